This design comes from an exercise in tuning for small area and few clock cycles on the open sky130 flow, not from production work. At most, simulation tests tie the RTL to the original design; equivalence was not proved. The runs stand in the order in which they began. Some may have run side by side, so a run need not build on the results above it, and the first need not be the original design. The series may have gaps, and a smaller design here may also do less where the tests do not look. For runs 4 to 7, only the layout was checked, not whether the RTL still works. No driver is modelled on the clock port, so clocking that relies on it looks cheaper here than on a real chip.

### design/flow/run.sh
#!/bin/bash
# synth_recipe.tcl (not shown) runs the flow's synth.tcl, then flattens the netlist and writes it again
# the make line also repeats each setting of config.mk as NAME=value (left out here)
make -C /OpenROAD-flow-scripts/flow DESIGN_CONFIG=/design/flow/config.mk WORK_HOME=/design/flow/orfs CLKGATE_MAP_FILE= SYNTH_SCRIPT=/design/flow/synth_recipe.tcl finish
### design/flow/config.mk
export PLATFORM = sky130hd
export DESIGN_NAME = ft245_bridge
export DESIGN_NICKNAME = ft245_bridge
export VERILOG_FILES = /design/flow/design.v
export SDC_FILE = /design/flow/constraint.sdc
export NUM_CORES = 4
export LEC_CHECK = 0
export CAP_MARGIN = 20
export CORE_MARGIN = 2
export CORE_UTILIZATION = 40
export PLACE_DENSITY = 0.6
export SLEW_MARGIN = 20
### design/flow/constraint.sdc
create_clock -name core_clock -period 20.0 [get_ports {clk}]
set_input_delay 4.0000 -clock core_clock [delete_from_list [all_inputs] [get_ports {clk}]]
set_output_delay 4.0000 -clock core_clock [all_outputs]
set_load 0.01 [all_outputs]
### design/flow/design.v
module ft245_bridge (
    input clk,
    input rst,
    input [7:0] D_in,
    output [7:0] D_out,
    output D_oe,
    input RXFn,
    input TXEn,
    output RDn,
    output WRn,
    input rd_en,
    output [7:0] rd_data,
    output rd_empty,
    input wr_en,
    input [7:0] wr_data,
    output wr_full
    );
    reg [1:0] rxf_sync, txe_sync;
    always @(posedge clk)
        if(rst) begin
            rxf_sync <= 2'b11;
            txe_sync <= 2'b11;
        end else begin
            rxf_sync <= {rxf_sync[0], RXFn};
            txe_sync <= {txe_sync[0], TXEn};
        end
    ft245_async_fifo #(.read_depth(3), .write_depth(3)) bridge (
        .D_in(D_in), .D_out(D_out), .D_oe(D_oe),
        .RXFn_sync(rxf_sync[1]), .TXEn_sync(txe_sync[1]),
        .RDn(RDn), .WRn(WRn),
        .clk_50mhz(clk), .rst(rst),
        .rd_en(rd_en), .rd_data(rd_data), .rd_empty(rd_empty),
        .wr_en(wr_en), .wr_data(wr_data), .wr_full(wr_full));
endmodule

module fifo #(
    parameter data_width=8,
    parameter depth_width=5
    )
    (
    input clk,
    input reset,
    input rd_en,
    output reg [data_width-1:0] rd_data,
    input wr_en,
    input [data_width-1:0] wr_data,
    output full,
    output empty
    );
    (* RAM_STYLE="BLOCK" *)
    reg [data_width-1:0] memory[(1<<depth_width)-1:0];
    localparam head_width = log2(1<<depth_width);
    reg [head_width:0] rd_head, wr_head;
    assign empty=reset?1'h0:(rd_head==wr_head);
    assign full=reset?1'h0:((rd_head[head_width-1:0]==wr_head[head_width-1:0])&&(rd_head[head_width]!=wr_head[head_width]));
    always @(posedge clk)
    begin
        if(reset)
            wr_head<=0;
        else if(wr_en && !full)
        begin
            memory[wr_head[head_width-1:0]]<=wr_data;
            wr_head<=wr_head+1'b1;
        end
    end
    always @(posedge clk)
    begin
        if(reset)
            rd_head<=0;
        else if(rd_en && !empty)
        begin
            rd_data<=memory[rd_head[head_width-1:0]];
            rd_head<=rd_head+1'b1;
        end
    end
    function integer log2(input integer n);
        integer i;
        begin
            log2=1;
            for(i=0; 2**i<n; i=i+1)
                log2=i+1;
        end
    endfunction
endmodule
module ft245_async_fifo #(
    parameter read_depth=3,
    parameter write_depth=3
    )
    (
    input [7:0] D_in,       
    output [7:0] D_out,     
    output D_oe,            
    input RXFn_sync,        
    input TXEn_sync,        
    output reg RDn,  
    output reg WRn,  
    input clk_50mhz,
    input rst,
    input rd_en,
    output [7:0] rd_data,
    output rd_empty,
    input wr_en,
    input [7:0] wr_data,
    output wr_full
    );
    wire read_full;
    reg read_wr_en;
    fifo #(.data_width(8), .depth_width(read_depth)) read_fifo
                (.clk(clk_50mhz), .reset(rst),
                 .rd_en(rd_en), .rd_data(rd_data),
                 .wr_en(read_wr_en), .wr_data(D_in),
                 .full(read_full), .empty(rd_empty));
    wire write_empty;
    reg write_rd_en;
    fifo #(.data_width(8), .depth_width(write_depth)) write_fifo
               (.clk(clk_50mhz), .reset(rst),
                .rd_en(write_rd_en), .rd_data(D_out),
                .wr_en(wr_en), .wr_data(wr_data),
                .full(wr_full), .empty(write_empty));
    assign D_oe=(WR_delay || !WRn);
    reg WR, WR_delay;
    always @(posedge clk_50mhz)
        if(rst) WR_delay<=1'b0;
        else WR_delay<=WR;
    always @(negedge clk_50mhz)
        if(rst) WRn<=1'b1;
        else WRn<=!WR_delay;
    reg [1:0] wait_clocks;
    localparam STATE_IDLE=2'h0, STATE_READ=2'h1, STATE_WRITE=2'h2, STATE_COMPLETE=2'h3;
    reg [1:0] state;
    always @(posedge clk_50mhz)
    begin
        if(rst)
        begin
            state <= STATE_IDLE;
            RDn <= 1'b1;
            WR <= 1'b0;
            read_wr_en <= 1'b0;
            write_rd_en <= 1'b0;
            wait_clocks <= 2'd0;
        end
        else
        case(state)
        STATE_IDLE:
        begin
            if((!read_full)&&(!RXFn_sync))  
            begin
                if(WRn)
                begin
                    state <= STATE_READ;
                    RDn <= 1'b0;  
                    write_rd_en <= 1'b0;  
                end
            end
            else if((!write_empty)&&(!TXEn_sync))  
            begin
                state <= STATE_WRITE;
                RDn <= 1'b1;  
                write_rd_en <= 1'b1;  
                WR <= 1'b1;
            end
            else
            begin
                RDn <= 1'b1;
                write_rd_en <= 1'b0;
            end
        end
        STATE_READ:
        begin
            read_wr_en <= 1'b1;
            wait_clocks <= 2'd2;
            state <= STATE_COMPLETE;
        end
        STATE_WRITE:
        begin
            write_rd_en <= 1'b0;  
            wait_clocks <= 2'd2;
            state <= STATE_COMPLETE;
        end
        STATE_COMPLETE:
        begin
            WR <= 1'b0;
            RDn <= 1'b1;  
            read_wr_en <= 1'b0;
            if(wait_clocks)
                wait_clocks <= wait_clocks - 1'b1;
            else
                state <= STATE_IDLE;
        end
        endcase
    end
endmodule
==> results of run 1 <==
-- registers in the layout, indices dropped and copies added, names as in the netlist --
name / count
bridge.read_fifo.wr_head: 4
bridge.WR: 1
bridge.read_fifo.rd_head: 4
bridge.read_fifo.memory: 64
bridge.WR_delay: 1
bridge.read_fifo.rd_data: 8
bridge.write_fifo.memory: 64
bridge.write_rd_en: 1
bridge.write_fifo.wr_head: 4
bridge.read_wr_en: 1
bridge.write_fifo.rd_data: 8
bridge.RDn: 1
txe_sync: 2
bridge.state: 2
bridge.WRn: 1
bridge.wait_clocks: 2
bridge.write_fifo.rd_head: 4
rxf_sync: 2
-- through the flow --
step	hold WS, ps	util [%]	area [µm²]
final	396.7	48.05	8283
after global routing	431.1	48.05	8283
after CTS	415.1	48.05	8283
after detailed placement	400.6	44.69	7702
after global placement	400.8	44.69	7702
after floorplan	389.5	-	7007
-- cell type report --
class                      instances  share of cell area, %
clock buffer                      20                  5.529
clock inverter                    13                  1.526
inverter                           7                 0.3172
multi-input combinational        200                  23.70
sequential                       174                  59.46
tap                              225                  3.399
timing repair buffer              53                  6.073
-- synth_stat cells (all sizes together) (2+ instances only) --
cell type | count | area share, %
edfxtp | 144 | 62
o21a | 2 | 0.21
nand2 | 12 | 0.64
o21bai | 2 | 0.21
mux2 | 17 | 2.7
buf | 12 | 1.1
a21oi | 6 | 0.48
dfxtp | 30 | 8.6
xor2 | 18 | 2.2
or2 | 4 | 0.36
nor2 | 30 | 1.6
and2 | 2 | 0.18
inv | 8 | 0.43
nand3 | 3 | 0.21
o211ai | 9 | 0.96
nor2b | 2 | 0.18
mux2i | 3 | 0.43
nor4 | 7 | 0.84
nand2b | 4 | 0.36
mux4 | 32 | 10
o21ai | 7 | 0.66
nor3 | 4 | 0.29
o2111ai | 4 | 0.50
xnor2 | 3 | 0.38
or4 | 3 | 0.37
nor4b | 2 | 0.25
ha | 9 | 1.6
and3 | 4 | 0.36
clkbuf | 10 | 0.54
-- logic make-up after synthesis --
family	share of synthesized area [%]
and+or+nand+nor	5.982
muxes	13.45
buffers and inverters	2.089
DFF	70.29
AOI/OAI and AO/OA	3.964
adders and majority gates	1.607
xor gates and xnor gates	2.625
-- per-layer routing --
metal	vias up	wire length, µm	track usage (%)	part of all wire, %
li1	1681	-	-	-
met1	1822	5706	19.00	45
met2	66	6231	23.95	50
met3	12	475	3.766	3.8
met4	0	146	6.076	1.2
met5	-	0	0	0
-- worst min path at each step --
| stage | from | endpoint | slack, ps |
|---|---|---|---|
| after global routing | rxf_sync[0]$_SDFF_PP1_ | rxf_sync[1]$_SDFF_PP1_ | 430 |
| after CTS | rxf_sync[0]$_SDFF_PP1_ | rxf_sync[1]$_SDFF_PP1_ | 420 |
| after floorplan | rxf_sync[0]$_SDFF_PP1_ | rxf_sync[1]$_SDFF_PP1_ | 390 |
| after global placement | txe_sync[0]$_SDFF_PP1_ | txe_sync[1]$_SDFF_PP1_ | 400 |
| final | rxf_sync[0]$_SDFF_PP1_ | rxf_sync[1]$_SDFF_PP1_ | 400 |
| after detailed placement | txe_sync[0]$_SDFF_PP1_ | txe_sync[1]$_SDFF_PP1_ | 400 |
==> summary.txt, run 1 <==
IO Pins - 43
row count - 48
core area - 0.01724 mm²
path type of the worst setup path - reg -> out
FILL cells - 1432
Total Nets Final - 485
Routed wire per std cell - 18.15 µm
Slew headroom - 33.71%
Crit Path Max Fanout - 6
total detailed-routing wirelength - 12560 µm
CP required - 16000 ps
DIE AREA - 0.01859 mm²
final hold violations - 0
CTS sink count - 174
Syn-to-layout area delta - 18.21%
fin worst setup slack - 4572 ps
residual DRC count - 0
register area - 0.004925 mm²
Worst-Margin Slew - 985.3 ps
commonest non-fill, non-tap cell in the layout - edfxtp_1
CTS tree - yes
vias in the first global route - 3571
CP Launch Type - register
width of the die - 136.4 µm
Placed Cells - 660
Mapped Area - 0.007007 mm²
FF-to-FF Start - bridge.WRn$_SDFF_NP1_
post-synth cell types - 47
hold depth - 1
CTS clk-pin slew, worst paths - 70 ps
DPL Wire Length - 7706 µm
CP Data Arrival Time - 11430 ps
post-route insts no fill - 692
Clock Latency Late Sink - 460 ps
max incr delay on CP - 570 ps
highest-count cells in the layout ignoring fill and taps - edfxtp_1 (144), clkdlybuf4s50_1 (42), mux4_2 (32)
routed via count - 3581
gr usage total - 14.78%
FF+latch count, synth - 174
WP buf/inv - 1
GP Congestion - 0.8127
CP Cell Sequence - clkdlybuf4s50_1
syn_nets - 435
synthesized instance count - 404
CP endpoint kind - output port
largest net degree at the start of global routing - 45
reg2reg setup slack - 8640 ps
Post-CTS Hold Buffers - 0
worst setup path endpoint - WRn
critical path's slowest cell - clkdlybuf4s50_1
WP depth - 1
layout cells sized above 1 - 22.27%
area of the multi-input gates - 0.001963 mm²
EDFF count, synth - 144
ANT nets after route - 0
clock root buffer - clkbuf_16
vias per inst - 5.175
antenna violations before repair - 0
delay-heaviest family, CP - buffers and inverters
setup_tns - 0 ps
dpl ws - 4928 ps
Syn Area/Cell - 17.34 µm²
Post-synth ARST share - 0%
Die Ht - 136.4 µm
initial DRC count - 236
Slew Viols, Final - 0
FF-to-FF End - bridge.RDn$_SDFFE_PP1P_
outcome - finished clean
Clock Tree Buf Depth - 2
postcts setup bufs - 0
synth warn - 3
H-tree Lvls - 4
R2R cell count - 3
max-cap viol count - 0
Final Skew - 46.23 ps
first-pass GRT wire length - 19780 µm
RSZ-0062 raised after global routing - false
Starting Density - 40.65%
CTS Buf Count - 17
post-cts repair resize count - 0
Main synth FF type - edfxtp_1
final setup vio count - 0
Worst Hold Class - reg -> reg
count of antenna diodes in the layout - 0
sequential area share after synthesis - 70.29%
1st-pass router iterations - 6
GR Overflow Total - 0
I/O Buffers - 42
Worst Setup SP - bridge.WRn$_SDFF_NP1_
Testbench counts, summed over its fixed seeds: cycles 10,282.
Power of run 1 is not shown: the default activity estimate is doubtful for this run.
==> run 2: changes to the inputs <==
==> design/flow/design.v (replaced) <==
module ft245_bridge (
    input clk,
    input rst,
    input [7:0] D_in,
    output [7:0] D_out,
    output D_oe,
    input RXFn,
    input TXEn,
    output RDn,
    output WRn,
    input rd_en,
    output [7:0] rd_data,
    output rd_empty,
    input wr_en,
    input [7:0] wr_data,
    output wr_full
    );
    reg [1:0] rxf_sync, txe_sync;
    always @(posedge clk)
        if(rst) begin
            rxf_sync <= 2'b11;
            txe_sync <= 2'b11;
        end else begin
            rxf_sync <= {rxf_sync[0], RXFn};
            txe_sync <= {txe_sync[0], TXEn};
        end
    ft245_async_fifo #(.read_depth(3), .write_depth(3)) bridge (
        .D_in(D_in), .D_out(D_out), .D_oe(D_oe),
        .RXFn_sync(rxf_sync[1]), .TXEn_sync(txe_sync[1]),
        .RDn(RDn), .WRn(WRn),
        .clk_50mhz(clk), .rst(rst),
        .rd_en(rd_en), .rd_data(rd_data), .rd_empty(rd_empty),
        .wr_en(wr_en), .wr_data(wr_data), .wr_full(wr_full));
endmodule

module fifo #(
    parameter data_width=8,
    parameter slots=9
    )
    (
    input clk,
    input push,
    input [data_width-1:0] din,
    input [3:0] sel,
    output [data_width-1:0] dout
    );
    reg [data_width*slots-1:0] mem;
    always @(posedge clk)
        if(push)
            mem <= {mem[data_width*(slots-1)-1:0], din};
    assign dout = mem[sel*data_width +: data_width];
endmodule
module ft245_async_fifo #(
    parameter read_depth=3,
    parameter write_depth=3,
    parameter policy=0
    )
    (
    input [7:0] D_in,       
    output [7:0] D_out,     
    output D_oe,            
    input RXFn_sync,        
    input TXEn_sync,        
    output RDn,             
    output WRn,             
    input clk_50mhz,
    input rst,
    input rd_en,
    output [7:0] rd_data,
    output rd_empty,
    input wr_en,
    input [7:0] wr_data,
    output wr_full
    );
    reg rs1, rs2, ws1, ws2;
    reg [3:0] rx_n;
    reg [3:0] tx_n;
    wire rd_can = !rs1 && !rs2 && !RXFn_sync && !rx_n[3];
    wire wr_can = !ws1 && !ws2 && !TXEn_sync && (tx_n != 4'd0);
    reg pref_wr;
    wire start_rd = rd_can && !ws1 && !(wr_can && pref_wr);
    wire start_wr = wr_can && !rs1 && !(rd_can && !pref_wr);
    assign RDn = !(start_rd || rs1);
    assign WRn = !(start_wr || ws1);
    assign D_oe = RDn;
    assign rd_empty = (rx_n == 4'd0);
    assign wr_full = (tx_n == 4'd9);
    wire rx_pop = rd_en && !rd_empty;
    wire tx_push = wr_en && !wr_full;
    fifo #(.data_width(8), .slots(9)) read_fifo
        (.clk(clk_50mhz), .push(rs1), .din(D_in), .sel(rx_n), .dout(rd_data));
    fifo #(.data_width(8), .slots(9)) write_fifo
        (.clk(clk_50mhz), .push(tx_push), .din(wr_data), .sel(tx_n - 4'd1), .dout(D_out));
    always @(posedge clk_50mhz)
    begin
        if(rst)
        begin
            rs1 <= 1'b0;
            rs2 <= 1'b0;
            ws1 <= 1'b0;
            ws2 <= 1'b0;
            rx_n <= 4'd0;
            tx_n <= 4'd0;
            pref_wr <= 1'b0;
        end
        else
        begin
            rs1 <= start_rd;
            rs2 <= rs1;
            ws1 <= start_wr;
            ws2 <= ws1;
            rx_n <= rx_n + rs1 - rx_pop;
            tx_n <= tx_n + tx_push - ws1;
            if(policy == 1)
            begin
                if(start_rd) pref_wr <= 1'b1;
                else if(start_wr) pref_wr <= 1'b0;
            end
            else if(policy == 2)
                pref_wr <= 1'b1;
        end
    end
endmodule
==> summary.txt, run 2 <==
outcome - finished clean
postcts setup bufs - 0
Yosys top cell area share - 67.65%
count of antenna diodes in the layout - 0
GP Congestion - 0.6936
synthesized instance count - 337
clock root buffer - clkbuf_16
most numerous cell in the Yosys netlist - edfxtp_1
Crit Path Max Fanout - 20
vias per inst - 5.106
CTS Buf Count - 17
gr usage total - 13.08%
path type of the worst setup path - reg -> out
CP Launch Type - register
Routed wire per std cell - 16.96 µm
width of the die - 130.4 µm
commonest non-fill, non-tap cell in the layout - edfxtp_1
residual DRC count - 0
Total Nets Final - 425
CP required - 16000 ps
GR Overflow Total - 0
IO Pins - 43
Post-synth ARST share - 0%
Syn-to-layout area delta - 18.34%
layout cells sized above 1 - 14.57%
Die Ht - 130.4 µm
synth warn - 3
Final Cycle Share - 38.82%
fin worst setup slack - 12240 ps
Slew headroom - 29.20%
DIE AREA - 0.01701 mm²
Clock Latency Late Sink - 420 ps
top cells by area, synth - edfxtp_1 (68%), mux4_1 (6.6%), dfxtp_1 (5.0%), ha_1 (2.9%), mux4_2 (2.8%)
hold_ws - 417.6 ps
first-pass GRT wire length - 16580 µm
final setup vio count - 0
DPL Wire Length - 6100 µm
Final Skew - 7.059 ps
fin util - 47.97%
area leader, netlist - edfxtp_1
Post-CTS Hold Buffers - 0
Worst-Margin Slew - 1061 ps
FF+latch count, synth - 160
CTS clk-pin slew, worst paths - 60 ps
post-cts repair resize count - 0
1st-pass router iterations - 4
antenna violations before repair - 0
Slew Viols, Final - 0
reg2reg setup slack - 16910 ps
RSZ-0062 raised after global routing - false
CTS sink count - 160
initial DRC count - 184
I/O Buffers - 42
final hold violations - 0
highest-count cells in the layout ignoring fill and taps - edfxtp_1 (144), clkdlybuf4s50_1 (42), nand2_1 (19)
Achievable Freq - 0.1288 GHz
Mapped Area - 0.006392 mm²
routed via count - 3135
syn_nets - 376
H-tree Lvls - 4
EDFF count, synth - 144
Worst Hold Class - reg -> reg
row count - 46
core area - 0.01577 mm²
ANT nets after route - 0
Final min period - 7764 ps
sequential area share after synthesis - 72.66%
vias in the first global route - 3120
max-cap viol count - 0
Main synth FF type - edfxtp_1
CP Data Arrival Time - 3760 ps
Starting Density - 40.53%
Clock Tree Buf Depth - 2
dpl ws - 12560 ps
post-synth cell types - 36
total detailed-routing wirelength - 10410 µm
CP endpoint kind - output port
Syn Area/Cell - 18.97 µm²
top cells by count, synth - edfxtp_1 (144), nand2_1 (19), dfxtp_1 (16), mux4_1 (16), ha_1 (15)
setup_tns - 0 ps
CTS tree - yes
largest net degree at the start of global routing - 76
## run 2: cell families after synthesis
family	synth area share, %
compound gates	3.797
xor+xnor	1.057
fa+ha+maj	3.562
buf+inv	2.329
flops	72.66
mux	12.06
simple gates	4.541
## run 2: area by class of cell
cell class              instances  area, µm²
repair buffers                 45      442.9
multi-input cells             148       1607
fillers                      1357       8205
inverters                      14      52.55
flip-flops and latches        160       4646
clock buffers                  17      425.4
clock inverters                14      121.4
well taps                     216      270.3
## run 2: metal layers
layer  GRT usage (%)  vias up  routed length (µm)
li1                -     1452                   -
met1           18.26     1598                5029
met2           19.13       69                4759
met3           4.275       16                 449
met4           5.319        0                 173
met5               0        -                   0
## run 2: worst paths after layout
kind	from	endpoint	cells after the start
max	bridge.tx_n[0]$_SDFF_PP0_	D_out[4]	6
max reg2reg	bridge.tx_n[0]$_SDFF_PP0_	bridge.tx_n[1]$_SDFF_PP0_	7
min	txe_sync[0]$_SDFF_PP1_	txe_sync[1]$_SDFF_PP1_	1
min reg2reg	txe_sync[0]$_SDFF_PP1_	txe_sync[1]$_SDFF_PP1_	1
## run 2: critical path, stage by stage (launching register included)
cell and delay, ps:
dfxtp_1 1020, inv_1 160, ha_1 770, nand2_1 180
nor3_4 400, a221o_1 260, clkdlybuf4s50_1 550
## run 2: per-stage QoR
step                      instances  cell area [µm²]
after detailed placement        583             7018
after floorplan                 337             6392
after global routing            614             7565
after CTS                       614             7565
final                           614             7565
after global placement          583             7018
Testbench counts for the RTL of run 2, summed over its fixed seeds: cycles 7,406.
Power of run 2 is not shown: the default activity estimate is doubtful for this run.
==> run 3: changes to the inputs <==
--- a/design/flow/config.mk
+++ b/design/flow/config.mk
@@ -10,2 +10,5 @@
 export CORE_UTILIZATION = 40
+export CTS_BUF_LIST = sky130_fd_sc_hd__clkbuf_8
+export CTS_CLUSTER_DIAMETER = 200
+export CTS_CLUSTER_SIZE = 60
 export PLACE_DENSITY = 0.6
==> summary.txt, run 3 <==
outcome - finished clean
max incr delay on CP - 1030 ps
FILL cells - 1387
Worst Hold Class - reg -> reg
Main synth FF type - edfxtp_1
clock root buffer - clkbuf_8
CTS clk-pin slew, worst paths - 80 ps
Clock Tree Buf Depth - 2
GP Congestion - 0.6936
Achievable Freq - 0.1278 GHz
Total Nets Final - 425
dpl ws - 12560 ps
layout cells sized above 1 - 14.57%
critical path's slowest cell - dfxtp_1
most numerous cell in the Yosys netlist - edfxtp_1
CP endpoint kind - output port
highest-count cells in the layout ignoring fill and taps - edfxtp_1 (144), clkdlybuf4s50_1 (42), nand2_1 (19)
first-pass GRT wire length - 16560 µm
initial DRC count - 199
IO Pins - 43
Final Skew - 9.488 ps
residual DRC count - 0
core area - 0.01577 mm²
vias per inst - 5.060
Post-synth ARST share - 0%
DPL Wire Length - 6100 µm
post-cts repair resize count - 0
setup_tns - 0 ps
I/O Buffers - 42
syn_nets - 376
CTS sink count - 160
max-cap viol count - 0
Worst-Margin Slew - 1070 ps
FF-to-FF Start - bridge.tx_n[0]$_SDFF_PP0_
Slew headroom - 28.58%
final hold violations - 0
register area - 0.004646 mm²
row count - 46
Post-CTS Hold Buffers - 0
worst hold start - txe_sync[0]$_SDFF_PP1_
top cells by count, synth - edfxtp_1 (144), nand2_1 (19), dfxtp_1 (16), mux4_1 (16), ha_1 (15)
Starting Density - 40.53%
RSZ-0062 raised after global routing - false
CP Data Arrival Time - 3820 ps
CTS tree - yes
Slew Viols, Final - 0
area leader, netlist - edfxtp_1
final setup vio count - 0
DIE AREA - 0.01701 mm²
R2R cell count - 7
postcts setup bufs - 0
total detailed-routing wirelength - 10390 µm
synth warn - 3
H-tree Lvls - 4
gr usage total - 13.02%
CTS Buf Count - 17
sequential area share after synthesis - 72.66%
Routed wire per std cell - 16.92 µm
EDFF count, synth - 144
GR Overflow Total - 0
Crit Path Max Fanout - 20
area of the multi-input gates - 0.001607 mm²
commonest non-fill, non-tap cell in the layout - edfxtp_1
synthesized instance count - 337
post-synth cell types - 36
Hold Path Sink - txe_sync[1]$_SDFF_PP1_
CP Cell Sequence - inv_1 > ha_1 > nand2_1 > nor3_4 > a221o_1 > clkdlybuf4s50_1
CP required - 16000 ps
vias in the first global route - 3110
Syn-to-layout area delta - 15.35%
CP Launch Type - register
antenna violations before repair - 0
Die Ht - 130.4 µm
path type of the worst setup path - reg -> out
Final min period - 7824 ps
largest net degree at the start of global routing - 76
routed via count - 3107
Clock Latency Late Sink - 450 ps
Syn Area/Cell - 18.97 µm²
Yosys top cell area share - 67.65%
Final Cycle Share - 39.12%
Mapped Area - 0.006392 mm²
ANT nets after route - 0
WP buf/inv - 2
1st-pass router iterations - 4
FF+latch count, synth - 160
hold depth - 1
width of the die - 130.4 µm
top cells by area, synth - edfxtp_1 (68%), mux4_1 (6.6%), dfxtp_1 (5.0%), ha_1 (2.9%), mux4_2 (2.8%)
reg2reg setup slack - 16890 ps
delay-heaviest family, CP - flip-flops
fin worst setup slack - 12180 ps
count of antenna diodes in the layout - 0
FF-to-FF End - bridge.tx_n[1]$_SDFF_PP0_
-- run 3: worst max path at each step --
stage	from	end	cells after the start
after global placement	bridge.tx_n[0]$_SDFF_PP0_	D_out[4]	6
after CTS	bridge.tx_n[0]$_SDFF_PP0_	D_out[4]	6
after global routing	bridge.tx_n[0]$_SDFF_PP0_	D_out[4]	6
final	bridge.tx_n[0]$_SDFF_PP0_	D_out[4]	6
after detailed placement	bridge.tx_n[0]$_SDFF_PP0_	D_out[4]	6
after floorplan	wr_en	bridge.tx_n[1]$_SDFF_PP0_	4
-- run 3: metrics by stage --
step,cells,hold slack (ps),util [%],cell area (µm²)
floorplan,337,389.5,-,6392
global placement,583,402.4,44.50,7018
detailed placement,583,405.9,44.50,7018
CTS,614,420.9,46.76,7373
global route,614,434.2,46.76,7373
finish,614,420.2,46.76,7373
-- run 3: logic make-up (layout without fill, tap and decap cells) --
family,after synthesis,in the layout,synth area share [%]
adders and majority gates,17,17,3.562
and+or+nand+nor,55,55,4.541
DFF,160,160,72.66
muxes,40,40,12.06
xor gates and xnor gates,6,6,1.057
buffers and inverters,29,90,2.329
AOI/OAI and AO/OA,30,30,3.797
-- run 3: routing by layer --
layer	up-vias	global-route usage, %	routed length, µm
li1	1446	-	-
met2	73	19.09	4845
met4	0	5.882	195
met1	1569	18.27	4899
met5	-	0	0
met3	19	3.664	449
-- run 3: layout make-up --
type	count	area share [%]
inverter	14	0.7127
clock buffer	17	3.173
sequential	160	63.01
clock inverter	14	1.646
timing repair buffer	45	6.007
multi-input combinational	148	21.79
tap	216	3.665
Power of run 3 is not shown: the default activity estimate is doubtful for this run.
==> run 4: changes to the inputs <==
--- a/design/flow/design.v
+++ b/design/flow/design.v
@@ -43,4 +43,4 @@
     input [data_width-1:0] din,
-    input [3:0] sel,
-    output [data_width-1:0] dout
+    input [slots-1:0] sel,
+    output reg [data_width-1:0] dout
     );
@@ -50,3 +50,9 @@
             mem <= {mem[data_width*(slots-1)-1:0], din};
-    assign dout = mem[sel*data_width +: data_width];
+    integer i;
+    always @*
+    begin
+        dout = {data_width{1'b0}};
+        for(i=0; i<slots; i=i+1)
+            dout = dout | (mem[i*data_width +: data_width] & {data_width{sel[i]}});
+    end
 endmodule
@@ -54,4 +60,3 @@
     parameter read_depth=3,
-    parameter write_depth=3,
-    parameter policy=0
+    parameter write_depth=3
     )
@@ -76,8 +81,19 @@
     reg [3:0] rx_n;
-    reg [3:0] tx_n;
+    reg [3:0] tx_t;
+    wire [8:0] rx_sel, tx_sel;
+    genvar g;
+    generate
+        for(g=0; g<9; g=g+1)
+        begin : dec
+            assign rx_sel[g] = (rx_n == g);
+            assign tx_sel[g] = (tx_t == g);
+        end
+    endgenerate
+    assign rd_empty = rx_sel[0];
+    assign wr_full = tx_sel[8];
+    wire tx_empty = tx_t[3] & tx_t[2];
     wire rd_can = !rs1 && !rs2 && !RXFn_sync && !rx_n[3];
-    wire wr_can = !ws1 && !ws2 && !TXEn_sync && (tx_n != 4'd0);
-    reg pref_wr;
-    wire start_rd = rd_can && !ws1 && !(wr_can && pref_wr);
-    wire start_wr = wr_can && !rs1 && !(rd_can && !pref_wr);
+    wire wr_can = !ws1 && !ws2 && !TXEn_sync && !tx_empty;
+    wire start_rd = rd_can && !ws1;
+    wire start_wr = wr_can && !rs1 && !rd_can;
     assign RDn = !(start_rd || rs1);
@@ -85,4 +101,2 @@
     assign D_oe = RDn;
-    assign rd_empty = (rx_n == 4'd0);
-    assign wr_full = (tx_n == 4'd9);
     wire rx_pop = rd_en && !rd_empty;
@@ -90,5 +104,5 @@
     fifo #(.data_width(8), .slots(9)) read_fifo
-        (.clk(clk_50mhz), .push(rs1), .din(D_in), .sel(rx_n), .dout(rd_data));
+        (.clk(clk_50mhz), .push(rs1), .din(D_in), .sel(rx_sel), .dout(rd_data));
     fifo #(.data_width(8), .slots(9)) write_fifo
-        (.clk(clk_50mhz), .push(tx_push), .din(wr_data), .sel(tx_n - 4'd1), .dout(D_out));
+        (.clk(clk_50mhz), .push(tx_push), .din(wr_data), .sel(tx_sel), .dout(D_out));
     always @(posedge clk_50mhz)
@@ -102,4 +116,3 @@
             rx_n <= 4'd0;
-            tx_n <= 4'd0;
-            pref_wr <= 1'b0;
+            tx_t <= 4'd15;
         end
@@ -111,11 +124,6 @@
             ws2 <= ws1;
-            rx_n <= rx_n + rs1 - rx_pop;
-            tx_n <= tx_n + tx_push - ws1;
-            if(policy == 1)
-            begin
-                if(start_rd) pref_wr <= 1'b1;
-                else if(start_wr) pref_wr <= 1'b0;
-            end
-            else if(policy == 2)
-                pref_wr <= 1'b1;
+            if(rs1 && !rx_pop) rx_n <= rx_n + 1'b1;
+            else if(rx_pop && !rs1) rx_n <= rx_n - 1'b1;
+            if(tx_push && !ws1) tx_t <= tx_t + 1'b1;
+            else if(ws1 && !tx_push) tx_t <= tx_t - 1'b1;
         end
--- a/design/flow/config.mk
+++ b/design/flow/config.mk
@@ -11,4 +11,2 @@
 export CTS_BUF_LIST = sky130_fd_sc_hd__clkbuf_8
-export CTS_CLUSTER_DIAMETER = 200
-export CTS_CLUSTER_SIZE = 60
 export PLACE_DENSITY = 0.6
==> summary.txt, run 4 <==
outcome - finished clean
R2R cell count - 10
syn_nets - 423
width of the die - 127.8 µm
top cells by area, synth - edfxtp_1 (70%), dfxtp_1 (5.2%), a22oi_1 (3.8%), a21oi_1 (2.5%), ha_1 (2.4%)
reg2reg setup slack - 16260 ps
ANT nets after route - 0
FF-to-FF End - bridge.tx_t[2]$_SDFFE_PP1P_
Final min period - 7066 ps
DPL Wire Length - 6329 µm
H-tree Lvls - 4
critical path's slowest cell - ha_1
Syn-to-layout area delta - 15.19%
CTS clk-pin slew, worst paths - 90 ps
Crit Path Max Fanout - 18
vias per inst - 5.524
first-pass GRT wire length - 18020 µm
Starting Density - 40.66%
Total Nets Final - 463
row count - 45
CTS sink count - 160
fin util - 46.83%
1st-pass router iterations - 8
max incr delay on CP - 650 ps
initial DRC count - 406
GR Overflow Total - 0
Worst-Margin Slew - 938.4 ps
FF-to-FF Start - bridge.tx_t[0]$_SDFFE_PP1P_
largest net degree at the start of global routing - 77
FF+latch count, synth - 160
Routed wire per std cell - 17.75 µm
layout cells sized above 1 - 9.729%
IO Pins - 43
CP Launch Type - register
worst setup path endpoint - D_out[4]
Clock Tree Buf Depth - 2
commonest non-fill, non-tap cell in the layout - edfxtp_1
synth warn - 3
Slew headroom - 37.44%
CTS tree - yes
Clock Latency Late Sink - 450 ps
DIE AREA - 0.01634 mm²
synthesized instance count - 389
Slew Viols, Final - 0
Final Skew - 12.24 ps
area leader, netlist - edfxtp_1
RSZ-0062 raised after global routing - false
Main synth FF type - edfxtp_1
CP endpoint kind - output port
Post-synth ARST share - 0%
Final Cycle Share - 35.33%
WP depth - 6
Worst Setup SP - bridge.tx_t[0]$_SDFFE_PP1P_
Achievable Freq - 0.1415 GHz
count of antenna diodes in the layout - 0
Mapped Area - 0.006135 mm²
Worst Hold Class - reg -> reg
gr usage total - 14.38%
vias in the first global route - 3413
GP Congestion - 0.7567
Placed Cells - 598
final hold violations - 0
Die Ht - 127.8 µm
Yosys top cell area share - 70.49%
Post-CTS Hold Buffers - 0
CP required - 16000 ps
clock root buffer - clkbuf_8
most numerous cell in the Yosys netlist - edfxtp_1
postcts setup bufs - 0
highest-count cells in the layout ignoring fill and taps - edfxtp_1 (144), clkdlybuf4s50_1 (42), a22oi_1 (31), a21oi_1 (31), nand2_1 (26)
FILL cells - 1311
antenna violations before repair - 0
post-synth cell types - 42
path type of the worst setup path - reg -> out
I/O Buffers - 42
hold_ws - 416.0 ps
final setup vio count - 0
routed via count - 3480
sequential area share after synthesis - 75.71%
setup_tns - 0 ps
EDFF count, synth - 144
WP buf/inv - 2
post-route insts no fill - 630
CP Data Arrival Time - 3070 ps
core area - 0.01509 mm²
top cells by count, synth - edfxtp_1 (144), a21oi_1 (31), a22oi_1 (31), nand2_1 (26), dfxtp_1 (16)
CP Cell Sequence - inv_1 > ha_1 > nor2b_1 > and2_1 > o2bb2ai_1 > clkdlybuf4s50_1
delay-heaviest family, CP - simple AND/OR/NAND/NOR gates
post-cts repair resize count - 0
CTS Buf Count - 17
residual DRC count - 0
max-cap viol count - 0
Syn Area/Cell - 15.77 µm²
total detailed-routing wirelength - 11180 µm
## run 4: stage by stage
stage	cell area [µm²]	setup slack, ps
2_1_floorplan	6135	11350
3_3_place_gp	6675	13500
3_5_place_dp	6675	13410
4_1_cts	7067	12910
5_1_grt	7067	12690
6_report	7067	12930
## run 4: worst min path at each step
stage                                 from                endpoint  slack (ps)  cells after the start
finish              txe_sync[0]$_SDFF_PP1_  txe_sync[1]$_SDFF_PP1_         420                      1
global route        rxf_sync[0]$_SDFF_PP1_  rxf_sync[1]$_SDFF_PP1_         430                      1
CTS                 rxf_sync[0]$_SDFF_PP1_  rxf_sync[1]$_SDFF_PP1_         420                      1
detailed placement  rxf_sync[0]$_SDFF_PP1_  rxf_sync[1]$_SDFF_PP1_         400                      1
global placement    rxf_sync[0]$_SDFF_PP1_  rxf_sync[1]$_SDFF_PP1_         400                      1
floorplan           rxf_sync[0]$_SDFF_PP1_  rxf_sync[1]$_SDFF_PP1_         390                      1
## run 4: cell type report
class	count	area, µm²	area share [%]
Clock buffer	17	234.0	3.311
Clock inverter	15	157.7	2.231
Inverter	6	22.52	0.3187
Multi-Input combinational cell	200	1336	18.91
Sequential cell	160	4646	65.74
Tap cell	188	235.2	3.329
Timing Repair Buffer	44	435.4	6.161
## run 4: cells by family (layout without fill, tap and decap cells)
family                     count (synthesis)  count (layout)  share of synthesized area [%]
AOI/OAI and AO/OA                        105             105                          11.89
xor gates and xnor gates                   6               6                         0.8566
adders and majority gates                 12              12                          2.447
buffers and inverters                     29              82                          2.631
DFF                                      160             160                          75.71
muxes                                      3               3                         0.5099
and+or+nand+nor                           74              74                          5.955
## run 4: worst reg2reg max path: stages, from the launching register on
cell and delay, ps:
dfxtp_1 430, inv_1 110, ha_1 480, nor2b_1 330, and2_1 310, nor2b_4 110
buf_4 690, ha_1 400, mux2i_1 240, nor3_1 60, or3b_2 460
## run 4: routing by layer
metal / wire (µm) / vias up / share of wire, % / GRT usage (%)
met5: 0 / - / 0 / 0
met3: 463 / 16 / 4.1 / 3.965
li1: - / 1621 / - / -
met2: 5410 / 98 / 48 / 22.24
met1: 5082 / 1745 / 45 / 19.00
met4: 223 / 0 / 2.0 / 6.593
Power of run 4 is not shown: the default activity estimate is doubtful for this run.
==> run 5: changes to the inputs <==
==> design/flow/flow/run.sh (new file) <==
#!/bin/bash
# The standard layout (standard.sh, standard synthesis unchanged),
# with two placement/CTS options changed:
#  - port buffers use the smallest buffer cell instead of clkdlybuf4s50_1;
#  - clock tree built from clkbuf_8 without dummy balancing loads.
# Full tool output goes to standard.log; ORFS's per-step logs stay under orfs/logs.
set -uo pipefail
export BUFFER_PORTS_ARGS="-buffer_cell sky130_fd_sc_hd__buf_1"
export CTS_ARGS="-sink_clustering_enable -repair_clock_nets -buf_list sky130_fd_sc_hd__clkbuf_8 -dont_use_dummy_load"
bash standard.sh > standard.log 2>&1
==> design/flow/standard.sh (new file) <==
#!/bin/bash
# synth_recipe.tcl (not shown) runs the flow's synth.tcl, then flattens the netlist and writes it again
# the make line also repeats each setting of config.mk as NAME=value (left out here)
make -C /OpenROAD-flow-scripts/flow DESIGN_CONFIG=/design/flow/config.mk WORK_HOME=/design/flow/orfs CLKGATE_MAP_FILE= SYNTH_SCRIPT=/design/flow/synth_recipe.tcl "${@:-finish}"
removed: design/flow/run.sh
==> summary.txt, run 5 <==
path type of the worst setup path - reg -> out
most numerous cell in the Yosys netlist - edfxtp_1
residual DRC count - 0
EDFF count, synth - 144
width of the die - 127.8 µm
Slew headroom - 37.48%
Starting Density - 40.66%
GP Congestion - 0.7418
initial DRC count - 410
Clock Tree Buf Depth - 2
Achievable Freq - 0.1501 GHz
routed via count - 3391
post-cts repair resize count - 0
layout cells sized above 1 - 7.026%
CTS sink count - 160
CP endpoint kind - output port
mux cell area share after synthesis - 0.5099%
synthesized instance count - 389
vias in the first global route - 3420
first-pass GRT wire length - 18070 µm
Clock Latency Late Sink - 440 ps
commonest non-fill, non-tap cell in the layout - edfxtp_1
row count - 45
RSZ-0062 raised after global routing - false
area leader, netlist - edfxtp_1
final setup vio count - 0
CP required - 16000 ps
Final Cycle Share - 33.32%
Slew Viols, Final - 0
ANT nets after route - 0
Post-CTS Hold Buffers - 0
synth warn - 3
top cells by area, synth - edfxtp_1 (70%), dfxtp_1 (5.2%), a22oi_1 (3.8%), a21oi_1 (2.5%), ha_1 (2.4%)
CTS Buf Count - 17
highest-count cells in the layout ignoring fill and taps - edfxtp_1 (144), buf_1 (42), a22oi_1 (31), a21oi_1 (31), nand2_1 (26)
clock root buffer - clkbuf_8
Post-synth ARST share - 0%
Yosys top cell area share - 70.49%
Final Skew - 23.12 ps
CTS tree - yes
largest net degree at the start of global routing - 77
postcts setup bufs - 0
critical path's slowest cell - ha_1
max-cap viol count - 0
Simple-Gate Fraction of Synth Area - 5.956%
top cells by count, synth - edfxtp_1 (144), a21oi_1 (31), a22oi_1 (31), nand2_1 (26), dfxtp_1 (16)
largest family of logic cells by synthesized area - compound AO/OA/AOI/OAI gates
post-synth cell types - 42
syn_nets - 423
IO Pins - 43
design area - 0.006646 mm²
CP Cell Sequence - inv_1 > ha_1 > nor2b_1 > and2_1 > o2bb2ai_1 > buf_1
Post-Synth Adder-Cell Area - 2.447%
Total Nets Final - 463
H-tree Lvls - 4
Worst Hold Class - reg -> reg
GR Overflow Total - 0
CP Launch Type - register
Die Ht - 127.8 µm
I/O Buffers - 42
DPL Wire Length - 6419 µm
FF+latch count, synth - 160
Routed wire per std cell - 18.25 µm
Syn-to-layout area delta - 8.342%
outcome - finished clean
total detailed-routing wirelength - 11220 µm
area post-placement - 0.006412 mm²
Syn Area/Cell - 15.77 µm²
count of antenna diodes in the layout - 0
1st-pass router iterations - 5
post-synthesis compound-gate area fraction - 11.89%
gr usage total - 14.50%
setup_tns - 0 ps
final hold violations - 0
core area - 0.01509 mm²
Crit Path Max Fanout - 18
max incr delay on CP - 670 ps
CTS clk-pin slew, worst paths - 70 ps
Main synth FF type - edfxtp_1
DIE AREA - 0.01634 mm²
antenna violations before repair - 0
CP Data Arrival Time - 2660 ps
vias per inst - 5.514
Final min period - 6664 ps
Mapped Area - 0.006135 mm²
sequential area share after synthesis - 75.71%
Worst-Margin Slew - 937.8 ps
area share of xor/xnor cells in the synthesized design - 0.8566%
## run 5: changes by cell type in the layout (fill, tap and decap cells not counted), sizes merged
| cell | delta |
|---|---|
| clkinv | -7 |
| bufinv | -2 |
| inv | -6 |
| clkdlybuf4s50 | -42 |
| buf | +42 |
## run 5: final timing paths
path	start	to	slack [ps]	cells after the start
worst min-delay path	txe_sync[0]$_SDFF_PP1_	txe_sync[1]$_SDFF_PP1_	410	1
worst max-delay path	bridge.tx_t[0]$_SDFFE_PP1P_	D_out[5]	13340	6
worst min register to register	txe_sync[0]$_SDFF_PP1_	txe_sync[1]$_SDFF_PP1_	410	1
worst max register to register	bridge.tx_t[0]$_SDFFE_PP1P_	bridge.tx_t[2]$_SDFFE_PP1P_	16230	10
## run 5: cell families after synthesis
family                     after synthesis
xor gates and xnor gates                 6
adders and majority gates               12
DFF                                    160
and+or+nand+nor                         74
buffers and inverters                   29
muxes                                    3
AOI/OAI and AO/OA                      105
## run 5: area by class of cell
type	instances	area (µm²)
clock buffers	17	234.0
fillers	1341	8443
inverters	6	22.52
multi-input cells	200	1336
flip-flops and latches	160	4646
well taps	188	235.2
repair buffers	44	172.7
## run 5: stage by stage
stage	hold WS [ps]	instances	util, %	setup slack (ps)
6_report	412.3	615	44.05	13340
5_1_grt	426.9	615	44.05	13130
4_1_cts	417.8	615	44.05	13300
3_5_place_dp	401.3	598	42.50	13750
3_3_place_gp	396.4	598	42.50	13870
2_1_floorplan	389.5	389	-	11350
## run 5: per-layer routing
| metal | GRT usage [%] | share of wire, % | up-vias |
|---|---|---|---|
| met2 | 23.12 | 48 | 93 |
| met5 | 0 | 0 | - |
| met3 | 4.215 | 5.4 | 10 |
| met1 | 19.01 | 45 | 1692 |
| met4 | 5.236 | 1.2 | 0 |
| li1 | - | - | 1596 |
## run 5: worst max-delay path, delay by kind of cell (launching register included)
kind | cells | cell delay, ps
buffers and inverters | 2 | 300
adders and majority gates | 1 | 670
DFF | 1 | 360
AOI/OAI and AO/OA | 1 | 150
and+or+nand+nor | 2 | 750
Power of run 5 is not shown: the default activity estimate is doubtful for this run.
==> run 6: changes to the inputs <==
--- a/design/flow/design.v
+++ b/design/flow/design.v
@@ -91,3 +91,3 @@
     endgenerate
-    assign rd_empty = rx_sel[0];
+    assign rd_empty = rx_sel[0] && !rs1;
     assign wr_full = tx_sel[8];
@@ -96,4 +96,5 @@
     wire wr_can = !ws1 && !ws2 && !TXEn_sync && !tx_empty;
-    wire start_rd = rd_can && !ws1;
-    wire start_wr = wr_can && !rs1 && !rd_can;
+    reg pref_wr;
+    wire start_rd = rd_can && !ws1 && !(wr_can && pref_wr);
+    wire start_wr = wr_can && !rs1 && !(rd_can && !pref_wr);
     assign RDn = !(start_rd || rs1);
@@ -117,2 +118,3 @@
             tx_t <= 4'd15;
+            pref_wr <= 1'b0;
         end
@@ -124,2 +126,4 @@
             ws2 <= ws1;
+            if(start_rd) pref_wr <= 1'b1;
+            else if(start_wr) pref_wr <= 1'b0;
             if(rs1 && !rx_pop) rx_n <= rx_n + 1'b1;
--- a/design/flow/config.mk
+++ b/design/flow/config.mk
@@ -9,5 +9,5 @@
 export CORE_MARGIN = 2
-export CORE_UTILIZATION = 40
+export CORE_UTILIZATION = 75
 export CTS_BUF_LIST = sky130_fd_sc_hd__clkbuf_8
-export PLACE_DENSITY = 0.6
+export PLACE_DENSITY = 0.85
 export SLEW_MARGIN = 20
==> summary.txt, run 6 <==
Mapped Area - 0.006148 mm²
Slew Viols, Final - 0
Final Cycle Share - 33.47%
post-synth cell types - 41
reg2reg setup slack - 16290 ps
antenna violations before repair - 0
ANT nets after route - 0
IO Pins - 43
Hold Path Sink - txe_sync[1]$_SDFF_PP1_
fin util - 81.48%
fin worst setup slack - 13310 ps
post-cts repair resize count - 0
max-cap viol count - 0
Final Skew - 18.48 ps
width of the die - 94.54 µm
Starting Density - 75.97%
Syn-to-layout area delta - 7.245%
Main synth FF type - edfxtp_1
setup_tns - 0 ps
clock root buffer - clkbuf_8
Clock Tree Buf Depth - 2
area leader, netlist - edfxtp_1
highest-count cells in the layout ignoring fill and taps - edfxtp_1 (144), buf_1 (42), a21oi_1 (25)
CTS tree - yes
FILL cells - 421
final hold violations - 0
Routed wire per std cell - 22.89 µm
count of antenna diodes in the layout - 0
RSZ-0062 raised after global routing - false
DPL Wire Length - 6916 µm
R2R cell count - 10
syn_nets - 421
design area - 0.006594 mm²
commonest non-fill, non-tap cell in the layout - edfxtp_1
EDFF count, synth - 144
GP Congestion - 0.7986
Post-CTS Hold Buffers - 0
CP Data Arrival Time - 2690 ps
vias per inst - 7.098
top cells by area, synth - edfxtp_1 (70%), dfxtp_1 (5.5%), a22oi_1 (2.6%), ha_1 (2.2%), a22o_1 (2.1%)
row count - 33
DIE AREA - 0.008938 mm²
most numerous cell in the Yosys netlist - edfxtp_1
Post-synth ARST share - 0%
vias in the first global route - 3631
dpl ws - 13770 ps
Worst-Margin Slew - 931.7 ps
layout cells sized above 1 - 6.383%
FF-to-FF Start - bridge.tx_t[0]$_SDFFE_PP1P_
CTS sink count - 161
Clock Latency Late Sink - 430 ps
Achievable Freq - 0.1494 GHz
GR Overflow Total - 0
CTS clk-pin slew, worst paths - 80 ps
initial DRC count - 464
largest net degree at the start of global routing - 78
hold depth - 1
outcome - finished clean
I/O Buffers - 42
gr usage total - 29.09%
CP endpoint kind - output port
Final min period - 6694 ps
sequential area share after synthesis - 75.86%
core area - 0.008093 mm²
Worst Hold Class - reg -> reg
area post-placement - 0.006360 mm²
FF-to-FF End - bridge.tx_t[2]$_SDFFE_PP1P_
Yosys top cell area share - 70.33%
H-tree Lvls - 4
Syn Area/Cell - 15.85 µm²
Crit Path Max Fanout - 20
worst hold start - txe_sync[0]$_SDFF_PP1_
synth warn - 3
synthesized instance count - 388
final setup vio count - 0
top cells by count, synth - edfxtp_1 (144), a21oi_1 (25), a22oi_1 (21), clkbuf_1 (20), dfxtp_1 (17)
1st-pass router iterations - 8
CTS Buf Count - 17
path type of the worst setup path - reg -> out
routed via count - 3748
total detailed-routing wirelength - 12090 µm
postcts setup bufs - 0
CP required - 16000 ps
CP Launch Type - register
Slew headroom - 37.88%
Die Ht - 94.54 µm
residual DRC count - 0
FF+latch count, synth - 161
Total Nets Final - 458
first-pass GRT wire length - 18810 µm
run 6: changes by cell type after synthesis, moves of 7 or more:
cell / change
nand2_1: -12
buf_2: -9
o22ai_1: +7
a22o_1: +12
clkbuf_1: +13
a22oi_1: -10
run 6: metrics by stage:
| step | hold WS [ps] | std cells |
|---|---|---|
| after CTS | 423.8 | 528 |
| final | 421.5 | 528 |
| after floorplan | 389.5 | 388 |
| after global placement | 393.9 | 511 |
| after detailed placement | 403.7 | 511 |
| after global routing | 446.2 | 528 |
run 6: critical path: stages, from the launching register on:
cell and delay (ps):
dfxtp_1 380, inv_1 130, ha_1 690, nor2b_1 330
a21oi_1 110, a311oi_1 420, buf_1 200
run 6: cells by family after synthesis:
family / after synthesis / synth area share (%)
xor gates and xnor gates: 5 / 0.7124
buffers and inverters: 32 / 2.015
adders and majority gates: 11 / 2.238
DFF: 161 / 75.86
AOI/OAI and AO/OA: 118 / 13.74
and+or+nand+nor: 58 / 4.925
muxes: 3 / 0.5088
run 6: how the worst max path moves through the flow:
stage | depth (start not counted) | from | end
floorplan | 5 | wr_en | bridge.tx_t[2]$_SDFFE_PP1P_
global placement | 7 | wr_en | bridge.tx_t[2]$_SDFFE_PP1P_
detailed placement | 7 | wr_en | bridge.tx_t[2]$_SDFFE_PP1P_
CTS | 7 | bridge.tx_t[0]$_SDFFE_PP1P_ | D_out[4]
global route | 7 | bridge.tx_t[0]$_SDFFE_PP1P_ | D_out[4]
finish | 6 | bridge.tx_t[0]$_SDFFE_PP1P_ | D_out[4]
run 6: layout make-up:
cell class / instances / area (µm²) / share of cell area (%)
Tap cell: 105 / 131.4 / 1.992
Multi-Input combinational cell: 195 / 1368 / 20.74
Timing Repair Buffer: 44 / 172.7 / 2.619
Clock buffer: 17 / 234.0 / 3.548
Inverter: 6 / 22.52 / 0.3416
Sequential cell: 161 / 4666 / 70.76
run 6: routing by layer:
| layer | part of all wire (%) | wire length (µm) | track usage [%] | vias up |
|---|---|---|---|---|
| met4 | 3.1 | 375 | 12.56 | 0 |
| met2 | 49 | 5877 | 44.23 | 264 |
| li1 | - | - | - | 1617 |
| met1 | 39 | 4696 | 40.76 | 1829 |
| met3 | 9.4 | 1136 | 7.741 | 38 |
| met5 | 0 | 0 | 0 | - |
Power of run 6 is not shown: the default activity estimate is doubtful for this run.
==> run 7: changes to the inputs <==
--- a/design/flow/config.mk
+++ b/design/flow/config.mk
@@ -9,5 +9,5 @@
 export CORE_MARGIN = 2
-export CORE_UTILIZATION = 75
+export CORE_UTILIZATION = 60
 export CTS_BUF_LIST = sky130_fd_sc_hd__clkbuf_8
-export PLACE_DENSITY = 0.85
+export PLACE_DENSITY = 0.75
 export SLEW_MARGIN = 20
==> summary.txt, run 7 <==
fin worst setup slack - 13330 ps
CP required - 16000 ps
Final Cycle Share - 33.36%
row count - 36
vias per inst - 6.272
sequential area share after synthesis - 75.86%
I/O Buffers - 42
Post-CTS Hold Buffers - 0
met1 wire length - 4878 µm
Slew Viols, Final - 0
GR Overflow Total - 0
Mapped Area - 0.006148 mm²
Slew headroom - 37.65%
DPL Wire Length - 6197 µm
Syn-to-layout area delta - 7.814%
design area - 0.006629 mm²
top cells by count, synth - edfxtp_1 (144), a21oi_1 (25), a22oi_1 (21), clkbuf_1 (20), dfxtp_1 (17)
final setup vio count - 0
postcts setup bufs - 0
Yosys top cell area share - 70.33%
vias in the first global route - 3293
ANT nets after route - 0
RSZ-0062 raised after global routing - false
clock root buffer - clkbuf_8
syn_nets - 421
path type of the worst setup path - reg -> out
IO Pins - 43
Starting Density - 62.33%
final hold violations - 0
Die Ht - 105.2 µm
CP Data Arrival Time - 2670 ps
met3 routed WL - 664 µm
dpl ws - 13760 ps
Post-synth ARST share - 0%
total detailed-routing wirelength - 10770 µm
GP Congestion - 0.7751
Top Metal Used - met4
Achievable Freq - 0.1499 GHz
area leader, netlist - edfxtp_1
setup_tns - 0 ps
commonest non-fill, non-tap cell in the layout - edfxtp_1
largest net degree at the start of global routing - 78
CTS tree - yes
hold_ws - 407.8 ps
DIE AREA - 0.01107 mm²
width of the die - 105.2 µm
Worst Setup SP - bridge.rx_n[0]$_SDFFE_PP0P_
highest-count cells in the layout ignoring fill and taps - edfxtp_1 (144), buf_1 (42), a21oi_1 (25)
FF-to-FF Start - bridge.tx_t[0]$_SDFFE_PP1P_
area post-placement - 0.006395 mm²
layout cells sized above 1 - 6.383%
1st-pass router iterations - 5
CP endpoint kind - output port
gr usage total - 20.75%
R2R cell count - 10
top cells by area, synth - edfxtp_1 (70%), dfxtp_1 (5.5%), a22oi_1 (2.6%), ha_1 (2.2%), a22o_1 (2.1%)
reg2reg setup slack - 16300 ps
antenna violations before repair - 0
Final min period - 6673 ps
Syn Area/Cell - 15.85 µm²
met2 wire len - 5122 µm
post-synth cell types - 41
CTS clk-pin slew, worst paths - 80 ps
worst setup path endpoint - rd_data[0]
Clock Tree Buf Depth - 2
post-cts repair resize count - 0
Routed wire per std cell - 19.38 µm
EDFF count, synth - 144
initial DRC count - 387
H-tree Lvls - 4
FF-to-FF End - bridge.tx_t[2]$_SDFFE_PP1P_
routed via count - 3487
synth warn - 3
Worst-Margin Slew - 935.2 ps
Crit Path Max Fanout - 24
Worst Hold Class - reg -> reg
most numerous cell in the Yosys netlist - edfxtp_1
count of antenna diodes in the layout - 0
outcome - finished clean
Main synth FF type - edfxtp_1
max-cap viol count - 0
synthesized instance count - 388
Final Skew - 23.01 ps
CTS sink count - 161
CP Launch Type - register
Clock Latency Late Sink - 440 ps
FF+latch count, synth - 161
core area - 0.009864 mm²
CTS Buf Count - 17
Total Nets Final - 458
residual DRC count - 0
first-pass GRT wire length - 17330 µm
## run 7: cell counts in the layout (fill, tap and decap cells not counted)
No cell type changed its count.
## run 7: how the worst min path moves through the flow
stage / from / to / cells after the start
2_1_floorplan: rxf_sync[0]$_SDFF_PP1_ / rxf_sync[1]$_SDFF_PP1_ / 1
3_3_place_gp: txe_sync[0]$_SDFF_PP1_ / txe_sync[1]$_SDFF_PP1_ / 1
3_5_place_dp: txe_sync[0]$_SDFF_PP1_ / txe_sync[1]$_SDFF_PP1_ / 1
4_1_cts: txe_sync[0]$_SDFF_PP1_ / txe_sync[1]$_SDFF_PP1_ / 1
5_1_grt: txe_sync[0]$_SDFF_PP1_ / txe_sync[1]$_SDFF_PP1_ / 1
6_report: txe_sync[0]$_SDFF_PP1_ / txe_sync[1]$_SDFF_PP1_ / 1
## run 7: stage by stage
stage | std cells | util [%]
6_report | 556 | 67.20
5_1_grt | 556 | 67.20
4_1_cts | 556 | 67.20
3_5_place_dp | 539 | 64.83
3_3_place_gp | 539 | 64.83
2_1_floorplan | 388 | -
## run 7: routing by layer
metal  vias up  global-route usage, %
li1       1617                      -
met1      1743                  30.77
met2       119                  28.89
met3         8                  6.741
met4         0                  7.810
met5         -                      0
## run 7: critical path: stages, from the launching register on
cell	delay, ps
dfxtp_1	410
inv_1	120
ha_1	520
nand3_1	200
o21ai_0	90
a2111oi_0	620
a311oi_1	90
buf_1	170
## run 7: final cells by class
type | count | area, µm²
clock buffers | 17 | 234.0
fillers | 678 | 3236
inverters | 6 | 22.52
multi-input cells | 195 | 1368
flip-flops and latches | 161 | 4666
well taps | 133 | 166.4
repair buffers | 44 | 172.7
## run 7: cell families (layout without fill, tap and decap cells)
logic type	after synthesis	count (layout)	share of synthesized area (%)
flip-flops	161	161	75.86
AO/OA/AOI/OAI	118	118	13.74
AND/OR/NAND/NOR	58	58	4.925
buffers and inverters	32	67	2.015
adder cells (fa/ha/maj)	11	11	2.238
XOR/XNOR	5	5	0.7124
multiplexers	3	3	0.5088
Power of run 7 is not shown: the default activity estimate is doubtful for this run.
==> run 8: changes to the inputs <==
==> design/flow/design.v (replaced) <==
module ft245_bridge (
    input clk,
    input rst,
    input [7:0] D_in,
    output [7:0] D_out,
    output D_oe,
    input RXFn,
    input TXEn,
    output RDn,
    output WRn,
    input rd_en,
    output [7:0] rd_data,
    output rd_empty,
    input wr_en,
    input [7:0] wr_data,
    output wr_full
    );
    reg [1:0] rxf_sync, txe_sync;
    always @(posedge clk)
        if(rst) begin
            rxf_sync <= 2'b11;
            txe_sync <= 2'b11;
        end else begin
            rxf_sync <= {rxf_sync[0], RXFn};
            txe_sync <= {txe_sync[0], TXEn};
        end
    ft245_async_fifo #(.read_depth(3), .write_depth(3)) bridge (
        .D_in(D_in), .D_out(D_out), .D_oe(D_oe),
        .RXFn_sync(rxf_sync[1]), .TXEn_sync(txe_sync[1]),
        .RDn(RDn), .WRn(WRn),
        .clk_50mhz(clk), .rst(rst),
        .rd_en(rd_en), .rd_data(rd_data), .rd_empty(rd_empty),
        .wr_en(wr_en), .wr_data(wr_data), .wr_full(wr_full));
endmodule

module fifo #(
    parameter data_width=8,
    parameter stages=9
    )
    (
    input clk,
    input reset,
    input push,                      
    input [data_width-1:0] din,
    input pop,                       
    output [data_width-1:0] dout,    
    output head_valid,               
    output ready_top                 
    );
    reg [data_width-1:0] data [0:stages-1];
    reg [stages-1:0] valid;
    wire [stages-1:0] ready;
    genvar i;
    generate
        for(i=0; i<stages; i=i+1)
        begin : st
            if(i == 0)
                assign ready[i] = !valid[i] || pop;
            else
                assign ready[i] = !valid[i] || ready[i-1];
            if(i == stages-1)
            begin
                always @(posedge clk)
                    if(reset) valid[i] <= 1'b0;
                    else if(ready[i]) valid[i] <= push;
                always @(posedge clk)
                    if(ready[i]) data[i] <= din;
            end
            else
            begin
                always @(posedge clk)
                    if(reset) valid[i] <= 1'b0;
                    else if(ready[i]) valid[i] <= valid[i+1];
                always @(posedge clk)
                    if(ready[i]) data[i] <= data[i+1];
            end
        end
    endgenerate
    assign dout = data[0];
    assign head_valid = valid[0];
    assign ready_top = ready[stages-1];
endmodule
module ft245_async_fifo #(
    parameter read_depth=3,
    parameter write_depth=3
    )
    (
    input [7:0] D_in,       
    output [7:0] D_out,     
    output D_oe,            
    input RXFn_sync,        
    input TXEn_sync,        
    output RDn,             
    output WRn,             
    input clk_50mhz,
    input rst,
    input rd_en,
    output reg [7:0] rd_data,
    output rd_empty,
    input wr_en,
    input [7:0] wr_data,
    output wr_full
    );
    reg rs1, rs2, ws1, ws2;
    wire rx_valid, rx_room;
    wire [7:0] rx_head;
    assign rd_empty = !rx_valid;
    wire rx_pop = rd_en && rx_valid;
    wire tx_valid, tx_room;
    assign wr_full = !tx_room;
    wire tx_push = wr_en && tx_room;
    reg pref_wr;
    wire rd_can = !rs1 && !rs2 && !RXFn_sync && rx_room;
    wire wr_can = !ws1 && !ws2 && !TXEn_sync && tx_valid;
    wire start_rd = rd_can && !ws1 && !(wr_can && pref_wr);
    wire start_wr = wr_can && !rs1 && !(rd_can && !pref_wr);
    assign RDn = !(start_rd || rs1);
    assign WRn = !(start_wr || ws1);
    assign D_oe = RDn;
    fifo #(.data_width(8), .stages(8)) read_fifo
        (.clk(clk_50mhz), .reset(rst),
         .push(rs1), .din(D_in),
         .pop(rx_pop), .dout(rx_head), .head_valid(rx_valid), .ready_top(rx_room));
    fifo #(.data_width(8), .stages(9)) write_fifo
        (.clk(clk_50mhz), .reset(rst),
         .push(tx_push), .din(wr_data),
         .pop(ws1), .dout(D_out), .head_valid(tx_valid), .ready_top(tx_room));
    always @(posedge clk_50mhz)
        if(rx_pop)
            rd_data <= rx_head;
    always @(posedge clk_50mhz)
    begin
        if(rst)
        begin
            rs1 <= 1'b0;
            rs2 <= 1'b0;
            ws1 <= 1'b0;
            ws2 <= 1'b0;
            pref_wr <= 1'b0;
        end
        else
        begin
            rs1 <= start_rd;
            rs2 <= rs1;
            ws1 <= start_wr;
            ws2 <= ws1;
            if(start_rd) pref_wr <= 1'b1;
            else if(start_wr) pref_wr <= 1'b0;
        end
    end
endmodule
--- a/design/flow/config.mk
+++ b/design/flow/config.mk
@@ -9,5 +9,5 @@
 export CORE_MARGIN = 2
-export CORE_UTILIZATION = 60
+export CORE_UTILIZATION = 40
 export CTS_BUF_LIST = sky130_fd_sc_hd__clkbuf_8
-export PLACE_DENSITY = 0.75
+export PLACE_DENSITY = 0.6
 export SLEW_MARGIN = 20
==> summary.txt, run 8 <==
GR Overflow Total - 0
FF-to-FF Start - bridge.read_fifo.valid[0]$_SDFFE_PP0P_
core area - 0.01314 mm²
FF+latch count, synth - 170
CTS sink count - 170
syn_nets - 283
Slew Viols, Final - 0
row count - 42
initial DRC count - 92
CTS tree - yes
DPL Wire Length - 3629 µm
Slew headroom - 62.33%
H-tree Lvls - 4
Mapped Area - 0.005339 mm²
Clock Latency Late Sink - 430 ps
Worst Setup SP - rd_en
top cells by area, synth - edfxtp_1 (81%), dfxtp_1 (9.7%), a21oi_1 (1.5%), inv_1 (0.98%), nor2_1 (0.70%)
synthesized instance count - 261
highest-count cells in the layout ignoring fill and taps - edfxtp_1 (144), buf_1 (41), dfxtp_1 (26)
Crit Path Max Fanout - 5
Final Cycle Share - 45.72%
Starting Density - 40.64%
Yosys top cell area share - 80.99%
GP Congestion - 0.7684
max-cap viol count - 0
setup_tns - 0 ps
I/O Buffers - 42
top cells by count, synth - edfxtp_1 (144), dfxtp_1 (26), a21oi_1 (16), inv_1 (14), nor2_1 (10)
Main synth FF type - edfxtp_1
Post-CTS Hold Buffers - 0
Syn Area/Cell - 20.46 µm²
IO Pins - 43
sequential area share after synthesis - 90.74%
worst setup path endpoint - D_oe
max reg flops - 72
final hold violations - 0
gr usage total - 9.035%
CP Launch Type - input port
antenna violations before repair - 0
CP endpoint kind - output port
postcts setup bufs - 0
Clock Tree Buf Depth - 2
area of the multi-input gates - 404.1 µm²
CP Data Arrival Time - 5140 ps
FILL cells - 1169
CTS clk-pin slew, worst paths - 70 ps
layout cells sized above 1 - 7.987%
clock root buffer - clkbuf_8
ANT nets after route - 0
routed via count - 2095
width of the die - 119.5 µm
commonest non-fill, non-tap cell in the layout - edfxtp_1
most numerous cell in the Yosys netlist - edfxtp_1
first-pass GRT wire length - 9556 µm
FF-to-FF End - bridge.read_fifo.data[7][5]$_DFFE_PP_
RSZ-0062 raised after global routing - false
register area - 0.004845 mm²
largest net degree at the start of global routing - 27
Top reg by flops - bridge.write_fifo.data
Post-synth ARST share - 0%
count of antenna diodes in the layout - 0
total detailed-routing wirelength - 5556 µm
Routed wire per std cell - 11.36 µm
Total Nets Final - 337
path type of the worst setup path - in -> out
Final Skew - 14.99 ps
post-synth cell types - 29
Worst-Margin Slew - 565.1 ps
vias in the first global route - 2056
DIE AREA - 0.01429 mm²
synth warn - 6
post-cts repair resize count - 0
Die Ht - 119.5 µm
vias per inst - 4.284
Syn-to-layout area delta - 10.78%
residual DRC count - 0
Achievable Freq - 0.1094 GHz
Final min period - 9144 ps
reg2reg setup slack - 17930 ps
EDFF count, synth - 144
Worst Hold Class - reg -> reg
1st-pass router iterations - 4
CTS Buf Count - 17
R2R cell count - 3
outcome - finished clean
area leader, netlist - edfxtp_1
CP required - 16000 ps
final setup vio count - 0
## run 8: cell families (layout without fill, tap and decap cells)
group / after synthesis / after routing / share of synthesized area (%)
buffers and inverters: 21 / 73 / 1.687
AND/OR/NAND/NOR: 49 / 49 / 5.390
flip-flops: 170 / 170 / 90.74
AO/OA/AOI/OAI: 21 / 21 / 2.180
## run 8: worst max-delay path: stages
cell     delay [ps]
buf_1           100
and4b_1         370
nand4_1         220
a31oi_1         280
buf_1           180
## run 8: how the worst min path moves through the flow
stage,depth (start not counted),start,endpoint
after floorplan,1,rxf_sync[0]$_SDFF_PP1_,rxf_sync[1]$_SDFF_PP1_
final,0,bridge.write_fifo.data[5][6]$_DFFE_PP_,bridge.write_fifo.data[4][6]$_DFFE_PP_
after detailed placement,1,rxf_sync[0]$_SDFF_PP1_,rxf_sync[1]$_SDFF_PP1_
after CTS,0,bridge.write_fifo.data[5][6]$_DFFE_PP_,bridge.write_fifo.data[4][6]$_DFFE_PP_
after global routing,0,bridge.read_fifo.data[6][6]$_DFFE_PP_,bridge.read_fifo.data[5][6]$_DFFE_PP_
after global placement,1,txe_sync[0]$_SDFF_PP1_,txe_sync[1]$_SDFF_PP1_
## run 8: stage by stage
step / utilization (%) / worst slack [ps] / hold WS, ps / cells / cell area (µm²)
after global placement: 43.23 / 10930 / 392.5 / 472 / 5679
after detailed placement: 43.23 / 10870 / 392.8 / 472 / 5679
after CTS: 45.01 / 10860 / 409.3 / 489 / 5913
after global routing: 45.02 / 10720 / 417.3 / 489 / 5914
final: 45.02 / 10860 / 407.0 / 489 / 5914
after floorplan: - / 11040 / 389.5 / 261 / 5339
## run 8: cell type report
cell class              instances  area share [%]
inverters                      14          0.8885
flip-flops and latches        170           81.91
clock buffers                  17           3.956
multi-input cells              70           6.833
repair buffers                 42           2.687
well taps                     176           3.723
## run 8: layer usage
layer	vias up	wire, µm	GRT usage (%)
li1	1075	-	-
met1	949	2463	10.88
met2	57	2604	13.18
met3	14	338	3.755
met4	0	149	6.324
met5	-	0	0
Testbench counts for the RTL of run 8, summed over its fixed seeds: cycles 7,398.
Power of run 8 is not shown: the default activity estimate is doubtful for this run.
==> run 9: changes to the inputs <==
==> design/flow/flow/run.sh (replaced) <==
#!/bin/bash
# The standard layout (standard.sh, standard synthesis unchanged),
# with two placement/CTS changes:
#  - port buffers use the smallest buffer cell instead of clkdlybuf4s50_1;
#  - the clock tree is built by flow/manual_cts.tcl (PRE_CTS hook): a root
#    clkbuf_4 and 10 clkbuf_8 leaves over balanced register clusters.
# Full tool output goes to standard.log; ORFS's per-step logs stay under orfs/logs.
set -uo pipefail
export BUFFER_PORTS_ARGS="-buffer_cell sky130_fd_sc_hd__buf_1"
export PRE_CTS_TCL="$PWD/flow/manual_cts.tcl"
export CTS_ARGS="-clk_nets clk -buf_list sky130_fd_sc_hd__clkbuf_8 -dont_use_dummy_load"
bash standard.sh > standard.log 2>&1
==> design/flow/flow/manual_cts.tcl (new file) <==
# PRE_CTS hook: builds the clock tree by hand, then TritonCTS (run with
# -clk_nets clk) finds the clock net already buffered and leaves it alone.
# Two levels: one root buffer at the centre of the leaves, driving NLEAF leaf
# buffers, each at the centroid of a balanced k-means cluster of register
# clock pins (clusters of equal size, so every leaf sees about the same load).
proc manual_clock_tree {nleaf leafcell rootcell} {
  set block [ord::get_db_block]
  set dbu [$block getDefUnits]
  set net [$block findNet clk]
  set pts {}
  foreach sp [get_pins -of_objects [get_nets clk] -filter "direction==input"] {
    set inst [[sta::sta_to_db_pin $sp] getInst]
    set bb [$inst getBBox]
    set x [expr {([$bb xMin] + [$bb xMax]) / 2.0 / $dbu}]
    set y [expr {([$bb yMin] + [$bb yMax]) / 2.0 / $dbu}]
    lappend pts [list $sp $x $y]
  }
  set n [llength $pts]
  # k-means, initial centres spread along sorted x then y
  set sorted [lsort -real -index 1 $pts]
  set cent {}
  for {set k 0} {$k < $nleaf} {incr k} {
    set p [lindex $sorted [expr {int(($k + 0.5) * $n / $nleaf)}]]
    lappend cent [list [lindex $p 1] [lindex $p 2]]
  }
  set cap [expr {int(ceil(double($n) / $nleaf))}]
  for {set iter 0} {$iter < 60} {incr iter} {
    # balanced assignment: points ordered by how much they prefer their best centre
    set order {}
    set i 0
    foreach p $pts {
      set ds {}
      for {set k 0} {$k < $nleaf} {incr k} {
        lassign [lindex $cent $k] cx cy
        lappend ds [list $k [expr {abs([lindex $p 1]-$cx) + abs([lindex $p 2]-$cy)}]]
      }
      set ds [lsort -real -index 1 $ds]
      set regret [expr {[llength $ds] > 1 ? [lindex $ds 1 1] - [lindex $ds 0 1] : 0}]
      lappend order [list $i $regret $ds]
      incr i
    }
    set order [lsort -real -decreasing -index 1 $order]
    for {set k 0} {$k < $nleaf} {incr k} { set sx($k) 0.0; set sy($k) 0.0; set c($k) 0 }
    set assign [lrepeat $n -1]
    foreach o $order {
      lassign $o i regret ds
      foreach kd $ds {
        set k [lindex $kd 0]
        if {$c($k) < $cap} {
          lset assign $i $k
          set p [lindex $pts $i]
          set sx($k) [expr {$sx($k) + [lindex $p 1]}]
          set sy($k) [expr {$sy($k) + [lindex $p 2]}]
          incr c($k)
          break
        }
      }
    }
    set cent {}
    for {set k 0} {$k < $nleaf} {incr k} {
      if {$c($k) > 0} { lappend cent [list [expr {$sx($k)/$c($k)}] [expr {$sy($k)/$c($k)}]] } else { lappend cent {0 0} }
    }
  }
  set gx 0.0; set gy 0.0
  foreach cc $cent { set gx [expr {$gx + [lindex $cc 0]}]; set gy [expr {$gy + [lindex $cc 1]}] }
  set gx [expr {$gx / $nleaf}]; set gy [expr {$gy / $nleaf}]
  insert_buffer -buffer_cell $rootcell -net clk -location [list $gx $gy] -buffer_name clkbuf_root -net_name clk_root
  for {set k 0} {$k < $nleaf} {incr k} {
    set pl {}
    set i 0
    foreach p $pts {
      if {[lindex $assign $i] == $k} { lappend pl [lindex $p 0] }
      incr i
    }
    puts "leaf $k: [llength $pl] sinks at [lindex $cent $k]"
    insert_buffer -buffer_cell $leafcell -net clk_root -load_pins $pl -location [lindex $cent $k] -buffer_name clkbuf_leaf_$k -net_name clk_leaf_$k
  }
}

manual_clock_tree 10 sky130_fd_sc_hd__clkbuf_8 sky130_fd_sc_hd__clkbuf_4
set_propagated_clock [all_clocks]
==> summary.txt, run 9 <==
GR Overflow Total - 0
CP Launch Type - input port
Yosys top cell area share - 80.99%
CP most frequent cell - buf_1
core area - 0.01314 mm²
syn_nets - 283
residual DRC count - 0
GP Congestion - 0.7684
antenna violations before repair - 1
top cells by count, synth - edfxtp_1 (144), dfxtp_1 (26), a21oi_1 (16), inv_1 (14), nor2_1 (10)
commonest non-fill, non-tap cell in the layout - edfxtp_1
RSZ-0062 raised after global routing - false
WP depth - 5
largest net degree at the start of global routing - 27
Worst Setup SP - rd_en
EDFF count, synth - 144
Crit Path Max Fanout - 5
gr usage total - 7.911%
CP Cell Sequence - buf_1 > and4b_1 > nand4_1 > a31oi_1 > buf_1
Final min period - 9149 ps
routed via count - 2062
FF-to-FF End - bridge.read_fifo.data[7][5]$_DFFE_PP_
Post-synth ARST share - 0%
Die Ht - 119.5 µm
max reg flops - 72
reg2reg setup slack - 17920 ps
IO Pins - 43
total detailed-routing wirelength - 5542 µm
delay-heaviest family, CP - simple AND/OR/NAND/NOR gates
Final Cycle Share - 45.75%
CP endpoint kind - output port
setup_tns - 0 ps
FF+latch count, synth - 170
Starting Density - 40.64%
most numerous cell in the Yosys netlist - edfxtp_1
synthesized instance count - 261
Post-CTS Hold Buffers - 0
final hold violations - 0
I/O Buffers - 42
Clock Latency Late Sink - 510 ps
max-cap viol count - 0
Syn Area/Cell - 20.46 µm²
worst hold start - rxf_sync[0]$_SDFF_PP1_
top cells by area, synth - edfxtp_1 (81%), dfxtp_1 (9.7%), a21oi_1 (1.5%), inv_1 (0.98%), nor2_1 (0.70%)
Worst Hold Class - reg -> reg
width of the die - 119.5 µm
DPL Wire Length - 3629 µm
CP Data Arrival Time - 5150 ps
Top reg by flops - bridge.write_fifo.data
post-synth cell types - 29
Worst-Margin Slew - 570.8 ps
CP required - 16000 ps
area leader, netlist - edfxtp_1
Total Nets Final - 331
Main synth FF type - edfxtp_1
sequential area share after synthesis - 90.74%
row count - 42
Routed wire per std cell - 11.45 µm
WP buf/inv - 2
DIE AREA - 0.01429 mm²
hold depth - 1
path type of the worst setup path - in -> out
ANT nets after route - 0
layout cells sized above 1 - 6.189%
vias per inst - 4.260
FF-to-FF Start - bridge.read_fifo.valid[0]$_SDFFE_PP0P_
vias in the first global route - 1998
worst setup path endpoint - D_oe
Slew headroom - 61.94%
FILL cells - 1171
Final Skew - 11.77 ps
critical path's slowest cell - and4b_1
Achievable Freq - 0.1093 GHz
post-cts repair resize count - 0
Mapped Area - 0.005339 mm²
Slew Viols, Final - 0
max incr delay on CP - 370 ps
initial DRC count - 71
Syn-to-layout area delta - 9.163%
outcome - finished clean
final setup vio count - 0
R2R cell count - 3
CTS clk-pin slew, worst paths - 90 ps
highest-count cells in the layout ignoring fill and taps - edfxtp_1 (144), buf_1 (41), dfxtp_1 (26)
first-pass GRT wire length - 9459 µm
1st-pass router iterations - 5
postcts setup bufs - 0
synth warn - 6
## run 9: cell counts after synthesis
No cell type changed its count.
## run 9: per-layer routing
| metal | track usage [%] | vias up | share of wire, % |
|---|---|---|---|
| li1 | - | 1061 | - |
| met1 | 10.81 | 921 | 43 |
| met2 | 13.32 | 70 | 47 |
| met3 | 1.568 | 10 | 7.5 |
| met4 | 1.618 | 0 | 2.1 |
| met5 | 0 | - | 0 |
## run 9: layout make-up, clock buffers not listed
type	instances	area, µm²	area share (%)
diodes	1	2.502	0.04294
flip-flops and latches	170	4845	83.13
well taps	176	220.2	3.778
repair buffers	42	158.9	2.726
multi-input cells	70	404.1	6.934
inverters	14	52.55	0.9017
## run 9: per-stage QoR
stage / setup slack [ps] / utilization, % / std cells / hold slack, ps / area [µm²]
global placement: 10930 / 43.23 / 472 / 392.5 / 5679
floorplan: 11040 / - / 261 / 389.5 / 5339
CTS: 10860 / 44.33 / 483 / 415.3 / 5824
detailed placement: 10870 / 43.23 / 472 / 392.8 / 5679
global route: 10720 / 44.34 / 483 / 428.3 / 5826
finish: 10850 / 44.36 / 484 / 415.8 / 5828
## run 9: cell families after synthesis
logic type / share of synthesized area [%]
AND/OR/NAND/NOR: 5.390
AO/OA/AOI/OAI: 2.180
flip-flops: 90.74
buffers and inverters: 1.687
## run 9: worst min path at each step
| stage | slack, ps | end |
|---|---|---|
| after detailed placement | 390 | rxf_sync[1]$_SDFF_PP1_ |
| after floorplan | 390 | rxf_sync[1]$_SDFF_PP1_ |
| after global placement | 390 | txe_sync[1]$_SDFF_PP1_ |
| final | 420 | rxf_sync[1]$_SDFF_PP1_ |
| after CTS | 420 | rxf_sync[1]$_SDFF_PP1_ |
| after global routing | 430 | rxf_sync[1]$_SDFF_PP1_ |
Power of run 9 is not shown: the default activity estimate is doubtful for this run.
==> run 10: changes to the inputs <==
--- a/design/flow/design.v
+++ b/design/flow/design.v
@@ -111,7 +111,6 @@
     wire tx_push = wr_en && tx_room;
-    reg pref_wr;
     wire rd_can = !rs1 && !rs2 && !RXFn_sync && rx_room;
     wire wr_can = !ws1 && !ws2 && !TXEn_sync && tx_valid;
-    wire start_rd = rd_can && !ws1 && !(wr_can && pref_wr);
-    wire start_wr = wr_can && !rs1 && !(rd_can && !pref_wr);
+    wire start_rd = rd_can && !ws1;
+    wire start_wr = wr_can && !rs1 && !rd_can;
     assign RDn = !(start_rd || rs1);
@@ -138,3 +137,2 @@
             ws2 <= 1'b0;
-            pref_wr <= 1'b0;
         end
@@ -146,4 +144,2 @@
             ws2 <= ws1;
-            if(start_rd) pref_wr <= 1'b1;
-            else if(start_wr) pref_wr <= 1'b0;
         end
--- a/design/flow/flow/run.sh
+++ b/design/flow/flow/run.sh
@@ -5,3 +5,3 @@
 #  - the clock tree is built by flow/manual_cts.tcl (PRE_CTS hook): a root
-#    clkbuf_4 and 10 clkbuf_8 leaves over balanced register clusters.
+#    clkbuf_4 and 8 clkbuf_8 leaves over balanced register clusters.
 # Full tool output goes to standard.log; ORFS's per-step logs stay under orfs/logs.
--- a/design/flow/flow/manual_cts.tcl
+++ b/design/flow/flow/manual_cts.tcl
@@ -79,3 +79,3 @@
 
-manual_clock_tree 10 sky130_fd_sc_hd__clkbuf_8 sky130_fd_sc_hd__clkbuf_4
+manual_clock_tree 8 sky130_fd_sc_hd__clkbuf_8 sky130_fd_sc_hd__clkbuf_4
 set_propagated_clock [all_clocks]
--- a/design/flow/config.mk
+++ b/design/flow/config.mk
@@ -9,5 +9,5 @@
 export CORE_MARGIN = 2
-export CORE_UTILIZATION = 40
+export CORE_UTILIZATION = 70
 export CTS_BUF_LIST = sky130_fd_sc_hd__clkbuf_8
-export PLACE_DENSITY = 0.6
+export PLACE_DENSITY = 0.8
 export SLEW_MARGIN = 20
==> summary.txt, run 10 <==
CP required - 16000 ps
highest-count cells in the layout ignoring fill and taps - edfxtp_1 (144), buf_1 (42), dfxtp_1 (25)
first-pass GRT wire length - 8480 µm
Routed wire per std cell - 13.05 µm
CTS clk-pin slew, worst paths - 110 ps
Slew headroom - 33.72%
critical path's slowest cell - and3b_1
syn_nets - 274
vias in the first global route - 1940
postcts setup bufs - 0
Final min period - 9119 ps
top cells by count, synth - edfxtp_1 (144), dfxtp_1 (25), nor2_1 (15), a21oi_1 (13), inv_1 (13)
Yosys top cell area share - 82.07%
Post-CTS Hold Buffers - 0
Syn-to-layout area delta - 6.910%
final setup vio count - 0
vias per inst - 5.217
final hold violations - 0
Slew Viols, Final - 0
max incr delay on CP - 320 ps
Die Ht - 90.76 µm
Mapped Area - 0.005269 mm²
Achievable Freq - 0.1097 GHz
max-cap viol count - 0
Total Nets Final - 321
DPL Wire Length - 3581 µm
Clock Latency Late Sink - 470 ps
Worst Hold Class - reg -> reg
RSZ-0062 raised after global routing - false
Syn Area/Cell - 20.91 µm²
GP Congestion - 0.7084
gr usage total - 12.52%
total detailed-routing wirelength - 5168 µm
Starting Density - 72.64%
antenna violations before repair - 0
sequential area share after synthesis - 91.57%
IO Pins - 43
Main synth FF type - edfxtp_1
count of antenna diodes in the layout - 0
synth warn - 6
DIE AREA - 0.008236 mm²
initial DRC count - 103
residual DRC count - 0
Crit Path Max Fanout - 12
EDFF count, synth - 144
FF+latch count, synth - 169
setup_tns - 0 ps
R2R cell count - 4
Final Cycle Share - 45.60%
ANT nets after route - 0
commonest non-fill, non-tap cell in the layout - edfxtp_1
path type of the worst setup path - in -> out
area leader, netlist - edfxtp_1
CP Launch Type - input port
GR Overflow Total - 0
Worst-Margin Slew - 994.2 ps
Final Skew - 12.59 ps
CP Data Arrival Time - 5120 ps
CP endpoint kind - output port
FILL cells - 414
routed via count - 2066
CP most frequent cell - buf_1
synthesized instance count - 252
outcome - finished clean
hold depth - 1
I/O Buffers - 42
row count - 31
top cells by area, synth - edfxtp_1 (82%), dfxtp_1 (9.5%), a21oi_1 (1.2%), nor2_1 (1.1%), inv_1 (0.93%)
CP Cell Sequence - buf_1 > and3b_1 > a41o_1 > a41oi_1 > buf_1
post-synth cell types - 27
1st-pass router iterations - 4
largest net degree at the start of global routing - 25
Post-synth ARST share - 0%
layout cells sized above 1 - 4.377%
Top reg by flops - bridge.write_fifo.data
width of the die - 90.76 µm
post-cts repair resize count - 0
most numerous cell in the Yosys netlist - edfxtp_1
max reg flops - 72
core area - 0.007253 mm²
[run 10: changes by cell type in the layout (fill, tap and decap cells not counted), sizes merged, moves of 2 or more]
cell and delta:
nor2 +5, clkbuf -3, a21oi -2, a41oi +2, and2 -2, and3 -2, and4 +2, nand2 -2
nor3 -2, or3 -2
[run 10: metrics by stage]
| step | utilization [%] | cells | area [µm²] | hold WS, ps | setup WS, ps |
|---|---|---|---|---|---|
| floorplan | - | 252 | 5269 | 383.2 | 11050 |
| global placement | 76.04 | 387 | 5515 | 387.4 | 10910 |
| detailed placement | 76.04 | 387 | 5515 | 393.4 | 10900 |
| CTS | 77.66 | 396 | 5633 | 418.9 | 10880 |
| global route | 77.66 | 396 | 5633 | 425.0 | 10770 |
| finish | 77.66 | 396 | 5633 | 415.5 | 10880 |
[run 10: logic make-up after synthesis]
kind of cell	count (synthesis)	synth area share, %
compound gates	18	2.042
simple gates	45	4.678
flops	169	91.57
buf+inv	20	1.710
[run 10: cell type report, clock buffers not listed]
type / instances / area (µm²) / share of cell area (%)
flip-flops and latches: 169 / 4825 / 85.65
inverters: 14 / 55.05 / 0.9773
well taps: 99 / 123.9 / 2.199
multi-input cells: 63 / 354.1 / 6.286
repair buffers: 42 / 157.7 / 2.799
[run 10: final timing paths]
kind | endpoint | from | slack, ps
worst max-delay path | WRn | rd_en | 10880
worst max register to register | bridge.write_fifo.data[7][4]$_DFFE_PP_ | bridge.ws1$_SDFF_PP0_ | 18140
worst min register to register | txe_sync[1]$_SDFF_PP1_ | txe_sync[0]$_SDFF_PP1_ | 420
worst min-delay path | txe_sync[1]$_SDFF_PP1_ | txe_sync[0]$_SDFF_PP1_ | 420
[run 10: worst max-delay path: cells and delay by family]
kind                   cells  cell delay [ps]
AOI/OAI and AO/OA          2              530
and+or+nand+nor            1              320
buffers and inverters      2              270
[run 10: routing by layer]
metal / vias to the layer above / global-route usage [%] / share of wire [%]
met3: 9 / 2.003 / 5.8
met1: 970 / 15.20 / 41
met4: 0 / 2.308 / 1.5
met2: 59 / 23.88 / 51
li1: 1028 / - / -
met5: - / 0 / 0
Testbench counts for the RTL of run 10, summed over its fixed seeds: cycles 7,432.
Power of run 10 is not shown: the default activity estimate is doubtful for this run.
==> run 11: changes to the inputs <==
--- a/design/flow/flow/run.sh
+++ b/design/flow/flow/run.sh
@@ -5,3 +5,3 @@
 #  - the clock tree is built by flow/manual_cts.tcl (PRE_CTS hook): a root
-#    clkbuf_4 and 8 clkbuf_8 leaves over balanced register clusters.
+#    clkbuf_4 and 10 clkbuf_8 leaves over balanced register clusters.
 # Full tool output goes to standard.log; ORFS's per-step logs stay under orfs/logs.
--- a/design/flow/flow/manual_cts.tcl
+++ b/design/flow/flow/manual_cts.tcl
@@ -79,3 +79,3 @@
 
-manual_clock_tree 8 sky130_fd_sc_hd__clkbuf_8 sky130_fd_sc_hd__clkbuf_4
+manual_clock_tree 10 sky130_fd_sc_hd__clkbuf_8 sky130_fd_sc_hd__clkbuf_4
 set_propagated_clock [all_clocks]
--- a/design/flow/config.mk
+++ b/design/flow/config.mk
@@ -9,5 +9,5 @@
 export CORE_MARGIN = 2
-export CORE_UTILIZATION = 70
+export CORE_UTILIZATION = 40
 export CTS_BUF_LIST = sky130_fd_sc_hd__clkbuf_8
-export PLACE_DENSITY = 0.8
+export PLACE_DENSITY = 0.6
 export SLEW_MARGIN = 20
==> summary.txt, run 11 <==
outcome - finished clean
CP Data Arrival Time - 5150 ps
postcts setup bufs - 0
Final Cycle Share - 45.76%
Post-Synth Adder-Cell Area - 0%
design area - 0.005752 mm²
final hold violations - 0
post-synthesis compound-gate area fraction - 2.042%
syn_nets - 274
FILL cells - 1136
Clock Latency Late Sink - 510 ps
Slew Viols, Final - 0
fin worst setup slack - 10850 ps
EDFF count, synth - 144
RSZ-0062 raised after global routing - false
Routed wire per std cell - 10.92 µm
Die Ht - 118.8 µm
area leader, netlist - edfxtp_1
post-synth cell types - 27
FF-to-FF Start - bridge.ws1$_SDFF_PP0_
largest net degree at the start of global routing - 25
setup_tns - 0 ps
vias per inst - 4.306
width of the die - 118.8 µm
highest-count cells in the layout ignoring fill and taps - edfxtp_1 (144), buf_1 (42), dfxtp_1 (25)
Post-synth ARST share - 0%
row count - 41
Syn Area/Cell - 20.91 µm²
synthesized instance count - 252
CP endpoint kind - output port
Final min period - 9151 ps
Main synth FF type - edfxtp_1
sequential area share after synthesis - 91.57%
Syn-to-layout area delta - 9.167%
Crit Path Max Fanout - 12
I/O Buffers - 42
post-route insts no fill - 471
Total Nets Final - 323
antenna violations before repair - 0
Starting Density - 41.41%
top cells by area, synth - edfxtp_1 (82%), dfxtp_1 (9.5%), a21oi_1 (1.2%), nor2_1 (1.1%), inv_1 (0.93%)
Final Skew - 13.93 ps
residual DRC count - 0
GP Congestion - 0.7529
routed via count - 2028
Mapped Area - 0.005269 mm²
initial DRC count - 115
path type of the worst setup path - in -> out
max-cap viol count - 0
layout cells sized above 1 - 5.017%
most numerous cell in the Yosys netlist - edfxtp_1
final setup vio count - 0
Worst-Margin Slew - 1066 ps
FF-to-FF End - bridge.write_fifo.data[7][1]$_DFFE_PP_
Top reg by flops - bridge.write_fifo.data
Achievable Freq - 0.1093 GHz
Worst Hold Class - reg -> reg
Simple-Gate Fraction of Synth Area - 4.678%
FF+latch count, synth - 169
CP Launch Type - input port
count of antenna diodes in the layout - 0
DIE AREA - 0.01411 mm²
total detailed-routing wirelength - 5142 µm
GR Overflow Total - 0
reg2reg setup slack - 18200 ps
max reg flops - 72
DPL Wire Length - 3401 µm
dpl ws - 10840 ps
hold depth - 0
Post-CTS Hold Buffers - 0
Placed Cells - 460
synth warn - 6
mux cell area share after synthesis - 0%
top cells by count, synth - edfxtp_1 (144), dfxtp_1 (25), nor2_1 (15), a21oi_1 (13), inv_1 (13)
gr usage total - 7.233%
first-pass GRT wire length - 8728 µm
IO Pins - 43
largest family of logic cells by synthesized area - simple AND/OR/NAND/NOR gates
worst hold start - bridge.write_fifo.data[6][6]$_DFFE_PP_
CTS clk-pin slew, worst paths - 100 ps
core area - 0.01272 mm²
area share of xor/xnor cells in the synthesized design - 0%
R2R cell count - 4
commonest non-fill, non-tap cell in the layout - edfxtp_1
post-cts repair resize count - 0
ANT nets after route - 0
Yosys top cell area share - 82.07%
area post-placement - 0.005607 mm²
1st-pass router iterations - 4
Slew headroom - 28.90%
vias in the first global route - 1951
CP required - 16000 ps
Hold Path Sink - bridge.write_fifo.data[5][6]$_DFFE_PP_
-- run 11: worst max-delay path, stage by stage --
cell and delay, ps:
buf_1 120, and3b_1 340, a41o_1 300, a41oi_1 210, buf_1 180
-- run 11: cells by family after synthesis --
| group | Yosys count |
|---|---|
| buf+inv | 20 |
| flops | 169 |
| simple gates | 45 |
| compound gates | 18 |
-- run 11: worst max-delay path by stage --
stage,start,endpoint,slack (ps),cells past startpoint
6_report,rd_en,WRn,10850,5
5_1_grt,rd_en,RDn,10720,5
4_1_cts,rd_en,WRn,10830,5
3_5_place_dp,rd_en,WRn,10840,5
3_3_place_gp,rd_en,WRn,10870,5
2_1_floorplan,rd_en,RDn,11050,5
-- run 11: metal layers --
| metal | wire length [µm] | track usage, % |
|---|---|---|
| met1 | 2279 | 9.390 |
| met4 | 119 | 1.711 |
| met2 | 2373 | 12.50 |
| met5 | 0 | 0 |
| met3 | 368 | 1.496 |
-- run 11: metrics by stage --
step | hold WS, ps | util, %
final | 414.0 | 45.21
after global placement | 387.3 | 44.07
after global routing | 429.1 | 45.21
after floorplan | 383.2 | -
after detailed placement | 395.5 | 44.07
after CTS | 414.0 | 45.21
-- run 11: cell type report, clock buffers not listed --
type | count | area [µm²] | area share (%)
Sequential cell | 169 | 4825 | 83.88
Timing Repair Buffer | 42 | 157.7 | 2.741
Tap cell | 172 | 215.2 | 3.742
Inverter | 14 | 55.05 | 0.9571
Multi-Input combinational cell | 63 | 354.1 | 6.156
Power of run 11 is not shown: the default activity estimate is doubtful for this run.
==> run 12: changes to the inputs <==
--- a/design/flow/design.v
+++ b/design/flow/design.v
@@ -88,3 +88,3 @@
     input [7:0] D_in,       
-    output [7:0] D_out,     
+    output reg [7:0] D_out,  
     output D_oe,            
@@ -109,2 +109,4 @@
     wire tx_valid, tx_room;
+    wire [7:0] tx_head;
+    reg tx_ready;
     assign wr_full = !tx_room;
@@ -112,3 +114,3 @@
     wire rd_can = !rs1 && !rs2 && !RXFn_sync && rx_room;
-    wire wr_can = !ws1 && !ws2 && !TXEn_sync && tx_valid;
+    wire wr_can = !ws1 && !ws2 && !TXEn_sync && tx_ready;
     wire start_rd = rd_can && !ws1;
@@ -122,6 +124,8 @@
          .pop(rx_pop), .dout(rx_head), .head_valid(rx_valid), .ready_top(rx_room));
-    fifo #(.data_width(8), .stages(9)) write_fifo
+    fifo #(.data_width(8), .stages(8)) write_fifo
         (.clk(clk_50mhz), .reset(rst),
          .push(tx_push), .din(wr_data),
-         .pop(ws1), .dout(D_out), .head_valid(tx_valid), .ready_top(tx_room));
+         .pop(start_wr), .dout(tx_head), .head_valid(tx_valid), .ready_top(tx_room));
+    always @(posedge clk_50mhz)
+        D_out <= tx_head;
     always @(posedge clk_50mhz)
@@ -137,2 +141,3 @@
             ws2 <= 1'b0;
+            tx_ready <= 1'b0;
         end
@@ -144,2 +149,3 @@
             ws2 <= ws1;
+            tx_ready <= tx_valid && !start_wr;
         end
==> summary.txt, run 12 <==
register area - 0.004745 mm²
CP endpoint kind - output port
CP required - 16000 ps
Final Cycle Share - 46.11%
max-cap viol count - 0
GP Congestion - 0.6896
initial DRC count - 143
area of the multi-input gates - 444.2 µm²
I/O Buffers - 42
postcts setup bufs - 0
Final Skew - 13.99 ps
FF-to-FF End - bridge.write_fifo.data[6][3]$_DFFE_PP_
Worst Setup SP - rd_en
final setup vio count - 0
Final min period - 9223 ps
Clock Latency Late Sink - 520 ps
width of the die - 118.8 µm
most numerous cell in the Yosys netlist - edfxtp_1
vias per inst - 4.277
Slew headroom - 65.59%
WP buf/inv - 2
1st-pass router iterations - 4
RSZ-0062 raised after global routing - false
Die Ht - 118.8 µm
max incr delay on CP - 500 ps
gr usage total - 7.942%
design area - 0.005764 mm²
EDFF count, synth - 136
vias in the first global route - 2022
post-synth cell types - 32
first-pass GRT wire length - 9508 µm
synthesized instance count - 260
Worst Hold Class - reg -> reg
critical path's slowest cell - o31ai_1
Post-CTS Hold Buffers - 0
WP depth - 6
Mapped Area - 0.005273 mm²
fin worst setup slack - 10780 ps
Syn Area/Cell - 20.28 µm²
FF-to-FF Start - bridge.read_fifo.valid[1]$_SDFFE_PP0P_
worst setup path endpoint - D_oe
Worst-Margin Slew - 516.1 ps
Total Nets Final - 332
delay-heaviest family, CP - compound AO/OA/AOI/OAI gates
final hold violations - 0
residual DRC count - 0
path type of the worst setup path - in -> out
core area - 0.01272 mm²
Routed wire per std cell - 11.54 µm
IO Pins - 43
area leader, netlist - edfxtp_1
Achievable Freq - 0.1084 GHz
highest-count cells in the layout ignoring fill and taps - edfxtp_1 (136), buf_1 (41), dfxtp_1 (33)
Main synth FF type - edfxtp_1
layout cells sized above 1 - 8.117%
CP Data Arrival Time - 5220 ps
area post-placement - 0.005615 mm²
commonest non-fill, non-tap cell in the layout - edfxtp_1
reg2reg setup slack - 18170 ps
setup_tns - 0 ps
CP Launch Type - input port
FILL cells - 1131
Post-synth ARST share - 0%
top cells by area, synth - edfxtp_1 (77%), dfxtp_1 (13%), nor2_1 (1.6%), inv_1 (0.78%), a21oi_1 (0.66%)
post-cts repair resize count - 0
Yosys top cell area share - 77.46%
routed via count - 2057
DIE AREA - 0.01412 mm²
Slew Viols, Final - 0
CTS clk-pin slew, worst paths - 100 ps
row count - 41
Crit Path Max Fanout - 4
antenna violations before repair - 1
largest net degree at the start of global routing - 28
FF+latch count, synth - 169
total detailed-routing wirelength - 5553 µm
dpl ws - 10780 ps
Syn-to-layout area delta - 9.326%
synth warn - 4
CP Cell Sequence - buf_1 > nand3b_1 > o31ai_1 > nor2_1 > nor2_1 > buf_1
GR Overflow Total - 0
outcome - finished clean
DPL Wire Length - 3662 µm
Starting Density - 41.44%
syn_nets - 282
sequential area share after synthesis - 89.99%
ANT nets after route - 0
top cells by count, synth - edfxtp_1 (136), dfxtp_1 (33), nor2_1 (23), inv_1 (11), a21oi_1 (7)
R2R cell count - 4
run 12: cell count changes after synthesis, moves of 3 or more:
cell / change
dfxtp_1: +8
edfxtp_1: -8
nor2_1: +8
a21oi_1: -6
nand4_1: -4
or2_1: -3
or2_2: +3
run 12: stage by stage:
| step | instances | utilization [%] | hold slack (ps) |
|---|---|---|---|
| 2_1_floorplan | 260 | - | 323.3 |
| 3_3_place_gp | 469 | 44.14 | 327.8 |
| 3_5_place_dp | 469 | 44.14 | 326.9 |
| 4_1_cts | 480 | 45.28 | 347.7 |
| 5_1_grt | 481 | 45.31 | 348.3 |
| 6_report | 481 | 45.31 | 338.3 |
run 12: layout make-up, clock buffers not listed:
class | instances | share of cell area [%]
sequential | 169 | 82.31
tap | 172 | 3.733
inverter | 13 | 0.9334
timing repair buffer | 42 | 2.757
antenna | 1 | 0.04341
multi-input combinational | 73 | 7.706
run 12: cells by family after synthesis:
kind of cell / count (synthesis) / synth area share [%]
AOI/OAI and AO/OA: 15 / 2.112
buffers and inverters: 18 / 1.590
DFF: 169 / 89.99
and+or+nand+nor: 58 / 6.312
run 12: routing by layer:
layer  vias to the layer above  track usage (%)  share of wire [%]
li1                       1047                -                  -
met5                         -                0                  0
met3                         9            1.628                5.8
met1                       950            10.28                 43
met4                         0            2.158                2.8
met2                        51            13.65                 48
run 12: how the worst min path moves through the flow:
stage / startpoint / depth (start not counted) / endpoint / slack [ps]
floorplan: bridge.write_fifo.data[0][0]$_DFFE_PP_ / 0 / bridge.D_out[0]$_DFF_P_ / 320
global placement: bridge.write_fifo.data[0][5]$_DFFE_PP_ / 0 / bridge.D_out[5]$_DFF_P_ / 330
detailed placement: bridge.write_fifo.data[0][6]$_DFFE_PP_ / 0 / bridge.D_out[6]$_DFF_P_ / 330
CTS: bridge.write_fifo.data[0][2]$_DFFE_PP_ / 0 / bridge.D_out[2]$_DFF_P_ / 350
global route: bridge.write_fifo.data[0][2]$_DFFE_PP_ / 0 / bridge.D_out[2]$_DFF_P_ / 350
finish: bridge.write_fifo.data[0][2]$_DFFE_PP_ / 0 / bridge.D_out[2]$_DFF_P_ / 340
Testbench counts for the RTL of run 12, summed over its fixed seeds: cycles 7,432.
Power of run 12 is not shown: the default activity estimate is doubtful for this run.
==> run 13: changes to the inputs <==
--- a/design/flow/design.v
+++ b/design/flow/design.v
@@ -88,3 +88,3 @@
     input [7:0] D_in,       
-    output reg [7:0] D_out,  
+    output [7:0] D_out,     
     output D_oe,            
@@ -109,4 +109,2 @@
     wire tx_valid, tx_room;
-    wire [7:0] tx_head;
-    reg tx_ready;
     assign wr_full = !tx_room;
@@ -114,3 +112,3 @@
     wire rd_can = !rs1 && !rs2 && !RXFn_sync && rx_room;
-    wire wr_can = !ws1 && !ws2 && !TXEn_sync && tx_ready;
+    wire wr_can = !ws1 && !ws2 && !TXEn_sync && tx_valid;
     wire start_rd = rd_can && !ws1;
@@ -124,8 +122,6 @@
          .pop(rx_pop), .dout(rx_head), .head_valid(rx_valid), .ready_top(rx_room));
-    fifo #(.data_width(8), .stages(8)) write_fifo
+    fifo #(.data_width(8), .stages(9)) write_fifo
         (.clk(clk_50mhz), .reset(rst),
          .push(tx_push), .din(wr_data),
-         .pop(start_wr), .dout(tx_head), .head_valid(tx_valid), .ready_top(tx_room));
-    always @(posedge clk_50mhz)
-        D_out <= tx_head;
+         .pop(ws1), .dout(D_out), .head_valid(tx_valid), .ready_top(tx_room));
     always @(posedge clk_50mhz)
@@ -141,3 +137,2 @@
             ws2 <= 1'b0;
-            tx_ready <= 1'b0;
         end
@@ -149,3 +144,2 @@
             ws2 <= ws1;
-            tx_ready <= tx_valid && !start_wr;
         end
--- a/design/flow/flow/run.sh
+++ b/design/flow/flow/run.sh
@@ -9,2 +9,3 @@
 export BUFFER_PORTS_ARGS="-buffer_cell sky130_fd_sc_hd__buf_1"
+export RECOVER_POWER=100
 export PRE_CTS_TCL="$PWD/flow/manual_cts.tcl"
==> summary.txt, run 13 <==
DPL Wire Length - 3401 µm
CP endpoint kind - output port
I/O Buffers - 42
ANT nets after route - 0
first-pass GRT wire length - 8728 µm
final hold violations - 0
DIE AREA - 0.01411 mm²
Die Ht - 118.8 µm
Crit Path Max Fanout - 12
antenna violations before repair - 0
dpl ws - 10840 ps
IO Pins - 43
syn_nets - 274
core area - 0.01272 mm²
initial DRC count - 114
GR Overflow Total - 0
Slew headroom - 27.04%
CP Cell Sequence - buf_1 > and3b_1 > a41o_1 > a41oi_1 > buf_1
critical path's slowest cell - and3b_1
final setup vio count - 0
Worst Hold Class - reg -> reg
area leader, netlist - edfxtp_1
EDFF count, synth - 144
top cells by area, synth - edfxtp_1 (82%), dfxtp_1 (9.5%), a21oi_1 (1.2%), nor2_1 (1.1%), inv_1 (0.93%)
Post-CTS Hold Buffers - 0
Slew Viols, Final - 0
highest-count cells in the layout ignoring fill and taps - edfxtp_1 (144), buf_1 (41), dfxtp_1 (25)
Top reg by flops - bridge.write_fifo.data
most numerous cell in the Yosys netlist - edfxtp_1
max-cap viol count - 0
R2R cell count - 3
max incr delay on CP - 330 ps
fin worst setup slack - 10850 ps
largest family of logic cells by synthesized area - simple AND/OR/NAND/NOR gates
Final Skew - 14.70 ps
Post-Synth Adder-Cell Area - 0%
Yosys top cell area share - 82.07%
Post-synth ARST share - 0%
vias in the first global route - 1951
post-cts repair resize count - 0
Simple-Gate Fraction of Synth Area - 4.678%
RSZ-0062 raised after global routing - false
width of the die - 118.8 µm
outcome - finished clean
Mapped Area - 0.005269 mm²
mux cell area share after synthesis - 0%
layout cells sized above 1 - 4.682%
post-synthesis compound-gate area fraction - 2.042%
CP required - 16000 ps
CP most frequent cell - buf_1
Final min period - 9151 ps
total detailed-routing wirelength - 5153 µm
Starting Density - 41.41%
CP Launch Type - input port
sequential area share after synthesis - 91.57%
max reg flops - 72
Worst-Margin Slew - 1094 ps
synth warn - 6
residual DRC count - 0
CTS clk-pin slew, worst paths - 100 ps
Syn-to-layout area delta - 9.048%
1st-pass router iterations - 4
path type of the worst setup path - in -> out
Achievable Freq - 0.1093 GHz
synthesized instance count - 252
area share of xor/xnor cells in the synthesized design - 0%
Total Nets Final - 323
gr usage total - 7.233%
CP Data Arrival Time - 5150 ps
count of antenna diodes in the layout - 0
FF+latch count, synth - 169
GP Congestion - 0.7529
top cells by count, synth - edfxtp_1 (144), dfxtp_1 (25), nor2_1 (15), a21oi_1 (13), inv_1 (13)
hold depth - 0
commonest non-fill, non-tap cell in the layout - edfxtp_1
row count - 41
Routed wire per std cell - 10.94 µm
Syn Area/Cell - 20.91 µm²
routed via count - 2038
post-synth cell types - 27
Main synth FF type - edfxtp_1
Final Cycle Share - 45.75%
vias per inst - 4.327
postcts setup bufs - 0
largest net degree at the start of global routing - 25
setup_tns - 0 ps
Clock Latency Late Sink - 510 ps
[run 13: changes by cell type after synthesis, moves of 3 or more]
cell | previous run | this run
or2_2 | 4 | 1
dfxtp_1 | 33 | 25
a21oi_1 | 7 | 13
nand4_1 | 1 | 5
or2_1 | 1 | 4
edfxtp_1 | 136 | 144
nor2_1 | 23 | 15
[run 13: per-stage QoR]
stage               instances  utilization (%)  hold WS (ps)  cell area, µm²
global placement          460            44.07         387.3            5607
floorplan                 252                -         383.2            5269
detailed placement        460            44.07         395.5            5607
finish                    471            45.16         415.0            5746
CTS                       471            45.21         414.0            5752
global route              471            45.16         429.1            5746
[run 13: path summary, 6_finish.rpt]
path,to,slack (ps),startpoint
worst min register to register,bridge.write_fifo.data[5][6]$_DFFE_PP_,420,bridge.write_fifo.data[6][6]$_DFFE_PP_
worst min-delay path,bridge.write_fifo.data[5][6]$_DFFE_PP_,420,bridge.write_fifo.data[6][6]$_DFFE_PP_
worst max-delay path,WRn,10850,rd_en
worst max register to register,bridge.write_fifo.data[8][1]$_DFFE_PN_,17770,bridge.ws1$_SDFF_PP0_
[run 13: worst max-delay path: cells and delay by family]
family,cells,cell delay [ps]
buffers and inverters,2,300
AND/OR/NAND/NOR,1,330
AO/OA/AOI/OAI,2,510
[run 13: kinds of logic (layout without fill, tap and decap cells)]
logic type      after synthesis  after routing
flops                       169            169
compound gates               18             18
buf+inv                      20             67
simple gates                 45             45
[run 13: cell type report, clock buffers not listed]
| type | count | area [µm²] |
|---|---|---|
| multi-input combinational | 63 | 349.1 |
| fill | 1138 | 6977 |
| tap | 172 | 215.2 |
| inverter | 14 | 53.80 |
| sequential | 169 | 4825 |
| timing repair buffer | 42 | 157.7 |
[run 13: layer usage]
metal  routed length, µm  track usage, %  up-vias
met5                   0               0        -
met3                 328           1.496       10
met4                 131           1.711        0
met1                2315           9.390      942
li1                    -               -     1033
met2                2377           12.50       53
Testbench counts for the RTL of run 13, summed over its fixed seeds: cycles 7,432.
Power of run 13 is not shown: the default activity estimate is doubtful for this run.
==> run 14: changes to the inputs <==
--- a/design/flow/design.v
+++ b/design/flow/design.v
@@ -88,3 +88,3 @@
     input [7:0] D_in,       
-    output [7:0] D_out,     
+    output reg [7:0] D_out,  
     output D_oe,            
@@ -109,2 +109,4 @@
     wire tx_valid, tx_room;
+    wire [7:0] tx_head;
+    reg tx_ready;
     assign wr_full = !tx_room;
@@ -112,3 +114,3 @@
     wire rd_can = !rs1 && !rs2 && !RXFn_sync && rx_room;
-    wire wr_can = !ws1 && !ws2 && !TXEn_sync && tx_valid;
+    wire wr_can = !ws1 && !ws2 && !TXEn_sync && tx_ready;
     wire start_rd = rd_can && !ws1;
@@ -122,6 +124,8 @@
          .pop(rx_pop), .dout(rx_head), .head_valid(rx_valid), .ready_top(rx_room));
-    fifo #(.data_width(8), .stages(9)) write_fifo
+    fifo #(.data_width(8), .stages(8)) write_fifo
         (.clk(clk_50mhz), .reset(rst),
          .push(tx_push), .din(wr_data),
-         .pop(ws1), .dout(D_out), .head_valid(tx_valid), .ready_top(tx_room));
+         .pop(start_wr), .dout(tx_head), .head_valid(tx_valid), .ready_top(tx_room));
+    always @(posedge clk_50mhz)
+        D_out <= tx_head;
     always @(posedge clk_50mhz)
@@ -137,2 +141,3 @@
             ws2 <= 1'b0;
+            tx_ready <= 1'b0;
         end
@@ -144,2 +149,3 @@
             ws2 <= ws1;
+            tx_ready <= tx_valid && !start_wr;
         end
==> summary.txt, run 14 <==
DPL Wire Length - 3662 µm
Total Nets Final - 332
RSZ-0062 raised after global routing - false
CP Cell Sequence - buf_1 > nand3b_1 > o31ai_1 > nor2_1 > nor2_1 > buf_1
Crit Path Max Fanout - 4
fin worst setup slack - 10770 ps
total detailed-routing wirelength - 5548 µm
area post-placement - 0.005615 mm²
post-cts repair resize count - 0
commonest non-fill, non-tap cell in the layout - edfxtp_1
postcts setup bufs - 0
max-cap viol count - 0
synthesized instance count - 260
1st-pass router iterations - 4
outcome - finished clean
highest-count cells in the layout ignoring fill and taps - edfxtp_1 (136), buf_1 (41), dfxtp_1 (33)
post-route insts no fill - 481
width of the die - 118.8 µm
EDFF count, synth - 136
residual DRC count - 0
GP Congestion - 0.6896
design area - 0.005741 mm²
Die Ht - 118.8 µm
final hold violations - 0
CP Launch Type - input port
Yosys top cell area share - 77.46%
antenna violations before repair - 1
most numerous cell in the Yosys netlist - edfxtp_1
core area - 0.01272 mm²
critical path's slowest cell - o31ai_1
FF+latch count, synth - 169
Syn-to-layout area delta - 8.875%
gr usage total - 7.942%
first-pass GRT wire length - 9508 µm
initial DRC count - 131
area leader, netlist - edfxtp_1
DIE AREA - 0.01412 mm²
area share of xor/xnor cells in the synthesized design - 0%
Worst Setup SP - rd_en
largest family of logic cells by synthesized area - simple AND/OR/NAND/NOR gates
CP required - 16000 ps
Starting Density - 41.44%
Clock Latency Late Sink - 520 ps
Mapped Area - 0.005273 mm²
syn_nets - 282
I/O Buffers - 42
Post-CTS Hold Buffers - 0
ANT nets after route - 0
row count - 41
Routed wire per std cell - 11.53 µm
GR Overflow Total - 0
Final Cycle Share - 46.14%
vias per inst - 4.301
Worst-Margin Slew - 1100 ps
largest net degree at the start of global routing - 28
IO Pins - 43
Placed Cells - 469
path type of the worst setup path - in -> out
CP endpoint kind - output port
layout cells sized above 1 - 6.818%
max incr delay on CP - 510 ps
synth warn - 4
top cells by area, synth - edfxtp_1 (77%), dfxtp_1 (13%), nor2_1 (1.6%), inv_1 (0.78%), a21oi_1 (0.66%)
CP Data Arrival Time - 5230 ps
Worst Hold Class - reg -> reg
Achievable Freq - 0.1084 GHz
Final min period - 9228 ps
Post-synth ARST share - 0%
top cells by count, synth - edfxtp_1 (136), dfxtp_1 (33), nor2_1 (23), inv_1 (11), a21oi_1 (7)
worst hold start - bridge.write_fifo.data[0][2]$_DFFE_PP_
Post-Synth Adder-Cell Area - 0%
dpl ws - 10780 ps
Slew headroom - 26.69%
vias in the first global route - 2022
routed via count - 2069
sequential area share after synthesis - 89.99%
Final Skew - 13.11 ps
FF-to-FF Start - bridge.ws1$_SDFF_PP0_
CTS clk-pin slew, worst paths - 100 ps
setup_tns - 0 ps
Slew Viols, Final - 0
WP buf/inv - 2
final setup vio count - 0
Main synth FF type - edfxtp_1
Syn Area/Cell - 20.28 µm²
Simple-Gate Fraction of Synth Area - 6.312%
post-synth cell types - 32
post-synthesis compound-gate area fraction - 2.112%
mux cell area share after synthesis - 0%
delay-heaviest family, CP - compound AO/OA/AOI/OAI gates
run 14: cell types whose count changed in the layout (fill, tap and decap cells not counted), sizes merged, moves of 2 or more:
cell    change
o31ai       +2
and3        +3
edfxtp      -8
dfxtp       +8
and2        +2
nand4       -4
nand3b      +2
a31oi       +3
and3b       -2
nor2        +8
nand2       +2
a21oi       -7
run 14: through the flow:
step | hold WS (ps) | util, %
2_1_floorplan | 323.3 | -
3_3_place_gp | 327.8 | 44.14
3_5_place_dp | 326.9 | 44.14
4_1_cts | 347.7 | 45.28
5_1_grt | 348.3 | 45.12
6_report | 338.4 | 45.12
run 14: path summary, 6_finish.rpt:
check | slack [ps] | to | depth (start not counted)
hold / removal | 340 | bridge.D_out[2]$_DFF_P_ | 0
setup reg to reg | 17840 | bridge.write_fifo.data[0][3]$_DFFE_PP_ | 4
setup / recovery | 10770 | D_oe | 6
hold reg to reg | 340 | bridge.D_out[2]$_DFF_P_ | 0
run 14: layout make-up, clock buffers not listed:
type | instances | area [µm²]
antenna | 1 | 2.502
timing repair buffer | 42 | 157.7
tap | 172 | 215.2
fill | 1136 | 6982
multi-input combinational | 73 | 425.4
sequential | 169 | 4745
inverter | 13 | 50.05
run 14: kinds of logic after synthesis:
family,Yosys count
compound gates,15
buf+inv,18
flops,169
simple gates,58
run 14: per-layer routing:
metal / GRT usage, % / wire length (µm)
met5: 0 / 0
met3: 1.628 / 335
met4: 2.158 / 152
met1: 10.28 / 2379
met2: 13.65 / 2681
Testbench counts for the RTL of run 14, summed over its fixed seeds: cycles 7,432.
Power of run 14 is not shown: the default activity estimate is doubtful for this run.
==> run 15: changes to the inputs <==
==> design/flow/flow/run.sh (replaced) <==
#!/bin/bash
# The standard layout (standard.sh, standard synthesis unchanged),
# with these placement/CTS changes:
#  - port buffers use the smallest buffer cell instead of clkdlybuf4s50_1;
#  - the clock tree is built by flow/manual_cts.tcl (PRE_CTS hook): a root
#    clkbuf_4 and clkbuf_8 leaves over balanced register clusters;
#  - flow/post_cts.tcl (POST_CTS hook) swaps logic gates that synthesis
#    sized up for drive-1 cells, then repairs slew/capacitance.
# Full tool output goes to standard.log; ORFS's per-step logs stay under orfs/logs.
set -uo pipefail
export BUFFER_PORTS_ARGS="-buffer_cell sky130_fd_sc_hd__buf_1"
export PRE_CTS_TCL="$PWD/flow/manual_cts.tcl"
export POST_CTS_TCL="$PWD/flow/post_cts.tcl"
export CTS_ARGS="-clk_nets clk -buf_list sky130_fd_sc_hd__clkbuf_8 -dont_use_dummy_load"
bash standard.sh > standard.log 2>&1
--- a/design/flow/flow/manual_cts.tcl
+++ b/design/flow/flow/manual_cts.tcl
@@ -79,3 +79,3 @@
 
-manual_clock_tree 10 sky130_fd_sc_hd__clkbuf_8 sky130_fd_sc_hd__clkbuf_4
+manual_clock_tree 9 sky130_fd_sc_hd__clkbuf_8 sky130_fd_sc_hd__clkbuf_4
 set_propagated_clock [all_clocks]
==> design/flow/flow/post_cts.tcl (new file) <==
# Swap every logic gate with a drive strength above 1 for the drive-1 (or
# drive-0) cell of the same footprint; repair_design then fixes any slew or
# capacitance limit this breaks. Clock-tree cells, flip-flops, buffers and
# inverters are left alone.
proc downsize_logic {} {
  set n 0
  set saved 0.0
  foreach inst [get_cells *] {
    set m [get_property $inst ref_name]
    if {![regexp {^sky130_fd_sc_hd__([a-z0-9]+)_([0-9]+)$} $m -> base drv]} { continue }
    if {$drv <= 1} { continue }
    if {[regexp {^(clk|buf|inv|dl|df|edf|sdf|tap|conb|fill|decap)} $base]} { continue }
    set new ""
    foreach d {0 1} {
      set lc [get_lib_cells -quiet sky130_fd_sc_hd__${base}_$d]
      if {$lc != ""} { set new $lc; break }
    }
    if {$new == ""} { continue }
    set saved [expr {$saved + [get_property [get_lib_cells $m] area] - [get_property $new area]}]
    replace_cell $inst $new
    incr n
  }
  puts "downsize_logic: $n cells, [format %.1f $saved] um2"
}

# POST_CTS hook: runs after CTS's own repair, before 4_1_cts.odb is written.
downsize_logic
estimate_parasitics -placement
repair_design -slew_margin $::env(SLEW_MARGIN) -cap_margin $::env(CAP_MARGIN)
detailed_placement
check_placement -verbose
--- a/design/flow/config.mk
+++ b/design/flow/config.mk
@@ -9,5 +9,5 @@
 export CORE_MARGIN = 2
-export CORE_UTILIZATION = 40
+export CORE_UTILIZATION = 70
 export CTS_BUF_LIST = sky130_fd_sc_hd__clkbuf_8
-export PLACE_DENSITY = 0.6
+export PLACE_DENSITY = 0.8
 export SLEW_MARGIN = 20
==> summary.txt, run 15 <==
top cells by count, synth - edfxtp_1 (136), dfxtp_1 (33), nor2_1 (23), inv_1 (11), a21oi_1 (7)
sequential area share after synthesis - 89.99%
Worst-Margin Slew - 1059 ps
Final Skew - 15.50 ps
DIE AREA - 0.008243 mm²
EDFF count, synth - 136
Yosys top cell area share - 77.46%
width of the die - 90.79 µm
area post-placement - 0.005524 mm²
top cells by area, synth - edfxtp_1 (77%), dfxtp_1 (13%), nor2_1 (1.6%), inv_1 (0.78%), a21oi_1 (0.66%)
CP Data Arrival Time - 5140 ps
CP endpoint kind - output port
max incr delay on CP - 470 ps
Worst Hold Class - reg -> reg
Starting Density - 72.31%
I/O Buffers - 42
vias per inst - 5.177
gr usage total - 13.80%
row count - 31
core area - 0.007292 mm²
Achievable Freq - 0.1094 GHz
DPL Wire Length - 3754 µm
area leader, netlist - edfxtp_1
layout cells sized above 1 - 3.909%
antenna violations before repair - 0
FF+latch count, synth - 169
Simple-Gate Fraction of Synth Area - 6.312%
Mapped Area - 0.005273 mm²
CP Launch Type - input port
critical path's slowest cell - o31ai_1
vias in the first global route - 2063
most numerous cell in the Yosys netlist - edfxtp_1
Total Nets Final - 331
Main synth FF type - edfxtp_1
Routed wire per std cell - 13.74 µm
IO Pins - 43
largest net degree at the start of global routing - 28
Slew headroom - 29.41%
1st-pass router iterations - 4
Post-synth ARST share - 0%
residual DRC count - 0
Syn Area/Cell - 20.28 µm²
final setup vio count - 0
fin worst setup slack - 10860 ps
max-cap viol count - 0
Die Ht - 90.79 µm
outcome - finished clean
routed via count - 2102
mux cell area share after synthesis - 0%
largest family of logic cells by synthesized area - simple AND/OR/NAND/NOR gates
initial DRC count - 105
WP buf/inv - 2
GP Congestion - 0.7800
synth warn - 4
Clock Latency Late Sink - 490 ps
setup_tns - 0 ps
commonest non-fill, non-tap cell in the layout - edfxtp_1
post-synth cell types - 32
Crit Path Max Fanout - 4
CP required - 16000 ps
ANT nets after route - 0
total detailed-routing wirelength - 5577 µm
synthesized instance count - 260
Post-Synth Adder-Cell Area - 0%
delay-heaviest family, CP - compound AO/OA/AOI/OAI gates
path type of the worst setup path - in -> out
GR Overflow Total - 0
Syn-to-layout area delta - 6.241%
CTS clk-pin slew, worst paths - 100 ps
syn_nets - 282
RSZ-0062 raised after global routing - false
highest-count cells in the layout ignoring fill and taps - edfxtp_1 (136), buf_1 (42), dfxtp_1 (33)
design area - 0.005602 mm²
fin util - 76.82%
CP Cell Sequence - buf_1 > nand3b_1 > o31ai_1 > nor2_1 > nor2_1 > buf_1
Slew Viols, Final - 0
Final Cycle Share - 45.71%
first-pass GRT wire length - 9204 µm
post-synthesis compound-gate area fraction - 2.112%
dpl ws - 10850 ps
Final min period - 9142 ps
area share of xor/xnor cells in the synthesized design - 0%
final hold violations - 0
count of antenna diodes in the layout - 0
==> run 15: changes by cell type in the layout (fill, tap and decap cells not counted), sizes merged <==
cell,change
buf,+1
clkbuf,-2
clkinvlp,-1
diode,-1
inv,+1
==> run 15: cell type report, clock buffers not listed <==
class | count | area [µm²]
Fill cell | 427 | 1690
Inverter | 13 | 53.80
Multi-Input combinational cell | 73 | 390.4
Sequential cell | 169 | 4745
Tap cell | 99 | 123.9
Timing Repair Buffer | 42 | 157.7
==> run 15: per-stage QoR <==
step	hold WS, ps	instances
after global placement	324.2	396
final	352.5	406
after floorplan	323.3	260
after global routing	359.1	406
after detailed placement	330.7	396
==> run 15: per-layer routing <==
| metal | track usage, % | vias up | part of all wire, % |
|---|---|---|---|
| met5 | 0 | - | 0 |
| met4 | 2.652 | 0 | 2.2 |
| met3 | 2.170 | 8 | 6.5 |
| met2 | 25.81 | 58 | 49 |
| met1 | 17.31 | 991 | 42 |
| li1 | - | 1045 | - |
==> run 15: worst reg2reg max path, stage by stage (launching register included) <==
cell,delay [ps]
dfxtp_1,350
nor3b_1,480
nand4bb_1,350
and2_0,420
nand3_1,400
==> run 15: kinds of logic (layout without fill, tap and decap cells) <==
group | Yosys count | in the layout
compound gates | 15 | 15
buf+inv | 18 | 65
flops | 169 | 169
simple gates | 58 | 58
==> run 15: worst paths after layout <==
check | slack (ps) | end | startpoint | depth (start not counted)
worst max-delay path | 10860 | RDn | rd_en | 6
worst min-delay path | 350 | bridge.D_out[1]$_DFF_P_ | bridge.write_fifo.data[0][1]$_DFFE_PP_ | 0
worst max register to register | 17640 | bridge.write_fifo.data[4][3]$_DFFE_PP_ | bridge.tx_ready$_SDFF_PP0_ | 4
worst min register to register | 350 | bridge.D_out[1]$_DFF_P_ | bridge.write_fifo.data[0][1]$_DFFE_PP_ | 0
Power of run 15 is not shown: the default activity estimate is doubtful for this run.
==> run 16: changes to the inputs <==
--- a/design/flow/flow/manual_cts.tcl
+++ b/design/flow/flow/manual_cts.tcl
@@ -79,3 +79,3 @@
 
-manual_clock_tree 9 sky130_fd_sc_hd__clkbuf_8 sky130_fd_sc_hd__clkbuf_4
+manual_clock_tree 10 sky130_fd_sc_hd__clkbuf_8 sky130_fd_sc_hd__clkbuf_4
 set_propagated_clock [all_clocks]
--- a/design/flow/config.mk
+++ b/design/flow/config.mk
@@ -9,5 +9,5 @@
 export CORE_MARGIN = 2
-export CORE_UTILIZATION = 70
+export CORE_UTILIZATION = 40
 export CTS_BUF_LIST = sky130_fd_sc_hd__clkbuf_8
-export PLACE_DENSITY = 0.8
+export PLACE_DENSITY = 0.6
 export SLEW_MARGIN = 20
==> summary.txt, run 16 <==
Clock Latency Late Sink - 520 ps
Final Skew - 15.80 ps
Worst-Margin Slew - 514.6 ps
final hold violations - 0
Syn-to-layout area delta - 8.306%
most numerous cell in the Yosys netlist - edfxtp_1
top cells by count, synth - edfxtp_1 (136), dfxtp_1 (33), nor2_1 (23), inv_1 (11), a21oi_1 (7)
antenna violations before repair - 1
vias per inst - 4.306
CP Data Arrival Time - 5220 ps
layout cells sized above 1 - 4.545%
reg2reg setup slack - 17790 ps
Die Ht - 118.8 µm
max-cap viol count - 0
I/O Buffers - 42
worst hold start - bridge.write_fifo.data[0][2]$_DFFE_PP_
Mapped Area - 0.005273 mm²
Slew headroom - 65.53%
CP Cell Sequence - buf_1 > nand3b_1 > o31ai_1 > nor2_1 > nor2_1 > buf_1
CP required - 16000 ps
EDFF count, synth - 136
row count - 41
GR Overflow Total - 0
FF-to-FF Start - bridge.ws2$_SDFF_PP0_
sequential area share after synthesis - 89.99%
core area - 0.01272 mm²
setup_tns - 0 ps
outcome - finished clean
DIE AREA - 0.01412 mm²
width of the die - 118.8 µm
Worst Hold Class - reg -> reg
Total Nets Final - 332
syn_nets - 282
CP endpoint kind - output port
ANT nets after route - 0
commonest non-fill, non-tap cell in the layout - edfxtp_1
synthesized instance count - 260
Crit Path Max Fanout - 4
Routed wire per std cell - 11.59 µm
Syn Area/Cell - 20.28 µm²
total detailed-routing wirelength - 5574 µm
RSZ-0062 raised after global routing - false
Final Cycle Share - 46.11%
Post-synth ARST share - 0%
critical path's slowest cell - o31ai_1
first-pass GRT wire length - 9501 µm
Main synth FF type - edfxtp_1
max incr delay on CP - 510 ps
Worst Setup SP - rd_en
Yosys top cell area share - 77.46%
vias in the first global route - 2023
FF+latch count, synth - 169
top cells by area, synth - edfxtp_1 (77%), dfxtp_1 (13%), nor2_1 (1.6%), inv_1 (0.78%), a21oi_1 (0.66%)
hold_ws - 339.2 ps
gr usage total - 7.932%
post-synth cell types - 32
area leader, netlist - edfxtp_1
residual DRC count - 0
largest net degree at the start of global routing - 28
initial DRC count - 140
path type of the worst setup path - in -> out
highest-count cells in the layout ignoring fill and taps - edfxtp_1 (136), buf_1 (41), dfxtp_1 (33)
Final min period - 9223 ps
GP Congestion - 0.6896
Achievable Freq - 0.1084 GHz
Starting Density - 41.44%
1st-pass router iterations - 4
synth warn - 4
Slew Viols, Final - 0
CTS clk-pin slew, worst paths - 100 ps
final setup vio count - 0
IO Pins - 43
DPL Wire Length - 3662 µm
CP Launch Type - input port
routed via count - 2071
run 16: critical path, delay by kind of cell:
kind	cells	cell delay, ps
AND/OR/NAND/NOR	3	460
AO/OA/AOI/OAI	1	510
buffers and inverters	2	260
run 16: through the flow:
stage / worst slack [ps] / utilization (%) / instance area, µm² / cells
2_1_floorplan: 11000 / - / 5273 / 260
3_3_place_gp: 10830 / 44.14 / 5615 / 469
3_5_place_dp: 10780 / 44.14 / 5615 / 469
5_1_grt: 10650 / 44.89 / 5710 / 481
6_report: 10780 / 44.89 / 5710 / 481
run 16: cell families after synthesis:
| family | share of synthesized area (%) |
|---|---|
| flip-flops | 89.99 |
| AND/OR/NAND/NOR | 6.312 |
| buffers and inverters | 1.590 |
| AO/OA/AOI/OAI | 2.112 |
run 16: final cells by class, clock buffers not listed:
type                            instances  area (µm²)
Multi-Input combinational cell         73       390.4
Inverter                               13       53.80
Antenna cell                            1       2.502
Sequential cell                       169        4745
Fill cell                            1138        7012
Timing Repair Buffer                   42       158.9
Tap cell                              172       215.2
run 16: per-layer routing:
layer  global-route usage, %  up-vias  part of all wire [%]
li1                        -     1047                     -
met1                   10.28      958                    43
met2                   13.61       57                    48
met3                   1.628        9                   6.0
met4                   2.158        0                   2.8
met5                       0        -                     0
run 16: path summary, 6_finish.rpt:
| kind | depth (start not counted) | endpoint |
|---|---|---|
| worst max-delay path | 6 | D_oe |
| worst min-delay path | 0 | bridge.D_out[2]$_DFF_P_ |
| worst max register to register | 4 | bridge.write_fifo.data[6][3]$_DFFE_PP_ |
| worst min register to register | 0 | bridge.D_out[2]$_DFF_P_ |
Power of run 16 is not shown: the default activity estimate is doubtful for this run.
==> run 17: changes to the inputs <==
--- a/design/flow/design.v
+++ b/design/flow/design.v
@@ -50,4 +50,5 @@
     reg [data_width-1:0] data [0:stages-1];
-    reg [stages-1:0] valid;
+    reg [stages-1:0] empty;
     wire [stages-1:0] ready;
+    wire [stages:0] empty_in = {!push, empty[stages-1:1]};
     genvar i;
@@ -57,10 +58,9 @@
             if(i == 0)
-                assign ready[i] = !valid[i] || pop;
+                assign ready[i] = empty[i] || pop;
             else
-                assign ready[i] = !valid[i] || ready[i-1];
+                assign ready[i] = empty[i] || ready[i-1];
+            always @(posedge clk)
+                empty[i] <= reset || (ready[i] && empty_in[i]);
             if(i == stages-1)
             begin
-                always @(posedge clk)
-                    if(reset) valid[i] <= 1'b0;
-                    else if(ready[i]) valid[i] <= push;
                 always @(posedge clk)
@@ -71,5 +71,2 @@
                 always @(posedge clk)
-                    if(reset) valid[i] <= 1'b0;
-                    else if(ready[i]) valid[i] <= valid[i+1];
-                always @(posedge clk)
                     if(ready[i]) data[i] <= data[i+1];
@@ -79,3 +76,3 @@
     assign dout = data[0];
-    assign head_valid = valid[0];
+    assign head_valid = !empty[0];
     assign ready_top = ready[stages-1];
--- a/design/flow/flow/manual_cts.tcl
+++ b/design/flow/flow/manual_cts.tcl
@@ -79,3 +79,3 @@
 
-manual_clock_tree 10 sky130_fd_sc_hd__clkbuf_8 sky130_fd_sc_hd__clkbuf_4
+manual_clock_tree 9 sky130_fd_sc_hd__clkbuf_8 sky130_fd_sc_hd__clkbuf_4
 set_propagated_clock [all_clocks]
--- a/design/flow/config.mk
+++ b/design/flow/config.mk
@@ -9,5 +9,5 @@
 export CORE_MARGIN = 2
-export CORE_UTILIZATION = 40
+export CORE_UTILIZATION = 70
 export CTS_BUF_LIST = sky130_fd_sc_hd__clkbuf_8
-export PLACE_DENSITY = 0.6
+export PLACE_DENSITY = 0.8
 export SLEW_MARGIN = 20
==> summary.txt, run 17 <==
GP Congestion - 0.6960
fin worst setup slack - 9316 ps
Mapped Area - 0.005194 mm²
core area - 0.007214 mm²
setup_tns - 0 ps
CP required - 16000 ps
ANT nets after route - 0
total detailed-routing wirelength - 5258 µm
max incr delay on CP - 740 ps
I/O Buffers - 42
largest family of logic cells by synthesized area - simple AND/OR/NAND/NOR gates
area post-placement - 0.005453 mm²
1st-pass router iterations - 4
FILL cells - 417
Clock Latency Late Sink - 470 ps
DPL Wire Length - 3667 µm
CP Launch Type - input port
synthesized instance count - 251
highest-count cells in the layout ignoring fill and taps - edfxtp_1 (136), buf_1 (42), dfxtp_1 (33)
vias in the first global route - 2007
GR Overflow Total - 0
dpl ws - 9762 ps
path type of the worst setup path - in -> out
Slew headroom - 43.07%
Routed wire per std cell - 13.21 µm
Final min period - 10680 ps
layout cells sized above 1 - 3.679%
RSZ-0062 raised after global routing - false
largest net degree at the start of global routing - 21
max-cap viol count - 0
Yosys top cell area share - 78.63%
gr usage total - 12.90%
routed via count - 2068
DIE AREA - 0.008124 mm²
Total Nets Final - 323
Starting Density - 71.99%
Achievable Freq - 0.09360 GHz
Syn Area/Cell - 20.69 µm²
CP Cell Sequence - buf_1 > nor4_1 > nand3b_1 > o31a_1 > inv_1 > nor4_1 > buf_1
final setup vio count - 0
Final Skew - 14.12 ps
IO Pins - 43
CP endpoint kind - output port
vias per inst - 5.196
FF+latch count, synth - 169
synth warn - 4
syn_nets - 273
Crit Path Max Fanout - 13
commonest non-fill, non-tap cell in the layout - edfxtp_1
post-synthesis compound-gate area fraction - 2.072%
row count - 31
Simple-Gate Fraction of Synth Area - 5.637%
top cells by area, synth - edfxtp_1 (79%), dfxtp_1 (13%), nor2_1 (1.2%), nand2_1 (1.0%), a31oi_1 (0.84%)
Post-Synth Adder-Cell Area - 0%
CP Data Arrival Time - 6680 ps
count of antenna diodes in the layout - 0
CTS clk-pin slew, worst paths - 100 ps
antenna violations before repair - 0
first-pass GRT wire length - 8666 µm
Worst Hold Class - reg -> reg
residual DRC count - 0
area share of xor/xnor cells in the synthesized design - 0%
sequential area share after synthesis - 91.35%
Worst-Margin Slew - 846.1 ps
most numerous cell in the Yosys netlist - edfxtp_1
EDFF count, synth - 136
Main synth FF type - edfxtp_1
Post-synth ARST share - 0%
outcome - finished clean
post-synth cell types - 27
design area - 0.005567 mm²
Syn-to-layout area delta - 7.179%
hold_ws - 349.0 ps
Die Ht - 90.14 µm
Final Cycle Share - 53.42%
initial DRC count - 76
area leader, netlist - edfxtp_1
Slew Viols, Final - 0
width of the die - 90.14 µm
top cells by count, synth - edfxtp_1 (136), dfxtp_1 (33), nor2_1 (16), nand2_1 (14)
critical path's slowest cell - nor4_1
mux cell area share after synthesis - 0%
final hold violations - 0
## run 17: changes by cell type in the layout (fill, tap and decap cells not counted), moves of 2 or more
cell,before,now
or2_0,4,7
a31oi_1,4,7
nor3_1,0,5
a21o_1,0,4
and2_1,2,0
and3_1,4,1
nand3_1,6,0
or3_1,0,4
o31ai_1,2,0
nor2_1,23,16
nand2_1,6,14
or2b_1,0,2
a21oi_1,7,2
inv_1,11,5
## run 17: final cells by class, clock buffers not listed
class,count,area (µm²),area share (%)
Inverter,5,18.77,0.3372
Multi-Input combinational cell,72,382.9,6.878
Sequential cell,169,4745,85.23
Tap cell,99,123.9,2.225
Timing Repair Buffer,43,165.2,2.967
## run 17: logic make-up after synthesis
group / after synthesis
buffers and inverters: 10
AND/OR/NAND/NOR: 56
flip-flops: 169
AO/OA/AOI/OAI: 16
## run 17: path summary, 6_finish.rpt
check | start | to | slack (ps) | cells past startpoint
max | rd_en | wr_full | 9320 | 7
min | bridge.write_fifo.data[0][3]$_DFFE_PP_ | bridge.D_out[3]$_DFF_P_ | 350 | 0
max reg2reg | bridge.read_fifo.empty[0]$_DFF_P_ | bridge.write_fifo.data[6][4]$_DFFE_PP_ | 16620 | 5
min reg2reg | bridge.write_fifo.data[0][3]$_DFFE_PP_ | bridge.D_out[3]$_DFF_P_ | 350 | 0
## run 17: through the flow
stage | util [%] | cells
after floorplan | - | 251
after global placement | 75.58 | 388
after detailed placement | 75.58 | 388
after global routing | 77.16 | 398
final | 77.16 | 398
## run 17: layer usage
layer  up-vias  track usage (%)  routed length, µm
met5         -                0                  0
met4         0            2.051                 97
met3        10            1.844                363
met2        73            24.81               2638
met1       961            15.84               2158
li1       1024                -                  -
## run 17: worst max-delay path: cells and delay by family
family,cells,cell delay (ps)
simple gates,3,1390
buf+inv,3,680
compound gates,1,600
Testbench counts for the RTL of run 17, summed over its fixed seeds: cycles 7,432.
Power of run 17 is not shown: the default activity estimate is doubtful for this run.
==> run 18: changes to the inputs <==
--- a/design/flow/design.v
+++ b/design/flow/design.v
@@ -112,4 +112,5 @@
     wire wr_can = !ws1 && !ws2 && !TXEn_sync && tx_ready;
-    wire start_rd = rd_can && !ws1;
-    wire start_wr = wr_can && !rs1 && !rd_can;
+    reg pref_wr;
+    wire start_rd = rd_can && !ws1 && !(wr_can && pref_wr);
+    wire start_wr = wr_can && !rs1 && !(rd_can && !pref_wr);
     assign RDn = !(start_rd || rs1);
@@ -139,2 +140,3 @@
             tx_ready <= 1'b0;
+            pref_wr <= 1'b0;
         end
@@ -147,2 +149,4 @@
             tx_ready <= tx_valid && !start_wr;
+            if(start_rd) pref_wr <= 1'b1;
+            else if(start_wr) pref_wr <= 1'b0;
         end
==> summary.txt, run 18 <==
area of the multi-input gates - 356.6 µm²
post-synthesis compound-gate area fraction - 2.103%
highest-count cells in the layout ignoring fill and taps - edfxtp_1 (136), buf_1 (42), dfxtp_1 (34)
Worst-Margin Slew - 655.3 ps
CP required - 16000 ps
max incr delay on CP - 750 ps
commonest non-fill, non-tap cell in the layout - edfxtp_1
ANT nets after route - 0
1st-pass router iterations - 4
Total Nets Final - 318
Routed wire per std cell - 13.49 µm
Yosys top cell area share - 78.90%
Post-synth ARST share - 0%
Slew Viols, Final - 0
Final Skew - 12.78 ps
delay-heaviest family, CP - simple AND/OR/NAND/NOR gates
Worst Hold Class - reg -> reg
vias in the first global route - 1948
GR Overflow Total - 0
mux cell area share after synthesis - 0%
count of antenna diodes in the layout - 0
max-cap viol count - 0
path type of the worst setup path - in -> out
most numerous cell in the Yosys netlist - edfxtp_1
routed via count - 2026
largest family of logic cells by synthesized area - simple AND/OR/NAND/NOR gates
Die Ht - 89.99 µm
antenna violations before repair - 0
EDFF count, synth - 136
syn_nets - 266
FILL cells - 412
Slew headroom - 56.23%
Simple-Gate Fraction of Synth Area - 5.270%
outcome - finished clean
critical path's slowest cell - or4_1
top cells by count, synth - edfxtp_1 (136), dfxtp_1 (34), nand2_1 (13), nor2_1 (10)
largest net degree at the start of global routing - 20
Mapped Area - 0.005176 mm²
Achievable Freq - 0.09479 GHz
layout cells sized above 1 - 4.422%
first-pass GRT wire length - 8728 µm
top cells by area, synth - edfxtp_1 (79%), dfxtp_1 (13%), a21o_1 (1.0%), nand2_1 (0.94%), or2_2 (0.85%)
Final Cycle Share - 52.75%
CTS clk-pin slew, worst paths - 100 ps
final hold violations - 0
Starting Density - 71.75%
Final min period - 10550 ps
synth warn - 4
setup_tns - 0 ps
final setup vio count - 0
CP Launch Type - input port
DIE AREA - 0.008098 mm²
CP most frequent cell - buf_1
hold_ws - 350.5 ps
Post-Synth Adder-Cell Area - 0%
RSZ-0062 raised after global routing - false
Clock Latency Late Sink - 490 ps
core area - 0.007214 mm²
Main synth FF type - edfxtp_1
gr usage total - 13.18%
synthesized instance count - 244
width of the die - 89.99 µm
Crit Path Max Fanout - 12
sequential area share after synthesis - 92.05%
GP Congestion - 0.7118
Syn Area/Cell - 21.21 µm²
CP endpoint kind - output port
WP buf/inv - 3
vias per inst - 5.155
IO Pins - 43
area leader, netlist - edfxtp_1
DPL Wire Length - 3566 µm
residual DRC count - 0
total detailed-routing wirelength - 5302 µm
register area - 0.004765 mm²
area share of xor/xnor cells in the synthesized design - 0%
FF+latch count, synth - 170
I/O Buffers - 42
initial DRC count - 71
post-synth cell types - 26
CP Cell Sequence - buf_1 > or4_1 > or3_1 > nor2_1 > inv_2 > a21oi_1 > nor4_1 > buf_1
Syn-to-layout area delta - 7.348%
row count - 31
CP Data Arrival Time - 6550 ps
run 18: routing by layer:
layer,vias up,GRT usage [%],part of all wire (%)
met2,53,24.49,50
met3,7,2.431,5.7
li1,1009,-,-
met1,957,16.77,43
met4,0,2.051,1.7
met5,-,0,0
run 18: kinds of logic (layout without fill, tap and decap cells):
group           after synthesis  in the layout
flops                       170            170
simple gates                 52             52
compound gates               15             15
buf+inv                       7             57
run 18: cell type report, clock buffers not listed:
type | count | share of cell area (%)
Inverter | 4 | 0.2702
Tap cell | 99 | 2.229
Multi-Input combinational cell | 67 | 6.417
Timing Repair Buffer | 43 | 2.972
Sequential cell | 170 | 85.75
run 18: final timing paths:
check                                                             from                                     end  slack (ps)  cells after the start
worst max-delay path                                             rd_en                                 wr_full        9450                      8
worst min-delay path            bridge.write_fifo.data[0][7]$_DFFE_PP_                 bridge.D_out[7]$_DFF_P_         350                      0
worst max register to register       bridge.read_fifo.empty[0]$_DFF_P_  bridge.write_fifo.data[2][7]$_DFFE_PP_       16590                      7
worst min register to register  bridge.write_fifo.data[0][7]$_DFFE_PP_                 bridge.D_out[7]$_DFF_P_         350                      0
run 18: stage by stage:
step                      util (%)  cell area [µm²]  cells  setup WS [ps]
after floorplan                  -             5176    244          10290
after global placement       75.55             5450    383          10060
after detailed placement     75.55             5450    383          10030
after global routing         77.02             5557    393           9161
final                        77.02             5557    393           9450
Testbench counts for the RTL of run 18, summed over its fixed seeds: cycles 7,398.
Power of run 18 is not shown: the default activity estimate is doubtful for this run.
==> run 19: changes to the inputs <==
--- a/design/flow/design.v
+++ b/design/flow/design.v
@@ -47,3 +47,4 @@
     output head_valid,               
-    output ready_top                 
+    output ready_top,                
+    output top_empty                 
     );
@@ -78,2 +79,3 @@
     assign ready_top = ready[stages-1];
+    assign top_empty = empty[stages-1];
 endmodule
@@ -100,4 +102,4 @@
     );
-    reg rs1, rs2, ws1, ws2;
-    wire rx_valid, rx_room;
+    reg rs1, ws1;
+    wire rx_valid, rx_room, rx_top_empty;
     wire [7:0] rx_head;
@@ -110,5 +112,5 @@
     wire tx_push = wr_en && tx_room;
-    wire rd_can = !rs1 && !rs2 && !RXFn_sync && rx_room;
-    wire wr_can = !ws1 && !ws2 && !TXEn_sync && tx_ready;
     reg pref_wr;
+    wire rd_can = !rs1 && rx_top_empty && !RXFn_sync;
+    wire wr_can = tx_ready && !TXEn_sync;
     wire start_rd = rd_can && !ws1 && !(wr_can && pref_wr);
@@ -121,3 +123,4 @@
          .push(rs1), .din(D_in),
-         .pop(rx_pop), .dout(rx_head), .head_valid(rx_valid), .ready_top(rx_room));
+         .pop(rx_pop), .dout(rx_head), .head_valid(rx_valid),
+         .ready_top(rx_room), .top_empty(rx_top_empty));
     fifo #(.data_width(8), .stages(8)) write_fifo
@@ -125,3 +128,4 @@
          .push(tx_push), .din(wr_data),
-         .pop(start_wr), .dout(tx_head), .head_valid(tx_valid), .ready_top(tx_room));
+         .pop(start_wr), .dout(tx_head), .head_valid(tx_valid),
+         .ready_top(tx_room), .top_empty());
     always @(posedge clk_50mhz)
@@ -136,5 +140,3 @@
             rs1 <= 1'b0;
-            rs2 <= 1'b0;
             ws1 <= 1'b0;
-            ws2 <= 1'b0;
             tx_ready <= 1'b0;
@@ -145,6 +147,4 @@
             rs1 <= start_rd;
-            rs2 <= rs1;
             ws1 <= start_wr;
-            ws2 <= ws1;
-            tx_ready <= tx_valid && !start_wr;
+            tx_ready <= tx_valid && !start_wr && !ws1;
             if(start_rd) pref_wr <= 1'b1;
==> summary.txt, run 19 <==
hold_ws - 350.0 ps
final setup vio count - 0
FF-to-FF End - bridge.write_fifo.data[5][1]$_DFFE_PP_
DIE AREA - 0.008084 mm²
highest-count cells in the layout ignoring fill and taps - edfxtp_1 (136), buf_1 (42), dfxtp_1 (32)
Syn Area/Cell - 21.44 µm²
outcome - finished clean
Routed wire per std cell - 13.30 µm
FF-to-FF Start - bridge.read_fifo.empty[7]$_DFF_P_
reg2reg setup slack - 17410 ps
met1 wire length - 2125 µm
Yosys top cell area share - 79.05%
final hold violations - 0
met2 wire len - 2566 µm
RSZ-0062 raised after global routing - false
1st-pass router iterations - 4
R2R cell count - 4
Slew headroom - 34.59%
vias per inst - 5.250
Slew Viols, Final - 0
Main synth FF type - edfxtp_1
Top Metal Used - met4
gr usage total - 12.74%
Final min period - 6083 ps
Die Ht - 89.91 µm
synthesized instance count - 241
commonest non-fill, non-tap cell in the layout - edfxtp_1
vias in the first global route - 2001
fin worst setup slack - 13920 ps
routed via count - 2037
fin util - 76.81%
Clock Latency Late Sink - 480 ps
first-pass GRT wire length - 8590 µm
synth warn - 4
Starting Density - 71.61%
syn_nets - 263
CP endpoint kind - output port
core area - 0.007214 mm²
Total Nets Final - 313
Worst-Margin Slew - 981.1 ps
Simple-Gate Fraction of Synth Area - 5.110%
most numerous cell in the Yosys netlist - edfxtp_1
largest family of logic cells by synthesized area - simple AND/OR/NAND/NOR gates
post-synth cell types - 32
dpl ws - 14360 ps
max-cap viol count - 0
top cells by area, synth - edfxtp_1 (79%), dfxtp_1 (12%), a21o_1 (1.0%), or2_2 (0.73%), nor2_1 (0.58%)
setup_tns - 0 ps
CP required - 16000 ps
GP Congestion - 0.8010
met3 routed WL - 344 µm
path type of the worst setup path - reg -> out
mux cell area share after synthesis - 0.1938%
initial DRC count - 110
worst hold start - bridge.write_fifo.data[0][3]$_DFFE_PP_
EDFF count, synth - 136
post-synthesis compound-gate area fraction - 2.446%
antenna violations before repair - 0
Final Skew - 20.06 ps
GR Overflow Total - 0
row count - 31
Post-synth ARST share - 0%
area share of xor/xnor cells in the synthesized design - 0%
I/O Buffers - 42
DPL Wire Length - 3532 µm
total detailed-routing wirelength - 5160 µm
CTS clk-pin slew, worst paths - 100 ps
layout cells sized above 1 - 3.806%
Worst Hold Class - reg -> reg
Hold Path Sink - bridge.D_out[3]$_DFF_P_
Crit Path Max Fanout - 7
Achievable Freq - 0.1644 GHz
ANT nets after route - 0
top cells by count, synth - edfxtp_1 (136), dfxtp_1 (32), nor2_1 (8), a21o_1 (7), nand2_1 (7)
residual DRC count - 0
Post-Synth Adder-Cell Area - 0%
count of antenna diodes in the layout - 0
hold depth - 0
IO Pins - 43
Final Cycle Share - 30.41%
Syn-to-layout area delta - 7.266%
largest net degree at the start of global routing - 22
width of the die - 89.91 µm
Mapped Area - 0.005166 mm²
CP Launch Type - register
FF+latch count, synth - 168
CP Data Arrival Time - 2080 ps
sequential area share after synthesis - 91.45%
area leader, netlist - edfxtp_1
## run 19: cell count changes after synthesis, sizes merged, moves of 3 or more
| cell | change |
|---|---|
| nor2 | -4 |
| nor3b | +3 |
| nor3 | +3 |
| nand2 | -6 |
| or3 | -3 |
| or4 | +3 |
| nand3 | -3 |
## run 19: worst max-delay path, stage by stage (launching register included)
cell,delay [ps]
dfxtp_1,390
or4_1,570
a211oi_1,440
buf_1,200
## run 19: per-layer routing
metal	vias to the layer above	track usage, %
met5	-	0
li1	1010	-
met3	10	2.096
met4	0	3.205
met1	946	15.93
met2	71	23.55
## run 19: area by class of cell, clock buffers not listed
cell class                      count  area [µm²]
Inverter                            4       15.01
Tap cell                           99       123.9
Fill cell                         404        1673
Timing Repair Buffer               42       157.7
Multi-Input combinational cell     65       389.1
Sequential cell                   168        4725
## run 19: logic make-up (layout without fill, tap and decap cells)
| group | count (synthesis) | in the layout |
|---|---|---|
| AO/OA/AOI/OAI | 19 | 19 |
| buffers and inverters | 8 | 56 |
| flip-flops | 168 | 168 |
| multiplexers | 1 | 1 |
| AND/OR/NAND/NOR | 45 | 45 |
## run 19: worst max path at each step
stage                                  startpoint                           endpoint  slack (ps)  depth (start not counted)
2_1_floorplan                               rd_en  bridge.read_fifo.empty[5]$_DFF_P_       14550                          4
3_3_place_gp                                rd_en  bridge.read_fifo.empty[4]$_DFF_P_       14400                          4
3_5_place_dp                                rd_en  bridge.read_fifo.empty[5]$_DFF_P_       14360                          4
5_1_grt        bridge.write_fifo.empty[1]$_DFF_P_                            wr_full       13810                          3
6_report       bridge.write_fifo.empty[1]$_DFF_P_                            wr_full       13920                          3
## run 19: through the flow
step / instances / instance area, µm²
2_1_floorplan: 241 / 5166
3_3_place_gp: 378 / 5421
3_5_place_dp: 378 / 5421
5_1_grt: 388 / 5542
6_report: 388 / 5542
Testbench counts for the RTL of run 19, summed over its fixed seeds: cycles 7,398.
Power of run 19 is not shown: the default activity estimate is doubtful for this run.
==> run 20: changes to the inputs <==
--- a/design/flow/flow/manual_cts.tcl
+++ b/design/flow/flow/manual_cts.tcl
@@ -79,3 +79,3 @@
 
-manual_clock_tree 9 sky130_fd_sc_hd__clkbuf_8 sky130_fd_sc_hd__clkbuf_4
+manual_clock_tree 10 sky130_fd_sc_hd__clkbuf_8 sky130_fd_sc_hd__clkbuf_4
 set_propagated_clock [all_clocks]
--- a/design/flow/config.mk
+++ b/design/flow/config.mk
@@ -7,2 +7,3 @@
 export LEC_CHECK = 0
+export ABC_AREA = 1
 export CAP_MARGIN = 20
==> summary.txt, run 20 <==
DPL Wire Length - 3706 µm
DIE AREA - 0.008082 mm²
initial DRC count - 106
final setup vio count - 0
post-synth cell types - 21
gr usage total - 13.00%
Routed wire per std cell - 13.00 µm
vias in the first global route - 1957
sequential area share after synthesis - 91.47%
register area - 0.004725 mm²
fin util - 76.43%
routed via count - 2011
commonest non-fill, non-tap cell in the layout - edfxtp_1
final hold violations - 0
Post-synth ARST share - 0%
layout cells sized above 1 - 3.896%
Main synth FF type - edfxtp_1
CTS clk-pin slew, worst paths - 90 ps
Final Skew - 10.41 ps
Worst Hold Class - reg -> reg
GR Overflow Total - 0
Final Cycle Share - 33.87%
critical path's slowest cell - nand4_1
Syn Area/Cell - 20.02 µm²
1st-pass router iterations - 4
Worst-Margin Slew - 654.8 ps
IO Pins - 43
Slew headroom - 56.19%
core area - 0.007214 mm²
setup_tns - 0 ps
Starting Density - 71.59%
RSZ-0062 raised after global routing - false
most numerous cell in the Yosys netlist - edfxtp_1
fin worst setup slack - 13230 ps
Die Ht - 89.90 µm
Final min period - 6774 ps
CP Launch Type - register
Total Nets Final - 332
Slew Viols, Final - 0
Mapped Area - 0.005165 mm²
antenna violations before repair - 0
area of the multi-input gates - 261.5 µm²
synthesized instance count - 258
top cells by area, synth - edfxtp_1 (79%), dfxtp_1 (12%), inv_1 (1.9%), nand2_1 (1.4%), o21ai_0 (0.78%)
total detailed-routing wirelength - 5291 µm
count of antenna diodes in the layout - 0
max-cap viol count - 0
highest-count cells in the layout ignoring fill and taps - edfxtp_1 (136), buf_1 (42), dfxtp_1 (32)
GP Congestion - 0.7431
FILL cells - 418
CP endpoint kind - output port
vias per inst - 4.941
I/O Buffers - 42
EDFF count, synth - 136
first-pass GRT wire length - 8535 µm
Yosys top cell area share - 79.07%
Syn-to-layout area delta - 6.759%
outcome - finished clean
path type of the worst setup path - reg -> out
max incr delay on CP - 490 ps
CP Cell Sequence - inv_1 > nand3b_1 > nand2_1 > nand4_1 > nor3_1 > nand4_1 > inv_1 > buf_1
synth warn - 4
syn_nets - 280
Clock Latency Late Sink - 490 ps
width of the die - 89.90 µm
top cells by count, synth - edfxtp_1 (136), dfxtp_1 (32), inv_1 (26), nand2_1 (19), nor2_1 (10)
largest net degree at the start of global routing - 18
area leader, netlist - edfxtp_1
dpl ws - 14130 ps
FF+latch count, synth - 168
Achievable Freq - 0.1476 GHz
row count - 31
residual DRC count - 0
CP required - 16000 ps
CP Data Arrival Time - 2770 ps
ANT nets after route - 0
Crit Path Max Fanout - 11
run 20: worst max-delay path: cells and delay by family (launching register included):
kind / cells / cell delay (ps)
simple gates: 5 / 1590
buf+inv: 3 / 380
flops: 1 / 320
run 20: cell families (layout without fill, tap and decap cells):
logic type | Yosys count | count (layout) | share of synthesized area [%]
flops | 168 | 168 | 91.47
simple gates | 50 | 50 | 5.305
buf+inv | 30 | 80 | 2.253
compound gates | 10 | 10 | 0.9688
run 20: final cells by class, clock buffers not listed:
cell class / instances / area share (%)
tap: 99 / 2.246
timing repair buffer: 42 / 2.859
inverter: 27 / 1.838
sequential: 168 / 85.68
multi-input combinational: 60 / 4.742
run 20: final timing paths:
check                                    startpoint                                endpoint  slack (ps)  depth (start not counted)
min          bridge.write_fifo.data[0][4]$_DFFE_PP_                 bridge.D_out[4]$_DFF_P_         350                          0
max                     bridge.pref_wr$_SDFFE_PP0P_                                 wr_full       13230                          8
min reg2reg  bridge.write_fifo.data[0][4]$_DFFE_PP_                 bridge.D_out[4]$_DFF_P_         350                          0
max reg2reg             bridge.pref_wr$_SDFFE_PP0P_  bridge.write_fifo.data[6][5]$_DFFE_PP_       17330                          8
run 20: metrics by stage:
stage / instance area, µm² / hold slack (ps) / instances
after floorplan: 5165 / 323.3 / 258
after global placement: 5431 / 323.4 / 396
after detailed placement: 5431 / 333.5 / 396
after global routing: 5514 / 361.7 / 407
final: 5514 / 351.8 / 407
run 20: layer usage:
layer  wire (µm)  global-route usage [%]
met5           0                       0
met4         171                   3.590
met3         266                   1.593
met2        2745                   25.06
met1        2107                   15.46
Power of run 20 is not shown: the default activity estimate is doubtful for this run.
==> run 21: changes to the inputs <==
--- a/design/flow/flow/manual_cts.tcl
+++ b/design/flow/flow/manual_cts.tcl
@@ -79,3 +79,3 @@
 
-manual_clock_tree 10 sky130_fd_sc_hd__clkbuf_8 sky130_fd_sc_hd__clkbuf_4
+manual_clock_tree 9 sky130_fd_sc_hd__clkbuf_8 sky130_fd_sc_hd__clkbuf_4
 set_propagated_clock [all_clocks]
==> summary.txt, run 21 <==
outcome - finished clean
sequential area share after synthesis - 91.47%
post-synth cell types - 21
reg2reg setup slack - 17330 ps
Final Skew - 27.69 ps
CP Cell Sequence - nand3b_1 > nand2_1 > nand4_1 > nor3_1 > nand4_1 > inv_1 > buf_1
FF-to-FF Start - bridge.read_fifo.empty[0]$_DFF_P_
count of antenna diodes in the layout - 0
I/O Buffers - 42
Total Nets Final - 331
1st-pass router iterations - 4
ANT nets after route - 0
Starting Density - 71.59%
largest net degree at the start of global routing - 20
FF+latch count, synth - 168
Routed wire per std cell - 13.17 µm
highest-count cells in the layout ignoring fill and taps - edfxtp_1 (136), buf_1 (42), dfxtp_1 (32)
Final Cycle Share - 34.01%
Die Ht - 89.90 µm
width of the die - 89.90 µm
setup_tns - 0 ps
Worst Hold Class - reg -> reg
residual DRC count - 0
row count - 31
R2R cell count - 8
delay-heaviest family, CP - simple AND/OR/NAND/NOR gates
layout cells sized above 1 - 3.583%
GR Overflow Total - 0
final hold violations - 0
CP Launch Type - register
Post-synth ARST share - 0%
IO Pins - 43
Main synth FF type - edfxtp_1
FF-to-FF End - bridge.read_fifo.data[7][0]$_DFFE_PN_
Crit Path Max Fanout - 11
Slew Viols, Final - 0
WP buf/inv - 2
WP depth - 7
Achievable Freq - 0.1470 GHz
CP most frequent cell - nand4_1
DPL Wire Length - 3706 µm
Final min period - 6803 ps
Clock Latency Late Sink - 500 ps
RSZ-0062 raised after global routing - false
Mapped Area - 0.005165 mm²
CP required - 16000 ps
CTS clk-pin slew, worst paths - 120 ps
CP Data Arrival Time - 2800 ps
max-cap viol count - 0
Worst-Margin Slew - 654.2 ps
top cells by area, synth - edfxtp_1 (79%), dfxtp_1 (12%), inv_1 (1.9%), nand2_1 (1.4%), o21ai_0 (0.78%)
vias in the first global route - 1980
synthesized instance count - 258
critical path's slowest cell - nand4_1
worst hold start - bridge.write_fifo.data[0][4]$_DFFE_PP_
syn_nets - 280
path type of the worst setup path - reg -> out
max incr delay on CP - 500 ps
vias per inst - 4.966
area leader, netlist - edfxtp_1
DIE AREA - 0.008082 mm²
hold depth - 0
top cells by count, synth - edfxtp_1 (136), dfxtp_1 (32), inv_1 (26), nand2_1 (19), nor2_1 (10)
EDFF count, synth - 136
Yosys top cell area share - 79.07%
initial DRC count - 99
commonest non-fill, non-tap cell in the layout - edfxtp_1
most numerous cell in the Yosys netlist - edfxtp_1
Syn-to-layout area delta - 6.492%
final setup vio count - 0
CP endpoint kind - output port
Hold Path Sink - bridge.D_out[4]$_DFF_P_
synth warn - 4
antenna violations before repair - 0
gr usage total - 13.09%
Slew headroom - 56.23%
GP Congestion - 0.7431
first-pass GRT wire length - 8611 µm
routed via count - 2016
Syn Area/Cell - 20.02 µm²
total detailed-routing wirelength - 5347 µm
core area - 0.007214 mm²
## run 21: changes by cell type in the layout (fill, tap and decap cells not counted)
cell / before / now
clkbuf_8: 10 / 9
## run 21: how the worst max path moves through the flow
| stage | from | end | slack, ps |
|---|---|---|---|
| finish | rxf_sync[1]$_SDFF_PP1_ | wr_full | 13200 |
| global route | rxf_sync[1]$_SDFF_PP1_ | wr_full | 12960 |
| detailed placement | bridge.pref_wr$_SDFFE_PP0P_ | wr_full | 14130 |
| global placement | rxf_sync[1]$_SDFF_PP1_ | wr_full | 14260 |
| floorplan | rxf_sync[1]$_SDFF_PP1_ | wr_full | 14540 |
## run 21: cell type report, clock buffers not listed
class	instances	area (µm²)
Sequential cell	168	4725
Fill cell	429	1714
Multi-Input combinational cell	60	261.5
Timing Repair Buffer	42	157.7
Tap cell	99	123.9
Inverter	27	101.3
## run 21: cells by family after synthesis
kind of cell    after synthesis  share of synthesized area, %
flops                       168                         91.47
compound gates               10                        0.9688
buf+inv                      30                         2.253
simple gates                 50                         5.305
## run 21: worst reg2reg max path, stage by stage (launching register included)
cell	delay, ps
dfxtp_1	340
nor2_1	160
nand2_1	270
nor2_1	230
nand2_1	270
nor2_1	270
nand2_1	300
nor2_1	280
nand2_1	250
## run 21: metal layers
layer | vias up | global-route usage, % | wire (µm)
li1 | 1000 | - | -
met1 | 938 | 15.01 | 2100
met2 | 69 | 25.57 | 2789
met3 | 9 | 2.347 | 354
met4 | 0 | 2.949 | 103
met5 | - | 0 | 0
## run 21: metrics by stage
| stage | hold slack (ps) | area, µm² | util (%) | worst slack (ps) | instances |
|---|---|---|---|---|---|
| 5_1_grt | 364.5 | 5500 | 76.24 | 12960 | 406 |
| 3_5_place_dp | 333.5 | 5431 | 75.29 | 14130 | 396 |
| 3_3_place_gp | 323.4 | 5431 | 75.29 | 14260 | 396 |
| 6_report | 354.3 | 5500 | 76.24 | 13200 | 406 |
| 2_1_floorplan | 323.3 | 5165 | - | 14540 | 258 |
Power of run 21 is not shown: the default activity estimate is doubtful for this run.
==> run 22: changes to the inputs <==
--- a/design/flow/design.v
+++ b/design/flow/design.v
@@ -51,3 +51,4 @@
     reg [data_width-1:0] data [0:stages-1];
-    reg [stages-1:0] empty;
+    reg [stages-1:0] flag;           
+    wire [stages-1:0] empty;
     wire [stages-1:0] ready;
@@ -58,2 +59,3 @@
         begin : st
+            assign empty[i] = (i % 2) ? !flag[i] : flag[i];
             if(i == 0)
@@ -62,4 +64,5 @@
                 assign ready[i] = empty[i] || ready[i-1];
+            wire empty_next = reset || (ready[i] && empty_in[i]);
             always @(posedge clk)
-                empty[i] <= reset || (ready[i] && empty_in[i]);
+                flag[i] <= (i % 2) ? !empty_next : empty_next;
             if(i == stages-1)
--- a/design/flow/flow/manual_cts.tcl
+++ b/design/flow/flow/manual_cts.tcl
@@ -79,3 +79,3 @@
 
-manual_clock_tree 9 sky130_fd_sc_hd__clkbuf_8 sky130_fd_sc_hd__clkbuf_4
+manual_clock_tree 10 sky130_fd_sc_hd__clkbuf_8 sky130_fd_sc_hd__clkbuf_4
 set_propagated_clock [all_clocks]
==> summary.txt, run 22 <==
initial DRC count - 122
post-synth cell types - 22
FF-to-FF End - bridge.read_fifo.data[7][5]$_DFFE_PN_
gr usage total - 12.34%
count of antenna diodes in the layout - 0
residual DRC count - 0
syn_nets - 266
Mapped Area - 0.005132 mm²
1st-pass router iterations - 4
layout cells sized above 1 - 4.054%
Slew Viols, Final - 0
CP required - 16000 ps
vias per inst - 5.020
Main synth FF type - edfxtp_1
GRT Max-Usage Layer - met2
max-cap viol count - 0
synth warn - 4
Yosys top cell area share - 79.57%
outcome - finished clean
antenna violations before repair - 0
CP Data Arrival Time - 3050 ps
dpl ws - 14240 ps
RSZ-0062 raised after global routing - false
Slew headroom - 59.79%
post-synthesis compound-gate area fraction - 1.706%
largest family of logic cells by synthesized area - simple AND/OR/NAND/NOR gates
Starting Density - 71.53%
core area - 0.007176 mm²
row count - 31
Total Nets Final - 320
path type of the worst setup path - reg -> out
met1 Track Usage GR - 15.57%
EDFF count, synth - 136
Final Cycle Share - 35.26%
Worst Hold Class - reg -> reg
CTS clk-pin slew, worst paths - 90 ps
DPL Wire Length - 3335 µm
sequential area share after synthesis - 92.05%
top cells by area, synth - edfxtp_1 (80%), dfxtp_1 (12%), inv_1 (1.5%), nor2_1 (0.88%), a21oi_1 (0.68%)
vias in the first global route - 1788
area share of xor/xnor cells in the synthesized design - 0%
ANT nets after route - 0
Syn Area/Cell - 21.03 µm²
fin util - 76.34%
top cells by count, synth - edfxtp_1 (136), dfxtp_1 (32), inv_1 (21), nor2_1 (12), a21oi_1 (7)
hold_ws - 349.4 ps
routed via count - 1983
CP Launch Type - register
total detailed-routing wirelength - 5032 µm
Clock Latency Late Sink - 510 ps
worst hold start - bridge.write_fifo.data[0][2]$_DFFE_PP_
Post-synth ARST share - 0%
fin worst setup slack - 12950 ps
most numerous cell in the Yosys netlist - edfxtp_1
Simple-Gate Fraction of Synth Area - 4.486%
Die Ht - 89.63 µm
Routed wire per std cell - 12.74 µm
final setup vio count - 0
width of the die - 89.63 µm
IO Pins - 43
reg2reg setup slack - 17370 ps
Syn-to-layout area delta - 6.728%
Final min period - 7052 ps
CP endpoint kind - output port
commonest non-fill, non-tap cell in the layout - edfxtp_1
area leader, netlist - edfxtp_1
largest net degree at the start of global routing - 18
M2 GR Usage - 22.53%
final hold violations - 0
I/O Buffers - 42
Crit Path Max Fanout - 11
mux cell area share after synthesis - 0%
highest-count cells in the layout ignoring fill and taps - edfxtp_1 (136), buf_1 (42), dfxtp_1 (32)
met3 usage - 2.285%
FF-to-FF Start - bridge.read_fifo.flag[0]$_DFF_P_
Final Skew - 8.209 ps
R2R cell count - 8
Worst-Margin Slew - 600.9 ps
first-pass GRT wire length - 7762 µm
synthesized instance count - 244
FF+latch count, synth - 168
GP Congestion - 0.7311
Post-Synth Adder-Cell Area - 0%
GR Overflow Total - 0
Hold Path Sink - bridge.D_out[2]$_DFF_P_
hold depth - 0
setup_tns - 0 ps
DIE AREA - 0.008033 mm²
Achievable Freq - 0.1418 GHz
[run 22: cell count changes in the layout (fill, tap and decap cells not counted), sizes merged]
cell    before  now
buf         42   43
inv         27   21
nand3        0    1
o21ai        9    7
a21oi        1    9
nor2        17   16
nand2       23   11
nand3b       1    0
clkbuf      10   11
[run 22: worst max path at each step]
stage          slack (ps)  endpoint                             start  cells past startpoint
5_1_grt             12620   wr_full  bridge.read_fifo.flag[7]$_DFF_P_                      8
6_report            12950   wr_full  bridge.read_fifo.flag[7]$_DFF_P_                      8
2_1_floorplan       14570   wr_full  bridge.read_fifo.flag[7]$_DFF_P_                      7
3_3_place_gp        14340   wr_full  bridge.read_fifo.flag[7]$_DFF_P_                      8
3_5_place_dp        14240   wr_full  bridge.read_fifo.flag[7]$_DFF_P_                      8
[run 22: cell type report, clock buffers not listed]
| class | instances | area (µm²) |
|---|---|---|
| sequential | 168 | 4725 |
| inverter | 21 | 78.83 |
| fill | 419 | 1698 |
| tap | 99 | 123.9 |
| timing repair buffer | 43 | 165.2 |
| multi-input combinational | 53 | 240.2 |
[run 22: metal layers]
layer  part of all wire (%)  wire length (µm)  vias up
li1                       -                 -      977
met3                    6.9               347       11
met4                    2.1               106        0
met2                     50              2531       70
met1                     41              2047      925
met5                      0                 0        -
[run 22: critical path: stages, from the launching register on]
cell	delay, ps
dfxtp_1	330
nor2_1	140
nand2_1	70
nand2_1	130
nand4_1	470
nor3_1	610
nand4_1	490
inv_1	150
buf_1	160
[run 22: cell families (layout without fill, tap and decap cells)]
logic type             after synthesis  after routing
AO/OA/AOI/OAI                       16             16
flip-flops                         168            168
buffers and inverters               23             75
AND/OR/NAND/NOR                     37             37
[run 22: through the flow]
step                      instances  instance area (µm²)
after floorplan                 244                 5132
after global placement          384                 5410
after detailed placement        384                 5410
after global routing            395                 5478
final                           395                 5478
Testbench counts for the RTL of run 22, summed over its fixed seeds: cycles 7,398.
Power of run 22 is not shown: the default activity estimate is doubtful for this run.
==> run 23: changes to the inputs <==
--- a/design/flow/flow/run.sh
+++ b/design/flow/flow/run.sh
@@ -5,3 +5,4 @@
 #  - the clock tree is built by flow/manual_cts.tcl (PRE_CTS hook): a root
-#    clkbuf_4 and clkbuf_8 leaves over balanced register clusters;
+#    clkbuf_4 and as few clkbuf_8 leaves over balanced register clusters
+#    as keep the estimated clock-pin slew within 112 ps;
 #  - flow/post_cts.tcl (POST_CTS hook) swaps logic gates that synthesis
--- a/design/flow/flow/manual_cts.tcl
+++ b/design/flow/flow/manual_cts.tcl
@@ -1,7 +1,2 @@
-# PRE_CTS hook: builds the clock tree by hand, then TritonCTS (run with
-# -clk_nets clk) finds the clock net already buffered and leaves it alone.
-# Two levels: one root buffer at the centre of the leaves, driving NLEAF leaf
-# buffers, each at the centroid of a balanced k-means cluster of register
-# clock pins (clusters of equal size, so every leaf sees about the same load).
-proc manual_clock_tree {nleaf leafcell rootcell} {
+proc manual_clock_tree {nleaf leafcell rootcell {axis 1}} {
   set block [ord::get_db_block]
@@ -18,4 +13,4 @@
   set n [llength $pts]
-  # k-means, initial centres spread along sorted x then y
-  set sorted [lsort -real -index 1 $pts]
+  # balanced k-means, initial centres spread along x (axis 1) or y (axis 2)
+  set sorted [lsort -real -index $axis $pts]
   set cent {}
@@ -79,3 +74,53 @@
 
-manual_clock_tree 10 sky130_fd_sc_hd__clkbuf_8 sky130_fd_sc_hd__clkbuf_4
+# Take the tree out again: reconnect its loads to the clock net.
+proc undo_clock_tree {} {
+  set block [ord::get_db_block]
+  set clknet [$block findNet clk]
+  set bufs {}
+  foreach inst [$block getInsts] {
+    if {[string match clkbuf_leaf_* [$inst getName]]} { lappend bufs $inst }
+  }
+  foreach inst [$block getInsts] {
+    if {[string match clkbuf_root* [$inst getName]]} { lappend bufs $inst }
+  }
+  foreach inst $bufs {
+    set out [[$inst findITerm X] getNet]
+    set in [[$inst findITerm A] getNet]
+    foreach it [$out getITerms] {
+      if {[$it getInst] == $inst} { continue }
+      $it disconnect
+      $it connect $in
+    }
+    odb::dbInst_destroy $inst
+    odb::dbNet_destroy $out
+  }
+}
+proc max_clk_pin_slew {} {
+  set mx 0
+  foreach pin [get_pins -hierarchical */CLK] {
+    set s [get_property $pin slew_max]
+    if {$s > $mx} {set mx $s}
+  }
+  return $mx
+}
+
+# Try trees with more and more leaves (and both initial spreads of the
+# clusters); keep the first whose largest estimated register clock-pin slew
+# is within the target.
+proc build_clock_tree {leafcell rootcell target} {
+  foreach n {7 8 9 10 11 12 13 14} {
+    foreach axis {1 2} {
+      manual_clock_tree $n $leafcell $rootcell $axis
+      estimate_parasitics -placement
+      set s [max_clk_pin_slew]
+      puts "clock tree: $n leaves, axis $axis, estimated largest clock-pin slew [format %.1f [expr {$s * 1e3}]] ps"
+      if {$s <= $target} { return }
+      undo_clock_tree
+      estimate_parasitics -placement
+    }
+  }
+  manual_clock_tree 16 $leafcell $rootcell 1
+}
+
 set_propagated_clock [all_clocks]
+build_clock_tree sky130_fd_sc_hd__clkbuf_8 sky130_fd_sc_hd__clkbuf_4 0.112
==> summary.txt, run 23 <==
outcome - finished clean
Routed wire per std cell - 12.47 µm
row count - 31
commonest non-fill, non-tap cell in the layout - edfxtp_1
CP Launch Type - register
max-cap viol count - 0
antenna violations before repair - 0
FF-to-FF End - bridge.write_fifo.data[7][0]$_DFFE_PP_
Starting Density - 71.53%
worst hold start - bridge.write_fifo.data[0][2]$_DFFE_PP_
final setup vio count - 0
setup_tns - 0 ps
Final Skew - 13.60 ps
top cells by area, synth - edfxtp_1 (80%), dfxtp_1 (12%), inv_1 (1.5%), nor2_1 (0.88%), a21oi_1 (0.68%)
Slew headroom - 58.68%
ANT nets after route - 0
total detailed-routing wirelength - 4914 µm
GR Overflow Total - 0
FILL cells - 423
DIE AREA - 0.008033 mm²
CP Data Arrival Time - 3120 ps
vias per inst - 4.937
layout cells sized above 1 - 3.729%
Die Ht - 89.63 µm
register area - 0.004725 mm²
top cells by count, synth - edfxtp_1 (136), dfxtp_1 (32), inv_1 (21), nor2_1 (12), a21oi_1 (7)
reg2reg setup slack - 17280 ps
EDFF count, synth - 136
I/O Buffers - 42
FF+latch count, synth - 168
Slew Viols, Final - 0
Hold Path Sink - bridge.D_out[2]$_DFF_P_
Syn Area/Cell - 21.03 µm²
Achievable Freq - 0.1405 GHz
R2R cell count - 6
GP Congestion - 0.7311
Clock Latency Late Sink - 480 ps
Syn-to-layout area delta - 6.460%
vias in the first global route - 1776
synthesized instance count - 244
FF-to-FF Start - bridge.read_fifo.flag[7]$_DFF_P_
Worst-Margin Slew - 617.5 ps
width of the die - 89.63 µm
DPL Wire Length - 3335 µm
sequential area share after synthesis - 92.05%
syn_nets - 266
RSZ-0062 raised after global routing - false
Crit Path Max Fanout - 11
Final Cycle Share - 35.58%
core area - 0.007176 mm²
CTS clk-pin slew, worst paths - 110 ps
highest-count cells in the layout ignoring fill and taps - edfxtp_1 (136), buf_1 (42), dfxtp_1 (32)
synth warn - 4
CP endpoint kind - output port
path type of the worst setup path - reg -> out
count of antenna diodes in the layout - 0
area post-placement - 0.005410 mm²
most numerous cell in the Yosys netlist - edfxtp_1
design area - 0.005464 mm²
area leader, netlist - edfxtp_1
initial DRC count - 91
Mapped Area - 0.005132 mm²
hold depth - 0
post-synth cell types - 22
Worst Hold Class - reg -> reg
routed via count - 1945
Yosys top cell area share - 79.57%
Main synth FF type - edfxtp_1
area of the multi-input gates - 240.2 µm²
Post-synth ARST share - 0%
largest net degree at the start of global routing - 20
residual DRC count - 0
Total Nets Final - 319
CP required - 16000 ps
IO Pins - 43
first-pass GRT wire length - 7631 µm
final hold violations - 0
Final min period - 7116 ps
gr usage total - 12.20%
1st-pass router iterations - 4
-- run 23: logic make-up after synthesis --
kind of cell / count (synthesis) / synth area share, %
flops: 168 / 92.05
buf+inv: 23 / 1.755
compound gates: 16 / 1.706
simple gates: 37 / 4.485
-- run 23: through the flow --
stage	setup slack [ps]	instances	hold WS [ps]	util (%)
after global routing	12560	394	367.4	76.15
after global placement	14340	384	323.9	75.40
final	12880	394	351.0	76.15
after floorplan	14570	244	323.3	-
after detailed placement	14240	384	327.9	75.40
-- run 23: worst max-delay path, cell delays in order (launching register included) --
cell and delay [ps]:
dfxtp_1 330, nor2_1 160, nand2_1 90, nand2_1 140, nand4_1 470, nor3_1 630
nand4_1 500, inv_1 150, buf_1 160
-- run 23: cell type report, clock buffers not listed --
class                   count  area share (%)
repair buffers             43           3.023
multi-input cells          53           4.397
well taps                  99           2.267
flip-flops and latches    168           86.47
inverters                  21           1.443
-- run 23: how the worst max path moves through the flow --
stage / start / end / cells after the start
detailed placement: bridge.read_fifo.flag[7]$_DFF_P_ / wr_full / 8
finish: bridge.read_fifo.flag[7]$_DFF_P_ / wr_full / 8
global placement: bridge.read_fifo.flag[7]$_DFF_P_ / wr_full / 8
floorplan: bridge.read_fifo.flag[7]$_DFF_P_ / wr_full / 7
global route: bridge.read_fifo.flag[7]$_DFF_P_ / wr_full / 8
-- run 23: metal layers --
layer	GRT usage, %	wire length (µm)
met4	2.849	130
met2	22.59	2448
met5	0	0
met3	1.737	298
met1	15.38	2036
Power of run 23 is not shown: the default activity estimate is doubtful for this run.
==> run 24: changes to the inputs <==
--- a/design/flow/config.mk
+++ b/design/flow/config.mk
@@ -10,5 +10,5 @@
 export CORE_MARGIN = 2
-export CORE_UTILIZATION = 70
+export CORE_UTILIZATION = 85
 export CTS_BUF_LIST = sky130_fd_sc_hd__clkbuf_8
-export PLACE_DENSITY = 0.8
+export PLACE_DENSITY = 0.92
 export SLEW_MARGIN = 20
==> summary.txt, run 24 <==
area leader, netlist - edfxtp_1
outcome - did not finish
Post-synth ARST share - 0%
Syn Area/Cell - 21.03 µm²
synth warn - 4
FF+latch count, synth - 168
synthesized instance count - 244
EDFF count, synth - 136
failing step - 3_5_place_dp
top cells by count, synth - edfxtp_1 (136), dfxtp_1 (32), inv_1 (21), nor2_1 (12), a21oi_1 (7)
Yosys top cell area share - 79.57%
post-synth cell types - 22
DPL Wire Length - 7714 µm
Main synth FF type - edfxtp_1
width of the die - 81.71 µm
Mapped Area - 0.005132 mm²
sequential area share after synthesis - 92.05%
top cells by area, synth - edfxtp_1 (80%), dfxtp_1 (12%), inv_1 (1.5%), nor2_1 (0.88%), a21oi_1 (0.68%)
GP Congestion - 0.7118
IO Pins - 43
Starting Density - 87.20%
Err - [ERROR DPL-0033] detailed placement checks failed during check placement.
syn_nets - 266
row count - 28
I/O Buffers - 42
most numerous cell in the Yosys netlist - edfxtp_1
Die Ht - 81.71 µm
-- run 24: how the worst min path moves through the flow --
stage	endpoint	cells past startpoint	start	slack, ps
floorplan	bridge.D_out[0]$_DFF_P_	0	bridge.write_fifo.data[0][0]$_DFFE_PP_	320
global placement	bridge.D_out[3]$_DFF_P_	0	bridge.write_fifo.data[0][3]$_DFFE_PP_	320
-- run 24: cells by family after synthesis --
| group | share of synthesized area [%] |
|---|---|
| compound gates | 1.706 |
| buf+inv | 1.755 |
| flops | 92.05 |
| simple gates | 4.485 |
-- run 24: metrics by stage --
| stage | hold WS, ps | instance area, µm² | setup WS [ps] | instances |
|---|---|---|---|---|
| 3_3_place_gp | 324.8 | 5380 | 14350 | 360 |
| 2_1_floorplan | 323.3 | 5132 | 14570 | 244 |
==> run 25: changes to the inputs <==
--- a/design/flow/config.mk
+++ b/design/flow/config.mk
@@ -10,5 +10,5 @@
 export CORE_MARGIN = 2
-export CORE_UTILIZATION = 85
+export CORE_UTILIZATION = 75
 export CTS_BUF_LIST = sky130_fd_sc_hd__clkbuf_8
-export PLACE_DENSITY = 0.92
+export PLACE_DENSITY = 0.95
 export SLEW_MARGIN = 20
==> summary.txt, run 25 <==
CP required - 16000 ps
total detailed-routing wirelength - 5698 µm
initial DRC count - 122
fin worst setup slack - 12850 ps
Routed wire per std cell - 15.19 µm
CP endpoint kind - output port
width of the die - 86.73 µm
delay-heaviest family, CP - simple AND/OR/NAND/NOR gates
final hold violations - 0
design area - 0.005440 mm²
ANT nets after route - 0
Syn Area/Cell - 21.03 µm²
residual DRC count - 0
area of the multi-input gates - 240.2 µm²
vias in the first global route - 2030
first-pass GRT wire length - 8983 µm
Slew Viols, Final - 0
Worst-Margin Slew - 577.1 ps
IO Pins - 43
FILL cells - 331
Syn-to-layout area delta - 5.997%
routed via count - 2027
Final Cycle Share - 35.74%
RSZ-0062 raised after global routing - false
Slew headroom - 61.39%
commonest non-fill, non-tap cell in the layout - edfxtp_1
count of antenna diodes in the layout - 0
1st-pass router iterations - 4
GP Congestion - 0.7233
largest net degree at the start of global routing - 20
register area - 0.004725 mm²
Worst Hold Class - reg -> reg
hold depth - 0
Clock Latency Late Sink - 480 ps
synthesized instance count - 244
row count - 30
max-cap viol count - 0
Crit Path Max Fanout - 11
path type of the worst setup path - reg -> out
top cells by count, synth - edfxtp_1 (136), dfxtp_1 (32), inv_1 (21), nor2_1 (12), a21oi_1 (7)
Total Nets Final - 319
I/O Buffers - 42
CP Launch Type - register
syn_nets - 266
Starting Density - 76.39%
Mapped Area - 0.005132 mm²
DIE AREA - 0.007521 mm²
WP buf/inv - 2
critical path's slowest cell - nor3_1
highest-count cells in the layout ignoring fill and taps - edfxtp_1 (136), buf_1 (42), dfxtp_1 (32)
most numerous cell in the Yosys netlist - edfxtp_1
vias per inst - 5.405
gr usage total - 15.45%
core area - 0.006719 mm²
synth warn - 4
CP Cell Sequence - nor2_1 > nand2_1 > nand2_1 > nand4_1 > nor3_1 > nand4_1 > inv_1 > buf_1
Main synth FF type - edfxtp_1
outcome - finished clean
Post-synth ARST share - 0%
Yosys top cell area share - 79.57%
Final min period - 7148 ps
Final Skew - 17.18 ps
sequential area share after synthesis - 92.05%
antenna violations before repair - 0
CP Data Arrival Time - 3150 ps
Die Ht - 86.73 µm
post-synth cell types - 22
area leader, netlist - edfxtp_1
dpl ws - 14190 ps
WP depth - 8
max incr delay on CP - 610 ps
setup_tns - 0 ps
CTS clk-pin slew, worst paths - 110 ps
hold_ws - 349.3 ps
EDFF count, synth - 136
GR Overflow Total - 0
FF+latch count, synth - 168
area post-placement - 0.005386 mm²
R2R cell count - 8
Achievable Freq - 0.1399 GHz
DPL Wire Length - 3968 µm
final setup vio count - 0
top cells by area, synth - edfxtp_1 (80%), dfxtp_1 (12%), inv_1 (1.5%), nor2_1 (0.88%), a21oi_1 (0.68%)
layout cells sized above 1 - 3.729%
==> run 25: cell counts after synthesis <==
Identical to the previous run, type by type.
==> run 25: logic make-up after synthesis <==
kind of cell	Yosys count	share of synthesized area (%)
and+or+nand+nor	37	4.485
DFF	168	92.05
AOI/OAI and AO/OA	16	1.706
buffers and inverters	23	1.755
==> run 25: cell type report, clock buffers not listed <==
cell class	instances	area share [%]
Sequential cell	168	86.84
Inverter	21	1.449
Tap cell	80	1.840
Multi-Input combinational cell	53	4.416
Timing Repair Buffer	43	3.036
==> run 25: worst register-to-register path, delay by kind of cell (launching register included) <==
kind          cells  cell delay (ps)
flops             1              340
simple gates      8             2140
==> run 25: through the flow <==
step / util [%] / cells
6_report: 80.97 / 375
5_1_grt: 80.97 / 375
3_5_place_dp: 80.17 / 365
3_3_place_gp: 80.17 / 365
2_1_floorplan: - / 244
==> run 25: final timing paths <==
check / from / endpoint / slack [ps]
setup reg to reg: bridge.read_fifo.flag[0]$_DFF_P_ / bridge.read_fifo.data[7][3]$_DFFE_PN_ / 17220
hold / removal: bridge.write_fifo.data[0][4]$_DFFE_PP_ / bridge.D_out[4]$_DFF_P_ / 350
setup / recovery: bridge.read_fifo.flag[7]$_DFF_P_ / wr_full / 12850
hold reg to reg: bridge.write_fifo.data[0][4]$_DFFE_PP_ / bridge.D_out[4]$_DFF_P_ / 350
==> run 25: metal layers <==
| metal | global-route usage [%] | vias to the layer above | wire (µm) |
|---|---|---|---|
| met1 | 17.89 | 965 | 2176 |
| met3 | 2.476 | 12 | 327 |
| met4 | 2.983 | 0 | 97 |
| met2 | 30.28 | 70 | 3097 |
| met5 | 0 | - | 0 |
| li1 | - | 980 | - |
Power of run 25 is not shown: the default activity estimate is doubtful for this run.

port drivers added, routing unchanged:
The results above use ideal ports. As a check the final layouts listed here were re-extracted and re-timed, cells and wires unchanged. Step 1 (the two cells are an assumption about what drives the block):
set clk [get_ports {clk}]
set_driving_cell -lib_cell sky130_fd_sc_hd__clkbuf_16 $clk
set_driving_cell -lib_cell sky130_fd_sc_hd__buf_2 [delete_from_list [all_inputs] $clk]
Step 2 adds t to the input delays and takes it off the output delays; t is the mean of the earliest and latest rising clock arrival at the registers after step 1. Input paths then give back, and output paths get back, about the clock's delay inside the block. Slacks: ideal / step 1 / step 2; pairs: ideal / step 1.
run | t, ns | slack for setup (ns) | worst slew at a driven data input, ns | cell pins on the clock port's net
run 2 | 0.460 | 12.236 / 12.194 / 12.654 | 0.04 | 1
run 3 | 0.478 | 12.176 / 12.138 / 12.616 | 0.04 | 1
run 4 | 0.481 | 12.934 / 12.902 / 13.383 | 0.04 | 1
run 5 | 0.468 | 13.336 / 13.302 / 13.768 | 0.04 | 1
run 6 | 0.461 | 13.306 / 13.267 / 13.728 | 0.04 | 1
run 7 | 0.456 | 13.327 / 13.294 / 13.750 | 0.03 | 1
run 8 | 0.454 | 10.856 / 10.822 / 10.822 | 0.04 | 1
run 9 | 0.531 | 10.851 / 10.817 / 10.817 | 0.04 | 1
run 10 | 0.487 | 10.881 / 10.850 / 10.850 | 0.03 | 1
run 11 | 0.530 | 10.849 / 10.824 / 10.824 | 0.03 | 1
run 12 | 0.544 | 10.777 / 10.742 / 10.742 | 0.04 | 1
run 13 | 0.530 | 10.849 / 10.824 / 10.824 | 0.03 | 1
run 14 | 0.544 | 10.772 / 10.737 / 10.737 | 0.04 | 1
run 15 | 0.516 | 10.858 / 10.835 / 10.835 | 0.03 | 1
run 16 | 0.544 | 10.777 / 10.736 / 10.736 | 0.05 | 1
run 17 | 0.492 | 9.316 / 9.293 / 9.293 | 0.03 | 1
run 18 | 0.520 | 9.450 / 9.428 / 9.428 | 0.03 | 1
run 19 | 0.502 | 13.917 / 13.889 / 14.039 | 0.04 | 1
run 20 | 0.514 | 13.226 / 13.200 / 13.570 | 0.03 | 1
run 21 | 0.510 | 13.197 / 13.171 / 13.540 | 0.03 | 1
run 22 | 0.530 | 12.948 / 12.920 / 13.450 | 0.03 | 1
run 23 | 0.504 | 12.884 / 12.857 / 13.361 | 0.03 | 1
run 25 | 0.499 | 12.852 / 12.827 / 13.326 | 0.03 | 1
After both steps every run listed still meets setup and hold. For run 16, which loses most, drivers alone change the setup slack by -0.041 ns; drivers and shift together by -0.041 ns.
